From an optimization exercise on the open Yosys and OpenROAD flow, aimed at small area; shortcuts taken in it are not production practice. At most, simulation tests tie the RTL to the original design; equivalence was not proved. The runs stand in the order in which they began. Some may have run side by side, so a run need not build on the results above it, and the first need not be the original design. The series may have gaps, and a smaller design here may also do less where the tests do not look. Function not checked in runs 1, 3 and 11: the RTL went through the layout flow alone. The clock port is modelled as an ideal driver; clocking choices that lean on that would not hold on a real chip. Power is estimated from default activity; no workload was simulated.

$ cat flow/run.sh
#!/bin/bash
# synth_recipe.tcl (not shown) runs the flow's synth.tcl, then flattens the netlist and writes it again
# the make line also repeats each setting of config.mk as NAME=value (left out here)
make -C /OpenROAD-flow-scripts/flow DESIGN_CONFIG=/design/flow/config.mk WORK_HOME=/design/flow/orfs CLKGATE_MAP_FILE= SYNTH_SCRIPT=/design/flow/synth_recipe.tcl finish
$ cat flow/config.mk
export PLATFORM = sky130hd
export DESIGN_NAME = jukebox_top
export DESIGN_NICKNAME = jukebox_top
export VERILOG_FILES = /design/flow/design.v
export SDC_FILE = /design/flow/constraint.sdc
export NUM_CORES = 4
export LEC_CHECK = 0
export CAP_MARGIN = 20
export CORE_MARGIN = 2
export CORE_UTILIZATION = 40
export SLEW_MARGIN = 20
$ cat flow/constraint.sdc
create_clock -name core_clock -period 80.0 [get_ports {clk}]
set_input_delay 16.0000 -clock core_clock [delete_from_list [all_inputs] [get_ports {clk}]]
set_output_delay 16.0000 -clock core_clock [all_outputs]
set_load 0.01 [all_outputs]
$ cat flow/design.v
module jukebox_top (
    input        clk,         
    input        rst_n,       
    input        uart_rx,     
    output       led_blink,   
    output       led_pwm,     
    output       buzzer,      
    output       lcd_rs,      
    output       lcd_en,      
    output [3:0] lcd_data     
);
parameter iCLK_frequency = 50000;
parameter NOTE_C4  = 262;
parameter NOTE_D4  = 294;
parameter NOTE_E4  = 330;
parameter NOTE_F4  = 349;
parameter NOTE_G4  = 392;
parameter NOTE_A4  = 440;
parameter NOTE_B4  = 494;
parameter NOTE_C5  = 523;
parameter NOTE_REST = 1;
reg [31:0] counter;
always @(posedge clk) begin
    if (!rst_n) begin
        counter <= 0;
    end else begin
        counter <= counter + 1;  
    end
end
assign led_blink = counter[12];
reg [15:0] pwm_threshold;
reg pwm_direction;
wire pwm_step = (counter[0] == 1'b0);
wire pwm_fading = counter[15:0] < pwm_threshold;
assign led_pwm = pwm_fading;
always @(posedge clk) begin
    if (!rst_n) begin
        pwm_threshold <= 0;
        pwm_direction <= 0;
    end else if (pwm_step) begin
        if (pwm_direction == 0) begin
            if (pwm_threshold == 16'hFFFF) begin
                pwm_direction <= 1;  
            end else begin
                pwm_threshold <= pwm_threshold + 1;  
            end
        end else begin
            if (pwm_threshold == 16'h0000) begin
                pwm_direction <= 0;  
            end else begin
                pwm_threshold <= pwm_threshold - 1;  
            end
        end
    end
end
reg [31:0] music_counter;
reg [31:0] music_divisor;
reg [31:0] music_frequency;
always @(posedge clk) begin
    if (!rst_n) begin
        music_counter <= 0;
        music_divisor <= 0;
    end else begin
        music_divisor <= iCLK_frequency / music_frequency;
        if (music_counter < (music_divisor-1)) begin
            music_counter <= music_counter + 1;
        end else begin
            music_counter <= 32'd0;
        end
    end
end
wire music_tone = music_frequency > 10 ?  
                    ((music_counter < (music_divisor/2)) ? 1'b1 : 1'b0) :  
                    (1'b0);  
assign buzzer = music_tone;
wire       lcd_refresh = counter[14];
wire [3:0] lcd_counter = counter[18:15];
wire       lcd_refresh_rise = (counter[14:0] == 15'h3FFF);
reg [15*8+7:0] lcd_line1;
reg [15*8+7:0] lcd_line2;
reg [15*8+7:0] lcd_line1_noscroll;
reg [15*8+7:0] lcd_line2_noscroll;
always @(posedge clk) begin
    if (!rst_n) begin
        lcd_line1 <= "                ";
        lcd_line2 <= "                ";
    end else if (lcd_refresh_rise) begin
        lcd_line1 <= lcd_line1_noscroll << 8*lcd_counter | lcd_line1_noscroll >> 8*(16-lcd_counter);
        lcd_line2 <= lcd_line2_noscroll >> 8*lcd_counter | lcd_line2_noscroll << 8*(16-lcd_counter);
    end
end
wire lcd_rw;
lcd #(
    .CLOCK_RATE(iCLK_frequency)
) u_lcd (
    .CLOCK(clk),
    .SYNC_RST(rst_n),
    .REFRESH(lcd_refresh),
    .LCD_RS(lcd_rs),
    .LCD_EN(lcd_en),
    .LCD_RW(lcd_rw),
    .LCD_DATA(lcd_data),
    .LCD_LINE1(lcd_line1),
    .LCD_LINE2(lcd_line2)
);
wire [7:0] uart_data;
wire       uart_ready;
uart_rx #(
    .CLOCK_RATE(iCLK_frequency),
    .BAUD_RATE(1200)
) u_uart (
    .i_CLK(clk),
    .i_RST_N(rst_n),
    .i_RX(uart_rx),
    .o_READY(uart_ready),
    .o_DATA(uart_data)
);
reg [15:0] jukebox_index;
reg [31:0] jukebox_counter;
reg [31:0] jukebox_frequency;
parameter MUSIC_NOTE = iCLK_frequency / 1000 * 250;  
parameter MUSIC_REST = iCLK_frequency / 1000 * 50;  
parameter MUSIC_DELAY = MUSIC_NOTE + MUSIC_REST;
parameter MUSIC_NONE = 0;
parameter MUSIC_0 = 1;  
parameter MUSIC_1 = MUSIC_0+9;   
parameter MUSIC_2 = MUSIC_1+30;  
parameter MUSIC_3 = MUSIC_2+50;  
parameter MUSIC_4 = MUSIC_3+30;  
always @(posedge clk) begin
  if (!rst_n) begin
    jukebox_index <= 0;
    jukebox_counter <= 0;
    jukebox_frequency <= NOTE_REST;
    music_frequency <= NOTE_REST;
    lcd_line1_noscroll <= " [Hello World!] ";
    lcd_line2_noscroll <= "---------------X";
  end else begin
    if (jukebox_counter < MUSIC_DELAY) begin
        jukebox_counter <= jukebox_counter + 1;
        if (jukebox_counter < MUSIC_NOTE) begin
            music_frequency <= jukebox_frequency;
        end else begin
            music_frequency <= NOTE_REST;
        end
    end else begin
        jukebox_counter <= 0;
        case (uart_data)
            "A": if (jukebox_index < MUSIC_0 || MUSIC_1 <= jukebox_index) jukebox_index <= MUSIC_0; else jukebox_index <= jukebox_index + 1;
            "B": if (jukebox_index < MUSIC_1 || MUSIC_2 <= jukebox_index) jukebox_index <= MUSIC_1; else jukebox_index <= jukebox_index + 1;
            "C": if (jukebox_index < MUSIC_2 || MUSIC_3 <= jukebox_index) jukebox_index <= MUSIC_2; else jukebox_index <= jukebox_index + 1;
            "D": if (jukebox_index < MUSIC_3 || MUSIC_4 <= jukebox_index) jukebox_index <= MUSIC_3; else jukebox_index <= jukebox_index + 1;
            default: jukebox_index <= MUSIC_NONE;
        endcase
        lcd_line1_noscroll <= "[Music Jukebox] ";
        case (uart_data)
            "A": lcd_line2_noscroll <= "Do, Re, Mi...   ";
            "B": lcd_line2_noscroll <= "Little Lamb     ";
            "C": lcd_line2_noscroll <= "Twinkle Twinkle ";
            "D": lcd_line2_noscroll <= "Old MacDonald   ";
            default: lcd_line2_noscroll <= {"---------------", uart_data};
        endcase
    end
    case (jukebox_index)
        MUSIC_0+0: jukebox_frequency <= NOTE_C4;
        MUSIC_0+1: jukebox_frequency <= NOTE_D4;
        MUSIC_0+2: jukebox_frequency <= NOTE_E4;
        MUSIC_0+3: jukebox_frequency <= NOTE_F4;
        MUSIC_0+4: jukebox_frequency <= NOTE_G4;
        MUSIC_0+5: jukebox_frequency <= NOTE_A4;
        MUSIC_0+6: jukebox_frequency <= NOTE_B4;
        MUSIC_0+7: jukebox_frequency <= NOTE_C5;
        MUSIC_0+8: jukebox_index <= 0;
        MUSIC_1+0: jukebox_frequency <= NOTE_E4;
        MUSIC_1+1: jukebox_frequency <= NOTE_D4;
        MUSIC_1+2: jukebox_frequency <= NOTE_C4;
        MUSIC_1+3: jukebox_frequency <= NOTE_D4;
        MUSIC_1+4: jukebox_frequency <= NOTE_E4;
        MUSIC_1+5: jukebox_frequency <= NOTE_E4;
        MUSIC_1+6: jukebox_frequency <= NOTE_E4;
        MUSIC_1+7: jukebox_frequency <= NOTE_REST;
        MUSIC_1+8: jukebox_frequency <= NOTE_D4;
        MUSIC_1+9: jukebox_frequency <= NOTE_D4;
        MUSIC_1+10: jukebox_frequency <= NOTE_D4;
        MUSIC_1+11: jukebox_frequency <= NOTE_E4;
        MUSIC_1+12: jukebox_frequency <= NOTE_E4;
        MUSIC_1+13: jukebox_frequency <= NOTE_E4;
        MUSIC_1+14: jukebox_frequency <= NOTE_REST;
        MUSIC_1+15: jukebox_frequency <= NOTE_E4;
        MUSIC_1+16: jukebox_frequency <= NOTE_D4;
        MUSIC_1+17: jukebox_frequency <= NOTE_C4;
        MUSIC_1+18: jukebox_frequency <= NOTE_D4;
        MUSIC_1+19: jukebox_frequency <= NOTE_E4;
        MUSIC_1+20: jukebox_frequency <= NOTE_E4;
        MUSIC_1+21: jukebox_frequency <= NOTE_E4;
        MUSIC_1+22: jukebox_frequency <= NOTE_E4;
        MUSIC_1+23: jukebox_frequency <= NOTE_D4;
        MUSIC_1+24: jukebox_frequency <= NOTE_D4;
        MUSIC_1+25: jukebox_frequency <= NOTE_E4;
        MUSIC_1+26: jukebox_frequency <= NOTE_D4;
        MUSIC_1+27: jukebox_frequency <= NOTE_C4;
        MUSIC_1+28: jukebox_frequency <= NOTE_REST;
        MUSIC_1+29: jukebox_index <= 0;
        MUSIC_2+0: jukebox_frequency <= NOTE_C4;
        MUSIC_2+1: jukebox_frequency <= NOTE_C4;
        MUSIC_2+2: jukebox_frequency <= NOTE_G4;
        MUSIC_2+3: jukebox_frequency <= NOTE_G4;
        MUSIC_2+4: jukebox_frequency <= NOTE_A4;
        MUSIC_2+5: jukebox_frequency <= NOTE_A4;
        MUSIC_2+6: jukebox_frequency <= NOTE_G4;
        MUSIC_2+7: jukebox_frequency <= NOTE_REST;
        MUSIC_2+8: jukebox_frequency <= NOTE_F4;
        MUSIC_2+9: jukebox_frequency <= NOTE_F4;
        MUSIC_2+10: jukebox_frequency <= NOTE_E4;
        MUSIC_2+11: jukebox_frequency <= NOTE_E4;
        MUSIC_2+12: jukebox_frequency <= NOTE_D4;
        MUSIC_2+13: jukebox_frequency <= NOTE_D4;
        MUSIC_2+14: jukebox_frequency <= NOTE_C4;
        MUSIC_2+15: jukebox_frequency <= NOTE_REST;
        MUSIC_2+16: jukebox_frequency <= NOTE_G4;
        MUSIC_2+17: jukebox_frequency <= NOTE_G4;
        MUSIC_2+18: jukebox_frequency <= NOTE_F4;
        MUSIC_2+19: jukebox_frequency <= NOTE_F4;
        MUSIC_2+20: jukebox_frequency <= NOTE_E4;
        MUSIC_2+21: jukebox_frequency <= NOTE_E4;
        MUSIC_2+22: jukebox_frequency <= NOTE_D4;
        MUSIC_2+23: jukebox_frequency <= NOTE_REST;
        MUSIC_2+24: jukebox_frequency <= NOTE_G4;
        MUSIC_2+25: jukebox_frequency <= NOTE_G4;
        MUSIC_2+26: jukebox_frequency <= NOTE_F4;
        MUSIC_2+27: jukebox_frequency <= NOTE_F4;
        MUSIC_2+28: jukebox_frequency <= NOTE_E4;
        MUSIC_2+29: jukebox_frequency <= NOTE_E4;
        MUSIC_2+30: jukebox_frequency <= NOTE_D4;
        MUSIC_2+31: jukebox_frequency <= NOTE_REST;
        MUSIC_2+32: jukebox_frequency <= NOTE_C4;
        MUSIC_2+33: jukebox_frequency <= NOTE_C4;
        MUSIC_2+34: jukebox_frequency <= NOTE_G4;
        MUSIC_2+35: jukebox_frequency <= NOTE_G4;
        MUSIC_2+36: jukebox_frequency <= NOTE_A4;
        MUSIC_2+37: jukebox_frequency <= NOTE_A4;
        MUSIC_2+38: jukebox_frequency <= NOTE_G4;
        MUSIC_2+39: jukebox_frequency <= NOTE_REST;
        MUSIC_2+40: jukebox_frequency <= NOTE_F4;
        MUSIC_2+41: jukebox_frequency <= NOTE_F4;
        MUSIC_2+42: jukebox_frequency <= NOTE_E4;
        MUSIC_2+43: jukebox_frequency <= NOTE_E4;
        MUSIC_2+44: jukebox_frequency <= NOTE_D4;
        MUSIC_2+45: jukebox_frequency <= NOTE_D4;
        MUSIC_2+46: jukebox_frequency <= NOTE_C4;
        MUSIC_2+47: jukebox_frequency <= NOTE_REST;
        MUSIC_2+48: jukebox_index <= 0;
        MUSIC_3+0: jukebox_frequency <= NOTE_G4;
        MUSIC_3+1: jukebox_frequency <= NOTE_G4;
        MUSIC_3+2: jukebox_frequency <= NOTE_G4;
        MUSIC_3+3: jukebox_frequency <= NOTE_D4;
        MUSIC_3+4: jukebox_frequency <= NOTE_E4;
        MUSIC_3+5: jukebox_frequency <= NOTE_E4;
        MUSIC_3+6: jukebox_frequency <= NOTE_D4;
        MUSIC_3+7: jukebox_frequency <= NOTE_REST;
        MUSIC_3+8: jukebox_frequency <= NOTE_B4;
        MUSIC_3+9: jukebox_frequency <= NOTE_B4;
        MUSIC_3+10: jukebox_frequency <= NOTE_A4;
        MUSIC_3+11: jukebox_frequency <= NOTE_A4;
        MUSIC_3+12: jukebox_frequency <= NOTE_G4;
        MUSIC_3+13: jukebox_frequency <= NOTE_REST;
        MUSIC_3+14: jukebox_frequency <= NOTE_D4;
        MUSIC_3+15: jukebox_frequency <= NOTE_G4;
        MUSIC_3+16: jukebox_frequency <= NOTE_G4;
        MUSIC_3+17: jukebox_frequency <= NOTE_G4;
        MUSIC_3+18: jukebox_frequency <= NOTE_D4;
        MUSIC_3+19: jukebox_frequency <= NOTE_E4;
        MUSIC_3+20: jukebox_frequency <= NOTE_E4;
        MUSIC_3+21: jukebox_frequency <= NOTE_D4;
        MUSIC_3+22: jukebox_frequency <= NOTE_REST;
        MUSIC_3+23: jukebox_frequency <= NOTE_B4;
        MUSIC_3+24: jukebox_frequency <= NOTE_B4;
        MUSIC_3+25: jukebox_frequency <= NOTE_A4;
        MUSIC_3+26: jukebox_frequency <= NOTE_A4;
        MUSIC_3+27: jukebox_frequency <= NOTE_G4;
        MUSIC_3+28: jukebox_frequency <= NOTE_REST;
        MUSIC_3+29: jukebox_index <= 0;
        default: jukebox_frequency <= NOTE_REST;
    endcase
  end
end
endmodule
module lcd #(
    parameter CLOCK_RATE = 48000000
)(
    input CLOCK,
    input SYNC_RST,
    input REFRESH,
    output reg LCD_RS,
    output reg LCD_EN,
    output reg LCD_RW,
    output reg [3:0] LCD_DATA,
    input [16*8-1:0] LCD_LINE1,
    input [16*8-1:0] LCD_LINE2
);
    parameter STATE_UPPER_DATA = 0;  
    parameter STATE_UPPER_CLOCK = 1;  
    parameter STATE_LOWER_DATA = 2;   
    parameter STATE_LOWER_CLOCK = 3;  
    parameter STATE_NEXT_INSTRUCTION = 4;
    parameter END_OF_INDEX = 256;
    parameter DELAY_CYCLES_CMD = CLOCK_RATE * 300 / 1000000;  
    parameter DELAY_CYCLES_CHR = CLOCK_RATE * 40 / 1000000;  
    wire [23:0] delay_cycles = (instruction[8] == 1'b1) ? DELAY_CYCLES_CHR : DELAY_CYCLES_CMD;
    reg [8:0] instruction;
    reg [9:0] index;
    reg [3:0] state;
    reg [23:0] delay;
    always @(posedge CLOCK) begin
        if (!SYNC_RST) begin
            index <= 0;
            state <= STATE_UPPER_DATA;
            delay <= 0;
            LCD_RS <= 1'b0;
            LCD_EN <= 1'b0;
            LCD_RW <= 1'b0;
            LCD_DATA <= 4'h0;
        end else begin
            case (state)
                STATE_UPPER_DATA: begin
                    LCD_RW <= 1'b0;
                    LCD_EN <= 1'b1;
                    LCD_RS <= instruction[8];
                    LCD_DATA[3:0] <= instruction[7:4];
                    state <= STATE_UPPER_CLOCK;
                    delay <= 0;
                end
                STATE_UPPER_CLOCK: begin
                    if (delay < delay_cycles) begin
                            delay <= delay + 1;
                        if ((delay_cycles/2) < delay) begin
                                LCD_EN <= 1'b0;
                        end
                    end else begin
                        state <= STATE_LOWER_DATA;
                        delay <= 0;
                    end
                end
                STATE_LOWER_DATA: begin
                    LCD_EN <= 1'b1;
                    LCD_RS <= instruction[8];
                    LCD_DATA[3:0] <= instruction[3:0];
                    state <= STATE_LOWER_CLOCK;
                    delay <= 0;
                end
                STATE_LOWER_CLOCK: begin
                    if (delay < delay_cycles) begin
                            delay <= delay + 1;
                        if ((delay_cycles/2) < delay) begin
                                LCD_EN <= 1'b0;
                        end
                    end else begin
                        state <= STATE_NEXT_INSTRUCTION;
                        delay <= 0;
                    end
                end
                STATE_NEXT_INSTRUCTION: begin
                    LCD_RW <= 1'b1;
                    if (delay < delay_cycles) begin
                            delay <= delay + 1;
                    end else begin
                        if (index < END_OF_INDEX) begin
                            index <= index + 1;
                            state <= STATE_UPPER_DATA;
                        end else if (REFRESH == 1'b1) begin
                            index <= 10;
                            state <= STATE_UPPER_DATA;
                        end
                    end
                end
                default: begin
                    index <= 0;
                    state <= STATE_UPPER_DATA;
                    delay <= 0;
                end
            endcase
        end
    end
    always @(*) begin
        case (index)
            0: instruction <= {1'b0, 8'h33};  
            1: instruction <= {1'b0, 8'h32};  
            2: instruction <= {1'b0, 8'h28};  
            3: instruction <= {1'b0, 8'h06};  
            4: instruction <= {1'b0, 8'h0C};  
            5: instruction <= {1'b0, 8'h01};  
            9: instruction <= {1'b0, 8'h01};  
            10: instruction <= {1'b0, 8'h80};  
            11: instruction <= {1'b1, LCD_LINE1[15*8+7:15*8]};  
            12: instruction <= {1'b1, LCD_LINE1[14*8+7:14*8]};  
            13: instruction <= {1'b1, LCD_LINE1[13*8+7:13*8]};  
            14: instruction <= {1'b1, LCD_LINE1[12*8+7:12*8]};  
            15: instruction <= {1'b1, LCD_LINE1[11*8+7:11*8]};  
            16: instruction <= {1'b1, LCD_LINE1[10*8+7:10*8]};  
            17: instruction <= {1'b1, LCD_LINE1[9*8+7:9*8]};  
            18: instruction <= {1'b1, LCD_LINE1[8*8+7:8*8]};  
            19: instruction <= {1'b1, LCD_LINE1[7*8+7:7*8]};  
            20: instruction <= {1'b1, LCD_LINE1[6*8+7:6*8]};  
            21: instruction <= {1'b1, LCD_LINE1[5*8+7:5*8]};  
            22: instruction <= {1'b1, LCD_LINE1[4*8+7:4*8]};  
            23: instruction <= {1'b1, LCD_LINE1[3*8+7:3*8]};  
            24: instruction <= {1'b1, LCD_LINE1[2*8+7:2*8]};  
            25: instruction <= {1'b1, LCD_LINE1[1*8+7:1*8]};  
            26: instruction <= {1'b1, LCD_LINE1[0*8+7:0*8]};  
            30: instruction <= {1'b0, 8'hC0};  
            31: instruction <= {1'b1, LCD_LINE2[15*8+7:15*8]};  
            32: instruction <= {1'b1, LCD_LINE2[14*8+7:14*8]};  
            33: instruction <= {1'b1, LCD_LINE2[13*8+7:13*8]};  
            34: instruction <= {1'b1, LCD_LINE2[12*8+7:12*8]};  
            35: instruction <= {1'b1, LCD_LINE2[11*8+7:11*8]};  
            36: instruction <= {1'b1, LCD_LINE2[10*8+7:10*8]};  
            37: instruction <= {1'b1, LCD_LINE2[9*8+7:9*8]};  
            38: instruction <= {1'b1, LCD_LINE2[8*8+7:8*8]};  
            39: instruction <= {1'b1, LCD_LINE2[7*8+7:7*8]};  
            40: instruction <= {1'b1, LCD_LINE2[6*8+7:6*8]};  
            41: instruction <= {1'b1, LCD_LINE2[5*8+7:5*8]};  
            42: instruction <= {1'b1, LCD_LINE2[4*8+7:4*8]};  
            43: instruction <= {1'b1, LCD_LINE2[3*8+7:3*8]};  
            44: instruction <= {1'b1, LCD_LINE2[2*8+7:2*8]};  
            45: instruction <= {1'b1, LCD_LINE2[1*8+7:1*8]};  
            46: instruction <= {1'b1, LCD_LINE2[0*8+7:0*8]};  
            default: instruction <= {1'b0, 1'h00};  
        endcase 
    end
endmodule
module uart_rx #(
    parameter CLOCK_RATE = 100000000,
    parameter BAUD_RATE = 9600
)(
    input        i_CLK,
    input        i_RST_N,
    input        i_RX,
    output       o_READY,
    output [7:0] o_DATA
);
    parameter CLKS_PER_BIT = CLOCK_RATE / BAUD_RATE;
    parameter STATE_IDLE = 4'h0;
    parameter STATE_START = 4'h1;
    parameter STATE_DATA = 4'h2;
    parameter STATE_STOP = 4'h3;
    reg [3:0] state;
    reg [15:0] delay_count;
    reg [3:0] data_index;
    reg       r_READY;
    reg [7:0] r_DATA;
    assign o_DATA = r_DATA;
    assign o_READY = r_READY;
    reg r_RX;
    reg [9:0] xfer_pipe;
    always @(posedge i_CLK) begin
        if (!i_RST_N)
            { r_RX, xfer_pipe } <= 11'h7FF;
        else
            { r_RX, xfer_pipe } <= { xfer_pipe, i_RX };
    end
    always @(posedge i_CLK) begin
      if (!i_RST_N) begin
        state <= STATE_IDLE;
        delay_count <= 0;
        data_index <= 0;
        r_READY <= 0;
        r_DATA <= "X";
      end else begin
        case (state)
            STATE_IDLE: begin
                r_READY <= 0;
                delay_count <= 0;
                data_index <= 0;
                if (r_RX == 1'b0) begin
                    state <= STATE_START;
                end else begin
                    state <= STATE_IDLE;
                end
            end
            STATE_START: begin
                if (delay_count < (CLKS_PER_BIT/2)) begin
                    delay_count <= delay_count + 1;
                end else begin
                    delay_count <= 0;
                    if (r_RX == 1'b0) begin
                        state <= STATE_DATA;
                    end else begin
                        state <= STATE_IDLE;
                    end
                end
            end
            STATE_DATA: begin
                if (delay_count < CLKS_PER_BIT) begin
                    delay_count <= delay_count + 1;
                end else if (delay_count == CLKS_PER_BIT) begin
                    if (data_index < 7) begin
                        r_DATA[data_index] <= r_RX;
                    end
                    delay_count <= delay_count + 1;
                end else begin
                    delay_count <= 0;
                    if (data_index < 7) begin
                        data_index <= data_index + 1;
                    end else begin
                        state <= STATE_STOP;
                    end
                end
            end
            STATE_STOP: begin
                if (delay_count < CLKS_PER_BIT) begin
                    delay_count <= delay_count + 1;
                end else begin
                    r_READY <= 1'b1;
                    if (r_RX == 1'b1) begin
                        state <= STATE_IDLE;
                    end
                end
            end
        endcase  
      end
    end  
endmodule  
==> results of run 1 <==
==> per-layer routing <==
layer / global-route usage, % / share of wire [%] / routed length [µm]
met5: 0.3431 / 0.035 / 85
met4: 17.45 / 6.6 / 15930
met3: 7.915 / 11 / 25940
met2: 49.84 / 43 / 103300
met1: 40.90 / 40 / 97360
==> repair_timing <==
item                                    in CTS  in global routing
pin swaps                                    0                 25
gates cloned                                 0                  3
resized for setup                            7                117
endpoints found under the setup margin       1                  3
setup buffers                                0                 38
==> worst max-delay path, delay by kind of cell, from the launching register on <==
family | cells | cell delay (ps)
flip-flops | 1 | 380
adder cells (fa/ha/maj) | 30 | 9390
multiplexers | 7 | 2050
AND/OR/NAND/NOR | 145 | 23860
buffers and inverters | 15 | 2080
AO/OA/AOI/OAI | 205 | 36140
==> kinds of logic after synthesis <==
kind of cell               count (synthesis)
buffers and inverters                    735
adders and majority gates                366
AOI/OAI and AO/OA                       2709
other                                      1
and+or+nand+nor                         3188
DFF                                      527
xor gates and xnor gates                 341
muxes                                    175
==> sequential cells by signal (all words and copies together), names as in the netlist, 8 cells and up, named ones only <==
| register | flops |
|---|---|
| counter | 19 |
| jukebox_counter | 32 |
| jukebox_frequency | 10 |
| jukebox_index | 16 |
| lcd_line1 | 112 |
| lcd_line2 | 128 |
| lcd_line2_noscroll | 33 |
| music_counter | 32 |
| music_divisor | 32 |
| music_frequency | 10 |
| pwm_threshold | 16 |
| u_lcd.delay | 24 |
| u_lcd.index | 10 |
| u_uart.delay_count | 16 |
| u_uart.r_DATA | 8 |
| u_uart.xfer_pipe | 10 |
==> through the flow <==
stage	std cells	instance area, µm²
after floorplan	8059	56430
after global placement	9600	58330
after detailed placement	9600	58330
after CTS	9715	60590
after global routing	9756	61360
final	9759	61370
==> final timing paths <==
check	from	to	slack, ps	cells past startpoint
worst max-delay path	music_frequency[8]	music_divisor[0]	5850	402
worst min-delay path	u_uart.xfer_pipe[7]	u_uart.xfer_pipe[8]	410	1
worst max register to register	music_frequency[8]	music_divisor[0]	5850	402
worst min register to register	u_uart.xfer_pipe[7]	u_uart.xfer_pipe[8]	410	1
==> layout make-up <==
type,instances,area [µm²],share of cell area (%)
well taps,1876,2347,3.825
flip-flops and latches,527,10570,17.23
clock buffers,72,1658,2.701
repair buffers,234,1810,2.950
diodes,3,7.507,0.01223
multi-input cells,6800,43630,71.09
inverters,204,773.2,1.260
clock inverters,43,574.3,0.9358
==> cells in the final DEF (no fill, tap or decap), types with 111 or more instances in the layout <==
cell | Yosys | final
a211oi_1 | 150 | 145
a21o_1 | 164 | 164
a21oi_1 | 648 | 632
and3_1 | 111 | 111
buf_4 | 2 | 221
dfxtp_1 | 527 | 519
ha_1 | 365 | 361
inv_1 | 199 | 195
nand2_1 | 683 | 670
nand2b_1 | 147 | 146
nand3_1 | 210 | 206
nor2_1 | 1104 | 1080
nor3_1 | 314 | 308
o21ai_0 | 571 | 555
xnor2_1 | 205 | 205
xor2_1 | 134 | 134
==> run_results.csv, run 1 <==
group,metric,value,unit
status,status,"complete, no violations",
detailed_routing,drc,0,
synthesis,synthTopCellsByArea,"dfxtp_1, ha_1, nor2_1",
clock_tree,cts.sink_count,527,
sta,finalHoldViolCount,0,
sta,tightestPinTransition,1319,ps
sta,maxSlewHeadroom,11.75,%
sta,min_period_over_period,92.69,%
critical_path,start_kind,"register",
sta,fmax,13.49,MHz
synthesis,synthFlopType,"dfxtp_1",
synthesis,synth_edf_count,0,
finish,nets,8197,
detailed_routing,wirelength,242.6,mm
placement,io_buffers,11,
synthesis,synth.most_common_cell,"nor2_1",
die,initial_utilization,40.32,%
sta,finalSetupViolations,0,
critical_path,required,80550,ps
placement,gp_congestion,1.077,
global_route,overflow,0,
clock_tree,insertion_delay,700,ps
finish,fill_cells,14460,
die,ios,12,
synthesis,synth_simple_gate_area_share,27.24,%
global_route,grt_pass1_wl,362.8,mm
synthesis,syn-cell-area,0.05632,mm²
global_route,grtUsageTotal,32.20,%
flow_run,drv_cap,0,
critical_path,crit_top_cell,"a21o_1",
critical_path,cp_max_fo,28,
detailed_routing,vias,64040,
critical_path,critPathKind,"register to register",
clock_tree,cts_root_buf,"clkbuf_16",
clock_tree,cts_buffers,61,
synthesis,ys_seq_area_share,18.73,%
finish,drive_gt1_share,8.871,%
clock_tree,cts_tree,"yes",
sta,maxSlewViolCount,0,
die,die_w,379.2,µm
sta,fin_hold_ws,408.9,ps
die,die_height,379.2,µm
clock_tree,clk_path_buf_depth,3,
synthesis,synth_compound_area_share,32.05,%
die,die-area,0.1438,mm²
synthesis,synth.top_cells.by_count,"nor2_1, nand2_1, a21oi_1",
synthesis,netlist_instances,8042,
critical_path,critPathArrivalTime,74700,ps
sta,fin_crit,74150,ps
detailed_routing,first_pass_iters,7,
synthesis,yosys_warnings,3,
detailed_routing,drt-vias-per-instance,6.562,
synthesis,yosys.area.top_type_share,18.73,%
finish,areaGrowthSynthToFinish,8.957,%
synthesis,synth_seq_cells,527,
die,core-area,0.1397,mm²
detailed_routing,avgRoutedWirePerCell,24.86,µm
placement,pre_cts_slack,-797.3,ps
synthesis,synth_fa_ha_area_share,8.144,%
placement,post-dp-hpwl,170.7,mm
clock_tree,hold_buffers,0,
detailed_routing,first_iter_violations,8430,
detailed_routing,ant_nets,0,
min_path,hold_path_class,"register to register",
global_route,grt_max_degree,131,
synthesis,ys_types,143,
synthesis,synth.largest_area_cell,"dfxtp_1",
clock_tree,htree_levels,2,
global_route,grt_pass1_vias,58970,
critical_path,cp-end-kind,"register",
sta,tns,0,ps
critical_path,max_stage_delay,630,ps
synthesis,syn_avg_cell_area,7.004,µm²
sta,skew,53.16,ps
clock_tree,cts.clk_slew.worst_paths,70,ps
finish,final_util,43.93,%
global_route,antenna_found_initial,6,
synthesis,synth_top_family_by_area,"compound AO/OA/AOI/OAI gates",
synthesis,synthArstFlopShare,0,%
synthesis,synthMuxAreaShare,3.457,%
synthesis,synthXorXnorAreaFrac,5.349,%
sta,finalWorstSetupSlack,5851,ps
die,rows,137,
critical_path,critPathSlowestCell,"or4b_4",
Power of run 1 is not shown: default switching activity piles up to over one toggle a cycle in this logic, so the estimate is an artifact.
==> run 2, diff against run 1 <==
==> flow/design.v (replaced) <==
module jukebox_top (
    input        clk,         
    input        rst_n,       
    input        uart_rx,     
    output       led_blink,
    output       led_pwm,
    output       buzzer,
    output       lcd_rs,
    output       lcd_en,
    output [3:0] lcd_data
);
reg [18:0] counter;
always @(posedge clk) begin
    if (!rst_n) counter <= 19'd0;
    else        counter <= counter + 19'd1;
end
assign led_blink = counter[12];
wire [1:0]  fade_w = counter[17:16];
wire [15:0] fade_x = counter[15:0];
assign led_pwm = (fade_w == 2'd1 && fade_x != 16'hFFFF) ||
                 (fade_w == 2'd2 && fade_x <= 16'd43689) ||
                 (fade_w == 2'd3 && fade_x <= 16'd21844);
wire [6:0] uart_data;
uart_rx u_uart (
    .i_CLK(clk),
    .i_RST_N(rst_n),
    .i_RX(uart_rx),
    .o_DATA(uart_data)
);
localparam [3:0] N_REST = 4'd0, N_C4 = 4'd1, N_D4 = 4'd2, N_E4 = 4'd3,
                 N_F4 = 4'd4, N_G4 = 4'd5, N_A4 = 4'd6, N_B4 = 4'd7, N_C5 = 4'd8;
reg [13:0] jukebox_counter;    
reg [6:0]  jukebox_index;      
reg [3:0]  jukebox_note;       
reg [3:0]  music_note;         
reg [3:0]  divisor_note;       
reg [15:0] music_counter;      
reg [6:0]  line2_char;         
wire period_end = (jukebox_counter == 14'd15000);
function [3:0] song_note(input [6:0] i);
    case (i)
        7'd1: song_note = N_C4;  7'd2: song_note = N_D4;  7'd3: song_note = N_E4;
        7'd4: song_note = N_F4;  7'd5: song_note = N_G4;  7'd6: song_note = N_A4;
        7'd7: song_note = N_B4;  7'd8: song_note = N_C5;
        7'd10: song_note = N_E4; 7'd11: song_note = N_D4; 7'd12: song_note = N_C4;
        7'd13: song_note = N_D4; 7'd14: song_note = N_E4; 7'd15: song_note = N_E4;
        7'd16: song_note = N_E4; 7'd17: song_note = N_REST;
        7'd18: song_note = N_D4; 7'd19: song_note = N_D4; 7'd20: song_note = N_D4;
        7'd21: song_note = N_E4; 7'd22: song_note = N_E4; 7'd23: song_note = N_E4;
        7'd24: song_note = N_REST;
        7'd25: song_note = N_E4; 7'd26: song_note = N_D4; 7'd27: song_note = N_C4;
        7'd28: song_note = N_D4; 7'd29: song_note = N_E4; 7'd30: song_note = N_E4;
        7'd31: song_note = N_E4;
        7'd32: song_note = N_E4; 7'd33: song_note = N_D4; 7'd34: song_note = N_D4;
        7'd35: song_note = N_E4; 7'd36: song_note = N_D4; 7'd37: song_note = N_C4;
        7'd38: song_note = N_REST;
        7'd40: song_note = N_C4; 7'd41: song_note = N_C4; 7'd42: song_note = N_G4;
        7'd43: song_note = N_G4; 7'd44: song_note = N_A4; 7'd45: song_note = N_A4;
        7'd46: song_note = N_G4; 7'd47: song_note = N_REST;
        7'd48: song_note = N_F4; 7'd49: song_note = N_F4; 7'd50: song_note = N_E4;
        7'd51: song_note = N_E4; 7'd52: song_note = N_D4; 7'd53: song_note = N_D4;
        7'd54: song_note = N_C4; 7'd55: song_note = N_REST;
        7'd56: song_note = N_G4; 7'd57: song_note = N_G4; 7'd58: song_note = N_F4;
        7'd59: song_note = N_F4; 7'd60: song_note = N_E4; 7'd61: song_note = N_E4;
        7'd62: song_note = N_D4; 7'd63: song_note = N_REST;
        7'd64: song_note = N_G4; 7'd65: song_note = N_G4; 7'd66: song_note = N_F4;
        7'd67: song_note = N_F4; 7'd68: song_note = N_E4; 7'd69: song_note = N_E4;
        7'd70: song_note = N_D4; 7'd71: song_note = N_REST;
        7'd72: song_note = N_C4; 7'd73: song_note = N_C4; 7'd74: song_note = N_G4;
        7'd75: song_note = N_G4; 7'd76: song_note = N_A4; 7'd77: song_note = N_A4;
        7'd78: song_note = N_G4; 7'd79: song_note = N_REST;
        7'd80: song_note = N_F4; 7'd81: song_note = N_F4; 7'd82: song_note = N_E4;
        7'd83: song_note = N_E4; 7'd84: song_note = N_D4; 7'd85: song_note = N_D4;
        7'd86: song_note = N_C4; 7'd87: song_note = N_REST;
        7'd90: song_note = N_G4; 7'd91: song_note = N_G4; 7'd92: song_note = N_G4;
        7'd93: song_note = N_D4; 7'd94: song_note = N_E4; 7'd95: song_note = N_E4;
        7'd96: song_note = N_D4; 7'd97: song_note = N_REST;
        7'd98: song_note = N_B4; 7'd99: song_note = N_B4; 7'd100: song_note = N_A4;
        7'd101: song_note = N_A4; 7'd102: song_note = N_G4; 7'd103: song_note = N_REST;
        7'd104: song_note = N_D4; 7'd105: song_note = N_G4; 7'd106: song_note = N_G4;
        7'd107: song_note = N_G4; 7'd108: song_note = N_D4; 7'd109: song_note = N_E4;
        7'd110: song_note = N_E4; 7'd111: song_note = N_D4; 7'd112: song_note = N_REST;
        7'd113: song_note = N_B4; 7'd114: song_note = N_B4; 7'd115: song_note = N_A4;
        7'd116: song_note = N_A4; 7'd117: song_note = N_G4; 7'd118: song_note = N_REST;
        default: song_note = N_REST;
    endcase
endfunction
wire index_end = (jukebox_index == 7'd9)  || (jukebox_index == 7'd39) ||
                 (jukebox_index == 7'd88) || (jukebox_index == 7'd119);
reg [6:0] index_next;
always @(*) begin
    index_next = jukebox_index;
    if (period_end) begin
        case (uart_data)
            "A": index_next = (jukebox_index >= 7'd1  && jukebox_index < 7'd10)  ? jukebox_index + 7'd1 : 7'd1;
            "B": index_next = (jukebox_index >= 7'd10 && jukebox_index < 7'd40)  ? jukebox_index + 7'd1 : 7'd10;
            "C": index_next = (jukebox_index >= 7'd40 && jukebox_index < 7'd90)  ? jukebox_index + 7'd1 : 7'd40;
            "D": index_next = (jukebox_index >= 7'd90 && jukebox_index < 7'd120) ? jukebox_index + 7'd1 : 7'd90;
            default: index_next = 7'd0;
        endcase
    end
    if (index_end) index_next = 7'd0;
end
always @(posedge clk) begin
    if (!rst_n) begin
        jukebox_counter <= 14'd0;
        jukebox_index <= 7'd0;
        jukebox_note <= N_REST;
        music_note <= N_REST;
        line2_char <= "X";
    end else begin
        jukebox_index <= index_next;
        if (!index_end) jukebox_note <= song_note(jukebox_index);
        if (period_end) begin
            jukebox_counter <= 14'd0;
            line2_char <= uart_data;
        end else begin
            jukebox_counter <= jukebox_counter + 14'd1;
            music_note <= (jukebox_counter < 14'd12500) ? jukebox_note : N_REST;
        end
    end
end
reg [15:0] div_m1;
reg [15:0] div_half;
always @(*) begin
    case (divisor_note)
        N_C4: begin div_m1 = 16'd189; div_half = 16'd95; end
        N_D4: begin div_m1 = 16'd169; div_half = 16'd85; end
        N_E4: begin div_m1 = 16'd150; div_half = 16'd75; end
        N_F4: begin div_m1 = 16'd142; div_half = 16'd71; end
        N_G4: begin div_m1 = 16'd126; div_half = 16'd63; end
        N_A4: begin div_m1 = 16'd112; div_half = 16'd56; end
        N_B4: begin div_m1 = 16'd100; div_half = 16'd50; end
        N_C5: begin div_m1 = 16'd94;  div_half = 16'd47; end
        default: begin div_m1 = 16'd49999; div_half = 16'd25000; end
    endcase
end
always @(posedge clk) begin
    if (!rst_n) begin
        divisor_note <= N_REST;
        music_counter <= 16'd0;
    end else begin
        divisor_note <= music_note;
        if (music_counter < div_m1) music_counter <= music_counter + 16'd1;
        else                        music_counter <= 16'd0;
    end
end
assign buzzer = (music_note != N_REST) && (music_counter < div_half);
wire lcd_copy = (counter[14:0] == 15'h3FFF);
reg       lcd_valid;
reg [6:0] lcd_char;
always @(posedge clk) begin
    if (!rst_n) begin
        lcd_valid <= 1'b0;
        lcd_char <= "X";
    end else if (lcd_copy) begin
        lcd_valid <= 1'b1;
        lcd_char <= line2_char;
    end
end
lcd u_lcd (
    .CLOCK(clk),
    .SYNC_RST(rst_n),
    .REFRESH(counter[14]),
    .SCROLL(counter[18:15]),
    .VALID(lcd_valid),
    .CHAR2(lcd_char),
    .LCD_RS(lcd_rs),
    .LCD_EN(lcd_en),
    .LCD_DATA(lcd_data)
);
endmodule
module lcd (
    input            CLOCK,
    input            SYNC_RST,
    input            REFRESH,
    input      [3:0] SCROLL,
    input            VALID,
    input      [6:0] CHAR2,
    output reg       LCD_RS,
    output reg       LCD_EN,
    output reg [3:0] LCD_DATA
);
    localparam [2:0] STATE_UPPER_DATA = 3'd0, STATE_UPPER_CLOCK = 3'd1,
                     STATE_LOWER_DATA = 3'd2, STATE_LOWER_CLOCK = 3'd3,
                     STATE_NEXT_INSTRUCTION = 3'd4;
    localparam [127:0] LINE1 = "[Music Jukebox] ";
    localparam [127:0] SONG_A = "Do, Re, Mi...   ";
    localparam [127:0] SONG_B = "Little Lamb     ";
    localparam [127:0] SONG_C = "Twinkle Twinkle ";
    localparam [127:0] SONG_D = "Old MacDonald   ";
    reg [8:0] index;      
    reg [2:0] state;
    reg [3:0] delay;      
    wire [3:0] pos1 = index[3:0] + 4'd5 + SCROLL;    
    wire [3:0] pos2 = index[3:0] + 4'd1 - SCROLL;    
    reg [7:0] char1, char2;
    always @(*) begin
        char1 = LINE1[(15 - pos1) * 8 +: 8];
        case (CHAR2)
            "A": char2 = SONG_A[(15 - pos2) * 8 +: 8];
            "B": char2 = SONG_B[(15 - pos2) * 8 +: 8];
            "C": char2 = SONG_C[(15 - pos2) * 8 +: 8];
            "D": char2 = SONG_D[(15 - pos2) * 8 +: 8];
            default: char2 = (pos2 == 4'd15) ? {1'b0, CHAR2} : "-";
        endcase
        if (!VALID) begin
            char1 = " ";
            char2 = " ";
        end
    end
    reg [8:0] instruction;
    always @(*) begin
        case (index)
            9'd0: instruction = {1'b0, 8'h33};
            9'd1: instruction = {1'b0, 8'h32};
            9'd2: instruction = {1'b0, 8'h28};
            9'd3: instruction = {1'b0, 8'h06};
            9'd4: instruction = {1'b0, 8'h0C};
            9'd5: instruction = {1'b0, 8'h01};
            9'd9: instruction = {1'b0, 8'h01};
            9'd10: instruction = {1'b0, 8'h80};
            9'd30: instruction = {1'b0, 8'hC0};
            default: begin
                if (index >= 9'd11 && index <= 9'd26)      instruction = {1'b1, char1};
                else if (index >= 9'd31 && index <= 9'd46) instruction = {1'b1, char2};
                else                                       instruction = 9'd0;
            end
        endcase
    end
    wire       is_chr = instruction[8];
    wire [3:0] delay_cycles = is_chr ? 4'd2 : 4'd15;
    wire       delay_done = (delay == delay_cycles);
    wire       en_off = is_chr ? (delay > 4'd1) : (delay > 4'd7);
    always @(posedge CLOCK) begin
        if (!SYNC_RST) begin
            index <= 9'd0;
            state <= STATE_UPPER_DATA;
            delay <= 4'd0;
            LCD_RS <= 1'b0;
            LCD_EN <= 1'b0;
            LCD_DATA <= 4'h0;
        end else begin
            case (state)
                STATE_UPPER_DATA: begin
                    LCD_EN <= 1'b1;
                    LCD_RS <= is_chr;
                    LCD_DATA <= instruction[7:4];
                    state <= STATE_UPPER_CLOCK;
                    delay <= 4'd0;
                end
                STATE_UPPER_CLOCK: begin
                    if (!delay_done) begin
                        delay <= delay + 4'd1;
                        if (en_off) LCD_EN <= 1'b0;
                    end else begin
                        state <= STATE_LOWER_DATA;
                        delay <= 4'd0;
                    end
                end
                STATE_LOWER_DATA: begin
                    LCD_EN <= 1'b1;
                    LCD_RS <= is_chr;
                    LCD_DATA <= instruction[3:0];
                    state <= STATE_LOWER_CLOCK;
                    delay <= 4'd0;
                end
                STATE_LOWER_CLOCK: begin
                    if (!delay_done) begin
                        delay <= delay + 4'd1;
                        if (en_off) LCD_EN <= 1'b0;
                    end else begin
                        state <= STATE_NEXT_INSTRUCTION;
                        delay <= 4'd0;
                    end
                end
                default: begin
                    if (!delay_done) begin
                        delay <= delay + 4'd1;
                    end else if (index != 9'd256) begin
                        index <= index + 9'd1;
                        state <= STATE_UPPER_DATA;
                    end else if (REFRESH) begin
                        index <= 9'd10;
                        state <= STATE_UPPER_DATA;
                    end
                end
            endcase
        end
    end
endmodule
module uart_rx (
    input        i_CLK,
    input        i_RST_N,
    input        i_RX,
    output [6:0] o_DATA
);
    localparam [1:0] STATE_IDLE = 2'd0, STATE_START = 2'd1,
                     STATE_DATA = 2'd2, STATE_STOP = 2'd3;
    reg [1:0] state;
    reg [5:0] delay_count;
    reg [2:0] data_index;
    reg [6:0] r_DATA;
    assign o_DATA = r_DATA;
    reg [10:0] rx_pipe;
    wire r_RX = rx_pipe[10];
    always @(posedge i_CLK) begin
        if (!i_RST_N) rx_pipe <= 11'h7FF;
        else          rx_pipe <= {rx_pipe[9:0], i_RX};
    end
    always @(posedge i_CLK) begin
        if (!i_RST_N) begin
            state <= STATE_IDLE;
            delay_count <= 6'd0;
            data_index <= 3'd0;
            r_DATA <= "X";
        end else begin
            case (state)
                STATE_IDLE: begin
                    delay_count <= 6'd0;
                    data_index <= 3'd0;
                    if (!r_RX) state <= STATE_START;
                end
                STATE_START: begin
                    if (delay_count < 6'd20) begin
                        delay_count <= delay_count + 6'd1;
                    end else begin
                        delay_count <= 6'd0;
                        state <= r_RX ? STATE_IDLE : STATE_DATA;
                    end
                end
                STATE_DATA: begin
                    if (delay_count < 6'd42) begin
                        delay_count <= delay_count + 6'd1;
                        if (delay_count == 6'd41 && data_index != 3'd7)
                            r_DATA[data_index] <= r_RX;
                    end else begin
                        delay_count <= 6'd0;
                        if (data_index != 3'd7) data_index <= data_index + 3'd1;
                        else                    state <= STATE_STOP;
                    end
                end
                STATE_STOP: begin
                    if (delay_count < 6'd41) delay_count <= delay_count + 6'd1;
                    else if (r_RX)           state <= STATE_IDLE;
                end
            endcase
        end
    end
endmodule
==> run 2 against run 1 <==
Compared with the run above:
- via count decreased by 87%
- utilization increased by 0.97 points
- highest routed layer is now met4
- die area decreased by 82%
- first-iteration DRC count decreased by 92%
- sequential share of layout area increased by 9.8 points
- sequential cell count decreased by 384
- routed wire length decreased by 91%
- cell count decreased by 84%
- clock-buffer cell count decreased by 55
- still clean
- synthesized cell count decreased by 85%
==> run_results.csv, run 2 <==
group,metric,value,unit
finish,final_common_cell,"dfxtp_1",
critical_path,required,64000,ps
clock_tree,insertion_delay,430,ps
synthesis,synthTopCellsByArea,"dfxtp_1, ha_1, nor2_1",
sta,fmax,52.81,MHz
critical_path,critPathSlowestCell,"clkdlybuf4s50_1",
synthesis,syn_avg_cell_area,7.906,µm²
pwr,p_leak,3.989,nW
synthesis,netlist_instances,1223,
synthesis,yosys.area.top_type_share,29.61,%
synthesis,syn-cell-area,0.009669,mm²
finish,drive_gt1_share,5.887,%
detailed_routing,first_pass_iters,5,
detailed_routing,drc,0,
critical_path,crit_top_cell,"a21o_1",
clock_tree,cts_resized,0,
synthesis,yosys_warnings,3,
min_path,hold_path_class,"register to register",
clock_tree,hold_buffers,0,
detailed_routing,vias,8491,
critical_path,critPathArrivalTime,2940,ps
synthesis,ys_types,85,
critical_path,cp_top_family,"compound AO/OA/AOI/OAI gates",
synthesis,synth.top_cells.by_count,"dfxtp_1, nor2_1, nand2_1",
critical_path,max_stage_delay,540,ps
die,rows,56,
detailed_routing,avgRoutedWirePerCell,14.74,µm
finish,nets,1271,
sta,rsz0062_at_grt,"no",
clock_tree,cts.clk_slew.worst_paths,70,ps
pwr,p_per_area,15.77,mW/mm²
sta,tns,0,ps
global_route,grt_max_degree,57,
finish,largest_register_ffs,19,
critical_path,start_kind,"register",
synthesis,ys_seq_area_share,29.61,%
synthesis,synthArstFlopShare,0,%
sta,finalHoldViolCount,0,
status,status,"complete, no violations",
die,die_height,159.5,µm
pwr,total_power,0.1672,mW
global_route,grt_pass1_wl,37.92,mm
die,ios,12,
synthesis,synthFlopType,"dfxtp_1",
sta,finalWorstSetupSlack,61060,ps
clock_tree,cts_tree,"yes",
global_route,overflow,0,
placement,gp_congestion,0.8633,
sta,maxSlewViolCount,0,
critical_path,cp_cell_sequence,"ha_1 -> a21o_1 -> a21o_1 -> a211oi_1 -> o21ai_0 -> a2111oi_0 -> o31a_1 -> clkdlybuf4s50_1",
sta,skew,11.65,ps
global_route,grt_pass1_vias,7592,
die,initial_utilization,40.95,%
placement,pre_cts_slack,61480,ps
sta,maxSlewHeadroom,41.40,%
clock_tree,cts_setup_buffers,0,
clock_tree,cts_root_buf,"clkbuf_16",
synthesis,synth.largest_area_cell,"dfxtp_1",
pwr,peakVddDrop,0.01468,mV
die,core-area,0.02361,mm²
placement,post-dp-hpwl,15.79,mm
clock_tree,cts.sink_count,143,
finish,regMostFlops,"counter",
finish,reg_top3,"counter x19, music_counter x16, jukebox_counter x14",
clock_tree,cts_buffers,17,
synthesis,synth_seq_cells,143,
critical_path,cp-end-kind,"primary output",
finish,areaGrowthSynthToFinish,9.640,%
sta,fin_crit,18940,ps
clock_tree,htree_levels,4,
finish,diodes,0,
detailed_routing,first_iter_violations,708,
die,die-area,0.02543,mm²
finish,final_cell_mix,"dfxtp_1, nor2_1, nand2_1",
synthesis,synth.most_common_cell,"dfxtp_1",
detailed_routing,drt-vias-per-instance,5.568,
sta,min_period_over_period,23.67,%
placement,io_buffers,11,
global_route,grtUsageTotal,17.59,%
critical_path,critPathKind,"register to primary output",
die,die_w,159.5,µm
sta,tightestPinTransition,867.5,ps
critical_path,cp_num_buf_inv,1,
detailed_routing,wirelength,22.48,mm
critical_path,cp_max_fo,5,
detailed_routing,ant_nets,0,
sta,finalSetupViolations,0,
clock_tree,clk_path_buf_depth,2,
global_route,antenna_found_initial,0,
synthesis,synth_edf_count,0,
flow_run,drv_cap,0,
run 2: cell count changes after synthesis, sizes merged, moves of 145 or more:
cell	change
dfxtp	-384
o21ai	-538
ha	-292
nand2	-589
nand3	-163
a21o	-153
a211oi	-145
clkbuf	-358
nor3	-297
nor2	-983
xnor2	-175
a21oi	-576
run 2: logic make-up after synthesis:
group | share of synthesized area (%)
buf+inv | 5.409
compound gates | 21.93
xor+xnor | 5.344
fa+ha+maj | 9.860
mux | 3.921
simple gates | 23.93
flops | 29.61
run 2: layer usage:
| metal | track usage [%] | routed length, µm | vias up |
|---|---|---|---|
| li1 | - | - | 4349 |
| met1 | 24.61 | 11200 | 3959 |
| met2 | 27.33 | 10150 | 154 |
| met3 | 3.022 | 767 | 29 |
| met4 | 5.992 | 367 | 0 |
| met5 | 0 | 0 | - |
run 2: per-stage QoR:
| step | util, % | area (µm²) | hold WS [ps] | cells |
|---|---|---|---|---|
| 6_report | 44.90 | 10600 | 410.9 | 1525 |
| 5_1_grt | 44.90 | 10600 | 421.5 | 1525 |
| 4_1_cts | 44.90 | 10600 | 415.0 | 1525 |
| 3_5_place_dp | 42.26 | 9978 | 394.9 | 1493 |
| 3_3_place_gp | 42.26 | 9978 | 390.1 | 1493 |
| 2_1_floorplan | - | 9669 | 386.3 | 1223 |
run 2: final timing paths:
| path | from | end | slack [ps] | cells after the start |
|---|---|---|---|---|
| min | u_uart.rx_pipe[3] | u_uart.rx_pipe[4] | 410 | 1 |
| max reg2reg | u_lcd.index[2] | u_lcd.LCD_DATA[2] | 76240 | 10 |
| max | music_counter[1] | buzzer | 61060 | 8 |
| min reg2reg | u_uart.rx_pipe[3] | u_uart.rx_pipe[4] | 410 | 1 |
run 2: layout make-up:
cell class | instances | area [µm²]
Sequential cell | 143 | 2863
Inverter | 67 | 251.5
Multi-Input combinational cell | 944 | 6292
Clock inverter | 15 | 197.7
Clock buffer | 17 | 425.4
Fill cell | 2353 | 13010
Tap cell | 319 | 399.1
Timing Repair Buffer | 20 | 172.7
run 2: where the power goes:
| group | internal [mW] | total, mW | switching, mW |
|---|---|---|---|
| clock network | 0.0502 | 0.0839 | 0.0337 |
| logic | 0.00378 | 0.00840 | 0.00462 |
| registers | 0.0728 | 0.0750 | 0.00212 |
==> run 3, diff against run 2 <==
--- a/flow/design.v
+++ b/flow/design.v
@@ -33,8 +33,6 @@
 reg [6:0]  jukebox_index;      
 reg [3:0]  jukebox_note;       
 reg [3:0]  music_note;         
-reg [3:0]  divisor_note;       
-reg [15:0] music_counter;      
 reg [6:0]  line2_char;         
 wire period_end = (jukebox_counter == 14'd15000);
 function [3:0] song_note(input [6:0] i);
@@ -101,6 +99,8 @@
     end
     if (index_end) index_next = 7'd0;
 end
+wire [3:0] music_note_next = period_end ? music_note :
+                             (jukebox_counter < 14'd12500) ? jukebox_note : N_REST;
 always @(posedge clk) begin
     if (!rst_n) begin
         jukebox_counter <= 14'd0;
@@ -110,42 +110,46 @@
         line2_char <= "X";
     end else begin
         jukebox_index <= index_next;
+        music_note <= music_note_next;
         if (!index_end) jukebox_note <= song_note(jukebox_index);
         if (period_end) begin
             jukebox_counter <= 14'd0;
             line2_char <= uart_data;
         end else begin
             jukebox_counter <= jukebox_counter + 14'd1;
-            music_note <= (jukebox_counter < 14'd12500) ? jukebox_note : N_REST;
         end
     end
 end
-reg [15:0] div_m1;
-reg [15:0] div_half;
+reg [15:0] music_counter;      
+reg        music_below;
+reg        tone_out;
+reg [15:0] lim_wrap;
+reg [15:0] lim_half;
 always @(*) begin
-    case (divisor_note)
-        N_C4: begin div_m1 = 16'd189; div_half = 16'd95; end
-        N_D4: begin div_m1 = 16'd169; div_half = 16'd85; end
-        N_E4: begin div_m1 = 16'd150; div_half = 16'd75; end
-        N_F4: begin div_m1 = 16'd142; div_half = 16'd71; end
-        N_G4: begin div_m1 = 16'd126; div_half = 16'd63; end
-        N_A4: begin div_m1 = 16'd112; div_half = 16'd56; end
-        N_B4: begin div_m1 = 16'd100; div_half = 16'd50; end
-        N_C5: begin div_m1 = 16'd94;  div_half = 16'd47; end
-        default: begin div_m1 = 16'd49999; div_half = 16'd25000; end
+    case (music_note)
+        N_C4: begin lim_wrap = 16'd188; lim_half = 16'd94; end
+        N_D4: begin lim_wrap = 16'd168; lim_half = 16'd84; end
+        N_E4: begin lim_wrap = 16'd149; lim_half = 16'd74; end
+        N_F4: begin lim_wrap = 16'd141; lim_half = 16'd70; end
+        N_G4: begin lim_wrap = 16'd125; lim_half = 16'd62; end
+        N_A4: begin lim_wrap = 16'd111; lim_half = 16'd55; end
+        N_B4: begin lim_wrap = 16'd99;  lim_half = 16'd49; end
+        N_C5: begin lim_wrap = 16'd93;  lim_half = 16'd46; end
+        default: begin lim_wrap = 16'd49998; lim_half = 16'd24999; end
     endcase
 end
 always @(posedge clk) begin
     if (!rst_n) begin
-        divisor_note <= N_REST;
         music_counter <= 16'd0;
+        music_below <= 1'b1;
+        tone_out <= 1'b0;
     end else begin
-        divisor_note <= music_note;
-        if (music_counter < div_m1) music_counter <= music_counter + 16'd1;
-        else                        music_counter <= 16'd0;
+        music_counter <= music_below ? music_counter + 16'd1 : 16'd0;
+        music_below <= !music_below || (music_counter < lim_wrap);
+        tone_out <= (music_note_next != N_REST) && (!music_below || (music_counter < lim_half));
     end
 end
-assign buzzer = (music_note != N_REST) && (music_counter < div_half);
+assign buzzer = tone_out;
 wire lcd_copy = (counter[14:0] == 15'h3FFF);
 reg       lcd_valid;
 reg [6:0] lcd_char;
@@ -181,29 +185,108 @@
     output reg       LCD_EN,
     output reg [3:0] LCD_DATA
 );
-    localparam [2:0] STATE_UPPER_DATA = 3'd0, STATE_UPPER_CLOCK = 3'd1,
-                     STATE_LOWER_DATA = 3'd2, STATE_LOWER_CLOCK = 3'd3,
-                     STATE_NEXT_INSTRUCTION = 3'd4;
-    localparam [127:0] LINE1 = "[Music Jukebox] ";
-    localparam [127:0] SONG_A = "Do, Re, Mi...   ";
-    localparam [127:0] SONG_B = "Little Lamb     ";
-    localparam [127:0] SONG_C = "Twinkle Twinkle ";
-    localparam [127:0] SONG_D = "Old MacDonald   ";
     reg [8:0] index;      
-    reg [2:0] state;
-    reg [3:0] delay;      
+    reg [5:0] step;       
     wire [3:0] pos1 = index[3:0] + 4'd5 + SCROLL;    
     wire [3:0] pos2 = index[3:0] + 4'd1 - SCROLL;    
-    reg [7:0] char1, char2;
+    reg [6:0] line1_rom;
+    always @(*) begin
+        case (pos1)
+            4'd0: line1_rom = 7'h5b;
+            4'd1: line1_rom = 7'h4d;
+            4'd2: line1_rom = 7'h75;
+            4'd3: line1_rom = 7'h73;
+            4'd4: line1_rom = 7'h69;
+            4'd5: line1_rom = 7'h63;
+            4'd6: line1_rom = 7'h20;
+            4'd7: line1_rom = 7'h4a;
+            4'd8: line1_rom = 7'h75;
+            4'd9: line1_rom = 7'h6b;
+            4'd10: line1_rom = 7'h65;
+            4'd11: line1_rom = 7'h62;
+            4'd12: line1_rom = 7'h6f;
+            4'd13: line1_rom = 7'h78;
+            4'd14: line1_rom = 7'h5d;
+            4'd15: line1_rom = 7'h20;
+        endcase
+    end
+    reg [6:0] title_rom;
     always @(*) begin
-        char1 = LINE1[(15 - pos1) * 8 +: 8];
-        case (CHAR2)
-            "A": char2 = SONG_A[(15 - pos2) * 8 +: 8];
-            "B": char2 = SONG_B[(15 - pos2) * 8 +: 8];
-            "C": char2 = SONG_C[(15 - pos2) * 8 +: 8];
-            "D": char2 = SONG_D[(15 - pos2) * 8 +: 8];
-            default: char2 = (pos2 == 4'd15) ? {1'b0, CHAR2} : "-";
+        case ({title, pos2})
+            6'd0: title_rom = 7'h44;
+            6'd1: title_rom = 7'h6f;
+            6'd2: title_rom = 7'h2c;
+            6'd3: title_rom = 7'h20;
+            6'd4: title_rom = 7'h52;
+            6'd5: title_rom = 7'h65;
+            6'd6: title_rom = 7'h2c;
+            6'd7: title_rom = 7'h20;
+            6'd8: title_rom = 7'h4d;
+            6'd9: title_rom = 7'h69;
+            6'd10: title_rom = 7'h2e;
+            6'd11: title_rom = 7'h2e;
+            6'd12: title_rom = 7'h2e;
+            6'd13: title_rom = 7'h20;
+            6'd14: title_rom = 7'h20;
+            6'd15: title_rom = 7'h20;
+            6'd16: title_rom = 7'h4c;
+            6'd17: title_rom = 7'h69;
+            6'd18: title_rom = 7'h74;
+            6'd19: title_rom = 7'h74;
+            6'd20: title_rom = 7'h6c;
+            6'd21: title_rom = 7'h65;
+            6'd22: title_rom = 7'h20;
+            6'd23: title_rom = 7'h4c;
+            6'd24: title_rom = 7'h61;
+            6'd25: title_rom = 7'h6d;
+            6'd26: title_rom = 7'h62;
+            6'd27: title_rom = 7'h20;
+            6'd28: title_rom = 7'h20;
+            6'd29: title_rom = 7'h20;
+            6'd30: title_rom = 7'h20;
+            6'd31: title_rom = 7'h20;
+            6'd32: title_rom = 7'h54;
+            6'd33: title_rom = 7'h77;
+            6'd34: title_rom = 7'h69;
+            6'd35: title_rom = 7'h6e;
+            6'd36: title_rom = 7'h6b;
+            6'd37: title_rom = 7'h6c;
+            6'd38: title_rom = 7'h65;
+            6'd39: title_rom = 7'h20;
+            6'd40: title_rom = 7'h54;
+            6'd41: title_rom = 7'h77;
+            6'd42: title_rom = 7'h69;
+            6'd43: title_rom = 7'h6e;
+            6'd44: title_rom = 7'h6b;
+            6'd45: title_rom = 7'h6c;
+            6'd46: title_rom = 7'h65;
+            6'd47: title_rom = 7'h20;
+            6'd48: title_rom = 7'h4f;
+            6'd49: title_rom = 7'h6c;
+            6'd50: title_rom = 7'h64;
+            6'd51: title_rom = 7'h20;
+            6'd52: title_rom = 7'h4d;
+            6'd53: title_rom = 7'h61;
+            6'd54: title_rom = 7'h63;
+            6'd55: title_rom = 7'h44;
+            6'd56: title_rom = 7'h6f;
+            6'd57: title_rom = 7'h6e;
+            6'd58: title_rom = 7'h61;
+            6'd59: title_rom = 7'h6c;
+            6'd60: title_rom = 7'h64;
+            6'd61: title_rom = 7'h20;
+            6'd62: title_rom = 7'h20;
+            6'd63: title_rom = 7'h20;
         endcase
+    end
+    wire       is_title = (CHAR2 == "A") || (CHAR2 == "B") || (CHAR2 == "C") || (CHAR2 == "D");
+    wire [1:0] title = CHAR2[2] ? 2'd3 : CHAR2[1:0] - 2'd1;
+    reg [7:0] char1, char2;
+    always @(*) begin
+        char1 = {1'b0, line1_rom};
+        if (is_title)           char2 = {1'b0, title_rom};
+        else if (pos2 == 4'd15) char2 = {1'b0, CHAR2};
+        else                    char2 = "-";
         if (!VALID) begin
             char1 = " ";
             char2 = " ";
@@ -228,64 +311,35 @@
             end
         endcase
     end
-    wire       is_chr = instruction[8];
-    wire [3:0] delay_cycles = is_chr ? 4'd2 : 4'd15;
-    wire       delay_done = (delay == delay_cycles);
-    wire       en_off = is_chr ? (delay > 4'd1) : (delay > 4'd7);
+    wire is_chr    = instruction[8];
+    wire step_hi   = (step == 6'd0);
+    wire step_lo   = is_chr ? (step == 6'd4) : (step == 6'd17);
+    wire step_last = is_chr ? (step == 6'd10) : (step == 6'd49);
+    wire step_off  = !is_chr && (step == 6'd9 || step == 6'd26);
     always @(posedge CLOCK) begin
         if (!SYNC_RST) begin
             index <= 9'd0;
-            state <= STATE_UPPER_DATA;
-            delay <= 4'd0;
+            step <= 6'd0;
             LCD_RS <= 1'b0;
             LCD_EN <= 1'b0;
             LCD_DATA <= 4'h0;
         end else begin
-            case (state)
-                STATE_UPPER_DATA: begin
-                    LCD_EN <= 1'b1;
-                    LCD_RS <= is_chr;
-                    LCD_DATA <= instruction[7:4];
-                    state <= STATE_UPPER_CLOCK;
-                    delay <= 4'd0;
-                end
-                STATE_UPPER_CLOCK: begin
-                    if (!delay_done) begin
-                        delay <= delay + 4'd1;
-                        if (en_off) LCD_EN <= 1'b0;
-                    end else begin
-                        state <= STATE_LOWER_DATA;
-                        delay <= 4'd0;
-                    end
-                end
-                STATE_LOWER_DATA: begin
-                    LCD_EN <= 1'b1;
-                    LCD_RS <= is_chr;
-                    LCD_DATA <= instruction[3:0];
-                    state <= STATE_LOWER_CLOCK;
-                    delay <= 4'd0;
-                end
-                STATE_LOWER_CLOCK: begin
-                    if (!delay_done) begin
-                        delay <= delay + 4'd1;
-                        if (en_off) LCD_EN <= 1'b0;
-                    end else begin
-                        state <= STATE_NEXT_INSTRUCTION;
-                        delay <= 4'd0;
-                    end
-                end
-                default: begin
-                    if (!delay_done) begin
-                        delay <= delay + 4'd1;
-                    end else if (index != 9'd256) begin
-                        index <= index + 9'd1;
-                        state <= STATE_UPPER_DATA;
-                    end else if (REFRESH) begin
-                        index <= 9'd10;
-                        state <= STATE_UPPER_DATA;
-                    end
-                end
-            endcase
+            if (step_hi || step_lo) begin
+                LCD_EN <= 1'b1;
+                LCD_RS <= is_chr;
+                LCD_DATA <= step_hi ? instruction[7:4] : instruction[3:0];
+            end else if (step_off) begin
+                LCD_EN <= 1'b0;
+            end
+            if (!step_last) begin
+                step <= step + 6'd1;
+            end else if (index != 9'd256) begin
+                index <= index + 9'd1;
+                step <= 6'd0;
+            end else if (REFRESH) begin
+                index <= 9'd10;
+                step <= 6'd0;
+            end
         end
     end
 endmodule
==> flow/flow/run.sh (new file) <==
#!/bin/bash
# Layout flow: the standard synthesis, then the combinational logic between
# the registers is re-mapped for area with ABC (registers, their names and cell
# types are kept), then the standard layout from floorplan to finish.
set -euo pipefail
W=$(pwd)
F=$W/flow
R=$W/orfs/results/$FLOW_PLATFORM/jukebox_top/base
YOSYS=$(command -v yosys || echo "$FLOW_HOME/../tools/install/yosys/bin/yosys")

bash standard.sh synth > "$W/log_1_standard_synth.txt" 2>&1

cp "$R/1_2_yosys.v" "$W/standard_synth.v"
export LIBFILE="$FLOW_HOME/platforms/$FLOW_PLATFORM/lib/sky130_fd_sc_hd__tt_025C_1v80.lib"
export STD_NETLIST="$W/standard_synth.v"
export OUT_NETLIST="$W/resynth.v"
export ABC_SCRIPT="$F/area.abc"
"$YOSYS" -c "$F/resynth.tcl" > "$W/log_2_resynth.txt" 2>&1

cp "$OUT_NETLIST" "$R/1_2_yosys.v"
rm -f "$R/1_synth.odb" "$R/1_synth.sdc"
bash standard.sh > "$W/log_3_standard_layout.txt" 2>&1
==> flow/flow/area.abc (new file) <==
strash
&get -n
&deepsyn -T 60
&put
dch -f
amap
topo
==> flow/flow/resynth.tcl (new file) <==
# Re-map the combinational logic of the standard synthesis netlist for area.
# Sequential cells stay as they are (same instances, names and cell types).
yosys -import
set lib $::env(LIBFILE)
read_liberty -ignore_miss_func $lib
read_verilog $::env(STD_NETLIST)
setattr -mod -set blackbox 1 sky130_fd_sc_hd__df* sky130_fd_sc_hd__edf* sky130_fd_sc_hd__sdf* sky130_fd_sc_hd__dl*
hierarchy -top $::env(FLOW_TOP)
flatten
opt_clean -purge
abc -script $::env(ABC_SCRIPT) -liberty $lib -dont_use *lpflow* -dont_use *probe*
setundef -zero
hilomap -singleton -hicell sky130_fd_sc_hd__conb_1 HI -locell sky130_fd_sc_hd__conb_1 LO
splitnets
opt_clean -purge
insbuf -buf sky130_fd_sc_hd__buf_1 A X
stat -liberty $lib
write_verilog -noattr -nohex -nodec $::env(OUT_NETLIST)
==> flow/standard.sh (new file) <==
#!/bin/bash
# synth_recipe.tcl (not shown) runs the flow's synth.tcl, then flattens the netlist and writes it again
# the make line also repeats each setting of config.mk as NAME=value (left out here)
make -C /OpenROAD-flow-scripts/flow DESIGN_CONFIG=/design/flow/config.mk WORK_HOME=/design/flow/orfs CLKGATE_MAP_FILE= SYNTH_SCRIPT=/design/flow/synth_recipe.tcl "${@:-finish}"
removed: flow/run.sh
==> run 3 against run 2 <==
Compared with the run above:
- global-route usage grew 0.82 points
- cell count shrank 21%
- highest routed layer unchanged
- clock skew down 3.2 ps
- clock power decreased by 1%
- critical endpoint is now led_pwm
- worst hold slack worse by 2.0 ps
- via count fell by 22%
- power down 5.1%
- design area fell by 26%
- utilization up 2.4 points
- non-clock buffer count shrank 6
- combinational power decreased by 46%
- still clean
- die area decreased by 29%
==> run_results.csv, run 3 <==
group,metric,value,unit
pwr,p_per_area,20.18,mW/mm²
finish,reg_top3,"counter x19, music_counter x16, jukebox_counter x14",
clock_tree,cts_root_buf,"clkbuf_16",
clock_tree,insertion_delay,420,ps
sta,skew,8.415,ps
detailed_routing,wirelength,16.02,mm
die,rows,47,
critical_path,reg2reg_slack,74620,ps
die,core-area,0.01664,mm²
finish,diodes,0,
die,initial_utilization,41.15,%
placement,io_buffers,11,
sta,min_period_over_period,24.70,%
sta,finalHoldViolCount,0,
synthesis,syn-cell-area,0.006848,mm²
die,die_height,134.8,µm
sta,fin_crit,19760,ps
clock_tree,cts.clk_slew.worst_paths,60,ps
sta,maxSlewHeadroom,38.78,%
critical_path,critPathArrivalTime,3760,ps
finish,drive_gt1_share,3.249,%
global_route,overflow,0,
finish,final_area,0.007865,mm²
global_route,grt_pass1_wl,27.59,mm
clock_tree,cts_buffers,17,
sta,finalSetupViolations,0,
sta,finalWorstSetupSlack,60240,ps
die,ios,12,
synthesis,yosys_warnings,3,
die,die-area,0.01818,mm²
placement,pre_cts_slack,60700,ps
clock_tree,htree_levels,4,
sta,tightestPinTransition,908.6,ps
sta,rsz0062_at_grt,"no",
sta,tns,0,ps
finish,nets,976,
critical_path,critPathKind,"register to primary output",
clock_tree,clk_path_buf_depth,2,
finish,regMostFlops,"counter",
global_route,antenna_found_initial,0,
placement,gp_congestion,0.9361,
synthesis,netlist_instances,944,
critical_path,start_kind,"register",
die,die_w,134.8,µm
clock_tree,cts.sink_count,140,
finish,final_common_cell,"nor2_1",
finish,largest_register_ffs,19,
clock_tree,cts_setup_buffers,0,
clock_tree,hold_buffers,0,
detailed_routing,drc,0,
sta,fin_hold_ws,408.9,ps
detailed_routing,avgRoutedWirePerCell,13.29,µm
placement,place_area,0.007241,mm²
placement,post-dp-hpwl,11.39,mm
global_route,grtUsageTotal,18.41,%
critical_path,cp_max_fo,4,
clock_tree,cts_tree,"yes",
critical_path,cp-end-kind,"primary output",
flow_run,drv_cap,0,
detailed_routing,first_pass_iters,5,
clock_tree,cts_resized,0,
global_route,grt_max_degree,43,
detailed_routing,drt-vias-per-instance,5.461,
sta,maxSlewViolCount,0,
synthesis,syn_avg_cell_area,7.254,µm²
detailed_routing,ant_nets,0,
global_route,grt_pass1_vias,5922,
pwr,p_leak,2.536,nW
detailed_routing,vias,6581,
detailed_routing,first_iter_violations,492,
status,status,"complete, no violations",
finish,areaGrowthSynthToFinish,14.85,%
pwr,peakVddDrop,0.01696,mV
sta,fmax,50.60,MHz
critical_path,required,64000,ps
min_path,hold_path_class,"register to register",
finish,final_cell_mix,"nor2_1, dfxtp_1, clkinv_1",
[run 3: layout make-up]
type	count	area (µm²)
well taps	220	275.3
repair buffers	14	132.6
inverters	120	450.4
fillers	1622	8777
flip-flops and latches	140	2803
multi-input cells	680	3580
clock inverters	10	163.9
clock buffers	21	460.4
[run 3: path summary, 6_finish.rpt]
check	depth (start not counted)	start	to
max	19	counter[0]	led_pwm
min	1	u_uart.rx_pipe[2]	u_uart.rx_pipe[3]
max reg2reg	24	u_lcd.index[2]	u_lcd.LCD_DATA[0]
min reg2reg	1	u_uart.rx_pipe[2]	u_uart.rx_pipe[3]
[run 3: routing by layer]
layer	track usage, %	routed length, µm	vias to the layer above
met5	0	0	-
met1	25.47	8042	2899
met3	3.904	886	35
li1	-	-	3436
met2	27.92	6807	211
met4	7.485	282	0
[run 3: stage by stage]
stage / std cells / total power, mW / util, %
CTS: 1205 / 0.1606 / 47.26
global placement: 1174 / 0.07722 / 43.51
floorplan: 944 / 0.07534 / -
finish: 1205 / 0.1587 / 47.26
global route: 1205 / 0.1643 / 47.26
detailed placement: 1174 / 0.07722 / 43.51
[run 3: power breakdown]
group          internal, mW  switching, mW  leakage [nW]
sequential           0.0706       0.000547          1.13
combinational       0.00167        0.00284          1.10
clock                0.0537         0.0293         0.304
total                 0.126         0.0327          2.54
[run 3: worst max-delay path, stage by stage (launching register included)]
cell and delay [ps]:
dfxtp_1 350, nand2_1 90, nor2_1 210, nand2_1 100, nor2_1 200, nand2_1 110, nor2_1 200, nand2_1 100
nor2_1 190, nand2_1 100, nor2_1 190, nand2_1 100, nor2_1 160, nand2_1 110, nor2_1 150, nand2_1 100
nor2_1 170, nor2_1 80, a21o_1 170, clkdlybuf4s50_1 470
==> run 4, diff against run 3 <==
==> flow/design.v (replaced) <==
module jukebox_top (
    input        clk,         
    input        rst_n,       
    input        uart_rx,     
    output       led_blink,
    output       led_pwm,
    output       buzzer,
    output       lcd_rs,
    output       lcd_en,
    output [3:0] lcd_data
);
reg [18:0] counter;
always @(posedge clk) begin
    if (!rst_n) counter <= 19'd0;
    else        counter <= counter + 19'd1;
end
assign led_blink = counter[12];
wire [1:0]  fade_w = counter[17:16];
wire [15:0] fade_x = counter[15:0];
assign led_pwm = (fade_w == 2'd1 && fade_x != 16'hFFFF) ||
                 (fade_w == 2'd2 && fade_x <= 16'd43689) ||
                 (fade_w == 2'd3 && fade_x <= 16'd21844);
wire [6:0] uart_data;
uart_rx u_uart (
    .i_CLK(clk),
    .i_RST_N(rst_n),
    .i_RX(uart_rx),
    .o_DATA(uart_data)
);
localparam [3:0] N_REST = 4'd0, N_C4 = 4'd1, N_D4 = 4'd2, N_E4 = 4'd3,
                 N_F4 = 4'd4, N_G4 = 4'd5, N_A4 = 4'd6, N_B4 = 4'd7, N_C5 = 4'd8;
localparam [13:0] JC_1     = 14'b00000000000001;
localparam [13:0] JC_12500 = 14'b10110000010010;
localparam [13:0] JC_15000 = 14'b01101100110111;
reg [13:0] jukebox_counter;    
reg        jukebox_late;       
reg [6:0]  jukebox_index;      
reg [3:0]  jukebox_note;       
reg [6:0]  line2_char;         
wire period_end = (jukebox_counter == JC_15000);
wire counter_0  = (jukebox_counter == 14'd0);
wire counter_1  = (jukebox_counter == JC_1);
wire note_end   = (jukebox_counter == JC_12500);
wire resting      = counter_0 || jukebox_late;
wire resting_next = note_end || jukebox_late;
localparam [511:0] NOTE_TABLE = 512'h00000000005667702332555205667702332555000122334405665511023344550233445501223344056655110012322333321230333222033321230876543210;
wire [3:0] index_note = NOTE_TABLE[{jukebox_index, 2'b00} +: 4];
wire index_end = (jukebox_index == 7'd9)  || (jukebox_index == 7'd39) ||
                 (jukebox_index == 7'd88) || (jukebox_index == 7'd119);
reg [6:0] index_next;
always @(*) begin
    index_next = jukebox_index;
    if (period_end) begin
        case (uart_data)
            "A": index_next = (jukebox_index >= 7'd1  && jukebox_index < 7'd10)  ? jukebox_index + 7'd1 : 7'd1;
            "B": index_next = (jukebox_index >= 7'd10 && jukebox_index < 7'd40)  ? jukebox_index + 7'd1 : 7'd10;
            "C": index_next = (jukebox_index >= 7'd40 && jukebox_index < 7'd90)  ? jukebox_index + 7'd1 : 7'd40;
            "D": index_next = (jukebox_index >= 7'd90 && jukebox_index < 7'd120) ? jukebox_index + 7'd1 : 7'd90;
            default: index_next = 7'd0;
        endcase
    end
    if (index_end && counter_1) index_next = 7'd0;
end
wire [3:0] note_next = (!resting && !resting_next && !index_end) ? index_note : jukebox_note;
wire [3:0] music_note      = resting ? N_REST : jukebox_note;
wire [3:0] music_note_next = resting_next ? N_REST : note_next;
always @(posedge clk) begin
    if (!rst_n) begin
        jukebox_counter <= 14'd0;
        jukebox_late <= 1'b0;
        jukebox_index <= 7'd0;
        jukebox_note <= N_REST;
    end else begin
        jukebox_index <= index_next;
        jukebox_note <= note_next;
        if (period_end) begin
            jukebox_counter <= 14'd0;
            jukebox_late <= 1'b0;
        end else begin
            jukebox_counter <= {jukebox_counter[12:0],
                                ~^{jukebox_counter[13], jukebox_counter[1], jukebox_counter[0]}};
            if (note_end) jukebox_late <= 1'b1;
        end
    end
end
always @(posedge clk) begin
    if (period_end) line2_char <= uart_data;
end
reg [15:0] music_counter;      
reg        music_below;
reg        tone_out;
reg [15:0] lim_wrap;
reg [15:0] lim_half;
always @(*) begin
    case (music_note)
        N_C4: begin lim_wrap = 16'd188; lim_half = 16'd94; end
        N_D4: begin lim_wrap = 16'd168; lim_half = 16'd84; end
        N_E4: begin lim_wrap = 16'd149; lim_half = 16'd74; end
        N_F4: begin lim_wrap = 16'd141; lim_half = 16'd70; end
        N_G4: begin lim_wrap = 16'd125; lim_half = 16'd62; end
        N_A4: begin lim_wrap = 16'd111; lim_half = 16'd55; end
        N_B4: begin lim_wrap = 16'd99;  lim_half = 16'd49; end
        N_C5: begin lim_wrap = 16'd93;  lim_half = 16'd46; end
        default: begin lim_wrap = 16'd49998; lim_half = 16'd24999; end
    endcase
end
always @(posedge clk) begin
    if (!rst_n) begin
        music_counter <= 16'd0;
        music_below <= 1'b1;
        tone_out <= 1'b0;
    end else begin
        music_counter <= music_below ? music_counter + 16'd1 : 16'd0;
        music_below <= !music_below || (music_counter < lim_wrap);
        tone_out <= (music_note_next != N_REST) && (!music_below || (music_counter < lim_half));
    end
end
assign buzzer = tone_out;
wire lcd_copy = (counter[14:0] == 15'h3FFF);
reg       lcd_valid;
reg [6:0] lcd_char;
always @(posedge clk) begin
    if (!rst_n)        lcd_valid <= 1'b0;
    else if (lcd_copy) lcd_valid <= 1'b1;
end
always @(posedge clk) begin
    if (lcd_copy) lcd_char <= line2_char;
end
lcd u_lcd (
    .CLOCK(clk),
    .SYNC_RST(rst_n),
    .REFRESH(counter[14]),
    .SCROLL(counter[18:15]),
    .VALID(lcd_valid),
    .CHAR2(lcd_char),
    .LCD_RS(lcd_rs),
    .LCD_EN(lcd_en),
    .LCD_DATA(lcd_data)
);
endmodule
module lcd (
    input            CLOCK,
    input            SYNC_RST,
    input            REFRESH,
    input      [3:0] SCROLL,
    input            VALID,
    input      [6:0] CHAR2,
    output reg       LCD_RS,
    output reg       LCD_EN,
    output reg [3:0] LCD_DATA
);
    reg [8:0] index;      
    reg [5:0] step;       
    wire in_line1 = (index >= 9'd11) && (index <= 9'd26);
    wire in_line2 = (index >= 9'd31) && (index <= 9'd46);
    wire [3:0] addr = index[3:0] + (in_line2 ? ~SCROLL : SCROLL);
    wire       is_title = (CHAR2 == "A") || (CHAR2 == "B") || (CHAR2 == "C") || (CHAR2 == "D");
    wire [1:0] title = CHAR2[2] ? 2'd3 : CHAR2[1:0] - 2'd1;
    reg [6:0] text_rom;
    always @(*) begin
        casez ({in_line2, title, addr})
            7'b0_??_0000: text_rom = 7'h63;
            7'b0_??_0001: text_rom = 7'h20;
            7'b0_??_0010: text_rom = 7'h4a;
            7'b0_??_0011: text_rom = 7'h75;
            7'b0_??_0100: text_rom = 7'h6b;
            7'b0_??_0101: text_rom = 7'h65;
            7'b0_??_0110: text_rom = 7'h62;
            7'b0_??_0111: text_rom = 7'h6f;
            7'b0_??_1000: text_rom = 7'h78;
            7'b0_??_1001: text_rom = 7'h5d;
            7'b0_??_1010: text_rom = 7'h20;
            7'b0_??_1011: text_rom = 7'h5b;
            7'b0_??_1100: text_rom = 7'h4d;
            7'b0_??_1101: text_rom = 7'h75;
            7'b0_??_1110: text_rom = 7'h73;
            7'b0_??_1111: text_rom = 7'h69;
            7'b1_00_0000: text_rom = 7'h2c;
            7'b1_00_0001: text_rom = 7'h20;
            7'b1_00_0010: text_rom = 7'h52;
            7'b1_00_0011: text_rom = 7'h65;
            7'b1_00_0100: text_rom = 7'h2c;
            7'b1_00_0101: text_rom = 7'h20;
            7'b1_00_0110: text_rom = 7'h4d;
            7'b1_00_0111: text_rom = 7'h69;
            7'b1_00_1000: text_rom = 7'h2e;
            7'b1_00_1001: text_rom = 7'h2e;
            7'b1_00_1010: text_rom = 7'h2e;
            7'b1_00_1011: text_rom = 7'h20;
            7'b1_00_1100: text_rom = 7'h20;
            7'b1_00_1101: text_rom = 7'h20;
            7'b1_00_1110: text_rom = 7'h44;
            7'b1_00_1111: text_rom = 7'h6f;
            7'b1_01_0000: text_rom = 7'h74;
            7'b1_01_0001: text_rom = 7'h74;
            7'b1_01_0010: text_rom = 7'h6c;
            7'b1_01_0011: text_rom = 7'h65;
            7'b1_01_0100: text_rom = 7'h20;
            7'b1_01_0101: text_rom = 7'h4c;
            7'b1_01_0110: text_rom = 7'h61;
            7'b1_01_0111: text_rom = 7'h6d;
            7'b1_01_1000: text_rom = 7'h62;
            7'b1_01_1001: text_rom = 7'h20;
            7'b1_01_1010: text_rom = 7'h20;
            7'b1_01_1011: text_rom = 7'h20;
            7'b1_01_1100: text_rom = 7'h20;
            7'b1_01_1101: text_rom = 7'h20;
            7'b1_01_1110: text_rom = 7'h4c;
            7'b1_01_1111: text_rom = 7'h69;
            7'b1_10_0000: text_rom = 7'h69;
            7'b1_10_0001: text_rom = 7'h6e;
            7'b1_10_0010: text_rom = 7'h6b;
            7'b1_10_0011: text_rom = 7'h6c;
            7'b1_10_0100: text_rom = 7'h65;
            7'b1_10_0101: text_rom = 7'h20;
            7'b1_10_0110: text_rom = 7'h54;
            7'b1_10_0111: text_rom = 7'h77;
            7'b1_10_1000: text_rom = 7'h69;
            7'b1_10_1001: text_rom = 7'h6e;
            7'b1_10_1010: text_rom = 7'h6b;
            7'b1_10_1011: text_rom = 7'h6c;
            7'b1_10_1100: text_rom = 7'h65;
            7'b1_10_1101: text_rom = 7'h20;
            7'b1_10_1110: text_rom = 7'h54;
            7'b1_10_1111: text_rom = 7'h77;
            7'b1_11_0000: text_rom = 7'h64;
            7'b1_11_0001: text_rom = 7'h20;
            7'b1_11_0010: text_rom = 7'h4d;
            7'b1_11_0011: text_rom = 7'h61;
            7'b1_11_0100: text_rom = 7'h63;
            7'b1_11_0101: text_rom = 7'h44;
            7'b1_11_0110: text_rom = 7'h6f;
            7'b1_11_0111: text_rom = 7'h6e;
            7'b1_11_1000: text_rom = 7'h61;
            7'b1_11_1001: text_rom = 7'h6c;
            7'b1_11_1010: text_rom = 7'h64;
            7'b1_11_1011: text_rom = 7'h20;
            7'b1_11_1100: text_rom = 7'h20;
            7'b1_11_1101: text_rom = 7'h20;
            7'b1_11_1110: text_rom = 7'h4f;
            7'b1_11_1111: text_rom = 7'h6c;
            default: text_rom = 7'h00;
        endcase
    end
    reg [7:0] char;
    always @(*) begin
        if (!VALID)                         char = " ";
        else if (!in_line2 || is_title)     char = {1'b0, text_rom};
        else if (addr == 4'd13)             char = {1'b0, CHAR2};
        else                                char = "-";
    end
    reg [8:0] instruction;
    always @(*) begin
        case (index)
            9'd0: instruction = {1'b0, 8'h33};
            9'd1: instruction = {1'b0, 8'h32};
            9'd2: instruction = {1'b0, 8'h28};
            9'd3: instruction = {1'b0, 8'h06};
            9'd4: instruction = {1'b0, 8'h0C};
            9'd5: instruction = {1'b0, 8'h01};
            9'd9: instruction = {1'b0, 8'h01};
            9'd10: instruction = {1'b0, 8'h80};
            9'd30: instruction = {1'b0, 8'hC0};
            default: instruction = (in_line1 || in_line2) ? {1'b1, char} : 9'd0;
        endcase
    end
    wire is_chr    = instruction[8];
    localparam [5:0] S4 = 6'b001111, S9 = 6'b110111, S10 = 6'b101111,
                     S17 = 6'b011101, S26 = 6'b000010, S49 = 6'b001001;
    wire step_hi   = (step == 6'd0);
    wire step_lo   = is_chr ? (step == S4) : (step == S17);
    wire step_last = is_chr ? (step == S10) : (step == S49);
    wire step_off  = !is_chr && (step == S9 || step == S26);
    always @(posedge CLOCK) begin
        if (!SYNC_RST) begin
            index <= 9'd0;
            step <= 6'd0;
            LCD_RS <= 1'b0;
            LCD_EN <= 1'b0;
            LCD_DATA <= 4'h0;
        end else begin
            if (step_hi || step_lo) begin
                LCD_EN <= 1'b1;
                LCD_RS <= is_chr;
                LCD_DATA <= step_hi ? instruction[7:4] : instruction[3:0];
            end else if (step_off) begin
                LCD_EN <= 1'b0;
            end
            if (!step_last) begin
                step <= {step[4:0], ~^{step[5], step[4]}};
            end else if (index != 9'd256) begin
                index <= index + 9'd1;
                step <= 6'd0;
            end else if (REFRESH) begin
                index <= 9'd10;
                step <= 6'd0;
            end
        end
    end
endmodule
module uart_rx (
    input        i_CLK,
    input        i_RST_N,
    input        i_RX,
    output [6:0] o_DATA
);
    localparam [1:0] STATE_IDLE = 2'd0, STATE_START = 2'd1,
                     STATE_DATA = 2'd2, STATE_STOP = 2'd3;
    reg [1:0] state;
    reg [5:0] delay_count;    
    reg [2:0] data_index;
    reg [6:0] r_DATA;
    assign o_DATA = r_DATA;
    reg [10:0] rx_pipe;
    wire r_RX = rx_pipe[10];
    always @(posedge i_CLK) begin
        if (!i_RST_N) rx_pipe <= 11'h7FF;
        else          rx_pipe <= {rx_pipe[9:0], i_RX};
    end
    localparam [5:0] D20 = 6'b101011, D41 = 6'b110100, D42 = 6'b101001;
    wire [5:0] delay_next = {delay_count[4:0], ~^{delay_count[5], delay_count[4]}};
    always @(posedge i_CLK) begin
        if (!i_RST_N) begin
            state <= STATE_IDLE;
            r_DATA <= "X";
        end else begin
            case (state)
                STATE_IDLE: begin
                    delay_count <= 6'd0;
                    data_index <= 3'd0;
                    if (!r_RX) state <= STATE_START;
                end
                STATE_START: begin
                    if (delay_count != D20) begin
                        delay_count <= delay_next;
                    end else begin
                        delay_count <= 6'd0;
                        state <= r_RX ? STATE_IDLE : STATE_DATA;
                    end
                end
                STATE_DATA: begin
                    if (delay_count != D42) begin
                        delay_count <= delay_next;
                        if (delay_count == D41 && data_index != 3'd7)
                            r_DATA[data_index] <= r_RX;
                    end else begin
                        delay_count <= 6'd0;
                        if (data_index != 3'd7) data_index <= data_index + 3'd1;
                        else                    state <= STATE_STOP;
                    end
                end
                STATE_STOP: begin
                    if (delay_count != D41)  delay_count <= delay_next;
                    else if (r_RX)           state <= STATE_IDLE;
                end
            endcase
        end
    end
endmodule
==> flow/flow/run.sh (replaced) <==
#!/bin/bash
# Layout flow: the standard synthesis, then the combinational logic between
# the registers is re-mapped for area with ABC (registers, their names and cell
# types are kept), then the standard layout from floorplan to finish with a
# smaller clock tree (small buffers, no dummy loads) and small port buffers.
set -euo pipefail
W=$(pwd)
F=$W/flow
R=$W/orfs/results/$FLOW_PLATFORM/jukebox_top/base
YOSYS=$(command -v yosys || echo "$FLOW_HOME/../tools/install/yosys/bin/yosys")

bash standard.sh synth > "$W/log_1_standard_synth.txt" 2>&1

cp "$R/1_2_yosys.v" "$W/standard_synth.v"
export LIBFILE="$FLOW_HOME/platforms/$FLOW_PLATFORM/lib/sky130_fd_sc_hd__tt_025C_1v80.lib"
export CELLMAP="$W/cellmap.v"
export STD_NETLIST="$W/standard_synth.v"
export OUT_NETLIST="$W/resynth.v"
export ABC_SCRIPT="$F/area.abc"
"$YOSYS" -c "$F/cellmap.tcl" > "$W/log_2_cellmap.txt" 2>&1
"$YOSYS" -c "$F/resynth.tcl" > "$W/log_3_resynth.txt" 2>&1

cp "$OUT_NETLIST" "$R/1_2_yosys.v"
rm -f "$R/1_synth.odb" "$R/1_synth.sdc"
bash standard.sh \
  "CTS_ARGS=$(cat "$F/cts_args.txt")" \
  "BUFFER_PORTS_ARGS=-buffer_cell sky130_fd_sc_hd__buf_1" \
  finish > "$W/log_4_standard_layout.txt" 2>&1
==> flow/flow/cellmap.tcl (new file) <==
# Combinational cells of the library as techmap rules (cell -> its function).
yosys -import
read_liberty -ignore_miss_func $::env(LIBFILE)
delete sky130_fd_sc_hd__df* sky130_fd_sc_hd__edf* sky130_fd_sc_hd__sdf* sky130_fd_sc_hd__dl* sky130_fd_sc_hd__lpflow* sky130_fd_sc_hd__probe*
write_verilog -noattr $::env(CELLMAP)
==> flow/flow/cts_args.txt (new file) <==
-sink_clustering_enable -repair_clock_nets -dont_use_dummy_load -buf_list sky130_fd_sc_hd__clkbuf_8 -root_buf sky130_fd_sc_hd__clkbuf_8 -sink_clustering_size 40 -sink_clustering_max_diameter 200
==> flow/flow/resynth.tcl (replaced) <==
# Re-map the combinational logic of the standard synthesis netlist for area.
# Sequential cells stay as they are (same instances, names and cell types).
yosys -import
set lib $::env(LIBFILE)
read_liberty -lib $lib
read_verilog $::env(STD_NETLIST)
hierarchy -top $::env(FLOW_TOP)
techmap -map $::env(CELLMAP)
simplemap
opt_clean
abc -script $::env(ABC_SCRIPT) -liberty $lib -dont_use *lpflow* -dont_use *probe*
setundef -zero
hilomap -singleton -hicell sky130_fd_sc_hd__conb_1 HI -locell sky130_fd_sc_hd__conb_1 LO
splitnets
opt_clean -purge
insbuf -buf sky130_fd_sc_hd__buf_1 A X
stat -liberty $lib
write_verilog -noattr -nohex -nodec $::env(OUT_NETLIST)
==> run 4 against run 3 <==
Compared with the run above:
- still clean
- fmax up 1.3%
- cell count down 8.4%
- utilization down 3.0 points
- critical path type unchanged
- largest cell class unchanged
- largest power group is now sequential cells
==> run_results.csv, run 4 <==
group,metric,value,unit
placement,post-dp-hpwl,10.71,mm
detailed_routing,avgRoutedWirePerCell,13.48,µm
clock_tree,clk_path_buf_depth,2,
sta,min_period_over_period,24.39,%
critical_path,crit_top_cell,"nor2_1",
clock_tree,cts.sink_count,128,
flow_run,drv_cap,0,
finish,nets,893,
pwr,clkPwrFrac,35.4,%
detailed_routing,first_pass_iters,5,
sta,finalHoldViolCount,0,
finish,areaGrowthSynthToFinish,9.062,%
status,status,"complete, no violations",
clock_tree,htree_levels,4,
detailed_routing,vias,5982,
pwr,p_per_area,16.03,mW/mm²
die,die-area,0.01704,mm²
die,core-area,0.01577,mm²
pwr,pwr-share-comb,4.5,%
sta,rsz0062_at_grt,"no",
critical_path,max_stage_delay,350,ps
global_route,grt_pass1_vias,5236,
sta,tns,0,ps
clock_tree,cts_tree,"yes",
finish,final_common_cell,"nor2_1",
finish,largest_register_ffs,19,
critical_path,critPathKind,"register to primary output",
placement,io_buffers,11,
detailed_routing,drc,0,
die,die_height,130.6,µm
sta,finalWorstSetupSlack,60490,ps
clock_tree,cts_resized,0,
min_path,hold_path_class,"register to register",
detailed_routing,ant_nets,0,
clock_tree,insertion_delay,440,ps
pwr,p_leak,2.236,nW
global_route,antenna_found_initial,0,
die,initial_utilization,40.62,%
critical_path,cp_max_fo,4,
detailed_routing,first_iter_violations,486,
clock_tree,cts_root_buf,"clkbuf_8",
sta,maxSlewHeadroom,32.95,%
critical_path,required,64000,ps
synthesis,netlist_instances,856,
detailed_routing,drt-vias-per-instance,5.418,
die,rows,46,
global_route,overflow,0,
pwr,seq_power_share,60.1,%
clock_tree,hold_buffers,0,
pwr,net-switching-power,0.02518,mW
synthesis,yosys_warnings,3,
sta,fin_crit,19510,ps
global_route,grtUsageTotal,17.97,%
critical_path,cp_cell_sequence,"nand2_1 -> nor2_1 -> nand2_1 -> nor2_1 -> nand2_1 -> nor2_1 -> nand2_1 -> nor2_1 -> nand2_1 -> nor2_1 -> nand2_1 -> nor2_1 -> nand2_1 -> nor2_1 -> nand2_1 -> nor2_1 -> nor2_1 -> a21o_1 -> buf_1",
finish,diodes,0,
critical_path,critPathArrivalTime,3510,ps
critical_path,cp-end-kind,"primary output",
pwr,p_sw_share,22.49,%
finish,drive_gt1_share,2.477,%
die,ios,12,
synthesis,syn_avg_cell_area,7.484,µm²
sta,fmax,51.26,MHz
sta,maxSlewViolCount,0,
finish,regMostFlops,"counter",
pwr,p_int,0.08679,mW
synthesis,syn-cell-area,0.006406,mm²
global_route,grt_pass1_wl,24.62,mm
detailed_routing,wirelength,14.88,mm
clock_tree,cts.clk_slew.worst_paths,80,ps
die,die_w,130.6,µm
sta,skew,30.28,ps
sta,tightestPinTransition,995.3,ps
placement,pre_cts_slack,60960,ps
finish,reg_top3,"counter x19, music_counter x16, jukebox_counter x14",
critical_path,start_kind,"register",
clock_tree,cts_setup_buffers,0,
sta,finalSetupViolations,0,
pwr,peakVddDrop,0.01003,mV
finish,final_cell_mix,"nor2_1, clkinv_1, dfxtp_1",
global_route,grt_max_degree,44,
clock_tree,cts_buffers,17,
critical_path,critPathSlowestCell,"dfxtp_1",
placement,gp_congestion,0.8809,
run 4: metrics by stage:
stage | area, µm² | utilization, % | power (mW) | hold WS, ps | cells
detailed placement | 6748 | 42.79 | 0.07377 | 400.9 | 1087
floorplan | 6406 | - | 0.07204 | 390.9 | 856
global route | 6987 | 44.30 | 0.1170 | 424.0 | 1104
finish | 6987 | 44.30 | 0.1120 | 394.8 | 1104
CTS | 6982 | 44.27 | 0.1136 | 400.8 | 1104
global placement | 6748 | 42.79 | 0.07377 | 391.5 | 1087
run 4: worst paths after layout:
path                                         from           endpoint  slack, ps  cells past startpoint
worst max-delay path                   counter[0]            led_pwm      60490                     19
worst min-delay path            u_uart.rx_pipe[7]  u_uart.rx_pipe[8]        390                      1
worst max register to register     u_lcd.index[3]  u_lcd.LCD_DATA[1]      74130                     23
worst min register to register  u_uart.rx_pipe[7]  u_uart.rx_pipe[8]        390                      1
run 4: layer usage:
layer / GRT usage (%) / vias up / wire [µm]
met4: 7.196 / 0 / 255
met5: 0 / - / 0
li1: - / 3120 / -
met2: 27.33 / 166 / 6465
met3: 3.787 / 21 / 600
met1: 25.01 / 2675 / 7561
run 4: power by group through the flow:
stage               Sequential, mW  Clock [mW]  Combinational [mW]
floorplan                   0.0686           0             0.00341
global placement            0.0687           0             0.00505
detailed placement          0.0687           0             0.00508
CTS                         0.0673      0.0412             0.00509
global route                0.0674      0.0438             0.00579
finish                      0.0673      0.0396             0.00505
run 4: cell type report:
cell class                 count  area, µm²
sequential                   128       2793
timing repair buffer          15      71.32
inverter                     121      454.2
clock buffer                  17      234.0
fill                        1611       8783
multi-input combinational    607       3164
tap                          216      270.3
run 4: worst max-delay path: cells and delay by family (launching register included):
| kind | cells | cell delay, ps |
|---|---|---|
| simple gates | 17 | 2420 |
| flops | 1 | 350 |
| buf+inv | 1 | 120 |
| compound gates | 1 | 180 |
==> run 5, diff against run 4 <==
==> flow/flow/cts_args.txt (replaced) <==
-sink_clustering_enable -repair_clock_nets -dont_use_dummy_load -buf_list sky130_fd_sc_hd__clkbuf_4 -root_buf sky130_fd_sc_hd__clkbuf_16
--- a/flow/config.mk
+++ b/flow/config.mk
@@ -7,5 +7,5 @@
 export LEC_CHECK = 0
 export CAP_MARGIN = 20
 export CORE_MARGIN = 2
-export CORE_UTILIZATION = 40
+export CORE_UTILIZATION = 65
 export SLEW_MARGIN = 20
==> run 5 against run 4 <==
Compared with the run above:
- worst setup slack got worse by 100 ps
- fmax down 0.52%
- non-clock buffer count is the same
- sequential share of layout area is 1.2 points higher
- critical path type unchanged
==> run_results.csv, run 5 <==
group,metric,value,unit
sta,fin_hold_ws,422.2,ps
placement,gp_congestion,0.9624,
global_route,grt_pass1_vias,5571,
pwr,p_leak,2.200,nW
sta,tns,0,ps
finish,reg_top3,"counter x19, music_counter x16, jukebox_counter x14",
sta,fin_crit,19610,ps
status,status,"complete, no violations",
critical_path,start_kind,"register",
finish,multi_input_area,0.003159,mm²
clock_tree,htree_levels,4,
clock_tree,hold_buffers,0,
sta,min_period_over_period,24.51,%
critical_path,critPathKind,"register to primary output",
clock_tree,cts.clk_slew.worst_paths,100,ps
global_route,grtUsageTotal,28.93,%
clock_tree,cts_buffers,17,
synthesis,yosys_warnings,3,
sta,tightestPinTransition,973.3,ps
finish,drive_gt1_share,2.365,%
die,ios,12,
die,rows,36,
clock_tree,cts_tree,"yes",
finish,largest_register_ffs,19,
finish,fill_cells,793,
die,core-area,0.009684,mm²
global_route,grt_pass1_wl,24.39,mm
global_route,overflow,0,
critical_path,required,64000,ps
die,die-area,0.01067,mm²
finish,areaGrowthSynthToFinish,5.977,%
pwr,p_per_area,15.20,mW/mm²
min_path,hold_path_class,"register to register",
global_route,grt_max_degree,32,
synthesis,syn-cell-area,0.006406,mm²
critical_path,crit_top_cell,"nor2_1",
sta,finalHoldViolCount,0,
critical_path,max_stage_delay,370,ps
finish,regMostFlops,"counter",
detailed_routing,drc,0,
global_route,antenna_found_initial,0,
sta,fmax,50.99,MHz
sta,maxSlewHeadroom,34.61,%
clock_tree,cts_root_buf,"clkbuf_16",
finish,regArea,0.002793,mm²
detailed_routing,wl_met2,6.926,mm
pwr,peakVddDrop,0.01443,mV
sta,finalSetupViolations,0,
clock_tree,clk_path_buf_depth,2,
clock_tree,insertion_delay,380,ps
critical_path,critPathSlowestCell,"dfxtp_1",
critical_path,reg2reg_slack,74150,ps
sta,skew,42.37,ps
detailed_routing,met1_length,6.347,mm
detailed_routing,vias,6208,
critical_path,r2r_cells,23,
detailed_routing,wirelength,14.74,mm
clock_tree,cts.sink_count,128,
sta,maxSlewViolCount,0,
finish,diodes,0,
sta,rsz0062_at_grt,"no",
detailed_routing,avgRoutedWirePerCell,14.44,µm
detailed_routing,first_pass_iters,6,
critical_path,startpoint,"counter[2]",
critical_path,cp-end-kind,"primary output",
pwr,total_power,0.1032,mW
critical_path,cp-endpoint,"led_pwm",
clock_tree,cts_resized,0,
finish,final_common_cell,"nor2_1",
synthesis,syn_avg_cell_area,7.484,µm²
flow_run,drv_cap,0,
placement,post-dp-hpwl,10.78,mm
detailed_routing,first_iter_violations,369,
critical_path,r2r-end,"u_lcd.LCD_DATA[1]",
critical_path,r2r_start,"u_lcd.index[3]",
critical_path,critPathArrivalTime,3610,ps
placement,io_buffers,11,
critical_path,cp_cell_sequence,"clkinv_1 -> nor2_1 -> nand2_1 -> nor2_1 -> nand2_1 -> nor2_1 -> nand2_1 -> nor2_1 -> nand2_1 -> nor2_1 -> nand2_1 -> nor2_1 -> nand2_1 -> nor2_1 -> nand2_1 -> nor2_1 -> nor2_1 -> a21o_1 -> buf_1",
finish,nets,893,
finish,final_cell_mix,"nor2_1, clkinv_1, dfxtp_1",
detailed_routing,drt-vias-per-instance,6.080,
detailed_routing,met3WireLength,1.097,mm
critical_path,cp_max_fo,4,
clock_tree,cts_setup_buffers,0,
synthesis,netlist_instances,856,
detailed_routing,highest_layer,"met4",
die,initial_utilization,66.15,%
finish,final_util,70.10,%
die,die_w,103.3,µm
die,die_height,103.3,µm
detailed_routing,ant_nets,0,
## run 5: cell types whose count changed in the layout (fill, tap and decap cells not counted)
cell,before,now
clkbuf_8,17,0
nor3_1,52,53
clkbuf_4,0,16
nor3_2,1,0
clkbuf_16,0,1
## run 5: how the worst min path moves through the flow
stage	from	end	slack (ps)	depth (start not counted)
2_1_floorplan	u_uart.rx_pipe[9]	u_uart.rx_pipe[10]	390	1
3_3_place_gp	u_uart.rx_pipe[8]	u_uart.rx_pipe[9]	400	1
3_5_place_dp	u_uart.rx_pipe[4]	u_uart.rx_pipe[5]	400	1
4_1_cts	jukebox_counter[9]	jukebox_counter[10]	430	2
5_1_grt	line2_char[5]	lcd_char[5]	440	0
6_report	u_uart.rx_pipe[4]	u_uart.rx_pipe[5]	420	1
## run 5: power breakdown
group          leakage [nW]  total, mW  switching (mW)  internal (mW)
sequential             1.07     0.0672        0.000830         0.0664
clock                0.0859     0.0308          0.0192         0.0116
combinational          1.04    0.00511         0.00347        0.00163
total                  2.20      0.103          0.0235         0.0796
## run 5: layout make-up
class,count,share of cell area (%)
multi-input cells,607,46.54
flip-flops and latches,128,41.14
inverters,121,6.690
well taps,133,2.451
clock buffers,17,2.138
repair buffers,15,1.050
## run 5: metrics by stage
stage | setup slack [ps] | instance area (µm²) | std cells
after global placement | 61120 | 6644 | 1004
after CTS | 60360 | 6789 | 1021
after global routing | 59870 | 6789 | 1021
after detailed placement | 60770 | 6644 | 1004
final | 60390 | 6789 | 1021
after floorplan | 61380 | 6406 | 856
## run 5: routing by layer
metal | track usage, % | vias up
li1 | - | 3118
met1 | 36.38 | 2750
met2 | 47.90 | 285
met3 | 7.594 | 55
met4 | 11.13 | 0
met5 | 0 | -
## run 5: worst max-delay path, delay by kind of cell, from the launching register on
| family | cells | cell delay [ps] |
|---|---|---|
| simple gates | 16 | 2450 |
| flops | 1 | 370 |
| buf+inv | 2 | 240 |
| compound gates | 1 | 170 |
==> run 6, diff against run 5 <==
--- a/flow/design.v
+++ b/flow/design.v
@@ -34,7 +34,7 @@
 localparam [13:0] JC_15000 = 14'b01101100110111;
 reg [13:0] jukebox_counter;    
 reg        jukebox_late;       
-reg [6:0]  jukebox_index;      
+reg [7:0]  jukebox_index;      
 reg [3:0]  jukebox_note;       
 reg [6:0]  line2_char;         
 wire period_end = (jukebox_counter == JC_15000);
@@ -43,23 +43,26 @@
 wire note_end   = (jukebox_counter == JC_12500);
 wire resting      = counter_0 || jukebox_late;
 wire resting_next = note_end || jukebox_late;
-localparam [511:0] NOTE_TABLE = 512'h00000000005667702332555205667702332555000122334405665511023344550233445501223344056655110012322333321230333222033321230876543210;
+localparam [7:0] SILENCE = 8'h3F;
+localparam [1023:0] NOTE_TABLE = 1024'h0000000000000000012233440566551102334455023344550122334405665511000000000000000000000000000000000000123223333212303332220333212300000000000000000000000000000000000000000000000000000000876543210000000000000000000000000000000000005667702332555205667702332555;
 wire [3:0] index_note = NOTE_TABLE[{jukebox_index, 2'b00} +: 4];
-wire index_end = (jukebox_index == 7'd9)  || (jukebox_index == 7'd39) ||
-                 (jukebox_index == 7'd88) || (jukebox_index == 7'd119);
-reg [6:0] index_next;
+wire [1:0] song     = jukebox_index[7:6];
+wire [5:0] position = jukebox_index[5:0];
+wire index_end = (jukebox_index == {2'd1, 6'd8})  || (jukebox_index == {2'd2, 6'd29}) ||
+                 (jukebox_index == {2'd3, 6'd48}) || (jukebox_index == {2'd0, 6'd29});
+wire       song_char = (uart_data[6:3] == 4'b1000) && (uart_data[2:0] != 3'd0) &&
+                       (uart_data[2:0] <= 3'd4);       
+wire [1:0] char_song = uart_data[1:0];
+wire       same_song = (song == char_song) && (char_song != 2'd0 || !position[5]);
+reg [7:0] index_next;
 always @(*) begin
     index_next = jukebox_index;
     if (period_end) begin
-        case (uart_data)
-            "A": index_next = (jukebox_index >= 7'd1  && jukebox_index < 7'd10)  ? jukebox_index + 7'd1 : 7'd1;
-            "B": index_next = (jukebox_index >= 7'd10 && jukebox_index < 7'd40)  ? jukebox_index + 7'd1 : 7'd10;
-            "C": index_next = (jukebox_index >= 7'd40 && jukebox_index < 7'd90)  ? jukebox_index + 7'd1 : 7'd40;
-            "D": index_next = (jukebox_index >= 7'd90 && jukebox_index < 7'd120) ? jukebox_index + 7'd1 : 7'd90;
-            default: index_next = 7'd0;
-        endcase
+        if (!song_char)     index_next = SILENCE;
+        else if (same_song) index_next = {song, position + 6'd1};
+        else                index_next = {char_song, 6'd0};
     end
-    if (index_end && counter_1) index_next = 7'd0;
+    if (index_end && counter_1) index_next = SILENCE;
 end
 wire [3:0] note_next = (!resting && !resting_next && !index_end) ? index_note : jukebox_note;
 wire [3:0] music_note      = resting ? N_REST : jukebox_note;
@@ -68,7 +71,7 @@
     if (!rst_n) begin
         jukebox_counter <= 14'd0;
         jukebox_late <= 1'b0;
-        jukebox_index <= 7'd0;
+        jukebox_index <= SILENCE;
         jukebox_note <= N_REST;
     end else begin
         jukebox_index <= index_next;
@@ -117,13 +120,8 @@
 end
 assign buzzer = tone_out;
 wire lcd_copy = (counter[14:0] == 15'h3FFF);
-reg       lcd_valid;
 reg [6:0] lcd_char;
 always @(posedge clk) begin
-    if (!rst_n)        lcd_valid <= 1'b0;
-    else if (lcd_copy) lcd_valid <= 1'b1;
-end
-always @(posedge clk) begin
     if (lcd_copy) lcd_char <= line2_char;
 end
 lcd u_lcd (
@@ -131,7 +129,7 @@
     .SYNC_RST(rst_n),
     .REFRESH(counter[14]),
     .SCROLL(counter[18:15]),
-    .VALID(lcd_valid),
+    .VALID(counter[14]),
     .CHAR2(lcd_char),
     .LCD_RS(lcd_rs),
     .LCD_EN(lcd_en),
@@ -151,8 +149,8 @@
 );
     reg [8:0] index;      
     reg [5:0] step;       
-    wire in_line1 = (index >= 9'd11) && (index <= 9'd26);
-    wire in_line2 = (index >= 9'd31) && (index <= 9'd46);
+    wire in_line1 = (index[7:0] >= 8'd11) && (index[7:0] <= 8'd26);
+    wire in_line2 = (index[7:0] >= 8'd31) && (index[7:0] <= 8'd46);
     wire [3:0] addr = index[3:0] + (in_line2 ? ~SCROLL : SCROLL);
     wire       is_title = (CHAR2 == "A") || (CHAR2 == "B") || (CHAR2 == "C") || (CHAR2 == "D");
     wire [1:0] title = CHAR2[2] ? 2'd3 : CHAR2[1:0] - 2'd1;
@@ -251,16 +249,16 @@
     end
     reg [8:0] instruction;
     always @(*) begin
-        case (index)
-            9'd0: instruction = {1'b0, 8'h33};
-            9'd1: instruction = {1'b0, 8'h32};
-            9'd2: instruction = {1'b0, 8'h28};
-            9'd3: instruction = {1'b0, 8'h06};
-            9'd4: instruction = {1'b0, 8'h0C};
-            9'd5: instruction = {1'b0, 8'h01};
-            9'd9: instruction = {1'b0, 8'h01};
-            9'd10: instruction = {1'b0, 8'h80};
-            9'd30: instruction = {1'b0, 8'hC0};
+        case (index[7:0])
+            8'd0: instruction = index[8] ? 9'd0 : {1'b0, 8'h33};
+            8'd1: instruction = {1'b0, 8'h32};
+            8'd2: instruction = {1'b0, 8'h28};
+            8'd3: instruction = {1'b0, 8'h06};
+            8'd4: instruction = {1'b0, 8'h0C};
+            8'd5: instruction = {1'b0, 8'h01};
+            8'd9: instruction = {1'b0, 8'h01};
+            8'd10: instruction = {1'b0, 8'h80};
+            8'd30: instruction = {1'b0, 8'hC0};
             default: instruction = (in_line1 || in_line2) ? {1'b1, char} : 9'd0;
         endcase
     end
@@ -279,16 +277,16 @@
             LCD_EN <= 1'b0;
             LCD_DATA <= 4'h0;
         end else begin
+            if (step_hi) LCD_RS <= is_chr;
             if (step_hi || step_lo) begin
                 LCD_EN <= 1'b1;
-                LCD_RS <= is_chr;
                 LCD_DATA <= step_hi ? instruction[7:4] : instruction[3:0];
             end else if (step_off) begin
                 LCD_EN <= 1'b0;
             end
             if (!step_last) begin
                 step <= {step[4:0], ~^{step[5], step[4]}};
-            end else if (index != 9'd256) begin
+            end else if (!index[8]) begin       
                 index <= index + 9'd1;
                 step <= 6'd0;
             end else if (REFRESH) begin
@@ -304,11 +302,11 @@
     input        i_RX,
     output [6:0] o_DATA
 );
-    localparam [1:0] STATE_IDLE = 2'd0, STATE_START = 2'd1,
-                     STATE_DATA = 2'd2, STATE_STOP = 2'd3;
-    reg [1:0] state;
-    reg [5:0] delay_count;    
-    reg [2:0] data_index;
+    localparam [8:0] S21  = 9'b000111010, S407 = 9'b001101000;
+    localparam [8:0] B0 = 9'b000011000, B1 = 9'b101010001, B2 = 9'b111101100,
+                     B3 = 9'b011101011, B4 = 9'b000000110, B5 = 9'b011100101,
+                     B6 = 9'b001100001;
+    reg [8:0] step;
     reg [6:0] r_DATA;
     assign o_DATA = r_DATA;
     reg [10:0] rx_pipe;
@@ -317,43 +315,31 @@
         if (!i_RST_N) rx_pipe <= 11'h7FF;
         else          rx_pipe <= {rx_pipe[9:0], i_RX};
     end
-    localparam [5:0] D20 = 6'b101011, D41 = 6'b110100, D42 = 6'b101001;
-    wire [5:0] delay_next = {delay_count[4:0], ~^{delay_count[5], delay_count[4]}};
+    wire [8:0] step_next = {step[7:0], ~^{step[8], step[4]}};
+    always @(posedge i_CLK) begin
+        if (!i_RST_N) begin
+            step <= 9'd0;
+        end else if (step == 9'd0) begin
+            if (!r_RX) step <= step_next;         
+        end else if (step == S21) begin
+            step <= r_RX ? 9'd0 : step_next;      
+        end else if (step == S407) begin
+            if (r_RX) step <= 9'd0;               
+        end else begin
+            step <= step_next;
+        end
+    end
     always @(posedge i_CLK) begin
         if (!i_RST_N) begin
-            state <= STATE_IDLE;
             r_DATA <= "X";
         end else begin
-            case (state)
-                STATE_IDLE: begin
-                    delay_count <= 6'd0;
-                    data_index <= 3'd0;
-                    if (!r_RX) state <= STATE_START;
-                end
-                STATE_START: begin
-                    if (delay_count != D20) begin
-                        delay_count <= delay_next;
-                    end else begin
-                        delay_count <= 6'd0;
-                        state <= r_RX ? STATE_IDLE : STATE_DATA;
-                    end
-                end
-                STATE_DATA: begin
-                    if (delay_count != D42) begin
-                        delay_count <= delay_next;
-                        if (delay_count == D41 && data_index != 3'd7)
-                            r_DATA[data_index] <= r_RX;
-                    end else begin
-                        delay_count <= 6'd0;
-                        if (data_index != 3'd7) data_index <= data_index + 3'd1;
-                        else                    state <= STATE_STOP;
-                    end
-                end
-                STATE_STOP: begin
-                    if (delay_count != D41)  delay_count <= delay_next;
-                    else if (r_RX)           state <= STATE_IDLE;
-                end
-            endcase
+            if (step == B0) r_DATA[0] <= r_RX;
+            if (step == B1) r_DATA[1] <= r_RX;
+            if (step == B2) r_DATA[2] <= r_RX;
+            if (step == B3) r_DATA[3] <= r_RX;
+            if (step == B4) r_DATA[4] <= r_RX;
+            if (step == B5) r_DATA[5] <= r_RX;
+            if (step == B6) r_DATA[6] <= r_RX;
         end
     end
 endmodule
--- a/flow/flow/run.sh
+++ b/flow/flow/run.sh
@@ -2,7 +2,8 @@
 # Layout flow: the standard synthesis, then the combinational logic between
 # the registers is re-mapped for area with ABC (registers, their names and cell
 # types are kept), then the standard layout from floorplan to finish with a
-# smaller clock tree (small buffers, no dummy loads) and small port buffers.
+# smaller clock tree (small buffers, no dummy loads, leaf buffers upsized only
+# where the flip-flops' clock edge is slow) and small port buffers.
 set -euo pipefail
 W=$(pwd)
 F=$W/flow
@@ -25,4 +26,5 @@
 bash standard.sh \
   "CTS_ARGS=$(cat "$F/cts_args.txt")" \
   "BUFFER_PORTS_ARGS=-buffer_cell sky130_fd_sc_hd__buf_1" \
+  "POST_CTS_TCL=$F/post_cts.tcl" \
   finish > "$W/log_4_standard_layout.txt" 2>&1
==> flow/flow/cts_args.txt (replaced) <==
-sink_clustering_enable -repair_clock_nets -dont_use_dummy_load -buf_list sky130_fd_sc_hd__clkbuf_4 -root_buf sky130_fd_sc_hd__clkbuf_8
==> flow/flow/post_cts.tcl (new file) <==
# Upsize the clock buffers that drive flip-flops with a slow clock edge.
estimate_parasitics -placement
set up [dict create]
foreach pin [get_pins -hierarchical */CLK] {
  set s [get_property $pin slew_max_rise]
  set s2 [get_property $pin slew_max_fall]
  if {$s2 > $s} { set s $s2 }
  if {$s > 0.105} {
    foreach drv [get_pins -of_objects [get_nets -of_objects $pin] -filter "direction==output"] {
      set inst [get_cells -of_objects $drv]
      if {[get_property $inst ref_name] == "sky130_fd_sc_hd__clkbuf_4"} {
        dict set up [get_full_name $inst] 1
      }
    }
  }
}
foreach name [dict keys $up] {
  replace_cell [get_cells $name] sky130_fd_sc_hd__clkbuf_8
}
puts "post_cts: upsized [dict size $up] clock buffers"
if {[dict size $up] > 0} {
  detailed_placement
  check_placement -verbose
  estimate_parasitics -placement
}
==> run 6 against run 5 <==
Compared with the run above:
- worst hold slack lost 21 ps
- non-clock buffer count shrank 1
- sequential share of layout area shrank 0.14 points
- critical path depth shrank 2
- clock power grew 3%
- sequential cell count shrank 2
- global-route usage grew 1.4 points
- utilization grew 0.52 points
- first-iteration DRC count grew 0.27%
- design area shrank 4.3%
- cell count shrank 6.2%
- clock-buffer cell count is the same
- highest routed layer unchanged
==> run_results.csv, run 6 <==
group,metric,value,unit
status,status,"complete, no violations",
clock_tree,cts.clk_slew.worst_paths,90,ps
critical_path,cp_max_fo,5,
critical_path,max_stage_delay,460,ps
detailed_routing,vias,6015,
critical_path,required,64000,ps
synthesis,netlist_instances,816,
die,die_w,101.1,µm
placement,gp_congestion,1.039,
finish,final_common_cell,"nor2_1",
placement,dpl.cell_count,941,
placement,io_buffers,11,
finish,drive_gt1_share,2.361,%
critical_path,critPathArrivalTime,3730,ps
sta,skew,27.20,ps
finish,final_cell_mix,"nor2_1, clkinv_1, dfxtp_1",
sta,min_period_over_period,24.66,%
finish,areaGrowthSynthToFinish,5.896,%
clock_tree,insertion_delay,400,ps
die,core-area,0.009196,mm²
sta,rsz0062_at_grt,"no",
finish,multi_input_area,0.003032,mm²
detailed_routing,ant_nets,0,
finish,final_area,0.006495,mm²
pwr,p_leak,2.165,nW
sta,finalWorstSetupSlack,60270,ps
critical_path,cp-end-kind,"primary output",
critical_path,cp_cell_sequence,"nand2_1 -> nor2_1 -> nand2_1 -> nor2_1 -> nand2_1 -> nor2_1 -> nand2_1 -> nor2_1 -> nand2_1 -> nor2_1 -> nand2_1 -> nor2_1 -> nand2_1 -> nor3_1 -> nor2_1 -> o21a_1 -> buf_1",
detailed_routing,first_pass_iters,5,
die,die-area,0.01023,mm²
finish,regMostFlops,"counter",
clock_tree,cts_tree,"yes",
clock_tree,cts.sink_count,126,
critical_path,critPathSlowestCell,"nor3_1",
synthesis,yosys_warnings,3,
min_path,hold_path_class,"register to register",
sta,fmax,50.68,MHz
global_route,grt_pass1_vias,5689,
finish,fill_cells,764,
sta,maxSlewHeadroom,41.52,%
synthesis,syn-cell-area,0.006133,mm²
pwr,p_int,0.08006,mW
detailed_routing,avgRoutedWirePerCell,15.50,µm
detailed_routing,met3WireLength,921,µm
pwr,peakVddDrop,0.01126,mV
global_route,grt_pass1_wl,25.25,mm
sta,fin_crit,19730,ps
finish,largest_register_ffs,19,
detailed_routing,met1_length,6.092,mm
die,ios,12,
die,rows,35,
detailed_routing,drt-vias-per-instance,6.279,
pwr,net-switching-power,0.02586,mW
global_route,grt_max_degree,48,
sta,finalHoldViolCount,0,
sta,tightestPinTransition,877.2,ps
critical_path,start_kind,"register",
global_route,grtUsageTotal,30.36,%
finish,regArea,0.002663,mm²
global_route,overflow,0,
sta,finalSetupViolations,0,
critical_path,critPathKind,"register to primary output",
detailed_routing,wirelength,14.85,mm
synthesis,syn_avg_cell_area,7.516,µm²
die,die_height,101.1,µm
finish,reg_top3,"counter x19, music_counter x16, jukebox_counter x14",
pwr,total_power,0.1059,mW
pwr,clkPwrFrac,29.8,%
detailed_routing,wl_met2,7.402,mm
pwr,p_sw_share,24.41,%
placement,place_area,0.006336,mm²
detailed_routing,drc,0,
die,initial_utilization,66.69,%
finish,nets,852,
finish,final_cells,958,
pwr,p_per_area,16.31,mW/mm²
placement,pre_cts_slack,60770,ps
detailed_routing,first_iter_violations,370,
detailed_routing,highest_layer,"met4",
finish,diodes,0,
sta,maxSlewViolCount,0,
pwr,pwr-share-comb,8.1,%
placement,post-dp-hpwl,11.07,mm
sta,tns,0,ps
global_route,antenna_found_initial,0,
pwr,seq_power_share,62.0,%
flow_run,drv_cap,0,
-- run 6: cell count changes in the layout (fill, tap and decap cells not counted), sizes merged, moves of 8 or more --
cell | before | now
nor2 | 195 | 175
o22ai | 23 | 9
nor3 | 53 | 42
nand3 | 5 | 15
edfxtp | 23 | 14
o21ai | 56 | 47
or4 | 1 | 10
a31oi | 19 | 11
-- run 6: worst paths after layout --
check	start	endpoint	slack (ps)	depth (start not counted)
max reg2reg	u_lcd.index[0]	u_lcd.LCD_DATA[1]	72920	29
min reg2reg	line2_char[6]	lcd_char[6]	400	0
max	counter[1]	led_pwm	60270	17
min	line2_char[6]	lcd_char[6]	400	0
-- run 6: worst max-delay path: cells and delay by family (launching register included) --
| kind | cells | cell delay, ps |
|---|---|---|
| AO/OA/AOI/OAI | 1 | 140 |
| AND/OR/NAND/NOR | 15 | 2710 |
| flip-flops | 1 | 360 |
| buffers and inverters | 1 | 130 |
-- run 6: metal layers --
layer / track usage (%) / vias to the layer above
li1: - / 2960
met1: 36.36 / 2745
met2: 53.23 / 257
met3: 6.004 / 53
met4: 12.79 / 0
met5: 0 / -
-- run 6: final cells by class --
cell class,count,area share [%]
clock buffer,17,2.447
multi-input combinational,573,46.68
sequential,126,40.99
timing repair buffer,14,0.9825
inverter,117,6.762
tap,111,2.138
-- run 6: power by group through the flow --
stage	clock network (mW)	registers, mW	logic (mW)
floorplan	0	0.0671	0.00593
global placement	0	0.0671	0.00816
detailed placement	0	0.0672	0.00832
global route	0.0346	0.0659	0.00959
finish	0.0316	0.0657	0.00861
-- run 6: per-stage QoR --
stage	util, %	hold WS (ps)
floorplan	-	390.9
global placement	68.90	393.1
detailed placement	68.90	404.5
global route	70.63	412.3
finish	70.63	401.1
==> run 7, diff against run 6 <==
--- a/flow/design.v
+++ b/flow/design.v
@@ -15,11 +15,20 @@
     else        counter <= counter + 19'd1;
 end
 assign led_blink = counter[12];
-wire [1:0]  fade_w = counter[17:16];
+reg pwm_on;
+wire [1:0] fade_w = counter[17:16];
 wire [15:0] fade_x = counter[15:0];
-assign led_pwm = (fade_w == 2'd1 && fade_x != 16'hFFFF) ||
-                 (fade_w == 2'd2 && fade_x <= 16'd43689) ||
-                 (fade_w == 2'd3 && fade_x <= 16'd21844);
+always @(posedge clk) begin
+    if (!rst_n)
+        pwm_on <= 1'b0;
+    else if (fade_x == 16'hFFFF)
+        pwm_on <= (fade_w != 2'd3);
+    else if ((fade_w == 2'd1 && fade_x == 16'hFFFE) ||
+             (fade_w == 2'd2 && fade_x == 16'd43689) ||
+             (fade_w == 2'd3 && fade_x == 16'd21844))
+        pwm_on <= 1'b0;
+end
+assign led_pwm = pwm_on;
 wire [6:0] uart_data;
 uart_rx u_uart (
     .i_CLK(clk),
@@ -30,55 +39,53 @@
 localparam [3:0] N_REST = 4'd0, N_C4 = 4'd1, N_D4 = 4'd2, N_E4 = 4'd3,
                  N_F4 = 4'd4, N_G4 = 4'd5, N_A4 = 4'd6, N_B4 = 4'd7, N_C5 = 4'd8;
 localparam [13:0] JC_1     = 14'b00000000000001;
+localparam [13:0] JC_2     = 14'b00000000000010;
 localparam [13:0] JC_12500 = 14'b10110000010010;
 localparam [13:0] JC_15000 = 14'b01101100110111;
 reg [13:0] jukebox_counter;    
 reg        jukebox_late;       
 reg [7:0]  jukebox_index;      
-reg [3:0]  jukebox_note;       
 reg [6:0]  line2_char;         
 wire period_end = (jukebox_counter == JC_15000);
 wire counter_0  = (jukebox_counter == 14'd0);
 wire counter_1  = (jukebox_counter == JC_1);
+wire counter_2  = (jukebox_counter == JC_2);
 wire note_end   = (jukebox_counter == JC_12500);
-wire resting      = counter_0 || jukebox_late;
-wire resting_next = note_end || jukebox_late;
 localparam [7:0] SILENCE = 8'h3F;
-localparam [1023:0] NOTE_TABLE = 1024'h0000000000000000012233440566551102334455023344550122334405665511000000000000000000000000000000000000123223333212303332220333212300000000000000000000000000000000000000000000000000000000876543210000000000000000000000000000000000005667702332555205667702332555;
+localparam [1023:0] NOTE_TABLE = 1024'h0000000000000000012233440566551102334455023344550122334405665511000000000000000000000000000000000000123223333212303332220333212300000000000000000000000000000000000000000000000000000008876543210000000000000000000000000000000000005667702332555205667702332555;
 wire [3:0] index_note = NOTE_TABLE[{jukebox_index, 2'b00} +: 4];
 wire [1:0] song     = jukebox_index[7:6];
 wire [5:0] position = jukebox_index[5:0];
 wire index_end = (jukebox_index == {2'd1, 6'd8})  || (jukebox_index == {2'd2, 6'd29}) ||
                  (jukebox_index == {2'd3, 6'd48}) || (jukebox_index == {2'd0, 6'd29});
-wire       song_char = (uart_data[6:3] == 4'b1000) && (uart_data[2:0] != 3'd0) &&
-                       (uart_data[2:0] <= 3'd4);       
-wire [1:0] char_song = uart_data[1:0];
+wire       song_char = (line2_char[6:3] == 4'b1000) && (line2_char[2:0] != 3'd0) &&
+                       (line2_char[2:0] <= 3'd4);       
+wire [1:0] char_song = line2_char[1:0];
 wire       same_song = (song == char_song) && (char_song != 2'd0 || !position[5]);
 reg [7:0] index_next;
 always @(*) begin
     index_next = jukebox_index;
-    if (period_end) begin
+    if (counter_1) begin
         if (!song_char)     index_next = SILENCE;
         else if (same_song) index_next = {song, position + 6'd1};
         else                index_next = {char_song, 6'd0};
     end
-    if (index_end && counter_1) index_next = SILENCE;
+    if (index_end && counter_2) index_next = SILENCE;
 end
-wire [3:0] note_next = (!resting && !resting_next && !index_end) ? index_note : jukebox_note;
-wire [3:0] music_note      = resting ? N_REST : jukebox_note;
-wire [3:0] music_note_next = resting_next ? N_REST : note_next;
+wire       resting    = counter_0 || jukebox_late;
+wire [3:0] music_note = resting ? N_REST : index_note;
 always @(posedge clk) begin
     if (!rst_n) begin
         jukebox_counter <= 14'd0;
         jukebox_late <= 1'b0;
         jukebox_index <= SILENCE;
-        jukebox_note <= N_REST;
+        line2_char <= "X";
     end else begin
         jukebox_index <= index_next;
-        jukebox_note <= note_next;
         if (period_end) begin
             jukebox_counter <= 14'd0;
             jukebox_late <= 1'b0;
+            line2_char <= uart_data;
         end else begin
             jukebox_counter <= {jukebox_counter[12:0],
                                 ~^{jukebox_counter[13], jukebox_counter[1], jukebox_counter[0]}};
@@ -86,9 +93,6 @@
         end
     end
 end
-always @(posedge clk) begin
-    if (period_end) line2_char <= uart_data;
-end
 reg [15:0] music_counter;      
 reg        music_below;
 reg        tone_out;
@@ -115,10 +119,10 @@
     end else begin
         music_counter <= music_below ? music_counter + 16'd1 : 16'd0;
         music_below <= !music_below || (music_counter < lim_wrap);
-        tone_out <= (music_note_next != N_REST) && (!music_below || (music_counter < lim_half));
+        tone_out <= !music_below || (music_counter < lim_half);
     end
 end
-assign buzzer = tone_out;
+assign buzzer = tone_out && (music_note != N_REST);
 wire lcd_copy = (counter[14:0] == 15'h3FFF);
 reg [6:0] lcd_char;
 always @(posedge clk) begin
==> run 7 against run 6 <==
Compared with the run above:
- critical path type unchanged
- clock skew is 1.7 ps lower
- routed wire length about the same
- first-iteration DRC count up 56%
- global-route usage is 0.27 points higher
- utilization decreased by 0.67 points
- synthesized cell count grew 0.98%
- still clean on timing, DRC and antenna
- critical endpoint is now buzzer
==> run_results.csv, run 7 <==
group,metric,value,unit
clock_tree,insertion_delay,400,ps
placement,gp_congestion,1.020,
critical_path,cp-end-kind,"primary output",
die,rows,35,
flow_run,drv_cap,0,
detailed_routing,ant_nets,0,
detailed_routing,drc,0,
status,status,"complete, no violations",
critical_path,reg2reg_slack,74070,ps
sta,fin_crit,19710,ps
sta,finalHoldViolCount,0,
detailed_routing,wirelength,14.84,mm
critical_path,cp_top_family,"compound AO/OA/AOI/OAI gates",
finish,largest_register_ffs,19,
pwr,p_leak,2.121,nW
die,die_height,100.2,µm
critical_path,start_kind,"register",
global_route,grtUsageTotal,30.63,%
finish,final_common_cell,"nor2_1",
clock_tree,cts.clk_slew.worst_paths,100,ps
pwr,total_power,0.1071,mW
placement,io_buffers,11,
critical_path,critPathArrivalTime,3710,ps
global_route,grt_max_degree,33,
pwr,p_per_area,16.80,mW/mm²
critical_path,cp_max_fo,7,
clock_tree,cts_tree,"yes",
die,ios,12,
global_route,grt_pass1_wl,25.23,mm
global_route,gr-usage-met2,50.59,%
sta,tns,0,ps
sta,rsz0062_at_grt,"no",
critical_path,cp_cell_sequence,"clkinv_1 -> nor2_1 -> nor2_1 -> a221o_1 -> nor3_1 -> nor3_1 -> a32o_1 -> o41ai_1 -> o21a_1 -> nand2_1 -> nor2_1 -> nor2b_1 -> buf_1",
sta,maxSlewHeadroom,38.45,%
placement,post-dp-hpwl,11.18,mm
finish,diodes,0,
die,core-area,0.009109,mm²
critical_path,required,64000,ps
global_route,overflow,0,
pwr,peakVddDrop,0.01809,mV
min_path,hold_path_class,"register to register",
critical_path,cp_num_buf_inv,2,
synthesis,netlist_instances,824,
synthesis,yosys_warnings,3,
critical_path,crit_top_cell,"nor2_1",
detailed_routing,vias,6119,
detailed_routing,drt-vias-per-instance,6.328,
detailed_routing,first_pass_iters,9,
sta,fmax,50.73,MHz
global_route,antenna_found_initial,0,
critical_path,critPathKind,"register to primary output",
global_route,use_met1,39.91,%
sta,skew,25.46,ps
finish,reg_top3,"counter x19, music_counter x16, jukebox_counter x14",
finish,areaGrowthSynthToFinish,5.928,%
sta,min_period_over_period,24.64,%
finish,final_cell_mix,"nor2_1, clkinv_1, dfxtp_1",
global_route,grt_pass1_vias,5714,
die,die_w,100.2,µm
finish,final_util,69.96,%
critical_path,critPathSlowestCell,"o41ai_1",
sta,tightestPinTransition,919.9,ps
synthesis,syn_avg_cell_area,7.301,µm²
clock_tree,cts.sink_count,123,
die,die-area,0.01004,mm²
synthesis,syn-cell-area,0.006016,mm²
detailed_routing,first_iter_violations,579,
finish,nets,861,
die,initial_utilization,66.04,%
critical_path,max_stage_delay,560,ps
sta,maxSlewViolCount,0,
sta,finalSetupViolations,0,
finish,regMostFlops,"counter",
detailed_routing,avgRoutedWirePerCell,15.35,µm
global_route,grt_use_met3,5.084,%
global_route,grt.busiest_layer,"met2",
finish,drive_gt1_share,2.453,%
run 7: path summary, 6_finish.rpt:
kind	startpoint	to	cells past startpoint
worst min-delay path	u_uart.rx_pipe[5]	u_uart.rx_pipe[6]	1
worst min register to register	u_uart.rx_pipe[5]	u_uart.rx_pipe[6]	1
worst max-delay path	jukebox_index[0]	buzzer	13
worst max register to register	u_lcd.index[3]	u_lcd.LCD_DATA[1]	26
run 7: final cells by class:
class | instances | area, µm²
Timing Repair Buffer | 15 | 71.32
Clock buffer | 17 | 146.4
Sequential cell | 123 | 2532
Fill cell | 716 | 2736
Tap cell | 111 | 138.9
Inverter | 117 | 439.2
Multi-Input combinational cell | 584 | 3044
run 7: metrics by stage:
step	hold WS, ps	area [µm²]	setup slack, ps	instances
6_report	422.2	6372	60290	967
5_1_grt	435.2	6372	59970	967
3_5_place_dp	402.7	6226	60780	950
3_3_place_gp	394.1	6226	60890	950
2_1_floorplan	390.9	6016	61350	824
run 7: where the power goes:
part           total (mW)  switching [mW]  leakage [nW]  internal, mW
sequential         0.0649         0.00177          1.01        0.0632
combinational      0.0114         0.00785          1.03       0.00354
clock              0.0307          0.0192        0.0860        0.0115
total               0.107          0.0289          2.12        0.0782
run 7: metal layers:
| metal | routed length, µm | vias up |
|---|---|---|
| met5 | 0 | - |
| met4 | 352 | 0 |
| met3 | 1127 | 46 |
| met2 | 6849 | 311 |
| met1 | 6511 | 2767 |
| li1 | - | 2995 |
==> run 8, diff against run 7 <==
--- a/flow/design.v
+++ b/flow/design.v
@@ -15,20 +15,11 @@
     else        counter <= counter + 19'd1;
 end
 assign led_blink = counter[12];
-reg pwm_on;
-wire [1:0] fade_w = counter[17:16];
+wire [1:0]  fade_w = counter[17:16];
 wire [15:0] fade_x = counter[15:0];
-always @(posedge clk) begin
-    if (!rst_n)
-        pwm_on <= 1'b0;
-    else if (fade_x == 16'hFFFF)
-        pwm_on <= (fade_w != 2'd3);
-    else if ((fade_w == 2'd1 && fade_x == 16'hFFFE) ||
-             (fade_w == 2'd2 && fade_x == 16'd43689) ||
-             (fade_w == 2'd3 && fade_x == 16'd21844))
-        pwm_on <= 1'b0;
-end
-assign led_pwm = pwm_on;
+assign led_pwm = (fade_w == 2'd1 && fade_x != 16'hFFFF) ||
+                 (fade_w == 2'd2 && fade_x <= 16'd43689) ||
+                 (fade_w == 2'd3 && fade_x <= 16'd21844);
 wire [6:0] uart_data;
 uart_rx u_uart (
     .i_CLK(clk),
@@ -147,7 +138,7 @@
     input      [3:0] SCROLL,
     input            VALID,
     input      [6:0] CHAR2,
-    output reg       LCD_RS,
+    output           LCD_RS,
     output reg       LCD_EN,
     output reg [3:0] LCD_DATA
 );
@@ -267,6 +258,9 @@
         endcase
     end
     wire is_chr    = instruction[8];
+    wire prev_chr = ((index[7:0] >= 8'd12) && (index[7:0] <= 8'd27)) ||
+                    ((index[7:0] >= 8'd32) && (index[7:0] <= 8'd47));
+    assign LCD_RS = step_hi ? prev_chr : is_chr;
     localparam [5:0] S4 = 6'b001111, S9 = 6'b110111, S10 = 6'b101111,
                      S17 = 6'b011101, S26 = 6'b000010, S49 = 6'b001001;
     wire step_hi   = (step == 6'd0);
@@ -277,11 +271,9 @@
         if (!SYNC_RST) begin
             index <= 9'd0;
             step <= 6'd0;
-            LCD_RS <= 1'b0;
             LCD_EN <= 1'b0;
             LCD_DATA <= 4'h0;
         end else begin
-            if (step_hi) LCD_RS <= is_chr;
             if (step_hi || step_lo) begin
                 LCD_EN <= 1'b1;
                 LCD_DATA <= step_hi ? instruction[7:4] : instruction[3:0];
--- a/flow/flow/run.sh
+++ b/flow/flow/run.sh
@@ -1,8 +1,9 @@
 #!/bin/bash
 # Layout flow: the standard synthesis, then the combinational logic between
-# the registers is re-mapped for area with ABC (registers, their names and cell
-# types are kept), then the standard layout from floorplan to finish with a
-# smaller clock tree (small buffers, no dummy loads, leaf buffers upsized only
+# the registers is re-mapped for area with ABC, best of four seeds (registers,
+# their names and cell types are kept), then the standard layout from
+# floorplan to finish with a
+# smaller clock tree (small buffers, no dummy loads, buffers upsized only
 # where the flip-flops' clock edge is slow) and small port buffers.
 set -euo pipefail
 W=$(pwd)
@@ -17,9 +18,27 @@
 export CELLMAP="$W/cellmap.v"
 export STD_NETLIST="$W/standard_synth.v"
 export OUT_NETLIST="$W/resynth.v"
-export ABC_SCRIPT="$F/area.abc"
 "$YOSYS" -c "$F/cellmap.tcl" > "$W/log_2_cellmap.txt" 2>&1
-"$YOSYS" -c "$F/resynth.tcl" > "$W/log_3_resynth.txt" 2>&1
+
+# Four ABC runs with different random seeds; the smallest netlist is used.
+best=""
+for seed in 0 3 4 5; do
+  sed "s/@SEED@/$seed/" "$F/area.abc.in" > "$W/area_$seed.abc"
+  ABC_SCRIPT="$W/area_$seed.abc" OUT_NETLIST="$W/resynth_$seed.v" \
+    "$YOSYS" -c "$F/resynth.tcl" > "$W/log_3_resynth_$seed.txt" 2>&1 &
+done
+wait
+for seed in 0 3 4 5; do
+  a=$(awk '/Chip area/ {print $NF}' "$W/log_3_resynth_$seed.txt" | tail -1)
+  echo "seed $seed: $a" >> "$W/log_3_resynth_pick.txt"
+  if [[ -s "$W/resynth_$seed.v" && -n "$a" ]]; then
+    if [[ -z "$best" ]] || awk -v a="$a" -v b="$best_area" 'BEGIN {exit !(a < b)}'; then
+      best=$seed; best_area=$a
+    fi
+  fi
+done
+echo "picked seed $best" >> "$W/log_3_resynth_pick.txt"
+cp "$W/resynth_$best.v" "$OUT_NETLIST"
 
 cp "$OUT_NETLIST" "$R/1_2_yosys.v"
 rm -f "$R/1_synth.odb" "$R/1_synth.sdc"
==> flow/flow/area.abc.in (new file) <==
strash
&get -n
&deepsyn -T 60 -S @SEED@
&put
dch -f
amap
topo
==> flow/flow/cts_args.txt (replaced) <==
-sink_clustering_enable -repair_clock_nets -dont_use_dummy_load -buf_list sky130_fd_sc_hd__clkbuf_4 -root_buf sky130_fd_sc_hd__clkbuf_4
==> flow/flow/post_cts.tcl (replaced) <==
# Upsize the clock buffers that drive flip-flops with a slow clock edge
# (estimated slew over 105 ps), up to three rounds, then legalize again.
estimate_parasitics -placement
proc slow_clock_drivers { limit } {
  set drivers [dict create]
  foreach pin [get_pins -hierarchical */CLK] {
    set slew [get_property $pin slew_max_rise]
    set fall [get_property $pin slew_max_fall]
    if { $fall > $slew } { set slew $fall }
    if { $slew > $limit } {
      foreach drv [get_pins -of_objects [get_nets -of_objects $pin] -filter "direction==output"] {
        dict set drivers [get_full_name [get_cells -of_objects $drv]] 1
      }
    }
  }
  return [dict keys $drivers]
}
set bigger [dict create \
  sky130_fd_sc_hd__clkbuf_2 sky130_fd_sc_hd__clkbuf_4 \
  sky130_fd_sc_hd__clkbuf_4 sky130_fd_sc_hd__clkbuf_8 \
  sky130_fd_sc_hd__clkbuf_8 sky130_fd_sc_hd__clkbuf_16]
set upsized 0
for { set round 0 } { $round < 3 } { incr round } {
  foreach name [slow_clock_drivers 0.105] {
    set inst [get_cells $name]
    set master [get_property $inst ref_name]
    if { [dict exists $bigger $master] } {
      replace_cell $inst [dict get $bigger $master]
      incr upsized
    }
  }
  estimate_parasitics -placement
}
puts "post_cts: upsized $upsized clock buffers"
if { $upsized > 0 } {
  detailed_placement
  check_placement -verbose
  estimate_parasitics -placement
}
removed: flow/flow/area.abc
==> run 8 against run 7 <==
Compared with the run above:
- sequential power increased by 1%
- die area decreased by 0.79%
- critical path depth increased by 6
- critical path type unchanged
- still clean
- clock-buffer cell count unchanged
- register-to-register slack got worse by 420 ps
- largest cell class unchanged
- design area decreased by 0.82%
==> run_results.csv, run 8 <==
group,metric,value,unit
sta,tns,0,ps
finish,largest_register_ffs,19,
critical_path,cp_max_fo,4,
detailed_routing,drt-vias-per-instance,6.460,
sta,finalSetupViolations,0,
global_route,grt_pass1_vias,5768,
die,initial_utilization,67.76,%
finish,drive_gt1_share,2.471,%
flow_run,drv_cap,0,
clock_tree,cts.sink_count,121,
critical_path,critPathArrivalTime,3830,ps
die,rows,34,
pwr,total_power,0.1122,mW
status,status,"complete, no violations",
synthesis,syn-cell-area,0.005967,mm²
sta,tightestPinTransition,883.0,ps
critical_path,required,64000,ps
finish,areaGrowthSynthToFinish,5.913,%
clock_tree,cts_tree,"yes",
sta,fmax,50.42,MHz
sta,fin_crit,19830,ps
clock_tree,insertion_delay,510,ps
detailed_routing,first_iter_violations,540,
finish,nets,855,
sta,skew,37.33,ps
detailed_routing,drc,0,
sta,min_period_over_period,24.79,%
global_route,grt_max_degree,29,
die,die_height,99.81,µm
die,die_w,99.81,µm
clock_tree,cts.clk_slew.worst_paths,100,ps
global_route,grtUsageTotal,32.17,%
sta,maxSlewViolCount,0,
placement,gp_congestion,0.9978,
synthesis,syn_avg_cell_area,7.295,µm²
die,core-area,0.008806,mm²
finish,final_cell_mix,"nor2_1, dfxtp_1, clkinv_1",
pwr,p_leak,2.077,nW
detailed_routing,wirelength,15.44,mm
pwr,p_per_area,17.75,mW/mm²
detailed_routing,first_pass_iters,8,
detailed_routing,avgRoutedWirePerCell,16.12,µm
global_route,grt_pass1_wl,26.20,mm
finish,reg_top3,"counter x19, music_counter x16, jukebox_counter x14",
global_route,overflow,0,
min_path,hold_path_class,"register to register",
synthesis,netlist_instances,818,
placement,post-dp-hpwl,11.35,mm
detailed_routing,ant_nets,0,
sta,finalHoldViolCount,0,
die,ios,12,
critical_path,cp-end-kind,"primary output",
placement,io_buffers,11,
global_route,antenna_found_initial,0,
critical_path,start_kind,"register",
detailed_routing,vias,6189,
sta,rsz0062_at_grt,"no",
finish,final_common_cell,"nor2_1",
synthesis,yosys_warnings,3,
finish,regMostFlops,"counter",
die,die-area,0.009962,mm²
sta,maxSlewHeadroom,40.91,%
finish,diodes,0,
pwr,peakVddDrop,0.01848,mV
critical_path,critPathKind,"register to primary output",
run 8: path summary, 6_finish.rpt:
check                                       start                end  slack (ps)  depth (start not counted)
worst max-delay path                   counter[1]            led_pwm       60170                         19
worst min-delay path            u_uart.rx_pipe[7]  u_uart.rx_pipe[8]         390                          1
worst max register to register     u_lcd.index[2]  u_lcd.LCD_DATA[1]       73650                         29
worst min register to register  u_uart.rx_pipe[7]  u_uart.rx_pipe[8]         390                          1
run 8: area by class of cell:
| class | count | area [µm²] |
|---|---|---|
| multi-input combinational | 587 | 3062 |
| sequential | 121 | 2492 |
| fill | 671 | 2486 |
| inverter | 110 | 412.9 |
| clock buffer | 17 | 146.4 |
| tap | 108 | 135.1 |
| timing repair buffer | 15 | 71.32 |
run 8: per-layer routing:
metal,routed length (µm),vias up,track usage [%]
li1,-,2969,-
met1,6552,2843,43.27
met3,1202,52,5.850
met2,7317,325,51.30
met5,0,-,0
met4,371,0,13.70
run 8: where the power goes:
part | leakage (nW) | total, mW | internal [mW] | switching [mW]
Combinational | 1.00 | 0.0158 | 0.00488 | 0.0109
Sequential | 0.987 | 0.0657 | 0.0629 | 0.00276
Clock | 0.0860 | 0.0307 | 0.0113 | 0.0194
run 8: through the flow:
step                      cell area, µm²  hold WS (ps)  cells  setup slack (ps)  util (%)
after floorplan                     5967         390.9    818             61380         -
after global placement              6173         399.7    941             60850     70.11
after detailed placement            6173         404.0    941             60790     70.11
after global routing                6320         401.5    958             59720     71.77
final                               6320         388.4    958             60170     71.77
run 8: worst max-delay path: stages, from the launching register on:
cell     delay [ps]
dfxtp_1         370
nand2_1         100
nor2_1          210
nand2_1         110
nor2_1          200
nand2_1         110
nor2_1          190
nand2_1         100
nor2_1          220
nand2_1         110
nor2_1          220
nand2_1         120
nor2_1          210
nand2_1         130
nor2_1          250
nand2_1         130
nor2_1          170
nor2_1           80
a21o_1          170
buf_1           120
==> run 9, diff against run 8 <==
--- a/flow/config.mk
+++ b/flow/config.mk
@@ -5,7 +5,7 @@
 export SDC_FILE = /design/flow/constraint.sdc
 export NUM_CORES = 4
 export LEC_CHECK = 0
-export CAP_MARGIN = 20
+export CAP_MARGIN = 0
 export CORE_MARGIN = 2
 export CORE_UTILIZATION = 65
-export SLEW_MARGIN = 20
+export SLEW_MARGIN = 0
==> run 9 against run 8 <==
Compared with the run above:
- utilization decreased by 0.18 points
- clock power decreased by 6%
- via count decreased by 2.8%
- synthesized area about the same
- combinational power decreased by 25%
- worst hold slack improved by 24 ps
- first-iteration DRC count increased by 3.5%
- power decreased by 7.3%
- sequential cell count unchanged
- sequential power decreased by 3.8%
- critical path depth decreased by 3
- non-clock buffer count decreased by 1
==> run_results.csv, run 9 <==
group,metric,value,unit
critical_path,cp_max_fo,10,
sta,tightestPinTransition,1029,ps
critical_path,cp_cell_sequence,"clkinv_1 -> o21ai_0 -> nand3_1 -> o21ai_0 -> nor2_1 -> nor4_1 -> a31oi_1 -> o31ai_1 -> o21ai_0 -> nor2_1 -> nor2_1 -> o21ai_0 -> clkinv_1 -> nor2_1 -> nor2b_1 -> buf_1",
die,die-area,0.009958,mm²
flow_run,drv_cap,0,
detailed_routing,avgRoutedWirePerCell,15.33,µm
die,die_w,99.79,µm
critical_path,required,64000,ps
clock_tree,cts.sink_count,121,
finish,final_common_cell,"nor2_1",
critical_path,cp_top_family,"simple AND/OR/NAND/NOR gates",
critical_path,cp-end-kind,"primary output",
global_route,antenna_found_initial,0,
global_route,grt_pass1_vias,5603,
global_route,grtUsageTotal,29.86,%
finish,final_area,0.006304,mm²
synthesis,netlist_instances,810,
finish,fill_cells,667,
sta,fmax,49.68,MHz
status,status,"complete, no violations",
die,rows,34,
die,initial_utilization,67.73,%
sta,skew,22.84,ps
finish,drive_gt1_share,2.378,%
sta,finalSetupViolations,0,
die,die_height,99.79,µm
critical_path,r2r_start,"u_lcd.index[0]",
finish,regMostFlops,"counter",
critical_path,cp_num_buf_inv,3,
min_path,holdPathStages,1,
clock_tree,insertion_delay,490,ps
sta,tns,0,ps
synthesis,syn_avg_cell_area,7.364,µm²
pwr,peakVddDrop,0.02235,mV
critical_path,r2r-end,"u_lcd.LCD_DATA[0]",
detailed_routing,drc,0,
pwr,p_leak,2.129,nW
detailed_routing,first_pass_iters,5,
critical_path,reg2reg_slack,73280,ps
clock_tree,cts.clk_slew.worst_paths,100,ps
placement,post-dp-hpwl,10.87,mm
finish,diodes,0,
critical_path,r2r_cells,28,
global_route,grt_max_degree,46,
finish,largest_register_ffs,19,
synthesis,syn-cell-area,0.005964,mm²
die,core-area,0.008806,mm²
sta,rsz0062_at_grt,"no",
global_route,grt_use_met3,5.292,%
placement,place_area,0.006163,mm²
detailed_routing,vias,6015,
die,ios,12,
placement,io_buffers,11,
min_path,hold_end,"u_uart.rx_pipe[8]",
detailed_routing,wirelength,14.55,mm
clock_tree,cts_tree,"yes",
sta,maxSlewHeadroom,31.41,%
min_path,hold_path_class,"register to register",
critical_path,max_stage_delay,470,ps
finish,nets,846,
critical_path,critPathArrivalTime,4130,ps
critical_path,critPathSlowestCell,"dfxtp_1",
pwr,p_per_area,16.50,mW/mm²
global_route,overflow,0,
finish,areaGrowthSynthToFinish,5.685,%
global_route,grt_pass1_wl,24.43,mm
detailed_routing,first_iter_violations,559,
finish,final_cell_mix,"nor2_1, clkinv_1, dfxtp_1",
pwr,total_power,0.1040,mW
global_route,gr-usage-met2,49.53,%
detailed_routing,drt-vias-per-instance,6.338,
sta,maxSlewViolCount,0,
global_route,use_met1,39.08,%
sta,fin_crit,20130,ps
detailed_routing,ant_nets,0,
sta,finalHoldViolCount,0,
finish,reg_top3,"counter x19, music_counter x16, jukebox_counter x14",
critical_path,critPathKind,"register to primary output",
global_route,grt.busiest_layer,"met2",
synthesis,yosys_warnings,3,
placement,gp_congestion,0.9726,
min_path,holdCritStartpoint,"u_uart.rx_pipe[7]",
sta,min_period_over_period,25.16,%
critical_path,start_kind,"register",
sta,fin_hold_ws,412.8,ps
finish,final_util,71.58,%
[run 9: layer usage]
metal | vias up | part of all wire [%]
met3 | 56 | 7.5
met4 | 0 | 3.0
met5 | - | 0
li1 | 2939 | -
met2 | 283 | 46
met1 | 2737 | 43
[run 9: power breakdown]
group          total (mW)  switching (mW)  internal, mW
Sequential         0.0632         0.00136        0.0618
Combinational      0.0119         0.00822       0.00366
Clock              0.0290          0.0182        0.0108
[run 9: worst max-delay path by stage]
stage / startpoint / end / slack (ps) / cells past startpoint
2_1_floorplan: jukebox_index[2] / buzzer / 61290 / 15
3_3_place_gp: jukebox_index[2] / buzzer / 60690 / 16
3_5_place_dp: jukebox_index[2] / buzzer / 60510 / 16
5_1_grt: jukebox_index[2] / buzzer / 59550 / 16
6_report: jukebox_index[2] / buzzer / 59870 / 16
[run 9: final cells by class]
class	instances	area, µm²	share of cell area, %
inverter	120	450.4	7.146
sequential	121	2492	39.54
multi-input combinational	569	3022	47.94
timing repair buffer	14	63.81	1.012
tap	108	135.1	2.144
clock buffer	17	140.1	2.223
[run 9: per-stage QoR]
| stage | setup slack, ps | std cells |
|---|---|---|
| global route | 59550 | 949 |
| finish | 59870 | 949 |
| detailed placement | 60510 | 932 |
| global placement | 60690 | 932 |
| floorplan | 61290 | 810 |
==> run 10, diff against run 9 <==
--- a/flow/flow/run.sh
+++ b/flow/flow/run.sh
@@ -1,6 +1,6 @@
 #!/bin/bash
 # Layout flow: the standard synthesis, then the combinational logic between
-# the registers is re-mapped for area with ABC, best of four seeds (registers,
+# the registers is re-mapped for area with ABC, best of eight seeds (registers,
 # their names and cell types are kept), then the standard layout from
 # floorplan to finish with a
 # smaller clock tree (small buffers, no dummy loads, buffers upsized only
@@ -20,15 +20,20 @@
 export OUT_NETLIST="$W/resynth.v"
 "$YOSYS" -c "$F/cellmap.tcl" > "$W/log_2_cellmap.txt" 2>&1
 
-# Four ABC runs with different random seeds; the smallest netlist is used.
+# Eight ABC runs with different random seeds, four at a time; the smallest
+# netlist is used.
+SEEDS="0 3 4 5 6 7 8 9"
 best=""
-for seed in 0 3 4 5; do
-  sed "s/@SEED@/$seed/" "$F/area.abc.in" > "$W/area_$seed.abc"
-  ABC_SCRIPT="$W/area_$seed.abc" OUT_NETLIST="$W/resynth_$seed.v" \
-    "$YOSYS" -c "$F/resynth.tcl" > "$W/log_3_resynth_$seed.txt" 2>&1 &
-done
+run_seed() {
+  sed "s/@SEED@/$1/" "$F/area.abc.in" > "$W/area_$1.abc"
+  ABC_SCRIPT="$W/area_$1.abc" OUT_NETLIST="$W/resynth_$1.v" \
+    "$YOSYS" -c "$F/resynth.tcl" > "$W/log_3_resynth_$1.txt" 2>&1
+}
+for seed in 0 3 4 5; do run_seed $seed & done
 wait
-for seed in 0 3 4 5; do
+for seed in 6 7 8 9; do run_seed $seed & done
+wait
+for seed in $SEEDS; do
   a=$(awk '/Chip area/ {print $NF}' "$W/log_3_resynth_$seed.txt" | tail -1)
   echo "seed $seed: $a" >> "$W/log_3_resynth_pick.txt"
   if [[ -s "$W/resynth_$seed.v" && -n "$a" ]]; then
==> flow/flow/area.abc.in (replaced) <==
strash
&get -n
&deepsyn -T 60 -S @SEED@
&put
dch -f
amap -m
topo
==> run 10 against run 9 <==
Compared with the run above:
- non-clock buffer count is the same
- worst hold slack lost 4.9 ps
- cell count grew 0.32%
- routed wire length grew 2.9%
- clock-buffer cell count is the same
- synthesized area is essentially flat
- global-route usage grew 1.8 points
- first-iteration DRC count grew 8.2%
- die area is essentially flat
- synthesized cell count grew 0.37%
- sequential share of layout area is essentially flat
==> run_results.csv, run 10 <==
group,metric,value,unit
pwr,p_leak,2.137,nW
detailed_routing,ant_nets,0,
sta,tns,0,ps
pwr,peakVddDrop,0.01553,mV
global_route,overflow,0,
detailed_routing,drt-vias-per-instance,6.454,
min_path,hold_path_class,"register to register",
finish,drive_gt1_share,2.370,%
critical_path,critPathArrivalTime,4060,ps
finish,largest_register_ffs,19,
critical_path,critPathKind,"register to primary output",
die,core-area,0.008806,mm²
die,die_height,99.78,µm
die,die-area,0.009956,mm²
global_route,grtUsageTotal,31.66,%
die,initial_utilization,67.72,%
sta,tightestPinTransition,1076,ps
placement,io_buffers,11,
sta,maxSlewViolCount,0,
clock_tree,cts.sink_count,121,
placement,dpl.cell_count,935,
sta,min_period_over_period,25.07,%
clock_tree,cts.clk_slew.worst_paths,90,ps
critical_path,required,64000,ps
clock_tree,cts_tree,"yes",
finish,reg_top3,"counter x19, music_counter x16, jukebox_counter x14",
global_route,grt_pass1_vias,5838,
synthesis,syn-cell-area,0.005963,mm²
critical_path,reg2reg_slack,72930,ps
detailed_routing,avgRoutedWirePerCell,15.73,µm
detailed_routing,vias,6144,
detailed_routing,drc,0,
global_route,antenna_found_initial,0,
die,rows,34,
finish,final_common_cell,"nor2_1",
synthesis,syn_avg_cell_area,7.335,µm²
detailed_routing,first_pass_iters,6,
finish,fill_cells,652,
critical_path,start_kind,"register",
finish,areaGrowthSynthToFinish,5.686,%
detailed_routing,first_iter_violations,605,
pwr,p_per_area,16.52,mW/mm²
finish,multi_input_area,0.003024,mm²
critical_path,critPathSlowestCell,"dfxtp_1",
detailed_routing,wirelength,14.98,mm
critical_path,max_stage_delay,480,ps
critical_path,cp_num_buf_inv,3,
finish,diodes,0,
sta,fmax,49.85,MHz
sta,rsz0062_at_grt,"no",
critical_path,cp_cell_sequence,"clkinv_1 -> o21ai_0 -> nand3_1 -> o21ai_0 -> nor2_1 -> nor4_1 -> a31oi_1 -> o31ai_1 -> o21ai_0 -> nor2_1 -> nor2_1 -> o21ai_0 -> clkinv_1 -> nor2_1 -> nor2b_1 -> buf_1",
flow_run,drv_cap,0,
finish,final_util,71.57,%
synthesis,netlist_instances,813,
clock_tree,insertion_delay,500,ps
critical_path,cp-end-kind,"primary output",
finish,regArea,0.002492,mm²
synthesis,yosys_warnings,3,
placement,post-dp-hpwl,11.13,mm
die,ios,12,
finish,final_cells,952,
global_route,grt_max_degree,47,
status,status,"complete, no violations",
finish,final_cell_mix,"nor2_1, clkinv_1, dfxtp_1",
finish,nets,849,
sta,finalHoldViolCount,0,
sta,finalSetupViolations,0,
sta,skew,37.41,ps
placement,gp_congestion,0.9651,
die,die_w,99.78,µm
sta,maxSlewHeadroom,28.30,%
critical_path,cp_top_family,"simple AND/OR/NAND/NOR gates",
sta,fin_crit,20060,ps
critical_path,cp_max_fo,10,
global_route,grt_pass1_wl,25.92,mm
finish,regMostFlops,"counter",
==> run 10: metrics by stage <==
step | hold WS, ps | power, mW | cell area, µm² | worst slack (ps)
after global placement | 397.9 | 0.07569 | 6162 | 60730
after floorplan | 390.9 | 0.07269 | 5963 | 61290
final | 407.8 | 0.1041 | 6302 | 59940
after detailed placement | 408.1 | 0.07596 | 6162 | 60620
after global routing | 435.8 | 0.1086 | 6302 | 59490
==> run 10: worst paths after layout <==
path,start,endpoint,cells after the start
setup / recovery,jukebox_index[2],buzzer,16
hold / removal,u_uart.rx_pipe[0],u_uart.rx_pipe[1],1
setup reg to reg,u_lcd.index[0],u_lcd.LCD_DATA[1],33
hold reg to reg,u_uart.rx_pipe[0],u_uart.rx_pipe[1],1
==> run 10: power by group <==
part	internal (mW)	leakage, nW	total (mW)	switching [mW]
Sequential	0.0618	0.988	0.0631	0.00134
Clock	0.0108	0.0834	0.0290	0.0183
Combinational	0.00364	1.07	0.0119	0.00830
==> run 10: final cells by class <==
cell class	instances	area share (%)
Multi-Input combinational cell	573	47.98
Sequential cell	121	39.55
Inverter	119	7.088
Clock buffer	17	2.224
Tap cell	108	2.144
Timing Repair Buffer	14	1.013
==> run 10: layer usage <==
layer | GRT usage (%) | vias up | part of all wire [%]
li1 | - | 2959 | -
met3 | 6.616 | 77 | 8.3
met1 | 39.71 | 2752 | 41
met5 | 0 | - | 0
met4 | 15.70 | 0 | 3.5
met2 | 52.08 | 356 | 47
==> run 11, diff against run 10 <==
--- a/flow/design.v
+++ b/flow/design.v
@@ -123,6 +123,7 @@
     .CLOCK(clk),
     .SYNC_RST(rst_n),
     .REFRESH(counter[14]),
+    .FIRST(counter[18:6] == 13'd0 && counter[5:0] < 6'd50),
     .SCROLL(counter[18:15]),
     .VALID(counter[14]),
     .CHAR2(lcd_char),
@@ -135,6 +136,7 @@
     input            CLOCK,
     input            SYNC_RST,
     input            REFRESH,
+    input            FIRST,
     input      [3:0] SCROLL,
     input            VALID,
     input      [6:0] CHAR2,
@@ -142,96 +144,97 @@
     output reg       LCD_EN,
     output reg [3:0] LCD_DATA
 );
-    reg [8:0] index;      
+    reg [7:0] index;      
     reg [5:0] step;       
-    wire in_line1 = (index[7:0] >= 8'd11) && (index[7:0] <= 8'd26);
-    wire in_line2 = (index[7:0] >= 8'd31) && (index[7:0] <= 8'd46);
+    wire first = (index == 8'd0) && FIRST;           
+    wire in_line1 = (index >= 8'd10) && (index <= 8'd25);      
+    wire in_line2 = (index >= 8'd30) && (index <= 8'd45);      
     wire [3:0] addr = index[3:0] + (in_line2 ? ~SCROLL : SCROLL);
     wire       is_title = (CHAR2 == "A") || (CHAR2 == "B") || (CHAR2 == "C") || (CHAR2 == "D");
     wire [1:0] title = CHAR2[2] ? 2'd3 : CHAR2[1:0] - 2'd1;
     reg [6:0] text_rom;
     always @(*) begin
         casez ({in_line2, title, addr})
-            7'b0_??_0000: text_rom = 7'h63;
-            7'b0_??_0001: text_rom = 7'h20;
-            7'b0_??_0010: text_rom = 7'h4a;
-            7'b0_??_0011: text_rom = 7'h75;
-            7'b0_??_0100: text_rom = 7'h6b;
-            7'b0_??_0101: text_rom = 7'h65;
-            7'b0_??_0110: text_rom = 7'h62;
-            7'b0_??_0111: text_rom = 7'h6f;
-            7'b0_??_1000: text_rom = 7'h78;
-            7'b0_??_1001: text_rom = 7'h5d;
-            7'b0_??_1010: text_rom = 7'h20;
-            7'b0_??_1011: text_rom = 7'h5b;
-            7'b0_??_1100: text_rom = 7'h4d;
-            7'b0_??_1101: text_rom = 7'h75;
-            7'b0_??_1110: text_rom = 7'h73;
-            7'b0_??_1111: text_rom = 7'h69;
-            7'b1_00_0000: text_rom = 7'h2c;
-            7'b1_00_0001: text_rom = 7'h20;
-            7'b1_00_0010: text_rom = 7'h52;
-            7'b1_00_0011: text_rom = 7'h65;
-            7'b1_00_0100: text_rom = 7'h2c;
-            7'b1_00_0101: text_rom = 7'h20;
-            7'b1_00_0110: text_rom = 7'h4d;
-            7'b1_00_0111: text_rom = 7'h69;
+            7'b0_??_0000: text_rom = 7'h20;
+            7'b0_??_0001: text_rom = 7'h4a;
+            7'b0_??_0010: text_rom = 7'h75;
+            7'b0_??_0011: text_rom = 7'h6b;
+            7'b0_??_0100: text_rom = 7'h65;
+            7'b0_??_0101: text_rom = 7'h62;
+            7'b0_??_0110: text_rom = 7'h6f;
+            7'b0_??_0111: text_rom = 7'h78;
+            7'b0_??_1000: text_rom = 7'h5d;
+            7'b0_??_1001: text_rom = 7'h20;
+            7'b0_??_1010: text_rom = 7'h5b;
+            7'b0_??_1011: text_rom = 7'h4d;
+            7'b0_??_1100: text_rom = 7'h75;
+            7'b0_??_1101: text_rom = 7'h73;
+            7'b0_??_1110: text_rom = 7'h69;
+            7'b0_??_1111: text_rom = 7'h63;
+            7'b1_00_0000: text_rom = 7'h20;
+            7'b1_00_0001: text_rom = 7'h52;
+            7'b1_00_0010: text_rom = 7'h65;
+            7'b1_00_0011: text_rom = 7'h2c;
+            7'b1_00_0100: text_rom = 7'h20;
+            7'b1_00_0101: text_rom = 7'h4d;
+            7'b1_00_0110: text_rom = 7'h69;
+            7'b1_00_0111: text_rom = 7'h2e;
             7'b1_00_1000: text_rom = 7'h2e;
             7'b1_00_1001: text_rom = 7'h2e;
-            7'b1_00_1010: text_rom = 7'h2e;
+            7'b1_00_1010: text_rom = 7'h20;
             7'b1_00_1011: text_rom = 7'h20;
             7'b1_00_1100: text_rom = 7'h20;
-            7'b1_00_1101: text_rom = 7'h20;
-            7'b1_00_1110: text_rom = 7'h44;
-            7'b1_00_1111: text_rom = 7'h6f;
+            7'b1_00_1101: text_rom = 7'h44;
+            7'b1_00_1110: text_rom = 7'h6f;
+            7'b1_00_1111: text_rom = 7'h2c;
             7'b1_01_0000: text_rom = 7'h74;
-            7'b1_01_0001: text_rom = 7'h74;
-            7'b1_01_0010: text_rom = 7'h6c;
-            7'b1_01_0011: text_rom = 7'h65;
-            7'b1_01_0100: text_rom = 7'h20;
-            7'b1_01_0101: text_rom = 7'h4c;
-            7'b1_01_0110: text_rom = 7'h61;
-            7'b1_01_0111: text_rom = 7'h6d;
-            7'b1_01_1000: text_rom = 7'h62;
+            7'b1_01_0001: text_rom = 7'h6c;
+            7'b1_01_0010: text_rom = 7'h65;
+            7'b1_01_0011: text_rom = 7'h20;
+            7'b1_01_0100: text_rom = 7'h4c;
+            7'b1_01_0101: text_rom = 7'h61;
+            7'b1_01_0110: text_rom = 7'h6d;
+            7'b1_01_0111: text_rom = 7'h62;
+            7'b1_01_1000: text_rom = 7'h20;
             7'b1_01_1001: text_rom = 7'h20;
             7'b1_01_1010: text_rom = 7'h20;
             7'b1_01_1011: text_rom = 7'h20;
             7'b1_01_1100: text_rom = 7'h20;
-            7'b1_01_1101: text_rom = 7'h20;
-            7'b1_01_1110: text_rom = 7'h4c;
-            7'b1_01_1111: text_rom = 7'h69;
-            7'b1_10_0000: text_rom = 7'h69;
-            7'b1_10_0001: text_rom = 7'h6e;
-            7'b1_10_0010: text_rom = 7'h6b;
-            7'b1_10_0011: text_rom = 7'h6c;
-            7'b1_10_0100: text_rom = 7'h65;
-            7'b1_10_0101: text_rom = 7'h20;
-            7'b1_10_0110: text_rom = 7'h54;
-            7'b1_10_0111: text_rom = 7'h77;
-            7'b1_10_1000: text_rom = 7'h69;
-            7'b1_10_1001: text_rom = 7'h6e;
-            7'b1_10_1010: text_rom = 7'h6b;
-            7'b1_10_1011: text_rom = 7'h6c;
-            7'b1_10_1100: text_rom = 7'h65;
-            7'b1_10_1101: text_rom = 7'h20;
-            7'b1_10_1110: text_rom = 7'h54;
-            7'b1_10_1111: text_rom = 7'h77;
-            7'b1_11_0000: text_rom = 7'h64;
-            7'b1_11_0001: text_rom = 7'h20;
-            7'b1_11_0010: text_rom = 7'h4d;
-            7'b1_11_0011: text_rom = 7'h61;
-            7'b1_11_0100: text_rom = 7'h63;
-            7'b1_11_0101: text_rom = 7'h44;
-            7'b1_11_0110: text_rom = 7'h6f;
-            7'b1_11_0111: text_rom = 7'h6e;
-            7'b1_11_1000: text_rom = 7'h61;
-            7'b1_11_1001: text_rom = 7'h6c;
-            7'b1_11_1010: text_rom = 7'h64;
+            7'b1_01_1101: text_rom = 7'h4c;
+            7'b1_01_1110: text_rom = 7'h69;
+            7'b1_01_1111: text_rom = 7'h74;
+            7'b1_10_0000: text_rom = 7'h6e;
+            7'b1_10_0001: text_rom = 7'h6b;
+            7'b1_10_0010: text_rom = 7'h6c;
+            7'b1_10_0011: text_rom = 7'h65;
+            7'b1_10_0100: text_rom = 7'h20;
+            7'b1_10_0101: text_rom = 7'h54;
+            7'b1_10_0110: text_rom = 7'h77;
+            7'b1_10_0111: text_rom = 7'h69;
+            7'b1_10_1000: text_rom = 7'h6e;
+            7'b1_10_1001: text_rom = 7'h6b;
+            7'b1_10_1010: text_rom = 7'h6c;
+            7'b1_10_1011: text_rom = 7'h65;
+            7'b1_10_1100: text_rom = 7'h20;
+            7'b1_10_1101: text_rom = 7'h54;
+            7'b1_10_1110: text_rom = 7'h77;
+            7'b1_10_1111: text_rom = 7'h69;
+            7'b1_11_0000: text_rom = 7'h20;
+            7'b1_11_0001: text_rom = 7'h4d;
+            7'b1_11_0010: text_rom = 7'h61;
+            7'b1_11_0011: text_rom = 7'h63;
+            7'b1_11_0100: text_rom = 7'h44;
+            7'b1_11_0101: text_rom = 7'h6f;
+            7'b1_11_0110: text_rom = 7'h6e;
+            7'b1_11_0111: text_rom = 7'h61;
+            7'b1_11_1000: text_rom = 7'h6c;
+            7'b1_11_1001: text_rom = 7'h64;
+            7'b1_11_1010: text_rom = 7'h20;
             7'b1_11_1011: text_rom = 7'h20;
             7'b1_11_1100: text_rom = 7'h20;
-            7'b1_11_1101: text_rom = 7'h20;
-            7'b1_11_1110: text_rom = 7'h4f;
-            7'b1_11_1111: text_rom = 7'h6c;
+            7'b1_11_1101: text_rom = 7'h4f;
+            7'b1_11_1110: text_rom = 7'h6c;
+            7'b1_11_1111: text_rom = 7'h64;
             default: text_rom = 7'h00;
         endcase
     end
@@ -239,37 +242,36 @@
     always @(*) begin
         if (!VALID)                         char = " ";
         else if (!in_line2 || is_title)     char = {1'b0, text_rom};
-        else if (addr == 4'd13)             char = {1'b0, CHAR2};
+        else if (addr == 4'd12)             char = {1'b0, CHAR2};
         else                                char = "-";
     end
     reg [8:0] instruction;
     always @(*) begin
-        case (index[7:0])
-            8'd0: instruction = index[8] ? 9'd0 : {1'b0, 8'h33};
-            8'd1: instruction = {1'b0, 8'h32};
-            8'd2: instruction = {1'b0, 8'h28};
-            8'd3: instruction = {1'b0, 8'h06};
-            8'd4: instruction = {1'b0, 8'h0C};
-            8'd5: instruction = {1'b0, 8'h01};
-            8'd9: instruction = {1'b0, 8'h01};
-            8'd10: instruction = {1'b0, 8'h80};
-            8'd30: instruction = {1'b0, 8'hC0};
+        case (index)
+            8'd0: instruction = first ? {1'b0, 8'h33} : {1'b0, 8'h32};
+            8'd1: instruction = {1'b0, 8'h28};
+            8'd2: instruction = {1'b0, 8'h06};
+            8'd3: instruction = {1'b0, 8'h0C};
+            8'd4: instruction = {1'b0, 8'h01};
+            8'd8: instruction = {1'b0, 8'h01};
+            8'd9: instruction = {1'b0, 8'h80};
+            8'd29: instruction = {1'b0, 8'hC0};
             default: instruction = (in_line1 || in_line2) ? {1'b1, char} : 9'd0;
         endcase
     end
     wire is_chr    = instruction[8];
-    wire prev_chr = ((index[7:0] >= 8'd12) && (index[7:0] <= 8'd27)) ||
-                    ((index[7:0] >= 8'd32) && (index[7:0] <= 8'd47));
-    assign LCD_RS = step_hi ? prev_chr : is_chr;
     localparam [5:0] S4 = 6'b001111, S9 = 6'b110111, S10 = 6'b101111,
                      S17 = 6'b011101, S26 = 6'b000010, S49 = 6'b001001;
     wire step_hi   = (step == 6'd0);
     wire step_lo   = is_chr ? (step == S4) : (step == S17);
     wire step_last = is_chr ? (step == S10) : (step == S49);
     wire step_off  = !is_chr && (step == S9 || step == S26);
+    wire prev_chr = ((index >= 8'd11) && (index <= 8'd26)) ||
+                    ((index >= 8'd31) && (index <= 8'd46));
+    assign LCD_RS = step_hi ? prev_chr : is_chr;
     always @(posedge CLOCK) begin
         if (!SYNC_RST) begin
-            index <= 9'd0;
+            index <= 8'd0;
             step <= 6'd0;
             LCD_EN <= 1'b0;
             LCD_DATA <= 4'h0;
@@ -282,11 +284,13 @@
             end
             if (!step_last) begin
                 step <= {step[4:0], ~^{step[5], step[4]}};
-            end else if (!index[8]) begin       
-                index <= index + 9'd1;
+            end else if (first) begin           
+                step <= 6'd0;
+            end else if (index != 8'd255) begin
+                index <= index + 8'd1;
                 step <= 6'd0;
-            end else if (REFRESH) begin
-                index <= 9'd10;
+            end else if (REFRESH) begin         
+                index <= 8'd9;
                 step <= 6'd0;
             end
         end
==> run 11 against run 10 <==
Compared with the run above:
- sequential cell count fell by 1
- worst setup slack got worse by 420 ps
- still clean on timing, DRC and antenna
- critical path depth fell by 2
- critical path type unchanged
- clock power rose by 4%
- combinational power barely moved
- sequential share of layout area fell by 0.20 points
- utilization rose by 0.13 points
- cell count fell by 0.84%
- design area fell by 0.30%
- via count fell by 0.47%
- register-to-register slack improved by 450 ps
==> run_results.csv, run 11 <==
group,metric,value,unit
status,status,"complete, no violations",
detailed_routing,drt-vias-per-instance,6.478,
die,ios,12,
finish,drive_gt1_share,2.512,%
sta,maxSlewViolCount,0,
detailed_routing,met3WireLength,1.199,mm
critical_path,critPathKind,"register to primary output",
placement,post-dp-hpwl,10.96,mm
global_route,antenna_found_initial,0,
placement,place_area,0.006131,mm²
pwr,clkPwrFrac,28.4,%
finish,multi_input_area,0.003043,mm²
sta,skew,33.20,ps
detailed_routing,first_iter_violations,654,
detailed_routing,met1_length,6.347,mm
synthesis,netlist_instances,804,
finish,final_util,71.70,%
finish,final_area,0.006284,mm²
synthesis,yosys_warnings,3,
pwr,peakVddDrop,0.01928,mV
die,initial_utilization,67.60,%
finish,nets,841,
pwr,p_int,0.07776,mW
critical_path,required,64000,ps
placement,gp_congestion,1.011,
detailed_routing,avgRoutedWirePerCell,15.72,µm
detailed_routing,highest_layer,"met4",
detailed_routing,wirelength,14.84,mm
critical_path,critPathArrivalTime,4480,ps
pwr,net-switching-power,0.02912,mW
global_route,grt_pass1_vias,5586,
finish,final_common_cell,"nor2_1",
clock_tree,insertion_delay,490,ps
die,die-area,0.009894,mm²
critical_path,cp-end-kind,"primary output",
flow_run,drv_cap,0,
detailed_routing,first_pass_iters,5,
finish,reg_top3,"counter x19, music_counter x16, jukebox_counter x14",
finish,final_cell_mix,"nor2_1, dfxtp_1, clkinv_1",
detailed_routing,vias,6115,
placement,io_buffers,11,
pwr,p_sw_share,27.24,%
clock_tree,cts.clk_slew.worst_paths,70,ps
die,core-area,0.008763,mm²
min_path,hold_path_class,"register to register",
sta,fmax,48.83,MHz
finish,areaGrowthSynthToFinish,6.061,%
clock_tree,cts.sink_count,120,
critical_path,max_stage_delay,720,ps
sta,min_period_over_period,25.60,%
detailed_routing,drc,0,
global_route,grtUsageTotal,30.73,%
critical_path,cp_cell_sequence,"clkinv_1 -> o311ai_0 -> a211oi_1 -> o21a_1 -> a2111oi_0 -> clkinv_1 -> nor2_1 -> o32a_1 -> nor2_1 -> nor2_1 -> clkinv_1 -> nor2_1 -> nor2b_1 -> buf_1",
detailed_routing,wl_met2,6.940,mm
clock_tree,cts_tree,"yes",
critical_path,crit_top_cell,"nor2_1",
sta,finalSetupViolations,0,
sta,tightestPinTransition,760.7,ps
global_route,grt_pass1_wl,25.16,mm
sta,tns,0,ps
finish,fill_cells,680,
global_route,grt_max_degree,53,
synthesis,syn_avg_cell_area,7.369,µm²
pwr,seq_power_share,60.4,%
sta,fin_crit,20480,ps
pwr,pwr-share-comb,11.2,%
die,die_height,99.47,µm
pwr,p_leak,2.042,nW
sta,maxSlewHeadroom,49.13,%
global_route,overflow,0,
sta,finalHoldViolCount,0,
critical_path,critPathSlowestCell,"o311ai_0",
critical_path,start_kind,"register",
finish,regMostFlops,"counter",
finish,regArea,0.002472,mm²
pwr,p_per_area,17.01,mW/mm²
finish,largest_register_ffs,19,
detailed_routing,ant_nets,0,
die,rows,34,
sta,rsz0062_at_grt,"no",
critical_path,cp_max_fo,15,
die,die_w,99.47,µm
finish,diodes,0,
synthesis,syn-cell-area,0.005924,mm²
-- run 11: per-stage QoR --
step,std cells,total power [mW],hold WS (ps),setup WS (ps)
final,944,0.1069,435.0,59520
after global routing,944,0.1116,451.6,59090
after detailed placement,927,0.07744,409.7,60120
after global placement,927,0.07710,398.9,60220
after floorplan,804,0.07394,390.9,60980
-- run 11: worst max-delay path: cells and delay by family, from the launching register on --
family          cells  cell delay [ps]
simple gates        5              840
compound gates      5             1810
flops               1              630
buf+inv             4              720
-- run 11: cell type report --
class	instances	area share [%]
inverter	109	6.511
tap	108	2.151
multi-input combinational	575	48.43
clock buffer	17	2.429
timing repair buffer	15	1.135
sequential	120	39.35
-- run 11: per-layer routing --
metal | vias to the layer above | global-route usage, %
li1 | 2954 | -
met1 | 2784 | 41.05
met2 | 329 | 50.10
met3 | 48 | 5.271
met4 | 0 | 11.80
met5 | - | 0
-- run 11: worst paths after layout --
path / from / to / cells after the start / slack, ps
worst max-delay path: jukebox_index[2] / buzzer / 14 / 59520
worst min-delay path: u_uart.rx_pipe[3] / u_uart.rx_pipe[4] / 1 / 430
worst max register to register: u_lcd.index[3] / u_lcd.LCD_DATA[1] / 29 / 73380
worst min register to register: u_uart.rx_pipe[3] / u_uart.rx_pipe[4] / 1 / 430
-- run 11: power by group through the flow --
stage	Clock, mW	Combinational, mW	Sequential, mW
3_5_place_dp	0	0.0116	0.0658
3_3_place_gp	0	0.0114	0.0657
6_report	0.0303	0.0120	0.0646
5_1_grt	0.0332	0.0135	0.0649
2_1_floorplan	0	0.00867	0.0653
==> run 12, diff against run 11 <==
==> flow/design.v (replaced) <==
module jukebox_top (
    input        clk,         
    input        rst_n,       
    input        uart_rx,     
    output       led_blink,
    output       led_pwm,
    output       buzzer,
    output       lcd_rs,
    output       lcd_en,
    output [3:0] lcd_data
);
reg [18:0] counter;
always @(posedge clk) begin
    if (!rst_n) counter <= 19'd0;
    else        counter <= counter + 19'd1;
end
assign led_blink = counter[12];
wire [1:0]  fade_w = counter[17:16];
wire [15:0] fade_x = counter[15:0];
assign led_pwm = (fade_w == 2'd1 && fade_x != 16'hFFFF) ||
                 (fade_w == 2'd2 && fade_x <= 16'd43689) ||
                 (fade_w == 2'd3 && fade_x <= 16'd21844);
wire [6:0] uart_data;
uart_rx u_uart (
    .i_CLK(clk),
    .i_RST_N(rst_n),
    .i_RX(uart_rx),
    .o_DATA(uart_data)
);
localparam [3:0] N_REST = 4'd0, N_C4 = 4'd1, N_D4 = 4'd2, N_E4 = 4'd3,
                 N_F4 = 4'd4, N_G4 = 4'd5, N_A4 = 4'd6, N_B4 = 4'd7, N_C5 = 4'd8;
localparam [13:0] JC_1     = 14'b00000000000001;
localparam [13:0] JC_2     = 14'b00000000000010;
localparam [13:0] JC_12500 = 14'b10110000010010;
localparam [13:0] JC_15000 = 14'b01101100110111;
reg [13:0] jukebox_counter;    
reg        jukebox_late;       
reg [7:0]  jukebox_index;      
reg [6:0]  line2_char;         
wire period_end = (jukebox_counter == JC_15000);
wire counter_0  = (jukebox_counter == 14'd0);
wire counter_1  = (jukebox_counter == JC_1);
wire counter_2  = (jukebox_counter == JC_2);
wire note_end   = (jukebox_counter == JC_12500);
localparam [7:0] SILENCE = 8'h3F;
localparam [1023:0] NOTE_TABLE = 1024'h0000000000000000012233440566551102334455023344550122334405665511000000000000000000000000000000000000123223333212303332220333212300000000000000000000000000000000000000000000000000000008876543210000000000000000000000000000000000005667702332555205667702332555;
wire [3:0] index_note = NOTE_TABLE[{jukebox_index, 2'b00} +: 4];
wire [1:0] song     = jukebox_index[7:6];
wire [5:0] position = jukebox_index[5:0];
wire index_end = (jukebox_index == {2'd1, 6'd8})  || (jukebox_index == {2'd2, 6'd29}) ||
                 (jukebox_index == {2'd3, 6'd48}) || (jukebox_index == {2'd0, 6'd29});
wire       song_char = (line2_char[6:3] == 4'b1000) && (line2_char[2:0] != 3'd0) &&
                       (line2_char[2:0] <= 3'd4);       
wire [1:0] char_song = line2_char[1:0];
wire       same_song = (song == char_song) && (char_song != 2'd0 || !position[5]);
reg [7:0] index_next;
always @(*) begin
    index_next = jukebox_index;
    if (counter_1) begin
        if (!song_char)     index_next = SILENCE;
        else if (same_song) index_next = {song, position + 6'd1};
        else                index_next = {char_song, 6'd0};
    end
    if (index_end && counter_2) index_next = SILENCE;
end
wire       resting    = counter_0 || jukebox_late;
wire [3:0] music_note = resting ? N_REST : index_note;
always @(posedge clk) begin
    if (!rst_n) begin
        jukebox_counter <= 14'd0;
        jukebox_late <= 1'b0;
        jukebox_index <= SILENCE;
        line2_char <= "X";
    end else begin
        jukebox_index <= index_next;
        if (period_end) begin
            jukebox_counter <= 14'd0;
            jukebox_late <= 1'b0;
            line2_char <= uart_data;
        end else begin
            jukebox_counter <= {jukebox_counter[12:0],
                                ~^{jukebox_counter[13], jukebox_counter[1], jukebox_counter[0]}};
            if (note_end) jukebox_late <= 1'b1;
        end
    end
end
reg [15:0] music_counter;      
reg        music_below;
reg        tone_out;
reg [15:0] lim_wrap;
reg [15:0] lim_half;
always @(*) begin
    case (music_note)
        N_C4: begin lim_wrap = 16'd188; lim_half = 16'd94; end
        N_D4: begin lim_wrap = 16'd168; lim_half = 16'd84; end
        N_E4: begin lim_wrap = 16'd149; lim_half = 16'd74; end
        N_F4: begin lim_wrap = 16'd141; lim_half = 16'd70; end
        N_G4: begin lim_wrap = 16'd125; lim_half = 16'd62; end
        N_A4: begin lim_wrap = 16'd111; lim_half = 16'd55; end
        N_B4: begin lim_wrap = 16'd99;  lim_half = 16'd49; end
        N_C5: begin lim_wrap = 16'd93;  lim_half = 16'd46; end
        default: begin lim_wrap = 16'd49998; lim_half = 16'd24999; end
    endcase
end
always @(posedge clk) begin
    if (!rst_n) begin
        music_counter <= 16'd0;
        music_below <= 1'b1;
        tone_out <= 1'b0;
    end else begin
        music_counter <= music_below ? music_counter + 16'd1 : 16'd0;
        music_below <= !music_below || (music_counter < lim_wrap);
        tone_out <= !music_below || (music_counter < lim_half);
    end
end
assign buzzer = tone_out && (music_note != N_REST);
wire lcd_copy = (counter[14:0] == 15'h3FFF);
reg [6:0] lcd_char;
always @(posedge clk) begin
    if (lcd_copy) lcd_char <= line2_char;
end
lcd u_lcd (
    .CLOCK(clk),
    .SYNC_RST(rst_n),
    .REFRESH(counter[14]),
    .SCROLL(counter[18:15]),
    .VALID(counter[14]),
    .CHAR2(lcd_char),
    .LCD_RS(lcd_rs),
    .LCD_EN(lcd_en),
    .LCD_DATA(lcd_data)
);
endmodule
module lcd (
    input            CLOCK,
    input            SYNC_RST,
    input            REFRESH,
    input      [3:0] SCROLL,
    input            VALID,
    input      [6:0] CHAR2,
    output           LCD_RS,
    output reg       LCD_EN,
    output reg [3:0] LCD_DATA
);
    reg [8:0] index;      
    reg [5:0] step;       
    wire in_line1 = (index[7:0] >= 8'd11) && (index[7:0] <= 8'd26);
    wire in_line2 = (index[7:0] >= 8'd31) && (index[7:0] <= 8'd46);
    wire [3:0] addr = index[3:0] + (in_line2 ? ~SCROLL : SCROLL);
    wire       is_title = (CHAR2 == "A") || (CHAR2 == "B") || (CHAR2 == "C") || (CHAR2 == "D");
    wire [1:0] title = CHAR2[2] ? 2'd3 : CHAR2[1:0] - 2'd1;
    reg [6:0] text_rom;
    always @(*) begin
        casez ({in_line2, title, addr})
            7'b0_??_0000: text_rom = 7'h63;
            7'b0_??_0001: text_rom = 7'h20;
            7'b0_??_0010: text_rom = 7'h4a;
            7'b0_??_0011: text_rom = 7'h75;
            7'b0_??_0100: text_rom = 7'h6b;
            7'b0_??_0101: text_rom = 7'h65;
            7'b0_??_0110: text_rom = 7'h62;
            7'b0_??_0111: text_rom = 7'h6f;
            7'b0_??_1000: text_rom = 7'h78;
            7'b0_??_1001: text_rom = 7'h5d;
            7'b0_??_1010: text_rom = 7'h20;
            7'b0_??_1011: text_rom = 7'h5b;
            7'b0_??_1100: text_rom = 7'h4d;
            7'b0_??_1101: text_rom = 7'h75;
            7'b0_??_1110: text_rom = 7'h73;
            7'b0_??_1111: text_rom = 7'h69;
            7'b1_00_0000: text_rom = 7'h2c;
            7'b1_00_0001: text_rom = 7'h20;
            7'b1_00_0010: text_rom = 7'h52;
            7'b1_00_0011: text_rom = 7'h65;
            7'b1_00_0100: text_rom = 7'h2c;
            7'b1_00_0101: text_rom = 7'h20;
            7'b1_00_0110: text_rom = 7'h4d;
            7'b1_00_0111: text_rom = 7'h69;
            7'b1_00_1000: text_rom = 7'h2e;
            7'b1_00_1001: text_rom = 7'h2e;
            7'b1_00_1010: text_rom = 7'h2e;
            7'b1_00_1011: text_rom = 7'h20;
            7'b1_00_1100: text_rom = 7'h20;
            7'b1_00_1101: text_rom = 7'h20;
            7'b1_00_1110: text_rom = 7'h44;
            7'b1_00_1111: text_rom = 7'h6f;
            7'b1_01_0000: text_rom = 7'h74;
            7'b1_01_0001: text_rom = 7'h74;
            7'b1_01_0010: text_rom = 7'h6c;
            7'b1_01_0011: text_rom = 7'h65;
            7'b1_01_0100: text_rom = 7'h20;
            7'b1_01_0101: text_rom = 7'h4c;
            7'b1_01_0110: text_rom = 7'h61;
            7'b1_01_0111: text_rom = 7'h6d;
            7'b1_01_1000: text_rom = 7'h62;
            7'b1_01_1001: text_rom = 7'h20;
            7'b1_01_1010: text_rom = 7'h20;
            7'b1_01_1011: text_rom = 7'h20;
            7'b1_01_1100: text_rom = 7'h20;
            7'b1_01_1101: text_rom = 7'h20;
            7'b1_01_1110: text_rom = 7'h4c;
            7'b1_01_1111: text_rom = 7'h69;
            7'b1_10_0000: text_rom = 7'h69;
            7'b1_10_0001: text_rom = 7'h6e;
            7'b1_10_0010: text_rom = 7'h6b;
            7'b1_10_0011: text_rom = 7'h6c;
            7'b1_10_0100: text_rom = 7'h65;
            7'b1_10_0101: text_rom = 7'h20;
            7'b1_10_0110: text_rom = 7'h54;
            7'b1_10_0111: text_rom = 7'h77;
            7'b1_10_1000: text_rom = 7'h69;
            7'b1_10_1001: text_rom = 7'h6e;
            7'b1_10_1010: text_rom = 7'h6b;
            7'b1_10_1011: text_rom = 7'h6c;
            7'b1_10_1100: text_rom = 7'h65;
            7'b1_10_1101: text_rom = 7'h20;
            7'b1_10_1110: text_rom = 7'h54;
            7'b1_10_1111: text_rom = 7'h77;
            7'b1_11_0000: text_rom = 7'h64;
            7'b1_11_0001: text_rom = 7'h20;
            7'b1_11_0010: text_rom = 7'h4d;
            7'b1_11_0011: text_rom = 7'h61;
            7'b1_11_0100: text_rom = 7'h63;
            7'b1_11_0101: text_rom = 7'h44;
            7'b1_11_0110: text_rom = 7'h6f;
            7'b1_11_0111: text_rom = 7'h6e;
            7'b1_11_1000: text_rom = 7'h61;
            7'b1_11_1001: text_rom = 7'h6c;
            7'b1_11_1010: text_rom = 7'h64;
            7'b1_11_1011: text_rom = 7'h20;
            7'b1_11_1100: text_rom = 7'h20;
            7'b1_11_1101: text_rom = 7'h20;
            7'b1_11_1110: text_rom = 7'h4f;
            7'b1_11_1111: text_rom = 7'h6c;
            default: text_rom = 7'h00;
        endcase
    end
    reg [7:0] char;
    always @(*) begin
        if (!VALID)                         char = " ";
        else if (!in_line2 || is_title)     char = {1'b0, text_rom};
        else if (addr == 4'd13)             char = {1'b0, CHAR2};
        else                                char = "-";
    end
    reg [8:0] instruction;
    always @(*) begin
        case (index[7:0])
            8'd0: instruction = index[8] ? 9'd0 : {1'b0, 8'h33};
            8'd1: instruction = {1'b0, 8'h32};
            8'd2: instruction = {1'b0, 8'h28};
            8'd3: instruction = {1'b0, 8'h06};
            8'd4: instruction = {1'b0, 8'h0C};
            8'd5: instruction = {1'b0, 8'h01};
            8'd9: instruction = {1'b0, 8'h01};
            8'd10: instruction = {1'b0, 8'h80};
            8'd30: instruction = {1'b0, 8'hC0};
            default: instruction = (in_line1 || in_line2) ? {1'b1, char} : 9'd0;
        endcase
    end
    wire is_chr    = instruction[8];
    wire prev_chr = ((index[7:0] >= 8'd12) && (index[7:0] <= 8'd27)) ||
                    ((index[7:0] >= 8'd32) && (index[7:0] <= 8'd47));
    assign LCD_RS = step_hi ? prev_chr : is_chr;
    localparam [5:0] S4 = 6'b001111, S9 = 6'b110111, S10 = 6'b101111,
                     S17 = 6'b011101, S26 = 6'b000010, S49 = 6'b001001;
    wire step_hi   = (step == 6'd0);
    wire step_lo   = is_chr ? (step == S4) : (step == S17);
    wire step_last = is_chr ? (step == S10) : (step == S49);
    wire step_off  = !is_chr && (step == S9 || step == S26);
    always @(posedge CLOCK) begin
        if (!SYNC_RST) begin
            index <= 9'd0;
            step <= 6'd0;
            LCD_EN <= 1'b0;
            LCD_DATA <= 4'h0;
        end else begin
            if (step_hi || step_lo) begin
                LCD_EN <= 1'b1;
                LCD_DATA <= step_hi ? instruction[7:4] : instruction[3:0];
            end else if (step_off) begin
                LCD_EN <= 1'b0;
            end
            if (!step_last) begin
                step <= {step[4:0], ~^{step[5], step[4]}};
            end else if (!index[8]) begin       
                index <= index + 9'd1;
                step <= 6'd0;
            end else if (REFRESH) begin
                index <= 9'd10;
                step <= 6'd0;
            end
        end
    end
endmodule
module uart_rx (
    input        i_CLK,
    input        i_RST_N,
    input        i_RX,
    output [6:0] o_DATA
);
    localparam [8:0] S21  = 9'b000111010, S407 = 9'b001101000;
    localparam [8:0] B0 = 9'b000011000, B1 = 9'b101010001, B2 = 9'b111101100,
                     B3 = 9'b011101011, B4 = 9'b000000110, B5 = 9'b011100101,
                     B6 = 9'b001100001;
    localparam [8:0] W0 = 9'b110010011, W1 = 9'b011001110, W2 = 9'b101010100,
                     W3 = 9'b010100101, W4 = 9'b001010110, W5 = 9'b100000001,
                     W6 = 9'b000001000;
    reg [8:0] step;
    reg       rx_bit;
    reg [6:0] r_DATA;
    assign o_DATA = r_DATA;
    wire [8:0] step_next = {step[7:0], ~^{step[8], step[4]}};
    always @(posedge i_CLK) begin
        if (!i_RST_N) begin
            step <= 9'd0;
        end else if (step == 9'd0) begin
            if (!i_RX) step <= step_next;         
        end else if (step == S21) begin
            step <= i_RX ? 9'd0 : step_next;      
        end else if (step == S407) begin
            if (i_RX) step <= 9'd0;               
        end else begin
            step <= step_next;
        end
    end
    always @(posedge i_CLK) begin
        if (step == B0 || step == B1 || step == B2 || step == B3 ||
            step == B4 || step == B5 || step == B6)
            rx_bit <= i_RX;
    end
    always @(posedge i_CLK) begin
        if (!i_RST_N) begin
            r_DATA <= "X";
        end else begin
            if (step == W0) r_DATA[0] <= rx_bit;
            if (step == W1) r_DATA[1] <= rx_bit;
            if (step == W2) r_DATA[2] <= rx_bit;
            if (step == W3) r_DATA[3] <= rx_bit;
            if (step == W4) r_DATA[4] <= rx_bit;
            if (step == W5) r_DATA[5] <= rx_bit;
            if (step == W6) r_DATA[6] <= rx_bit;
        end
    end
endmodule
==> run 12 against run 11 <==
Compared with the run above:
- clock-buffer cell count shrank 8
- worst setup slack improved by 1200 ps
- routed wire length is 3.5% lower
- sequential share of layout area shrank 1.6 points
- via count is 1.3% lower
- worst hold slack improved by 11 ps
- critical path depth up 4
- register-to-register slack better by 330 ps
- critical endpoint is now led_pwm
- largest cell class unchanged
==> run_results.csv, run 12 <==
group,metric,value,unit
finish,regMostFlops,"counter",
min_path,hold_path_class,"register to register",
critical_path,required,64000,ps
finish,final_common_cell,"nor2_1",
finish,largest_register_ffs,19,
clock_tree,cts.clk_slew.worst_paths,100,ps
min_path,holdPathStages,2,
sta,tightestPinTransition,1050,ps
critical_path,r2r-end,"u_lcd.LCD_DATA[0]",
pwr,peakVddDrop,0.01415,mV
pwr,p_leak,1.956,nW
synthesis,syn_avg_cell_area,7.115,µm²
finish,final_cells,942,
detailed_routing,avgRoutedWirePerCell,15.20,µm
flow_run,drv_cap,0,
min_path,hold_end,"jukebox_counter[13]",
critical_path,cp-end-kind,"primary output",
placement,post-dp-hpwl,10.70,mm
pwr,p_per_area,16.13,mW/mm²
sta,fin_crit,19290,ps
die,initial_utilization,66.41,%
finish,diodes,0,
sta,finalHoldViolCount,0,
finish,drive_gt1_share,1.559,%
critical_path,critPathArrivalTime,3290,ps
finish,areaGrowthSynthToFinish,5.710,%
sta,fin_hold_ws,446.4,ps
clock_tree,cts_tree,"yes",
critical_path,reg2reg_slack,73710,ps
detailed_routing,ant_nets,0,
min_path,holdCritStartpoint,"jukebox_counter[12]",
global_route,grtUsageTotal,29.43,%
sta,skew,29.06,ps
placement,gp_congestion,1.014,
critical_path,startpoint,"counter[0]",
finish,final_area,0.006092,mm²
sta,maxSlewViolCount,0,
critical_path,cp_max_fo,4,
detailed_routing,first_pass_iters,5,
die,die-area,0.009635,mm²
sta,rsz0062_at_grt,"no",
detailed_routing,first_iter_violations,697,
sta,min_period_over_period,24.11,%
die,ios,12,
critical_path,start_kind,"register",
placement,io_buffers,11,
detailed_routing,vias,6035,
die,rows,34,
placement,place_area,0.005969,mm²
die,die_height,98.16,µm
sta,fmax,51.85,MHz
synthesis,syn-cell-area,0.005763,mm²
detailed_routing,drt-vias-per-instance,6.407,
synthesis,yosys_warnings,3,
detailed_routing,wirelength,14.32,mm
placement,dpl.cell_count,933,
die,core-area,0.008678,mm²
clock_tree,cts.sink_count,111,
global_route,overflow,0,
status,status,"complete, no violations",
critical_path,r2r_start,"u_lcd.index[0]",
critical_path,r2r_cells,28,
die,die_w,98.16,µm
sta,tns,0,ps
global_route,grt_pass1_wl,23.93,mm
global_route,grt_max_degree,37,
detailed_routing,drc,0,
sta,maxSlewHeadroom,29.54,%
clock_tree,insertion_delay,450,ps
synthesis,netlist_instances,810,
finish,final_util,70.20,%
finish,nets,839,
global_route,grt_pass1_vias,5436,
critical_path,critPathKind,"register to primary output",
sta,finalSetupViolations,0,
finish,fill_cells,726,
finish,final_cell_mix,"nor2_1, clkinv_1, dfxtp_1",
global_route,antenna_found_initial,0,
finish,reg_top3,"counter x19, music_counter x16, jukebox_counter x14",
-- run 12: final cells by class --
| class | count | area (µm²) | share of cell area, % |
|---|---|---|---|
| sequential | 111 | 2302 | 37.79 |
| multi-input combinational | 576 | 2999 | 49.23 |
| timing repair buffer | 15 | 71.32 | 1.171 |
| clock buffer | 9 | 122.6 | 2.013 |
| tap | 108 | 135.1 | 2.218 |
| inverter | 123 | 461.7 | 7.579 |
-- run 12: per-stage QoR --
| step | worst slack [ps] | total power, mW |
|---|---|---|
| 6_report | 60710 | 0.09826 |
| 5_1_grt | 60260 | 0.1023 |
| 3_5_place_dp | 61180 | 0.07313 |
| 3_3_place_gp | 61430 | 0.07295 |
| 2_1_floorplan | 61650 | 0.06950 |
-- run 12: how the worst max path moves through the flow --
stage	depth (start not counted)	slack [ps]	end
2_1_floorplan	17	61650	led_pwm
3_3_place_gp	18	61430	led_pwm
3_5_place_dp	18	61180	led_pwm
5_1_grt	18	60260	led_pwm
6_report	18	60710	led_pwm
-- run 12: where the power goes --
group	internal (mW)	total (mW)	switching [mW]
Sequential	0.0573	0.0593	0.00194
Combinational	0.00405	0.0131	0.00907
Clock	0.0100	0.0259	0.0158
-- run 12: layer usage --
layer / global-route usage [%] / wire [µm]
met5: 0 / 0
met1: 37.82 / 6079
met4: 13.80 / 410
met3: 5.583 / 1187
met2: 48.16 / 6638
-- run 12: worst max-delay path, cell delays in order (launching register included) --
cell and delay (ps):
dfxtp_1 360, nand2_1 100, nor2_1 190, nand2_1 100, nor2_1 190, nand2_1 100, nor2_1 190, nand2_1 100
nor2_1 200, nand2_1 100, nor2_1 190, nand2_1 110, nor2_1 210, nand2_1 120, nor2_1 190, nand2_1 120
clkinv_1 70, o31ai_1 60, buf_1 130
==> run 13, diff against run 12 <==
==> flow/flow/area.abc.in (replaced) <==
strash
&get -n
&deepsyn -T 240 -S @SEED@
&put
dch -f
amap -m
topo
==> run 13 against run 12 <==
Compared with the run above:
- utilization increased by 0.46 points
- cell count shrank 0.11%
- sequential power about the same
- fmax down 4.2%
==> run_results.csv, run 13 <==
group,metric,value,unit
sta,fin_crit,20130,ps
die,rows,34,
sta,maxSlewHeadroom,40.36,%
die,initial_utilization,66.55,%
global_route,grt_max_degree,35,
global_route,grt_pass1_vias,5472,
die,die_height,98.03,µm
detailed_routing,drc,0,
finish,reg_top3,"counter x19, music_counter x16, jukebox_counter x14",
finish,areaGrowthSynthToFinish,6.183,%
critical_path,startpoint,"jukebox_index[1]",
critical_path,critPathKind,"register to primary output",
sta,maxSlewViolCount,0,
detailed_routing,highest_layer,"met4",
critical_path,cp-end-kind,"primary output",
global_route,grt_pass1_wl,24.81,mm
detailed_routing,ant_nets,0,
critical_path,max_stage_delay,470,ps
synthesis,syn_avg_cell_area,7.121,µm²
synthesis,syn-cell-area,0.005747,mm²
critical_path,cp_top_family,"simple AND/OR/NAND/NOR gates",
detailed_routing,drt-vias-per-instance,6.353,
placement,gp_congestion,1.037,
clock_tree,cts.sink_count,111,
clock_tree,cts_tree,"yes",
finish,largest_register_ffs,19,
synthesis,netlist_instances,807,
sta,min_period_over_period,25.16,%
die,ios,12,
flow_run,drv_cap,0,
detailed_routing,vias,5978,
critical_path,critPathArrivalTime,4130,ps
clock_tree,cts.clk_slew.worst_paths,90,ps
global_route,antenna_found_initial,1,
critical_path,crit_top_cell,"nor2_1",
sta,tns,0,ps
synthesis,yosys_warnings,3,
finish,final_cell_mix,"nor2_1, clkinv_1, dfxtp_1",
critical_path,path_depth,16,
critical_path,r2r-end,"u_lcd.LCD_DATA[1]",
status,status,"complete, no violations",
min_path,hold_path_class,"register to register",
critical_path,start_kind,"register",
critical_path,r2r_cells,34,
detailed_routing,first_pass_iters,7,
finish,nets,837,
finish,final_common_cell,"nor2_1",
critical_path,r2r_start,"u_lcd.index[2]",
die,core-area,0.008636,mm²
detailed_routing,wl_met2,6.887,mm
critical_path,cp_num_buf_inv,4,
critical_path,critPathSlowestCell,"o32ai_1",
placement,post-dp-hpwl,11.01,mm
die,die_w,98.03,µm
finish,regMostFlops,"counter",
pwr,p_per_area,16.43,mW/mm²
sta,fmax,49.68,MHz
finish,final_util,70.66,%
critical_path,required,64000,ps
sta,tightestPinTransition,886.5,ps
global_route,grtUsageTotal,30.69,%
pwr,p_leak,1.983,nW
detailed_routing,met3WireLength,1.125,mm
global_route,overflow,0,
finish,drive_gt1_share,1.683,%
clock_tree,insertion_delay,460,ps
pwr,peakVddDrop,0.01486,mV
critical_path,cp_max_fo,8,
detailed_routing,first_iter_violations,445,
die,die-area,0.009609,mm²
detailed_routing,met1_length,6.459,mm
critical_path,cp_cell_sequence,"clkinv_1 -> nor2_1 -> clkinv_1 -> nor2_1 -> nor2_1 -> a31oi_1 -> nor3_1 -> and3_1 -> o32ai_1 -> nor2_1 -> o32ai_1 -> o21ai_0 -> nand2_1 -> clkinv_1 -> nor2b_1 -> buf_1",
critical_path,reg2reg_slack,72650,ps
detailed_routing,avgRoutedWirePerCell,15.72,µm
placement,io_buffers,11,
sta,rsz0062_at_grt,"no",
sta,skew,26.68,ps
critical_path,cp-endpoint,"buzzer",
sta,finalSetupViolations,0,
detailed_routing,wirelength,14.79,mm
sta,finalHoldViolCount,0,
run 13: changes by cell type in the layout (fill, tap and decap cells not counted), moves of 4 or more:
| cell | delta |
|---|---|
| nand4_1 | +5 |
| o22ai_1 | -5 |
| clkinv_1 | -9 |
| o21a_1 | +5 |
| or2_0 | +4 |
| o2111a_1 | -5 |
| a22oi_1 | -5 |
| nand2_1 | +5 |
| o211ai_1 | -4 |
run 13: worst reg2reg max path, delay by kind of cell, from the launching register on:
kind / cells / cell delay, ps
AOI/OAI and AO/OA: 12 / 3080
and+or+nand+nor: 16 / 2720
buffers and inverters: 6 / 1070
DFF: 1 / 390
run 13: stage by stage:
step           hold WS, ps  setup WS, ps  instance area (µm²)  instances  power, mW
2_1_floorplan        397.8         61230                 5747        807    0.06922
3_3_place_gp         410.7         60640                 5961        931    0.07250
3_5_place_dp         417.7         60500                 5961        931    0.07280
5_1_grt              443.6         59460                 6102        941     0.1040
6_report             424.2         59870                 6102        941     0.1002
run 13: how the worst min path moves through the flow:
stage | start | to | cells after the start
6_report | line2_char[3] | lcd_char[3] | 0
5_1_grt | line2_char[3] | lcd_char[3] | 0
3_5_place_dp | counter[0] | counter[0] | 1
3_3_place_gp | counter[0] | counter[0] | 1
2_1_floorplan | counter[0] | counter[0] | 1
run 13: final cells by class:
class / count / area [µm²]
clock buffer: 9 / 138.9
sequential: 111 / 2302
tap: 108 / 135.1
antenna: 1 / 2.502
fill: 729 / 2534
timing repair buffer: 16 / 78.83
multi-input combinational: 582 / 3017
inverter: 114 / 427.9
run 13: power breakdown:
| group | total, mW | leakage, nW | internal [mW] | switching [mW] |
|---|---|---|---|---|
| clock network | 0.0283 | 0.0723 | 0.0117 | 0.0166 |
| logic | 0.0127 | 0.999 | 0.00403 | 0.00869 |
| registers | 0.0593 | 0.911 | 0.0573 | 0.00194 |
| total | 0.100 | 1.98 | 0.0730 | 0.0272 |
run 13: per-layer routing:
metal / GRT usage, % / vias up
met5: 0 / -
met3: 5.440 / 43
met4: 9.615 / 0
met2: 50.63 / 292
met1: 41.25 / 2718
li1: - / 2925
==> run 14, diff against run 13 <==
--- a/flow/flow/post_cts.tcl
+++ b/flow/flow/post_cts.tcl
@@ -1,5 +1,5 @@
 # Upsize the clock buffers that drive flip-flops with a slow clock edge
-# (estimated slew over 105 ps), up to three rounds, then legalize again.
+# (estimated slew over 115 ps), to at most clkbuf_8, then legalize again.
 estimate_parasitics -placement
 proc slow_clock_drivers { limit } {
   set drivers [dict create]
@@ -17,11 +17,10 @@
 }
 set bigger [dict create \
   sky130_fd_sc_hd__clkbuf_2 sky130_fd_sc_hd__clkbuf_4 \
-  sky130_fd_sc_hd__clkbuf_4 sky130_fd_sc_hd__clkbuf_8 \
-  sky130_fd_sc_hd__clkbuf_8 sky130_fd_sc_hd__clkbuf_16]
+  sky130_fd_sc_hd__clkbuf_4 sky130_fd_sc_hd__clkbuf_8]
 set upsized 0
 for { set round 0 } { $round < 3 } { incr round } {
-  foreach name [slow_clock_drivers 0.105] {
+  foreach name [slow_clock_drivers 0.115] {
     set inst [get_cells $name]
     set master [get_property $inst ref_name]
     if { [dict exists $bigger $master] } {
==> run 14 against run 13 <==
Compared with the run above:
- worst setup slack improved by 90 ps
- largest power group unchanged
- clock power decreased by 14%
- synthesized area fell by 0.17%
- combinational power down 35%
- sequential power decreased by 2%
- utilization decreased by 0.62 points
- clock-buffer cell count unchanged
- critical path depth fell by 1
- via count down 1.1%
- sequential share of layout area rose by 0.34 points
- global-route usage down 0.51 points
- highest routed layer unchanged
==> run_results.csv, run 14 <==
group,metric,value,unit
global_route,antenna_found_initial,0,
detailed_routing,avgRoutedWirePerCell,15.06,µm
finish,areaGrowthSynthToFinish,5.431,%
sta,finalSetupViolations,0,
detailed_routing,drt-vias-per-instance,6.291,
finish,final_util,70.04,%
detailed_routing,first_pass_iters,6,
status,status,"complete, no violations",
clock_tree,cts.clk_slew.worst_paths,100,ps
sta,tightestPinTransition,856.5,ps
detailed_routing,wirelength,14.16,mm
finish,final_common_cell,"nor2_1",
critical_path,cp_max_fo,11,
pwr,clkPwrFrac,26.9,%
sta,fin_crit,20040,ps
pwr,p_sw_share,24.92,%
synthesis,syn_avg_cell_area,7.100,µm²
pwr,p_int,0.06803,mW
pwr,p_leak,1.943,nW
die,die-area,0.009593,mm²
pwr,peakVddDrop,0.01266,mV
sta,min_period_over_period,25.05,%
critical_path,cp_top_family,"compound AO/OA/AOI/OAI gates",
placement,place_area,0.005943,mm²
critical_path,critPathKind,"register to primary output",
detailed_routing,met3WireLength,1.043,mm
critical_path,max_stage_delay,460,ps
sta,maxSlewHeadroom,42.90,%
critical_path,required,64000,ps
pwr,net-switching-power,0.02257,mW
critical_path,critPathArrivalTime,4040,ps
clock_tree,cts_tree,"yes",
flow_run,drv_cap,0,
synthesis,netlist_instances,808,
finish,final_area,0.006048,mm²
die,initial_utilization,66.43,%
global_route,grt_max_degree,35,
finish,drive_gt1_share,1.563,%
sta,fin_hold_ws,428.6,ps
detailed_routing,vias,5914,
detailed_routing,met1_length,6.071,mm
sta,rsz0062_at_grt,"no",
pwr,p_per_area,14.98,mW/mm²
finish,reg_top3,"counter x19, music_counter x16, jukebox_counter x14",
critical_path,cp-end-kind,"primary output",
die,ios,12,
global_route,grt_pass1_wl,24.50,mm
global_route,grtUsageTotal,30.18,%
clock_tree,cts.sink_count,111,
synthesis,syn-cell-area,0.005737,mm²
critical_path,critPathSlowestCell,"a222oi_1",
finish,diodes,0,
detailed_routing,wl_met2,6.803,mm
detailed_routing,drc,0,
critical_path,cp_cell_sequence,"clkinv_1 -> nor2_1 -> a2111oi_0 -> nor4_1 -> nor3_1 -> a21oi_1 -> nand2_1 -> a222oi_1 -> a21oi_1 -> a211oi_1 -> clkinv_1 -> nand2_1 -> nor2_1 -> nor2b_1 -> buf_1",
pwr,pwr-share-comb,9.1,%
global_route,grt_pass1_vias,5510,
min_path,hold_path_class,"register to register",
sta,skew,24.43,ps
finish,regMostFlops,"counter",
die,core-area,0.008636,mm²
sta,fmax,49.90,MHz
die,die_height,97.95,µm
synthesis,yosys_warnings,3,
critical_path,cp_num_buf_inv,3,
global_route,overflow,0,
detailed_routing,first_iter_violations,393,
detailed_routing,ant_nets,0,
clock_tree,insertion_delay,440,ps
finish,largest_register_ffs,19,
pwr,seq_power_share,64.0,%
detailed_routing,highest_layer,"met4",
die,rows,34,
placement,io_buffers,11,
die,die_w,97.95,µm
placement,post-dp-hpwl,10.66,mm
sta,finalHoldViolCount,0,
placement,gp_congestion,0.9954,
finish,final_cell_mix,"nor2_1, clkinv_1, dfxtp_1",
sta,maxSlewViolCount,0,
critical_path,start_kind,"register",
sta,tns,0,ps
finish,nets,837,
==> run 14: changes by cell type in the layout (fill, tap and decap cells not counted), moves of 4 or more <==
| cell | before | now |
|---|---|---|
| nand2_1 | 68 | 59 |
| nor3_1 | 43 | 47 |
| o2111a_1 | 1 | 5 |
| or2_0 | 8 | 3 |
| o21a_1 | 15 | 11 |
| o31ai_1 | 5 | 1 |
| nand3_1 | 20 | 24 |
| o21ai_0 | 56 | 46 |
| clkinv_1 | 114 | 118 |
| nand4_1 | 12 | 6 |
| nor2_1 | 181 | 201 |
==> run 14: path summary, 6_finish.rpt <==
check,startpoint,to,slack (ps),depth (start not counted)
worst max register to register,u_lcd.index[2],u_lcd.LCD_DATA[0],73410,28
worst max-delay path,jukebox_index[3],buzzer,59960,15
worst min-delay path,jukebox_counter[3],jukebox_counter[4],430,2
worst min register to register,jukebox_counter[3],jukebox_counter[4],430,2
==> run 14: power by group through the flow <==
| stage | sequential, mW | combinational [mW] | clock, mW |
|---|---|---|---|
| final | 0.0579 | 0.00828 | 0.0244 |
| after global routing | 0.0582 | 0.00910 | 0.0266 |
| after detailed placement | 0.0592 | 0.00797 | 0 |
| after global placement | 0.0592 | 0.00781 | 0 |
| after floorplan | 0.0591 | 0.00572 | 0 |
==> run 14: routing by layer <==
layer | global-route usage (%) | vias to the layer above
li1 | - | 2917
met2 | 51.11 | 272
met3 | 5.583 | 37
met1 | 38.51 | 2688
met4 | 11.32 | 0
met5 | 0 | -
==> run 14: worst min-delay path, cell delays in order (launching register included) <==
cell	delay [ps]
dfxtp_1	320
clkinv_1	50
nor2_1	30
==> run 14: area by class of cell <==
type                            instances  area [µm²]
Fill cell                             725        2587
Inverter                              118       442.9
Tap cell                              108       135.1
Timing Repair Buffer                   15       71.32
Clock buffer                            9       105.1
Sequential cell                       111        2302
Multi-Input combinational cell        579        2992
==> run 14: metrics by stage <==
stage,setup slack (ps),cells,power (mW)
finish,59960,940,0.09061
floorplan,61210,808,0.06483
detailed placement,60610,931,0.06719
global route,59730,940,0.09387
global placement,60780,931,0.06696
==> run 15, diff against run 14 <==
--- a/flow/flow/run.sh
+++ b/flow/flow/run.sh
@@ -1,6 +1,6 @@
 #!/bin/bash
 # Layout flow: the standard synthesis, then the combinational logic between
-# the registers is re-mapped for area with ABC, best of eight seeds (registers,
+# the registers is re-mapped for area with ABC, best of twelve seeds (registers,
 # their names and cell types are kept), then the standard layout from
 # floorplan to finish with a
 # smaller clock tree (small buffers, no dummy loads, buffers upsized only
@@ -20,9 +20,9 @@
 export OUT_NETLIST="$W/resynth.v"
 "$YOSYS" -c "$F/cellmap.tcl" > "$W/log_2_cellmap.txt" 2>&1
 
-# Eight ABC runs with different random seeds, four at a time; the smallest
+# Twelve ABC runs with different random seeds, four at a time; the smallest
 # netlist is used.
-SEEDS="0 3 4 5 6 7 8 9"
+SEEDS="0 3 4 5 6 7 8 9 10 11 12 13"
 best=""
 run_seed() {
   sed "s/@SEED@/$1/" "$F/area.abc.in" > "$W/area_$1.abc"
@@ -32,6 +32,8 @@
 for seed in 0 3 4 5; do run_seed $seed & done
 wait
 for seed in 6 7 8 9; do run_seed $seed & done
+wait
+for seed in 10 11 12 13; do run_seed $seed & done
 wait
 for seed in $SEEDS; do
   a=$(awk '/Chip area/ {print $NF}' "$W/log_3_resynth_$seed.txt" | tail -1)
--- a/flow/config.mk
+++ b/flow/config.mk
@@ -7,5 +7,5 @@
 export LEC_CHECK = 0
 export CAP_MARGIN = 0
 export CORE_MARGIN = 2
-export CORE_UTILIZATION = 65
+export CORE_UTILIZATION = 70
 export SLEW_MARGIN = 0
==> run 15 against run 14 <==
Compared with the run above:
- largest power group unchanged
- sequential power increased by 2%
- critical path depth increased by 3
- fmax increased by 0.45%
- global-route usage increased by 2.0 points
- worst setup slack improved by 89 ps
- clock power about the same
- clock-buffer cell count unchanged
- cell count decreased by 1.7%
- via count increased by 1.8%
- routed wire length increased by 1.6%
- combinational power increased by 57%
- sequential cell count unchanged
==> run_results.csv, run 15 <==
group,metric,value,unit
finish,reg_top3,"counter x19, music_counter x16, jukebox_counter x14",
pwr,peakVddDrop,0.01233,mV
die,core-area,0.008093,mm²
finish,nets,824,
sta,tns,0,ps
min_path,hold_end,"jukebox_counter[7]",
sta,maxSlewViolCount,0,
finish,diodes,0,
critical_path,cp_max_fo,7,
detailed_routing,vias,6019,
critical_path,r2r_start,"u_lcd.index[2]",
pwr,net-switching-power,0.02682,mW
die,die_w,94.56,µm
critical_path,r2r_cells,33,
flow_run,drv_cap,0,
critical_path,r2r-end,"u_lcd.LCD_DATA[1]",
clock_tree,insertion_delay,440,ps
sta,fin_crit,19950,ps
sta,rsz0062_at_grt,"no",
clock_tree,cts.clk_slew.worst_paths,120,ps
min_path,holdPathStages,2,
min_path,hold_path_class,"register to register",
global_route,grtUsageTotal,32.14,%
min_path,holdCritStartpoint,"jukebox_counter[6]",
sta,min_period_over_period,24.94,%
pwr,clkPwrFrac,25.4,%
synthesis,syn-cell-area,0.005741,mm²
pwr,p_per_area,16.02,mW/mm²
global_route,grt_max_degree,27,
critical_path,cp-end-kind,"primary output",
sta,finalHoldViolCount,0,
die,ios,12,
sta,fmax,50.13,MHz
sta,skew,32.34,ps
die,rows,33,
detailed_routing,avgRoutedWirePerCell,15.57,µm
finish,final_common_cell,"nor2_1",
detailed_routing,highest_layer,"met4",
critical_path,reg2reg_slack,72830,ps
clock_tree,cts.sink_count,111,
die,initial_utilization,70.93,%
pwr,p_sw_share,27.71,%
placement,io_buffers,11,
status,status,"complete, no violations",
detailed_routing,wl_met2,6.743,mm
critical_path,required,64000,ps
pwr,p_int,0.06997,mW
finish,largest_register_ffs,19,
pwr,seq_power_share,61.1,%
placement,dpl.cell_count,915,
finish,multi_input_area,0.002988,mm²
placement,post-dp-hpwl,10.70,mm
finish,areaGrowthSynthToFinish,5.231,%
detailed_routing,first_pass_iters,5,
finish,regMostFlops,"counter",
pwr,p_leak,1.968,nW
global_route,grt_pass1_vias,5373,
die,die-area,0.008941,mm²
sta,finalSetupViolations,0,
detailed_routing,first_iter_violations,625,
finish,drive_gt1_share,1.465,%
global_route,antenna_found_initial,0,
finish,final_cell_mix,"nor2_1, clkinv_1, dfxtp_1",
detailed_routing,drc,0,
finish,fill_cells,616,
synthesis,syn_avg_cell_area,7.212,µm²
critical_path,critPathKind,"register to primary output",
detailed_routing,wirelength,14.39,mm
synthesis,netlist_instances,796,
sta,maxSlewHeadroom,42.06,%
placement,gp_congestion,1.030,
global_route,grt_pass1_wl,23.33,mm
pwr,pwr-share-comb,13.5,%
die,die_height,94.56,µm
critical_path,start_kind,"register",
sta,fin_hold_ws,441.3,ps
detailed_routing,drt-vias-per-instance,6.514,
detailed_routing,ant_nets,0,
synthesis,yosys_warnings,3,
finish,final_cells,924,
sta,tightestPinTransition,863.9,ps
detailed_routing,met1_length,6.073,mm
finish,regArea,0.002302,mm²
clock_tree,cts_tree,"yes",
pwr,total_power,0.09679,mW
global_route,overflow,0,
critical_path,critPathArrivalTime,3950,ps
detailed_routing,met3WireLength,1.230,mm
[run 15: power groups by stage]
stage               clock network [mW]  logic (mW)  registers, mW
floorplan                            0     0.00941         0.0600
finish                          0.0246      0.0130         0.0591
global placement                     0      0.0124         0.0603
detailed placement                   0      0.0125         0.0603
global route                    0.0265      0.0145         0.0593
[run 15: cell type report]
cell class | count | share of cell area [%]
clock buffer | 9 | 1.740
inverter | 120 | 7.457
multi-input combinational | 565 | 49.46
sequential | 111 | 38.11
tap | 105 | 2.175
timing repair buffer | 14 | 1.056
[run 15: stage by stage]
step / setup slack, ps / cell area [µm²] / utilization (%)
2_1_floorplan: 61140 / 5741 / -
6_report: 60050 / 6041 / 74.64
5_1_grt: 59590 / 6041 / 74.64
3_5_place_dp: 60580 / 5936 / 73.35
3_3_place_gp: 60640 / 5936 / 73.35
[run 15: layer usage]
metal	up-vias	track usage [%]
li1	2887	-
met1	2716	42.74
met2	371	52.86
met3	45	5.108
met4	0	12.20
met5	-	0
[run 15: worst max path at each step]
stage | from | end | slack (ps) | depth (start not counted)
after floorplan | jukebox_index[2] | buzzer | 61140 | 17
after global placement | jukebox_index[2] | buzzer | 60640 | 18
after detailed placement | jukebox_index[2] | buzzer | 60580 | 18
after global routing | jukebox_index[2] | buzzer | 59590 | 18
final | jukebox_index[4] | buzzer | 60050 | 18
[run 15: critical path, stage by stage (launching register included)]
cell,delay (ps)
dfxtp_1,470
clkinv_1,250
nor2_1,210
nor2_1,70
a211oi_1,250
o311a_1,220
nor3_1,40
a31oi_1,250
o21ai_0,140
o21a_1,120
a311oi_1,360
nand2_1,140
clkinv_1,110
o32ai_1,100
o21ai_0,330
clkinv_1,140
nor2_1,160
nor2b_1,60
buf_1,130

[what the ideal ports hide]
The flow's constraints put no driver on any port. The routed layouts listed below were extracted and timed again, unchanged, in two steps. Step 1, drivers: a clkbuf_16 drives clk and a buf_2 each remaining input, both assumed. Step 2 times the ports against the registers' clock, not the clock port: input delays grow and output delays shrink by t, the midpoint of the rising clock arrivals with the driver on. Slacks: ideal / step 1 / step 2; pairs: ideal / step 1.
| run | t, ns | slack for setup (ns) | clock arrival spread, ns | worst slew at a driven data input, ns | cell pins on the clock port's net |
|---|---|---|---|---|---|
| run 1 | 0.753 | 5.851 / 5.851 / 5.851 | 0.054 / 0.054 | 0.03 | 1 |
| run 2 | 0.468 | 61.064 / 61.017 / 61.485 | 0.016 / 0.016 | 0.03 | 1 |
| run 3 | 0.459 | 60.238 / 60.195 / 60.654 | 0.011 / 0.011 | 0.03 | 1 |
| run 4 | 0.458 | 60.491 / 60.457 / 60.915 | 0.031 / 0.031 | 0.03 | 1 |
| run 5 | 0.393 | 60.389 / 60.352 / 60.745 | 0.045 / 0.044 | 0.03 | 1 |
| run 6 | 0.427 | 60.269 / 60.233 / 60.660 | 0.028 / 0.028 | 0.04 | 1 |
| run 7 | 0.422 | 60.288 / 60.252 / 60.674 | 0.026 / 0.027 | 0.03 | 1 |
| run 8 | 0.523 | 60.166 / 60.133 / 60.656 | 0.037 / 0.038 | 0.03 | 1 |
| run 9 | 0.510 | 59.872 / 59.839 / 60.349 | 0.034 / 0.033 | 0.03 | 1 |
| run 10 | 0.512 | 59.941 / 59.908 / 60.420 | 0.037 / 0.038 | 0.03 | 1 |
| run 11 | 0.508 | 59.519 / 59.485 / 59.993 | 0.034 / 0.034 | 0.03 | 1 |
| run 12 | 0.465 | 60.712 / 60.680 / 61.145 | 0.030 / 0.029 | 0.03 | 1 |
| run 13 | 0.488 | 59.871 / 59.831 / 60.319 | 0.027 / 0.027 | 0.03 | 1 |
| run 14 | 0.458 | 59.961 / 59.927 / 60.385 | 0.024 / 0.024 | 0.03 | 1 |
| run 15 | 0.453 | 60.050 / 60.018 / 60.470 | 0.034 / 0.035 | 0.03 | 1 |
After both steps every run listed still meets setup and hold.
